This design comes from an exercise in tuning for small area on the open sky130 flow, not from production work. Where RTL was checked, it was by simulation tests only, not by an equivalence proof against the original. Order is by start time. A run may have started before the one above it ended, and the first run may already hold edits. The series may have gaps, and a smaller design here may also do less where the tests do not look. Only the layout flow was run in runs 2 to 4; the RTL was not checked for function there. Power figures rest on the tool's default switching activity, not on a simulated workload.

==> flow/config.mk <==
export PLATFORM = sky130hd
export DESIGN_NAME = RISC_V_pp
export DESIGN_NICKNAME = RISC_V_pp
export VERILOG_FILES = /design/flow/design.v
export SDC_FILE = /design/flow/constraint.sdc
export NUM_CORES = 4
export LEC_CHECK = 0
export CAP_MARGIN = 20
export CORE_MARGIN = 2
export CORE_UTILIZATION = 40
export SLEW_MARGIN = 20
==> flow/design.v <==
module RISC_V_pp (
    input clk,
    input rst_n,
    output [31:0] imem_addr,
    input  [31:0] imem_rdata,
    output [31:0] dmem_addr,
    output [31:0] dmem_wdata,
    output        dmem_we,
    input  [31:0] dmem_rdata
);
    localparam INIT = 3'd0, WIN = 3'd1, ZERO = 3'd2, EXEC = 3'd3,
               ITER = 3'd4, FIN = 3'd5, PCU = 3'd6;
    reg [2:0]  st;
    reg [4:0]  h;
    reg [4:0]  cnt;
    reg [31:0] w [0:30];
    reg [31:0] A, B, PC;
    reg [32:0] R;
    reg [4:0]  rdp;
    reg        seenA, seenB, seenW, sgn, zA, taken;
    wire [31:0] ins = imem_rdata;
    wire [4:0] rs1 = ins[19:15];
    wire [4:0] rs2 = ins[24:20];
    wire [4:0] rd  = ins[11:7];
    wire isR   = ~ins[6] &  ins[5] &  ins[4];
    wire isI   = ~ins[6] & ~ins[5] &  ins[4];
    wire isLd  = ~ins[6] & ~ins[5] & ~ins[4] & ins[0];
    wire isSt  = ~ins[6] &  ins[5] & ~ins[4];
    wire isBr  =  ins[6] & ~ins[2];
    wire isJal =  ins[6] &  ins[2];
    wire isM   = isR & ins[25];
    wire isDiv = isM & ins[14];
    wire isAlu = (isR & ~isM) | isI;
    wire use1 = isR | isI | isLd | isSt | isBr;
    wire use2 = isR | isSt | isBr;
    wire z1 = (rs1 == 5'd0);
    wire z2 = (rs2 == 5'd0);
    reg [31:0] imm;
    always @(*) begin
        if (isSt)      imm = {{20{ins[31]}}, ins[31:25], ins[11:7]};
        else if (isBr) imm = {{20{ins[31]}}, ins[7], ins[30:25], ins[11:8], 1'b0};
        else if (isJal) imm = {{12{ins[31]}}, ins[19:12], ins[20], ins[30:21], 1'b0};
        else           imm = {{20{ins[31]}}, ins[31:20]};
    end
    reg [9:0] rom;
    always @(*) begin
        case (h)
            5'd1: rom = 10'd4;    5'd2: rom = 10'd120;  5'd3: rom = 10'd2;
            5'd4: rom = 10'd4;    5'd5: rom = 10'd1;    5'd6: rom = 10'd14;
            5'd7: rom = 10'd4;    5'd8: rom = 10'd24;   5'd9: rom = 10'd12;
            5'd10: rom = 10'd23;  5'd11: rom = 10'd4;   5'd12: rom = 10'd90;
            5'd13: rom = 10'd10;  5'd14: rom = 10'd1000; 5'd15: rom = 10'd30;
            5'd16: rom = 10'd40;  5'd17: rom = 10'd50;  5'd18: rom = 10'd60;
            5'd19: rom = 10'd70;  5'd20: rom = 10'd80;  5'd21: rom = 10'd80;
            5'd22: rom = 10'd90;  5'd23: rom = 10'd70;  5'd24: rom = 10'd60;
            5'd25: rom = 10'd65;  5'd26: rom = 10'd4;   5'd27: rom = 10'd32;
            5'd28: rom = 10'd12;  5'd29: rom = 10'd34;  5'd30: rom = 10'd5;
            default: rom = 10'd10;
        endcase
    end
    wire [31:0] head = w[30];
    wire hitW = (h == rdp);
    wire [31:0] wmux = (st == INIT) ? {22'd0, rom} : (hitW ? R[31:0] : head);
    wire inWin = (st == WIN);
    wire needA = use2 & ~z2;
    wire needB = use1 & ~z1;
    wire hitA = inWin & needA & ~seenA & (h == rs2);
    wire hitB = inWin & needB & ~seenB & (h == rs1);
    wire doneA = ~needA | seenA | hitA;
    wire doneB = ~needB | seenB | hitB;
    wire doneW = (rdp == 5'd0) | seenW | hitW;
    wire negq = sgn & ~zA;
    wire sgnBr = isBr & ~ins[13];
    reg [32:0] X, Yp;
    reg inv, cin;
    always @(*) begin
        X = 33'd0; Yp = 33'd0; inv = 1'b0; cin = 1'b0;
        case (st)
            WIN: begin
                Yp = {1'b0, wmux};
                inv = isDiv & wmux[31]; cin = inv;
            end
            EXEC: begin
                if (isJal) begin
                    X = {1'b0, PC}; Yp = 33'd4;
                end else if (isAlu | isLd | isSt | isBr) begin
                    X = {sgnBr & B[31], B};
                    Yp = (isR | isBr) ? {sgnBr & A[31], A} : {1'b0, imm};
                    inv = (isR & ins[30]) | isBr; cin = inv;
                end
            end
            ITER: begin
                X = {R[31:0], isDiv & B[31]};
                if (isDiv) begin
                    Yp = {1'b0, A}; inv = ~R[32]; cin = inv;
                end else
                    Yp = B[31] ? {1'b0, A} : 33'd0;
            end
            FIN: begin
                X = {1'b0, B}; cin = negq;
            end
            PCU: begin
                X = {1'b0, PC}; Yp = taken ? {1'b0, imm} : 33'd4;
            end
            default: ;
        endcase
    end
    wire [32:0] S = X + (Yp ^ {33{inv}}) + {32'd0, cin};
    wire eqz = (S[31:0] == 32'd0);
    wire brc = ins[14] ? (S[32] ^ ins[12]) : (eqz ^ ins[12]);
    assign imem_addr  = PC;
    assign dmem_addr  = S[31:0];
    assign dmem_wdata = A;
    assign dmem_we    = (st == EXEC) & isSt;
    integer k;
    always @(posedge clk) begin
        w[0] <= wmux;
        for (k = 1; k < 31; k = k + 1) w[k] <= w[k-1];
    end
    always @(posedge clk or negedge rst_n) begin
        if (!rst_n) begin
            st <= INIT;
            h  <= 5'd1;
        end else begin
            h <= (h == 5'd31) ? 5'd1 : h + 5'd1;
            case (st)
                INIT: if (h == 5'd31) st <= WIN;
                WIN:  if (doneA & doneB & doneW)
                          st <= ((needA | ~use2) & (needB | ~use1)) ? EXEC : ZERO;
                ZERO: st <= EXEC;
                EXEC: st <= isM ? ITER : PCU;
                ITER: if (cnt == 5'd31) st <= FIN;
                FIN:  st <= PCU;
                default: st <= WIN;
            endcase
        end
    end
    always @(posedge clk) begin
        case (st)
            INIT: begin
                PC <= S[31:0];
                rdp <= 5'd0; seenW <= 1'b0;
                seenA <= 1'b0; seenB <= 1'b0; sgn <= 1'b0; zA <= 1'b1;
            end
            WIN: begin
                if (hitA) begin A <= S[31:0]; zA <= eqz; end
                if (hitB) B <= S[31:0];
                sgn <= sgn ^ (hitA & wmux[31]) ^ (hitB & wmux[31]);
                seenA <= seenA | hitA;
                seenB <= seenB | hitB;
                seenW <= seenW | hitW;
            end
            ZERO: begin
                if (use2 & z2) A <= S[31:0];
                if (use1 & z1) B <= S[31:0];
                seenW <= seenW | hitW;
            end
            EXEC: begin
                cnt <= 5'd0;
                taken <= (isBr & brc) | isJal;
                seenW <= 1'b0;
                if (isLd) R <= {1'b0, dmem_rdata};
                else if (isAlu & ins[13]) R <= {1'b0, ins[12] ? (X[31:0] & Yp[31:0]) : (X[31:0] | Yp[31:0])};
                else R <= S;
                rdp <= (isAlu | isLd | isJal) ? rd : 5'd0;
            end
            ITER: begin
                cnt <= cnt + 5'd1;
                R <= S;
                B <= {B[30:0], isDiv & (~S[32] ^ negq)};
            end
            FIN: begin
                if (isDiv) R <= S;
                rdp <= rd; seenW <= 1'b0;
            end
            PCU: begin
                PC <= S[31:0];
                seenA <= 1'b0; seenB <= 1'b0; sgn <= 1'b0; zA <= 1'b1;
                seenW <= seenW | hitW;
            end
            default: ;
        endcase
    end
endmodule
==> flow/run.sh <==
#!/bin/bash
# synth_recipe.tcl (not shown) runs the flow's synth.tcl, then flattens the netlist and writes it again
# the make line also repeats each setting of config.mk as NAME=value (left out here)
make -C /OpenROAD-flow-scripts/flow DESIGN_CONFIG=/design/flow/config.mk WORK_HOME=/design/flow/orfs CLKGATE_MAP_FILE= SYNTH_SCRIPT=/design/flow/synth_recipe.tcl finish
==> flow/constraint.sdc <==
create_clock -name core_clock -period 150.0 [get_ports {clk}]
set_input_delay 30.0000 -clock core_clock [delete_from_list [all_inputs] [get_ports {clk}]]
set_output_delay 30.0000 -clock core_clock [all_outputs]
set_load 0.01 [all_outputs]
==> results of run 1 <==
## registers in the layout, summed over array words and instances, names as in the netlist
register and cells:
sgn 1, seenB 1, A 32, R 33, seenW 1, zA 1, h 5, taken 1
st 3, B 32, PC 32, seenA 1, rdp 5, w 992, cnt 5
## critical path: cells and delay by family
kind	cells	cell delay, ns
buffers and inverters	4	1.92
AOI/OAI and AO/OA	5	1.88
and+or+nand+nor	5	1.37
xor gates and xnor gates	2	0.99
adders and majority gates	1	0.55
## metal layers
metal | track usage | vias up
li1 | - | 8135
met1 | 0.258 | 8568
met2 | 0.268 | 653
met3 | 0.0420 | 128
met4 | 0.0566 | 0
met5 | 0 | -
## worst max path at each step
| stage | slack (ns) | endpoint | cells after the start | from |
|---|---|---|---|---|
| 5_1_grt | 82.95 | dmem_addr[26] | 18 | imem_rdata[6] |
| 3_3_place_gp | 83.31 | dmem_addr[20] | 17 | imem_rdata[6] |
| 3_5_place_dp | 83.31 | dmem_addr[20] | 17 | imem_rdata[6] |
| 6_report | 83.24 | dmem_addr[20] | 17 | imem_rdata[6] |
| 2_1_floorplan | 85.62 | dmem_addr[14] | 16 | imem_rdata[5] |
| 4_1_cts | 83.27 | dmem_addr[20] | 17 | imem_rdata[6] |
## cell type report
| type | count | area share |
|---|---|---|
| Sequential cell | 1145 | 0.647 |
| Inverter | 72 | 0.00720 |
| Multi-Input combinational cell | 931 | 0.169 |
| Clock inverter | 46 | 0.0136 |
| Clock buffer | 146 | 0.0810 |
| Tap cell | 1040 | 0.0345 |
| Timing Repair Buffer | 184 | 0.0476 |
## cells in the mapped netlist (16+ instances only)
cell type	instances	area (µm²)
a222oi_1	47	470
dfxtp_1	992	19900
nor2_1	93	349
o21ai_0	73	365
nand3_1	30	150
mux2i_1	38	380
nor3_1	23	115
clkbuf_1	61	229
xor2_1	36	315
a22oi_1	16	120
xnor2_1	44	385
edfxtp_1	145	4350
a21oi_1	76	380
inv_1	72	270
nand2_1	153	574
a21o_1	16	120
ha_1	42	526
maj3_1	32	320
## logic make-up (layout without fill, tap and decap cells)
| family | Yosys count | count (layout) | share of synthesized area |
|---|---|---|---|
| AOI/OAI and AO/OA | 350 | 350 | 0.0793 |
| muxes | 40 | 40 | 0.0128 |
| adders and majority gates | 76 | 76 | 0.0282 |
| xor gates and xnor gates | 80 | 80 | 0.0223 |
| DFF | 1145 | 1145 | 0.778 |
| buffers and inverters | 155 | 448 | 0.0211 |
| and+or+nand+nor | 385 | 385 | 0.0577 |
## report_power, final
| part | switching (mW) | internal (mW) | leakage [nW] |
|---|---|---|---|
| combinational | 0.123 | 0.0684 | 3.95 |
| clock | 0.112 | 0.153 | 1.77 |
| sequential | 0.0194 | 0.380 | 9.48 |
## placed cells by master (no fill, tap or decap), drive strengths merged, types with 44 or more instances in the layout
cell type / netlist / final
xnor2: 44 / 44
inv: 72 / 81
edfxtp: 145 / 145
a21oi: 78 / 78
nand2: 153 / 153
nor2: 93 / 93
dfxtp: 992 / 992
clkdlybuf4s50: 0 / 160
clkbuf: 61 / 146
o21ai: 74 / 74
a222oi: 47 / 47
==> flow_summary.json, run 1 <==
{
  "status": "finished clean",
  "period_share": 0.445,
  "drt_iter0_markers": 1725,
  "gr-usage-all-layers": 0.180,
  "highest_layer": "met4",
  "min_period_ns": 66.76,
  "synth_edf_count": 145,
  "die_w_um": 284,
  "cts_made_buffers": 102,
  "antenna_found_initial": 2,
  "worst_pin_slew_ns": 1.18,
  "multi_input_area_um2": 6370,
  "cts_resized": 0,
  "portBuffers": 160,
  "maxSlewViolCount": 0,
  "final_area_um2": 37700,
  "num-nets-final": 2546,
  "synth_cell_types": 80,
  "drive_gt1_frac": 0.0951,
  "num-fill-cells": 6759,
  "max_cap_viol_count": 0,
  "placed_cells": 3371,
  "initial_core_util": 0.404,
  "total_power_mw": 0.855,
  "cpPeakStageDelay_ns": 0.85,
  "relSlewSlack": 0.207,
  "diodes": 0,
  "reg2reg_slack_ns": 142.62,
  "rr_worst_depth": 19,
  "core_area_um2": 77600,
  "synth_flop_cell": "dfxtp_1",
  "worstPathRequired_ns": 120.00,
  "postPlaceCellArea_um2": 34100,
  "p_per_area_nw_per_um2": 22.7,
  "holdWs_ns": 0.308,
  "synth_async_sr_flop_share": 0.00699,
  "grt_pass1_vias": 17500,
  "hold_path_end": "w[14][30]",
  "rows": 102,
  "drc": 0,
  "cts_tree": "yes",
  "cts_setup_buffers": 0,
  "die_h_um": 284,
  "ant_nets": 0,
  "dr_wl_met2_um": 31700,
  "dr.pass1.iters": 9,
  "grt_pass1_wl_um": 110000,
  "critPathArrivalTime_ns": 36.76,
  "p_leak_nw": 15.2,
  "grt_start_max_net_pins": 45,
  "timing.final.ws_setup_ns": 83.24,
  "cts.clk_slew.worst_paths_ns": 0.07,
  "synth.cell_area_um2": 31400,
  "synth.yosys.seq_area_share": 0.778,
  "netlist_instances": 2231,
  "ctsHoldBuffers": 0,
  "ios": 163,
  "dp_slack_ns": 83.31,
  "fmax_ghz": 0.0150,
  "overflow": 0,
  "fin_tns_setup_ns": 0,
  "end_kind": "primary output",
  "worst_skew_pair.late_latency_ns": 0.67,
  "syn-num-nets": 2341,
  "crit_type": "input port to primary output",
  "fin_util": 0.486,
  "via_per_inst": 4.91,
  "finalClockSkew_ns": 0.0324,
  "hold_violations": 0,
  "root_buffer": "clkbuf_16",
  "post_drt_wl_per_cell_um": 20.4,
  "wl_met3_um": 5090,
  "start_kind": "input port",
  "setup_viol": 0,
  "hp-start": "w[13][30]",
  "hp-class": "flip-flop to flip-flop",
  "rsz0062_at_grt": "false",
  "critPathMaxFanout": 22,
  "r2r-start": "h[3]",
  "cts_max_path_buffers": 3,
  "gp_congestion": 0.885,
  "area_growth_pct": 20.3,
  "wirelength_um": 72900,
  "synth-seq-cells": 1145,
  "regArea_um2": 24400,
  "ys_warn_count": 2,
  "worstReg2RegEnd": "taken",
  "synth.avg_cell_area_um2": 14.1,
  "finalNonFillerCells": 3564,
  "htree_levels": 3,
  "dieArea_um2": 80700,
  "cp_cell_sequence": "clkdlybuf4s50_1, buf_4, nor2b_1, a21o_1, o21ai_0, nor3_1, a21o_2, buf_4, xnor2_1, ha_1, nand4_4, or3_1, a2111o_1, a21oi_4, nor2_1, xnor2_1, clkdlybuf4s50_1",
  "dp_hpwl_um": 47500,
  "cts.sinks": 1145,
  "vdd_ir_drop_max_mv": 0.0126,
  "whs_path_depth": 0,
  "cp_slowest_cell": "xnor2_1",
  "vias": 17500,
  "wl_met1_um": 34100
}
==> inputs of run 2 (changes only) <==
--- a/flow/design.v
+++ b/flow/design.v
@@ -106,5 +106,13 @@
         endcase
     end
-    wire [32:0] S = X + (Yp ^ {33{inv}}) + {32'd0, cin};
+    wire [32:0] Yx = Yp ^ {33{inv}};
+    wire [33:0] cy;
+    wire [32:0] S;
+    assign cy[0] = cin;
+    genvar gi;
+    generate for (gi = 0; gi < 33; gi = gi + 1) begin : g_add
+        assign S[gi] = X[gi] ^ Yx[gi] ^ cy[gi];
+        assign cy[gi+1] = (X[gi] & Yx[gi]) | (X[gi] & cy[gi]) | (Yx[gi] & cy[gi]);
+    end endgenerate
     wire eqz = (S[31:0] == 32'd0);
     wire brc = ins[14] ? (S[32] ^ ins[12]) : (eqz ^ ins[12]);
--- a/flow/config.mk
+++ b/flow/config.mk
@@ -8,4 +8,7 @@
 export CAP_MARGIN = 20
 export CORE_MARGIN = 2
-export CORE_UTILIZATION = 40
+export CORE_UTILIZATION = 60
+export CTS_BUF_LIST = sky130_fd_sc_hd__clkbuf_4
+export CTS_CLUSTER_DIAMETER = 40
+export CTS_CLUSTER_SIZE = 10
 export SLEW_MARGIN = 20
==> run 2 against run 1 <==
Count of clock-buffer cells in the layout is 23 higher. Largest cell class unchanged. Still clean on timing, DRC and antenna. Total power is 21% lower. Synthesized cell count shrank 9.6%. Sequential cell count unchanged. Clock power is 39% lower. Critical path type unchanged. Maximum frequency fell by 15%.
==> flow_summary.json, run 2 <==
{
  "p_comb_frac": 0.189,
  "cts_tree": "yes",
  "fin_tns_setup_ns": 0,
  "synth_edf_count": 145,
  "num-nets-final": 2385,
  "hp-start": "w[6][7]",
  "status": "finished clean",
  "final_cell_mix": "dfxtp_1 (992), clkbuf_4 (169), clkdlybuf4s50_1 (159)",
  "switching_share": 0.282,
  "worstPathRequired_ns": 120.00,
  "rr_worst_depth": 46,
  "total_power_mw": 0.679,
  "synthTopCellsByArea": "dfxtp_1 (65%), edfxtp_1 (14%), fa_1 (2.1%)",
  "vias": 16100,
  "portBuffers": 160,
  "cpPeakStageDelay_ns": 0.85,
  "worst_skew_pair.late_latency_ns": 0.98,
  "crit_path_start": "imem_rdata[5]",
  "ios": 163,
  "drive_gt1_frac": 0.120,
  "critPathMaxFanout": 15,
  "r2r-start": "h[3]",
  "hold_violations": 0,
  "min_period_ns": 78.83,
  "critPathArrivalTime_ns": 48.83,
  "max_cap_viol_count": 0,
  "synth.yosys.seq_area_share": 0.803,
  "post_drt_wl_per_cell_um": 21.3,
  "period_share": 0.526,
  "critPathBufInv": 3,
  "core_area_um2": 50100,
  "largest_reg_flops": 992,
  "pwr-share-seq": 0.574,
  "syn-num-nets": 2125,
  "hp-class": "flip-flop to flip-flop",
  "yosysMostFrequentCell": "dfxtp_1",
  "wirelength_um": 64200,
  "die_h_um": 229,
  "via_per_inst": 5.33,
  "synth_flop_cell": "dfxtp_1",
  "synth.cell_area_um2": 30400,
  "maxSlewViolCount": 0,
  "cts_resized": 0,
  "crit_family": "adder cells",
  "finalClockSkew_ns": 0.0574,
  "grt_pass1_wl_um": 97700,
  "cp_slowest_cell": "clkdlybuf4s50_1",
  "start_kind": "input port",
  "drc": 0,
  "largestRegisters": "w (992), R (33)",
  "mostFrequentLayoutCell": "dfxtp_1",
  "netlist.area_leader.share": 0.653,
  "relSlewSlack": 0.323,
  "grt_pass1_vias": 16300,
  "ant_nets": 0,
  "crit_type": "input port to primary output",
  "grt_start_max_net_pins": 71,
  "p_per_area_nw_per_um2": 19.7,
  "overflow": 0,
  "whs_path_depth": 0,
  "cts.clk_slew.worst_paths_ns": 0.10,
  "area_growth_pct": 13.1,
  "die_w_um": 229,
  "cts.sinks": 1145,
  "fin_util": 0.687,
  "p_leak_nw": 13.6,
  "synth_cell_types": 80,
  "synth_async_sr_flop_share": 0.00699,
  "power.internal_mw": 0.488,
  "worst_pin_slew_ns": 1.02,
  "cts_max_path_buffers": 3,
  "dp_hpwl_um": 41900,
  "fmax_ghz": 0.0127,
  "ys_warn_count": 2,
  "vdd_ir_drop_max_mv": 0.0136,
  "dr.pass1.iters": 8,
  "gr-usage-all-layers": 0.251,
  "end_kind": "primary output",
  "htree_levels": 4,
  "root_buffer": "clkbuf_4",
  "path_common_cell": "fa_1",
  "dieArea_um2": 52500,
  "setup_viol": 0,
  "drt_iter0_markers": 1349,
  "ctsHoldBuffers": 0,
  "rows": 82,
  "cts_made_buffers": 145,
  "switching_power_mw": 0.191,
  "crit_cells": 41,
  "yosysTopAreaCell": "dfxtp_1",
  "antenna_found_initial": 3,
  "rsz0062_at_grt": "false",
  "power_frac_clock": 0.237,
  "synth-seq-cells": 1145,
  "initial_core_util": 0.607,
  "synth_common_cells": "dfxtp_1 (992), edfxtp_1 (145), nor2_1 (113)",
  "top_register": "w",
  "gp_congestion": 0.882,
  "netlist_instances": 2016,
  "cts_setup_buffers": 0,
  "num-fill-cells": 3513,
  "synth.avg_cell_area_um2": 15.1
}
[run 2: worst register-to-register path, delay by kind of cell, from the launching register on]
family	cells	cell delay, ns
fa+ha+maj	32	15.51
simple gates	7	2.19
flops	1	1.02
compound gates	5	0.70
mux	1	0.40
xor+xnor	1	0.15
[run 2: cell families (layout without fill, tap and decap cells)]
group,Yosys count,count (layout),synth area share
AND/OR/NAND/NOR,273,273,0.0428
buffers and inverters,131,454,0.0196
AO/OA/AOI/OAI,289,289,0.0660
adder cells (fa/ha/maj),72,72,0.0352
flip-flops,1145,1145,0.803
other,0,2,0
XOR/XNOR,51,51,0.0151
multiplexers,55,55,0.0184
[run 2: metal layers]
metal	track usage	share of wire	wire length [µm]
met1	0.355	0.45	29000
met2	0.366	0.44	28000
met3	0.0661	0.078	5030
met4	0.109	0.032	2070
met5	0	0.00020	13
[run 2: path summary, 6_finish.rpt]
| kind | endpoint | slack, ns |
|---|---|---|
| worst max-delay path | dmem_addr[31] | 71.17 |
| worst min-delay path | w[7][7] | 0.31 |
| worst max register to register | taken | 129.81 |
| worst min register to register | w[7][7] | 0.31 |
| max in group asynchronous | h[0] | 120.23 |
| min in group asynchronous | st[0] | 29.39 |
[run 2: per-stage QoR]
step           std cells  setup WS (ns)  instance area, µm²  hold slack [ns]
3_5_place_dp        2800          71.22               32700            0.312
5_1_grt             3013          70.60               34400            0.306
6_report            3013          71.17               34400            0.310
3_3_place_gp        2800          71.24               32700            0.310
4_1_cts             3010          71.16               34400            0.295
2_1_floorplan       2016          73.80               30400            0.310
[run 2: final cells by class]
type	count	area, µm²	area share
clock buffers	169	1270	0.0369
well taps	672	841	0.0244
diodes	2	5.00	0.000145
clock inverters	41	409	0.0119
inverters	58	218	0.00633
repair buffers	186	1800	0.0524
flip-flops and latches	1145	24400	0.710
multi-input cells	740	5440	0.158
[run 2: power by group through the flow]
stage	Clock, mW	Combinational (mW)	Sequential, mW
final	0.161	0.128	0.390
after global routing	0.179	0.138	0.395
after CTS	0.166	0.127	0.391
after detailed placement	0	0.126	0.397
after global placement	0	0.125	0.395
after floorplan	0	0.0737	0.388
==> inputs of run 3 (changes only) <==
--- a/flow/config.mk
+++ b/flow/config.mk
@@ -9,6 +9,6 @@
 export CORE_MARGIN = 2
 export CORE_UTILIZATION = 60
-export CTS_BUF_LIST = sky130_fd_sc_hd__clkbuf_4
-export CTS_CLUSTER_DIAMETER = 40
-export CTS_CLUSTER_SIZE = 10
+export CTS_BUF_LIST = sky130_fd_sc_hd__clkbuf_8
+export CTS_CLUSTER_DIAMETER = 60
+export CTS_CLUSTER_SIZE = 16
 export SLEW_MARGIN = 20
==> run 3 against run 2 <==
Worst setup slack worse by 0.088 ns. Total power is 1.7% lower. Combinational power hardly changed. Critical endpoint unchanged. Largest cell class unchanged. Largest power group unchanged. Highest routed layer unchanged.
==> flow_summary.json, run 3 <==
{
  "status": "finished clean",
  "ant_nets": 0,
  "largestRegisters": "w (992), R (33)",
  "cts.sinks": 1145,
  "cts_setup_buffers": 0,
  "p_comb_frac": 0.192,
  "synth.cell_area_um2": 30400,
  "regArea_um2": 24400,
  "drive_gt1_frac": 0.0799,
  "synth.yosys.seq_area_share": 0.803,
  "maxSlewViolCount": 0,
  "top_register": "w",
  "crit_path_start": "imem_rdata[5]",
  "largest_reg_flops": 992,
  "cts_resized": 0,
  "start_kind": "input port",
  "hold_violations": 0,
  "cp_slowest_cell": "clkdlybuf4s50_1",
  "vdd_ir_drop_max_mv": 0.0184,
  "finalClockSkew_ns": 0.0349,
  "crit_end": "dmem_addr[31]",
  "cts_made_buffers": 85,
  "crit_type": "input port to primary output",
  "die_w_um": 229,
  "worstReg2RegEnd": "taken",
  "cpPeakStageDelay_ns": 0.85,
  "total_power_mw": 0.668,
  "wirelength_um": 63500,
  "p_per_area_nw_per_um2": 19.5,
  "htree_levels": 3,
  "synth_common_cells": "dfxtp_1 (992), edfxtp_1 (145), nor2_1 (113)",
  "reg2reg_slack_ns": 129.82,
  "drt_iter0_markers": 1518,
  "dr.pass1.iters": 6,
  "yosysTopAreaCell": "dfxtp_1",
  "ys_warn_count": 2,
  "end_kind": "primary output",
  "fmax_ghz": 0.0127,
  "root_buffer": "clkbuf_8",
  "overflow": 0,
  "yosysMostFrequentCell": "dfxtp_1",
  "ctsHoldBuffers": 0,
  "syn-num-nets": 2125,
  "synth_cell_types": 80,
  "synth_flop_cell": "dfxtp_1",
  "num-nets-final": 2325,
  "cts_tree": "yes",
  "synth_async_sr_flop_share": 0.00699,
  "portBuffers": 160,
  "num-fill-cells": 3483,
  "switching_share": 0.279,
  "mostFrequentLayoutCell": "dfxtp_1",
  "hp-class": "flip-flop to flip-flop",
  "pwr-share-seq": 0.584,
  "min_period_ns": 78.92,
  "cts_max_path_buffers": 3,
  "worst_skew_pair.late_latency_ns": 0.72,
  "via_per_inst": 5.35,
  "worstPathRequired_ns": 120.00,
  "crit_family": "adder cells",
  "crit_cells": 41,
  "netlist_instances": 2016,
  "die_h_um": 229,
  "drc": 0,
  "rsz0062_at_grt": "false",
  "vias": 15700,
  "synth.avg_cell_area_um2": 15.1,
  "rows": 82,
  "netlist.area_leader.share": 0.653,
  "core_area_um2": 50100,
  "grt_pass1_wl_um": 95900,
  "synth-seq-cells": 1145,
  "cts.clk_slew.worst_paths_ns": 0.10,
  "p_leak_nw": 13.4,
  "final_cell_mix": "dfxtp_1 (992), clkdlybuf4s50_1 (159), edfxtp_1 (145)",
  "path_common_cell": "fa_1",
  "area_growth_pct": 12.5,
  "gp_congestion": 0.882,
  "rr_worst_depth": 46,
  "worst_pin_slew_ns": 1.03,
  "power.internal_mw": 0.481,
  "grt_start_max_net_pins": 71,
  "relSlewSlack": 0.312,
  "gr-usage-all-layers": 0.244,
  "period_share": 0.526,
  "dieArea_um2": 52500,
  "fin_tns_setup_ns": 0,
  "antenna_found_initial": 2,
  "critPathMaxFanout": 15,
  "multi_input_area_um2": 5440,
  "critPathBufInv": 3,
  "setup_viol": 0,
  "r2r-start": "h[3]",
  "dp_hpwl_um": 41900,
  "diodes": 0,
  "ios": 163,
  "post_drt_wl_per_cell_um": 21.7,
  "grt_pass1_vias": 15700,
  "switching_power_mw": 0.187,
  "synth_edf_count": 145,
  "initial_core_util": 0.607,
  "critPathArrivalTime_ns": 48.92,
  "max_cap_viol_count": 0,
  "power_frac_clock": 0.224,
  "synthTopCellsByArea": "dfxtp_1 (65%), edfxtp_1 (14%), fa_1 (2.1%)"
}
==> run 3: cell counts after synthesis <==
No cell type changed its count.
==> run 3: metrics by stage <==
stage	hold slack, ns	std cells	util	cell area, µm²	worst slack [ns]
6_report	0.314	2924	0.683	34200	71.08
5_1_grt	0.317	2924	0.683	34200	70.60
2_1_floorplan	0.310	2016	-	30400	73.80
3_3_place_gp	0.310	2800	0.653	32700	71.24
3_5_place_dp	0.312	2800	0.653	32700	71.22
4_1_cts	0.316	2923	0.683	34200	71.16
==> run 3: kinds of logic after synthesis <==
group | count (synthesis) | synth area share
xor gates and xnor gates | 51 | 0.0151
DFF | 1145 | 0.803
adders and majority gates | 72 | 0.0352
and+or+nand+nor | 273 | 0.0428
muxes | 55 | 0.0184
buffers and inverters | 131 | 0.0196
AOI/OAI and AO/OA | 289 | 0.0660
==> run 3: how the worst min path moves through the flow <==
stage / from / end / cells past startpoint
after floorplan: w[9][0] / w[10][0] / 0
after global placement: w[1][23] / w[2][23] / 0
after detailed placement: w[12][9] / w[13][9] / 0
after CTS: w[25][11] / w[26][11] / 0
after global routing: w[0][4] / w[1][4] / 0
final: w[15][12] / w[16][12] / 0
==> run 3: power by group through the flow <==
stage,Clock (mW),Combinational (mW),Sequential [mW]
final,0.150,0.128,0.390
after global routing,0.165,0.138,0.395
after CTS,0.154,0.127,0.391
after detailed placement,0,0.126,0.397
after global placement,0,0.125,0.395
after floorplan,0,0.0737,0.388
==> run 3: final cells by class <==
| type | instances | area share |
|---|---|---|
| flip-flops and latches | 1145 | 0.714 |
| multi-input cells | 740 | 0.159 |
| repair buffers | 186 | 0.0527 |
| clock buffers | 90 | 0.0362 |
| well taps | 672 | 0.0246 |
| clock inverters | 33 | 0.00750 |
| inverters | 58 | 0.00636 |
==> run 3: metal layers <==
metal  routed length, µm  GRT usage  share of wire
met1               29000      0.354           0.46
met3                4800     0.0565          0.076
met5                  13          0        0.00020
met2               27700      0.364           0.44
met4                1980     0.0848          0.031
==> inputs of run 4 (changes only) <==
==> flow/flow/run.sh (new file) <==
#!/bin/bash
# Standard layout, with the port buffers made from the smallest buffer cell.
cp standard.sh standard.sh.txt 2>/dev/null
export BUFFER_PORTS_ARGS="-buffer_cell sky130_fd_sc_hd__buf_1"
bash standard.sh > standard.log 2>&1
==> flow/standard.sh (new file) <==
#!/bin/bash
# synth_recipe.tcl (not shown) runs the flow's synth.tcl, then flattens the netlist and writes it again
# the make line also repeats each setting of config.mk as NAME=value (left out here)
make -C /OpenROAD-flow-scripts/flow DESIGN_CONFIG=/design/flow/config.mk WORK_HOME=/design/flow/orfs CLKGATE_MAP_FILE= SYNTH_SCRIPT=/design/flow/synth_recipe.tcl "${@:-finish}"
removed: flow/run.sh
==> run 4 against run 3 <==
Worst hold slack got worse by 0.0070 ns. Routed wire length increased by 1.0%. Utilization fell by 1.9 points. Combinational power is 9% lower. Worst setup slack improved by 0.59 ns. Via count fell by 0.43%. Sequential cell count unchanged. Critical endpoint unchanged. Highest routed layer is now met4.
==> flow_summary.json, run 4 <==
{
  "dr.pass1.iters": 8,
  "hp-class": "flip-flop to flip-flop",
  "final_cell_mix": "dfxtp_1 (992), buf_1 (159), edfxtp_1 (145)",
  "largestRegisters": "w (992), R (33)",
  "num-nets-final": 2328,
  "gp_congestion": 0.903,
  "portBuffers": 160,
  "period_share": 0.522,
  "post_drt_wl_per_cell_um": 22.0,
  "overflow": 0,
  "area_growth_pct": 9.32,
  "ys_warn_count": 2,
  "via_per_inst": 5.34,
  "dp_slack_ns": 71.72,
  "cts.sinks": 1145,
  "top_register": "w",
  "p_per_area_nw_per_um2": 19.8,
  "diodes": 0,
  "drc": 0,
  "wirelength_um": 64100,
  "rsz0062_at_grt": "false",
  "dieArea_um2": 52500,
  "dp_hpwl_um": 42300,
  "yosysMostFrequentCell": "dfxtp_1",
  "synthTopCellsByArea": "dfxtp_1 (65%), edfxtp_1 (14%), fa_1 (2.1%)",
  "hold_violations": 0,
  "mostFrequentLayoutCell": "dfxtp_1",
  "synth.yosys.seq_area_share": 0.803,
  "end_kind": "primary output",
  "netlist.area_leader.share": 0.653,
  "critPathMaxFanout": 36,
  "htree_levels": 3,
  "power.internal_mw": 0.471,
  "fin_util": 0.664,
  "worst_pin_slew_ns": 1.12,
  "syn-num-nets": 2125,
  "setup_viol": 0,
  "cts.clk_slew.worst_paths_ns": 0.10,
  "drive_gt1_frac": 0.0809,
  "grt_start_max_net_pins": 71,
  "gr-usage-all-layers": 0.245,
  "vdd_ir_drop_max_mv": 0.0133,
  "p_leak_nw": 13.0,
  "ant_nets": 0,
  "switching_power_mw": 0.188,
  "cts_max_path_buffers": 3,
  "maxSlewViolCount": 0,
  "cts_setup_buffers": 0,
  "yosysTopAreaCell": "dfxtp_1",
  "synth.cell_area_um2": 30400,
  "grt_pass1_wl_um": 95900,
  "status": "finished clean",
  "finalClockSkew_ns": 0.0471,
  "cts_tree": "yes",
  "rows": 82,
  "core_area_um2": 50100,
  "synth_common_cells": "dfxtp_1 (992), edfxtp_1 (145), nor2_1 (113)",
  "fmax_ghz": 0.0128,
  "die_w_um": 229,
  "netlist_instances": 2016,
  "ctsHoldBuffers": 0,
  "synth_edf_count": 145,
  "cts_resized": 0,
  "synth.avg_cell_area_um2": 15.1,
  "holdWs_ns": 0.307,
  "ios": 163,
  "synth_flop_cell": "dfxtp_1",
  "max_cap_viol_count": 0,
  "worstPathRequired_ns": 120.00,
  "synth_cell_types": 80,
  "synth_async_sr_flop_share": 0.00699,
  "vias": 15600,
  "critPathArrivalTime_ns": 48.33,
  "largest_reg_flops": 992,
  "cts_made_buffers": 85,
  "worst_skew_pair.late_latency_ns": 0.73,
  "start_kind": "input port",
  "root_buffer": "clkbuf_8",
  "die_h_um": 229,
  "power_frac_clock": 0.232,
  "grt_pass1_vias": 15600,
  "cpPeakStageDelay_ns": 0.60,
  "switching_share": 0.286,
  "min_period_ns": 78.33,
  "relSlewSlack": 0.253,
  "cp_slowest_cell": "fa_1",
  "p_comb_frac": 0.176,
  "initial_core_util": 0.607,
  "crit_type": "input port to primary output",
  "synth-seq-cells": 1145,
  "antenna_found_initial": 0,
  "drt_iter0_markers": 1465,
  "timing.final.ws_setup_ns": 71.67,
  "path_common_cell": "fa_1",
  "fin_tns_setup_ns": 0,
  "pwr-share-seq": 0.592
}
## run 4: worst max-delay path, delay by kind of cell
kind	cells	cell delay (ns)
adder cells (fa/ha/maj)	32	15.47
buffers and inverters	4	1.44
AND/OR/NAND/NOR	3	0.70
AO/OA/AOI/OAI	3	0.70
## run 4: area by class of cell
class	count	area, µm²
tap	672	841
inverter	58	218
sequential	1145	24400
timing repair buffer	189	820
clock inverter	29	295
clock buffer	88	1210
fill	3645	16800
multi-input combinational	740	5440
## run 4: path summary, 6_finish.rpt
path,startpoint,to,slack (ns),cells past startpoint
worst max register to register,st[1],taken,129.88,47
min in group asynchronous,rst_n,st[2],29.27,1
worst min register to register,w[28][6],w[29][6],0.31,0
max in group asynchronous,rst_n,h[2],120.31,1
worst max-delay path,imem_rdata[5],dmem_addr[31],71.67,42
worst min-delay path,w[28][6],w[29][6],0.31,0
## run 4: power groups by stage
stage | clock, mW | combinational, mW | sequential (mW)
after floorplan | 0 | 0.0737 | 0.388
after global placement | 0 | 0.112 | 0.395
after detailed placement | 0 | 0.114 | 0.397
after CTS | 0.157 | 0.115 | 0.391
after global routing | 0.168 | 0.125 | 0.395
final | 0.153 | 0.116 | 0.391
## run 4: metrics by stage
stage / power (mW) / area (µm²) / std cells
floorplan: 0.462 / 30400 / 2016
global placement: 0.508 / 31700 / 2804
detailed placement: 0.511 / 31700 / 2804
CTS: 0.663 / 33200 / 2921
global route: 0.688 / 33200 / 2921
finish: 0.659 / 33200 / 2921
## run 4: logic make-up after synthesis
kind of cell / synth area share
DFF: 0.803
AOI/OAI and AO/OA: 0.0660
and+or+nand+nor: 0.0428
buffers and inverters: 0.0196
adders and majority gates: 0.0352
muxes: 0.0184
xor gates and xnor gates: 0.0151
## run 4: routing by layer
| metal | GRT usage | share of wire | vias to the layer above |
|---|---|---|---|
| met2 | 0.367 | 0.44 | 556 |
| met4 | 0.0826 | 0.029 | 0 |
| met3 | 0.0544 | 0.068 | 138 |
| met1 | 0.356 | 0.46 | 7629 |
| met5 | 0 | 0 | - |
| li1 | - | - | 7266 |
==> inputs of run 5 (changes only) <==
--- a/flow/design.v
+++ b/flow/design.v
@@ -10,5 +10,5 @@
 );
     localparam INIT = 3'd0, WIN = 3'd1, ZERO = 3'd2, EXEC = 3'd3,
-               ITER = 3'd4, FIN = 3'd5, PCU = 3'd6;
+               ITER = 3'd4, FIN = 3'd5, PCU = 3'd6, MEM = 3'd7;
     reg [2:0]  st;
     reg [4:0]  h;
@@ -100,4 +100,7 @@
                 X = {1'b0, B}; cin = negq;
             end
+            MEM: begin
+                Yp = {1'b0, dmem_rdata};
+            end
             PCU: begin
                 X = {1'b0, PC}; Yp = taken ? {1'b0, imm} : 33'd4;
@@ -118,7 +121,7 @@
     wire brc = ins[14] ? (S[32] ^ ins[12]) : (eqz ^ ins[12]);
     assign imem_addr  = PC;
-    assign dmem_addr  = S[31:0];
+    assign dmem_addr  = B;
     assign dmem_wdata = A;
-    assign dmem_we    = (st == EXEC) & isSt;
+    assign dmem_we    = (st == MEM) & isSt;
     integer k;
     always @(posedge clk) begin
@@ -137,5 +140,6 @@
                           st <= ((needA | ~use2) & (needB | ~use1)) ? EXEC : ZERO;
                 ZERO: st <= EXEC;
-                EXEC: st <= isM ? ITER : PCU;
+                EXEC: st <= isM ? ITER : ((isLd | isSt) ? MEM : PCU);
+                MEM:  st <= PCU;
                 ITER: if (cnt == 5'd31) st <= FIN;
                 FIN:  st <= PCU;
@@ -168,8 +172,8 @@
                 taken <= (isBr & brc) | isJal;
                 seenW <= 1'b0;
-                if (isLd) R <= {1'b0, dmem_rdata};
+                if (isLd | isSt) B <= S[31:0];
                 else if (isAlu & ins[13]) R <= {1'b0, ins[12] ? (X[31:0] & Yp[31:0]) : (X[31:0] | Yp[31:0])};
                 else R <= S;
-                rdp <= (isAlu | isLd | isJal) ? rd : 5'd0;
+                rdp <= (isAlu | isJal) ? rd : 5'd0;
             end
             ITER: begin
@@ -178,4 +182,9 @@
                 B <= {B[30:0], isDiv & (~S[32] ^ negq)};
             end
+            MEM: begin
+                R <= S;
+                rdp <= isLd ? rd : 5'd0;
+                seenW <= 1'b0;
+            end
             FIN: begin
                 if (isDiv) R <= S;
==> run 5 against run 4 <==
Non-clock buffer count down 1. Worst hold slack worse by 0.012 ns. Highest routed layer unchanged. Largest power group unchanged. Synthesized cell count up 11%. Via count up 10%. Worst setup slack better by 17 ns.
==> flow_summary.json, run 5 <==
{
  "gr-usage-all-layers": 0.250,
  "final_cell_mix": "dfxtp_1 (992), buf_1 (160), edfxtp_1 (145)",
  "cts_tree": "yes",
  "fmax_ghz": 0.0163,
  "grt_start_max_net_pins": 73,
  "period_share": 0.409,
  "wirelength_um": 66200,
  "fin_util": 0.662,
  "antenna_found_initial": 1,
  "vdd_ir_drop_max_mv": 0.0144,
  "drive_gt1_frac": 0.0651,
  "vias": 17200,
  "netlist_instances": 2243,
  "grt_pass1_vias": 17000,
  "drc": 0,
  "mostFrequentLayoutCell": "dfxtp_1",
  "cts_made_buffers": 85,
  "finalClockSkew_ns": 0.0510,
  "end_kind": "primary output",
  "worstPathRequired_ns": 120.00,
  "total_power_mw": 0.784,
  "synth_async_sr_flop_share": 0.00699,
  "dieArea_um2": 53800,
  "whs_path_depth": 0,
  "synthTopCellsByArea": "dfxtp_1 (64%), edfxtp_1 (14%), fa_1 (2.1%)",
  "synth.cell_area_um2": 31200,
  "cts_setup_buffers": 0,
  "synth.yosys.seq_area_share": 0.783,
  "setup_viol": 0,
  "root_buffer": "clkbuf_8",
  "cts.sinks": 1145,
  "netlist.area_leader.share": 0.637,
  "ios": 163,
  "critPathMaxFanout": 14,
  "synth_cell_types": 86,
  "top_register": "w",
  "synth.avg_cell_area_um2": 13.9,
  "synth_flop_cell": "dfxtp_1",
  "synth-seq-cells": 1145,
  "cp_slowest_cell": "nor3b_2",
  "synth_common_cells": "dfxtp_1 (992), edfxtp_1 (145), a21oi_1 (127)",
  "start_kind": "input port",
  "post_drt_wl_per_cell_um": 21.1,
  "relSlewSlack": 0.239,
  "cts_resized": 0,
  "crit_type": "input port to primary output",
  "gp_congestion": 0.899,
  "area_growth_pct": 9.11,
  "portBuffers": 160,
  "status": "finished clean",
  "rsz0062_at_grt": "false",
  "htree_levels": 3,
  "max_cap_viol_count": 0,
  "core_area_um2": 51400,
  "rr_worst_depth": 48,
  "worst_skew_pair.late_latency_ns": 0.70,
  "worst_pin_slew_ns": 1.13,
  "p_leak_nw": 13.0,
  "path_common_cell": "buf_1",
  "dp_hpwl_um": 42500,
  "maxSlewViolCount": 0,
  "cpPeakStageDelay_ns": 0.50,
  "yosysMostFrequentCell": "dfxtp_1",
  "timing.final.ws_setup_ns": 88.69,
  "ys_warn_count": 2,
  "initial_core_util": 0.607,
  "dp_slack_ns": 88.72,
  "critPathArrivalTime_ns": 31.31,
  "die_w_um": 232,
  "yosysTopAreaCell": "dfxtp_1",
  "via_per_inst": 5.47,
  "syn-num-nets": 2353,
  "hold_violations": 0,
  "rows": 83,
  "cts_max_path_buffers": 3,
  "largestRegisters": "w (992), R (33)",
  "cp_cell_sequence": "buf_1, nor3b_2, and2_1, buf_1",
  "hp-class": "flip-flop to flip-flop",
  "num-nets-final": 2535,
  "drt_iter0_markers": 1402,
  "ant_nets": 0,
  "fin_tns_setup_ns": 0,
  "overflow": 0,
  "min_period_ns": 61.31,
  "p_per_area_nw_per_um2": 23.0,
  "grt_pass1_wl_um": 100000,
  "die_h_um": 232,
  "synth_edf_count": 145,
  "ctsHoldBuffers": 0,
  "cts.clk_slew.worst_paths_ns": 0.10,
  "largest_reg_flops": 992,
  "dr.pass1.iters": 5
}
run 5: changes by cell type after synthesis, moves of 30 or more:
cell      change
a222oi_1     -32
a31oi_1      +41
mux2i_1      -43
nor3_1       +30
o21ai_0      +31
o22ai_1      -32
o31ai_1      +30
xnor2_1      +33
run 5: cells by family (layout without fill, tap and decap cells):
logic type                 count (synthesis)  after routing  share of synthesized area
DFF                                     1145           1145                      0.783
AOI/OAI and AO/OA                        436            436                     0.0903
and+or+nand+nor                          377            377                     0.0596
buffers and inverters                    177            393                     0.0229
xor gates and xnor gates                  57             57                     0.0167
adders and majority gates                 44             44                     0.0254
muxes                                      7              7                    0.00233
other                                      0              1                          0
run 5: layer usage:
layer / global-route usage / vias to the layer above / routed length (µm)
li1: - / 8008 / -
met1: 0.354 / 8308 / 29500
met2: 0.363 / 698 / 28400
met3: 0.0610 / 159 / 5450
met4: 0.123 / 0 / 2790
met5: 0 / - / 0
run 5: critical path, delay by kind of cell:
kind	cells	cell delay (ns)
buffers and inverters	2	0.61
AND/OR/NAND/NOR	2	0.70
run 5: area by class of cell:
type,count,area [µm²]
Sequential cell,1145,24400
Fill cell,3807,17400
Multi-Input combinational cell,921,6130
Clock buffer,89,1220
Tap cell,680,851
Timing Repair Buffer,188,811
Inverter,84,320
Clock inverter,32,275
Antenna cell,1,2.50
run 5: stage by stage:
stage / cell area, µm² / instances / hold slack, ns
detailed placement: 32500 / 3018 / 0.312
finish: 34000 / 3140 / 0.295
CTS: 34000 / 3139 / 0.290
global route: 34000 / 3140 / 0.288
floorplan: 31200 / 2243 / 0.310
global placement: 32500 / 3018 / 0.310
run 5: path summary, 6_finish.rpt:
kind                          startpoint       end  slack [ns]
max in group asynchronous          rst_n      h[0]      120.43
hold reg to reg                 w[1][30]  w[2][30]        0.30
hold / removal                  w[1][30]  w[2][30]        0.30
setup / recovery           imem_rdata[5]   dmem_we       88.69
setup reg to reg                   st[1]     taken      129.24
min in group asynchronous          rst_n     st[1]       29.22
run 5: where the power goes:
group	switching [mW]	total, mW	internal [mW]
registers	0.0236	0.426	0.403
clock network	0.0917	0.151	0.0595
logic	0.141	0.207	0.0658
==> inputs of run 6 (changes only) <==
--- a/flow/config.mk
+++ b/flow/config.mk
@@ -8,7 +8,7 @@
 export CAP_MARGIN = 20
 export CORE_MARGIN = 2
-export CORE_UTILIZATION = 60
-export CTS_BUF_LIST = sky130_fd_sc_hd__clkbuf_8
-export CTS_CLUSTER_DIAMETER = 60
-export CTS_CLUSTER_SIZE = 16
+export CORE_UTILIZATION = 70
+export CTS_BUF_LIST = sky130_fd_sc_hd__clkbuf_16
+export CTS_CLUSTER_DIAMETER = 80
+export CTS_CLUSTER_SIZE = 30
 export SLEW_MARGIN = 20
==> run 6 against run 5 <==
Sequential cell count stayed put. Worst setup slack better by 0.014 ns. Die area is 14% lower. Clock power hardly changed. Via count is 8.3% higher. Cell count is 4.6% lower. Still clean on timing, DRC and antenna. Maximum frequency hardly changed. Synthesized cell count stayed put. Largest cell class unchanged. Global-route usage is 10 points higher. Combinational power is 8% higher. Worst hold slack better by 0.014 ns. Sequential share of layout area is 0.65 points higher.
==> flow_summary.json, run 6 <==
{
  "status": "finished clean",
  "critPathArrivalTime_ns": 31.30,
  "hold_violations": 0,
  "ios": 163,
  "finalClockSkew_ns": 0.0418,
  "worst_pin_slew_ns": 1.20,
  "portBuffers": 160,
  "p_per_area_nw_per_um2": 24.0,
  "ant_nets": 0,
  "dp_hpwl_um": 46600,
  "netlist.area_leader.share": 0.637,
  "dieArea_um2": 46300,
  "relSlewSlack": 0.192,
  "fmax_ghz": 0.0163,
  "timing.final.ws_setup_ns": 88.70,
  "cts_tree": "yes",
  "initial_core_util": 0.707,
  "maxSlewViolCount": 0,
  "synth-seq-cells": 1145,
  "grt_start_max_net_pins": 73,
  "vdd_ir_drop_max_mv": 0.0150,
  "gp_congestion": 0.929,
  "largest_reg_flops": 992,
  "mostFrequentLayoutCell": "dfxtp_1",
  "cts_setup_buffers": 0,
  "via_per_inst": 6.21,
  "placed_cells": 2930,
  "worstPathRequired_ns": 120.00,
  "yosysTopAreaCell": "dfxtp_1",
  "drc": 0,
  "crit_family": "simple AND/OR/NAND/NOR gates",
  "max_cap_viol_count": 0,
  "dr.pass1.iters": 6,
  "largestRegisters": "w (992), R (33)",
  "drive_gt1_frac": 0.0466,
  "fin_tns_setup_ns": 0,
  "area_growth_pct": 8.14,
  "netlist_instances": 2243,
  "rows": 77,
  "rsz0062_at_grt": "false",
  "cts_resized": 0,
  "antenna_found_initial": 5,
  "ys_warn_count": 2,
  "die_w_um": 215,
  "final_area_um2": 33700,
  "cts_made_buffers": 45,
  "final_cell_mix": "dfxtp_1 (992), buf_1 (160), edfxtp_1 (145)",
  "synth_cell_types": 86,
  "top_register": "w",
  "htree_levels": 2,
  "syn-num-nets": 2353,
  "dp_slack_ns": 88.74,
  "start_kind": "input port",
  "synth.avg_cell_area_um2": 13.9,
  "cpPeakStageDelay_ns": 0.45,
  "grt_pass1_vias": 18700,
  "die_h_um": 215,
  "cts.sinks": 1145,
  "synth_common_cells": "dfxtp_1 (992), edfxtp_1 (145), a21oi_1 (127)",
  "hp-class": "flip-flop to flip-flop",
  "synth_async_sr_flop_share": 0.00699,
  "worst_skew_pair.late_latency_ns": 0.64,
  "synthTopCellsByArea": "dfxtp_1 (64%), edfxtp_1 (14%), fa_1 (2.1%)",
  "p_leak_nw": 12.9,
  "wirelength_um": 81300,
  "synth.yosys.seq_area_share": 0.783,
  "cp_cell_sequence": "buf_1, nor3b_2, and2_1, buf_1",
  "synth.cell_area_um2": 31200,
  "core_area_um2": 44100,
  "period_share": 0.409,
  "grt_pass1_wl_um": 120000,
  "min_period_ns": 61.30,
  "yosysMostFrequentCell": "dfxtp_1",
  "drt_iter0_markers": 2456,
  "critPathBufInv": 2,
  "gr-usage-all-layers": 0.352,
  "root_buffer": "clkbuf_16",
  "ctsHoldBuffers": 0,
  "end_kind": "primary output",
  "num-nets-final": 2495,
  "overflow": 0,
  "postPlaceCellArea_um2": 32400,
  "cts_max_path_buffers": 3,
  "vias": 18600,
  "critPathMaxFanout": 14,
  "post_drt_wl_per_cell_um": 27.1,
  "path_common_cell": "buf_1",
  "finalNonFillerCells": 2996,
  "synth_flop_cell": "dfxtp_1",
  "cts.clk_slew.worst_paths_ns": 0.11,
  "synth_edf_count": 145,
  "crit_type": "input port to primary output",
  "cp_slowest_cell": "buf_1",
  "setup_viol": 0
}
==> run 6: cell counts after synthesis <==
Identical to the previous run, type by type.
==> run 6: layer usage <==
layer | global-route usage | part of all wire | vias up
met4 | 0.174 | 0.060 | 0
met3 | 0.0992 | 0.12 | 337
met5 | 0 | 0 | -
li1 | - | - | 7918
met1 | 0.465 | 0.38 | 8965
met2 | 0.539 | 0.45 | 1377
==> run 6: worst paths after layout <==
check                         startpoint       end  slack [ns]  depth (start not counted)
max                        imem_rdata[5]   dmem_we       88.70                          4
min                             w[27][5]  w[28][5]        0.31                          0
max reg2reg                    flip-flop     taken      129.41                         47
min reg2reg                     w[27][5]  w[28][5]        0.31                          0
max in group asynchronous          rst_n     st[0]      120.34                          1
min in group asynchronous          rst_n     st[1]       29.30                          1
==> run 6: metrics by stage <==
stage,utilization,hold WS (ns),power [mW]
2_1_floorplan,-,0.310,0.556
6_report,0.764,0.309,0.809
3_5_place_dp,0.735,0.312,0.638
5_1_grt,0.764,0.327,0.833
4_1_cts,0.764,0.324,0.798
3_3_place_gp,0.735,0.310,0.623
==> run 6: area by class of cell <==
class / count / area (µm²)
Timing Repair Buffer: 188 / 811
Multi-Input combinational cell: 921 / 6140
Clock inverter: 19 / 145
Clock buffer: 46 / 1150
Inverter: 84 / 320
Antenna cell: 1 / 2.50
Sequential cell: 1145 / 24400
Fill cell: 2482 / 10400
Tap cell: 592 / 741
==> run 6: logic make-up (layout without fill, tap and decap cells) <==
logic type / count (synthesis) / after routing / share of synthesized area
DFF: 1145 / 1145 / 0.783
AOI/OAI and AO/OA: 436 / 436 / 0.0903
and+or+nand+nor: 377 / 377 / 0.0596
buffers and inverters: 177 / 337 / 0.0229
xor gates and xnor gates: 57 / 57 / 0.0167
adders and majority gates: 44 / 44 / 0.0254
muxes: 7 / 7 / 0.00233
other: 0 / 1 / 0
==> run 6: power by group <==
| part | internal, mW | switching (mW) |
|---|---|---|
| Sequential | 0.403 | 0.0321 |
| Combinational | 0.0659 | 0.158 |
| Clock | 0.0581 | 0.0922 |
==> inputs of run 7 (changes only) <==
--- a/flow/design.v
+++ b/flow/design.v
@@ -13,7 +13,8 @@
     reg [2:0]  st;
     reg [4:0]  h;
-    reg [4:0]  cnt;
     reg [31:0] w [0:30];
-    reg [31:0] A, B, PC;
+    reg [31:0] A, B;
+    reg [31:1] PCh;
+    wire [31:0] PC = {PCh, 1'b0};
     reg [32:0] R;
     reg [4:0]  rdp;
@@ -60,5 +61,5 @@
     end
     wire [31:0] head = w[30];
-    wire hitW = (h == rdp);
+    wire hitW = (h == rdp) & (st != ITER);    
     wire [31:0] wmux = (st == INIT) ? {22'd0, rom} : (hitW ? R[31:0] : head);
     wire inWin = (st == WIN);
@@ -142,5 +143,5 @@
                 EXEC: st <= isM ? ITER : ((isLd | isSt) ? MEM : PCU);
                 MEM:  st <= PCU;
-                ITER: if (cnt == 5'd31) st <= FIN;
+                ITER: if (rdp == 5'd31) st <= FIN;
                 FIN:  st <= PCU;
                 default: st <= WIN;
@@ -151,5 +152,5 @@
         case (st)
             INIT: begin
-                PC <= S[31:0];
+                PCh <= S[31:1];
                 rdp <= 5'd0; seenW <= 1'b0;
                 seenA <= 1'b0; seenB <= 1'b0; sgn <= 1'b0; zA <= 1'b1;
@@ -169,5 +170,4 @@
             end
             EXEC: begin
-                cnt <= 5'd0;
                 taken <= (isBr & brc) | isJal;
                 seenW <= 1'b0;
@@ -175,8 +175,8 @@
                 else if (isAlu & ins[13]) R <= {1'b0, ins[12] ? (X[31:0] & Yp[31:0]) : (X[31:0] | Yp[31:0])};
                 else R <= S;
-                rdp <= (isAlu | isJal) ? rd : 5'd0;
+                rdp <= (isAlu | isJal) ? rd : 5'd0;    
             end
             ITER: begin
-                cnt <= cnt + 5'd1;
+                rdp <= rdp + 5'd1;
                 R <= S;
                 B <= {B[30:0], isDiv & (~S[32] ^ negq)};
@@ -192,5 +192,5 @@
             end
             PCU: begin
-                PC <= S[31:0];
+                PCh <= S[31:1];
                 seenA <= 1'b0; seenB <= 1'b0; sgn <= 1'b0; zA <= 1'b1;
                 seenW <= seenW | hitW;
--- a/flow/config.mk
+++ b/flow/config.mk
@@ -8,7 +8,7 @@
 export CAP_MARGIN = 20
 export CORE_MARGIN = 2
-export CORE_UTILIZATION = 70
-export CTS_BUF_LIST = sky130_fd_sc_hd__clkbuf_16
-export CTS_CLUSTER_DIAMETER = 80
-export CTS_CLUSTER_SIZE = 30
+export CORE_UTILIZATION = 60
+export CTS_BUF_LIST = sky130_fd_sc_hd__clkbuf_8
+export CTS_CLUSTER_DIAMETER = 60
+export CTS_CLUSTER_SIZE = 16
 export SLEW_MARGIN = 20
==> run 7 against run 6 <==
Maximum frequency rose by 0.30%. Synthesized cell count fell by 13%. Sequential share of layout area rose by 1.9 points. Combinational power fell by 29%. Routed wire length fell by 29%. Cell count fell by 5.7%. Critical path type unchanged. Critical endpoint unchanged. Largest cell class unchanged. Highest routed layer is now met5.
==> flow_summary.json, run 7 <==
{
  "grt_start_max_net_pins": 74,
  "hold_violations": 0,
  "ios": 163,
  "initial_core_util": 0.610,
  "netlist.area_leader.share": 0.663,
  "die_h_um": 227,
  "yosysTopAreaCell": "dfxtp_1",
  "synth.yosys.seq_area_share": 0.810,
  "synth_common_cells": "dfxtp_1 (992), edfxtp_1 (139), a21oi_1 (75)",
  "drive_gt1_frac": 0.0694,
  "largest_reg_flops": 992,
  "cpPeakStageDelay_ns": 0.49,
  "htree_levels": 3,
  "path_common_cell": "buf_1",
  "vias": 14800,
  "fin_tns_setup_ns": 0,
  "antenna_found_initial": 1,
  "p_leak_nw": 12.7,
  "status": "finished clean",
  "syn-num-nets": 2053,
  "yosysMostFrequentCell": "dfxtp_1",
  "setup_viol": 0,
  "cts_made_buffers": 83,
  "final_cell_mix": "dfxtp_1 (992), buf_1 (158), edfxtp_1 (139)",
  "maxSlewViolCount": 0,
  "worst_skew_pair.late_latency_ns": 0.70,
  "netlist_instances": 1942,
  "rsz0062_at_grt": "false",
  "cts_resized": 0,
  "postPlaceCellArea_um2": 31200,
  "grt_pass1_wl_um": 85800,
  "cts_tree": "yes",
  "cts.sinks": 1139,
  "dieArea_um2": 51700,
  "portBuffers": 159,
  "ys_warn_count": 2,
  "area_growth_pct": 8.90,
  "num-fill-cells": 3633,
  "via_per_inst": 5.25,
  "crit_type": "input port to primary output",
  "largestRegisters": "w (992), R (33)",
  "cts.clk_slew.worst_paths_ns": 0.11,
  "fin_util": 0.665,
  "dr.pass1.iters": 6,
  "cp_slowest_cell": "buf_1",
  "synth-seq-cells": 1139,
  "vdd_ir_drop_max_mv": 0.0147,
  "final_area_um2": 32600,
  "top_register": "w",
  "fmax_ghz": 0.0164,
  "worst_pin_slew_ns": 0.897,
  "gr-usage-all-layers": 0.224,
  "rows": 81,
  "synth_async_sr_flop_share": 0.00702,
  "critPathMaxFanout": 17,
  "max_cap_viol_count": 0,
  "cts_max_path_buffers": 3,
  "min_period_ns": 61.12,
  "synth.avg_cell_area_um2": 15.4,
  "placed_cells": 2709,
  "num-nets-final": 2241,
  "synth_flop_cell": "dfxtp_1",
  "cts_setup_buffers": 0,
  "dp_hpwl_um": 36900,
  "post_drt_wl_per_cell_um": 20.3,
  "relSlewSlack": 0.402,
  "die_w_um": 227,
  "synth_edf_count": 139,
  "multi_input_area_um2": 5240,
  "critPathArrivalTime_ns": 31.12,
  "drt_iter0_markers": 1190,
  "cp_cell_sequence": "buf_1, nor2_1, and3_1, buf_1",
  "hp-class": "flip-flop to flip-flop",
  "ctsHoldBuffers": 0,
  "mostFrequentLayoutCell": "dfxtp_1",
  "start_kind": "input port",
  "synthTopCellsByArea": "dfxtp_1 (66%), edfxtp_1 (14%), fa_1 (2.1%)",
  "ant_nets": 0,
  "overflow": 0,
  "end_kind": "primary output",
  "worstPathRequired_ns": 120.00,
  "wirelength_um": 57400,
  "synth.cell_area_um2": 29900,
  "diodes": 0,
  "finalNonFillerCells": 2826,
  "period_share": 0.407,
  "core_area_um2": 49100,
  "drc": 0,
  "p_per_area_nw_per_um2": 21.8,
  "root_buffer": "clkbuf_8",
  "gp_congestion": 0.842,
  "grt_pass1_vias": 14700,
  "finalClockSkew_ns": 0.0341,
  "synth_cell_types": 76,
  "regArea_um2": 24200
}
-- run 7: final cells by class --
type | count | share of cell area
flip-flops and latches | 1139 | 0.743
clock inverters | 34 | 0.00691
repair buffers | 180 | 0.0232
well taps | 664 | 0.0255
inverters | 46 | 0.00530
multi-input cells | 680 | 0.161
clock buffers | 83 | 0.0350
-- run 7: metal layers --
metal  vias up  part of all wire  global-route usage
li1       6955                 -                   -
met1      7219              0.45               0.315
met2       523              0.44               0.335
met3       133             0.078              0.0621
met4         2             0.031              0.0841
met5         -           0.00023                   0
-- run 7: path summary, 6_finish.rpt --
check / from / end / slack (ns) / cells after the start
setup / recovery: imem_rdata[6] / dmem_we / 88.88 / 4
hold reg to reg: w[2][4] / w[3][4] / 0.32 / 0
max in group asynchronous: rst_n / h[0] / 120.46 / 1
hold / removal: w[2][4] / w[3][4] / 0.32 / 0
setup reg to reg: h[2] / taken / 129.95 / 44
min in group asynchronous: rst_n / h[3] / 29.21 / 1
-- run 7: logic make-up (layout without fill, tap and decap cells) --
logic type	after synthesis	after routing	share of synthesized area
other	1	1	0.000125
flip-flops	1139	1139	0.810
AND/OR/NAND/NOR	236	236	0.0390
AO/OA/AOI/OAI	249	249	0.0592
adder cells (fa/ha/maj)	77	77	0.0376
XOR/XNOR	56	56	0.0164
buffers and inverters	123	343	0.0174
multiplexers	61	61	0.0206
-- run 7: worst max-delay path: cells and delay by family --
| family | cells | cell delay, ns |
|---|---|---|
| buffers and inverters | 2 | 0.63 |
| AND/OR/NAND/NOR | 2 | 0.49 |
-- run 7: power by group --
group | switching, mW | internal (mW) | total (mW)
combinational | 0.103 | 0.0559 | 0.159
sequential | 0.0226 | 0.387 | 0.410
clock | 0.0886 | 0.0540 | 0.143
-- run 7: through the flow --
stage	total power [mW]	setup slack, ns	hold WS (ns)
finish	0.711	88.88	0.319
global route	0.746	88.81	0.334
CTS	0.716	88.92	0.316
detailed placement	0.573	88.93	0.312
global placement	0.568	88.90	0.310
floorplan	0.513	89.44	0.310
==> inputs of run 8 (changes only) <==
--- a/flow/config.mk
+++ b/flow/config.mk
@@ -8,7 +8,7 @@
 export CAP_MARGIN = 20
 export CORE_MARGIN = 2
-export CORE_UTILIZATION = 60
+export CORE_UTILIZATION = 70
 export CTS_BUF_LIST = sky130_fd_sc_hd__clkbuf_8
-export CTS_CLUSTER_DIAMETER = 60
-export CTS_CLUSTER_SIZE = 16
+export CTS_CLUSTER_DIAMETER = 50
+export CTS_CLUSTER_SIZE = 20
 export SLEW_MARGIN = 20
==> run 8 against run 7 <==
Register-to-register slack better by 0.21 ns. Cell count down 4.8%. Sequential cell count unchanged. Clock skew about the same. Total power down 0.53%. Area after synthesis unchanged. Clock power down 4%. Non-clock buffer count up 2. First-iteration DRC count up 21%. Sequential share of layout area up 0.62 points. Count of clock-buffer cells in the layout down 10. Utilization up 10 points. Highest routed layer unchanged.
==> flow_summary.json, run 8 <==
{
  "status": "finished clean",
  "cts_setup_buffers": 0,
  "setup_viol": 0,
  "maxSlewViolCount": 0,
  "vdd_ir_drop_max_mv": 0.0165,
  "initial_core_util": 0.712,
  "gp_congestion": 0.885,
  "p_leak_nw": 12.6,
  "dp_slack_ns": 88.93,
  "mostFrequentLayoutCell": "dfxtp_1",
  "num-fill-cells": 2355,
  "cts_max_path_buffers": 3,
  "drive_gt1_frac": 0.0675,
  "ios": 163,
  "grt.busiest_layer": "met2",
  "power.internal_mw": 0.492,
  "grt_pass1_wl_um": 89000,
  "syn-num-nets": 2053,
  "power_frac_clock": 0.194,
  "critPathArrivalTime_ns": 31.12,
  "synth_common_cells": "dfxtp_1 (992), edfxtp_1 (139), a21oi_1 (75)",
  "top_register": "w",
  "yosysMostFrequentCell": "dfxtp_1",
  "synthAdderAreaFrac": 0.0376,
  "die_h_um": 211,
  "pwr-share-seq": 0.581,
  "cts_resized": 0,
  "ys_warn_count": 2,
  "worstPathRequired_ns": 120.00,
  "synth.avg_cell_area_um2": 15.4,
  "portBuffers": 159,
  "max_cap_viol_count": 0,
  "dp_hpwl_um": 37300,
  "ant_nets": 0,
  "postPlaceCellArea_um2": 31100,
  "rsz0062_at_grt": "false",
  "core_area_um2": 42000,
  "worst_skew_pair.late_latency_ns": 0.68,
  "cts_made_buffers": 71,
  "drc": 0,
  "synth-seq-cells": 1139,
  "area_growth_pct": 8.01,
  "wirelength_um": 58900,
  "fin_util": 0.769,
  "synth_async_sr_flop_share": 0.00702,
  "regArea_um2": 24200,
  "synth.cell_area_um2": 29900,
  "via_per_inst": 5.55,
  "crit_type": "input port to primary output",
  "synth_cell_types": 76,
  "relSlewSlack": 0.333,
  "ctsHoldBuffers": 0,
  "synthXorXnorAreaFrac": 0.0164,
  "synth-simple-area-share": 0.0390,
  "yosysTopAreaCell": "dfxtp_1",
  "final_area_um2": 32300,
  "switching_power_mw": 0.215,
  "vias": 14900,
  "synth.yosys.seq_area_share": 0.810,
  "grt_start_max_net_pins": 68,
  "netlist.area_leader.share": 0.663,
  "antenna_found_initial": 2,
  "drt_iter0_markers": 1434,
  "hold_violations": 0,
  "synth_edf_count": 139,
  "die_w_um": 211,
  "total_power_mw": 0.707,
  "synth_top_family_by_area": "compound AO/OA/AOI/OAI gates",
  "p_per_area_nw_per_um2": 21.9,
  "final_cell_mix": "dfxtp_1 (992), buf_1 (158), edfxtp_1 (139)",
  "grt_use_met3": 0.0574,
  "largestRegisters": "w (992), R (33)",
  "grt_pass1_vias": 15200,
  "largest_reg_flops": 992,
  "start_kind": "input port",
  "synth_flop_cell": "dfxtp_1",
  "period_share": 0.407,
  "cts_tree": "yes",
  "synth.area.mux_share": 0.0206,
  "p_comb_frac": 0.225,
  "dr.pass1.iters": 9,
  "min_period_ns": 61.12,
  "multi_input_area_um2": 5240,
  "synth_compound_area_frac": 0.0592,
  "timing.final.ws_setup_ns": 88.88,
  "cts.sinks": 1139,
  "post_drt_wl_per_cell_um": 21.9,
  "num-nets-final": 2231,
  "hp-class": "flip-flop to flip-flop",
  "critPathMaxFanout": 17,
  "netlist_instances": 1942,
  "synthTopCellsByArea": "dfxtp_1 (66%), edfxtp_1 (14%), fa_1 (2.1%)",
  "cts.clk_slew.worst_paths_ns": 0.12,
  "finalClockSkew_ns": 0.0342,
  "root_buffer": "clkbuf_8",
  "rows": 75,
  "grtUsageMet2": 0.421,
  "dieArea_um2": 44400,
  "end_kind": "primary output",
  "htree_levels": 3,
  "grtUsageMet1": 0.371,
  "worst_pin_slew_ns": 1.00,
  "overflow": 0,
  "fin_tns_setup_ns": 0,
  "switching_share": 0.304,
  "gr-usage-all-layers": 0.269,
  "fmax_ghz": 0.0164
}
## run 8: cell count changes in the layout (fill, tap and decap cells not counted), moves of 2 or more
| cell | delta |
|---|---|
| inv_1 | -10 |
| clkbuf_8 | -10 |
| buf_4 | +2 |
| inv_8 | -3 |
| clkinvlp_4 | +3 |
| diode_2 | +4 |
## run 8: kinds of logic (layout without fill, tap and decap cells)
logic type	after synthesis	in the layout
AO/OA/AOI/OAI	249	249
XOR/XNOR	56	56
adder cells (fa/ha/maj)	77	77
buffers and inverters	123	329
flip-flops	1139	1139
multiplexers	61	61
other	1	5
AND/OR/NAND/NOR	236	236
## run 8: worst max-delay path: stages
cell	delay [ns]
buf_1	0.52
nor2_1	0.19
and3_1	0.27
buf_1	0.14
## run 8: final timing paths
path / start / to / slack, ns / cells after the start
min in group asynchronous: rst_n / st[0] / 29.25 / 1
max in group asynchronous: rst_n / h[0] / 120.38 / 1
max: imem_rdata[6] / dmem_we / 88.88 / 4
min: w[16][4] / w[17][4] / 0.32 / 0
min reg2reg: w[16][4] / w[17][4] / 0.32 / 0
max reg2reg: h[3] / taken / 130.16 / 45
## run 8: layout make-up
cell class              instances  area share
diodes                          4    0.000310
inverters                      46     0.00534
clock buffers                  73      0.0311
multi-input cells             680       0.162
clock inverters                28     0.00704
well taps                     539      0.0209
flip-flops and latches       1139       0.750
repair buffers                182      0.0238
## run 8: per-stage QoR
step,hold slack [ns],cells
finish,0.319,2691
global route,0.335,2688
CTS,0.328,2687
detailed placement,0.312,2586
global placement,0.310,2586
floorplan,0.310,1942
## run 8: routing by layer
metal	vias to the layer above	wire length, µm
li1	6937	-
met4	2	1970
met1	7245	25100
met2	604	27400
met5	-	15
met3	136	4440
## run 8: power groups by stage
stage | Combinational [mW] | Clock [mW] | Sequential, mW
3_5_place_dp | 0.157 | 0 | 0.416
2_1_floorplan | 0.102 | 0 | 0.411
3_3_place_gp | 0.151 | 0 | 0.414
4_1_cts | 0.157 | 0.140 | 0.411
5_1_grt | 0.172 | 0.151 | 0.415
6_report | 0.159 | 0.137 | 0.411
==> inputs of run 9 (changes only) <==
--- a/flow/design.v
+++ b/flow/design.v
@@ -26,5 +26,5 @@
     wire isR   = ~ins[6] &  ins[5] &  ins[4];
     wire isI   = ~ins[6] & ~ins[5] &  ins[4];
-    wire isLd  = ~ins[6] & ~ins[5] & ~ins[4] & ins[0];
+    wire isLd  = ~ins[6] & ~ins[5] & ~ins[4] & ins[13];    
     wire isSt  = ~ins[6] &  ins[5] & ~ins[4];
     wire isBr  =  ins[6] & ~ins[2];
==> flow/flow/run.sh (replaced) <==
#!/bin/bash
# Standard layout (standard.sh) with two changes: the port buffers
# use the smallest buffer cell, and CTS inserts no dummy loads.
export BUFFER_PORTS_ARGS="-buffer_cell sky130_fd_sc_hd__buf_1"
export CTS_ARGS="-sink_clustering_enable -repair_clock_nets -buf_list sky130_fd_sc_hd__clkbuf_8 -sink_clustering_size 16 -sink_clustering_max_diameter 60 -dont_use_dummy_load"
bash standard.sh > standard.log 2>&1
--- a/flow/config.mk
+++ b/flow/config.mk
@@ -10,5 +10,5 @@
 export CORE_UTILIZATION = 70
 export CTS_BUF_LIST = sky130_fd_sc_hd__clkbuf_8
-export CTS_CLUSTER_DIAMETER = 50
-export CTS_CLUSTER_SIZE = 20
+export CTS_CLUSTER_DIAMETER = 60
+export CTS_CLUSTER_SIZE = 16
 export SLEW_MARGIN = 20
==> run 9 against run 8 <==
Synthesized cell count fell by 0.21%. Non-clock buffer count rose by 4. Maximum frequency fell by 0.13%. Worst hold slack got worse by 0.021 ns. Die area fell by 0.34%.
==> flow_summary.json, run 9 <==
{
  "status": "finished clean",
  "hold_violations": 0,
  "synth.area.mux_share": 0.0150,
  "fin_tns_setup_ns": 0,
  "synthTopCellsByArea": "dfxtp_1 (67%), edfxtp_1 (14%), fa_1 (2.1%)",
  "cts_setup_buffers": 0,
  "gp_congestion": 0.860,
  "largest_reg_flops": 992,
  "worstPathRequired_ns": 120.00,
  "die_h_um": 210,
  "p_per_area_nw_per_um2": 22.4,
  "synth_flop_cell": "dfxtp_1",
  "synth.cell_area_um2": 29800,
  "fmax_ghz": 0.0163,
  "start_kind": "input port",
  "yosysTopAreaCell": "dfxtp_1",
  "largestRegisters": "w (992), R (33)",
  "grt_start_max_net_pins": 72,
  "num-nets-final": 2245,
  "dr.pass1.iters": 9,
  "postPlaceCellArea_um2": 31000,
  "ctsHoldBuffers": 0,
  "max_cap_viol_count": 0,
  "maxSlewViolCount": 0,
  "via_per_inst": 5.73,
  "vdd_ir_drop_max_mv": 0.0170,
  "synth_edf_count": 139,
  "ios": 163,
  "period_share": 0.408,
  "die_w_um": 210,
  "initial_core_util": 0.710,
  "hp-class": "flip-flop to flip-flop",
  "worst_pin_slew_ns": 0.929,
  "overflow": 0,
  "gr-usage-all-layers": 0.283,
  "ant_nets": 0,
  "synth-seq-cells": 1139,
  "p_leak_nw": 12.6,
  "critPathMaxFanout": 11,
  "synth_top_family_by_area": "compound AO/OA/AOI/OAI gates",
  "mostFrequentLayoutCell": "dfxtp_1",
  "rsz0062_at_grt": "false",
  "final_area_um2": 32100,
  "synth.yosys.seq_area_share": 0.812,
  "cts.clk_slew.worst_paths_ns": 0.09,
  "cts_max_path_buffers": 3,
  "antenna_found_initial": 1,
  "drc": 0,
  "netlist_instances": 1938,
  "grt_pass1_vias": 15700,
  "area_growth_pct": 7.74,
  "netlist.area_leader.share": 0.666,
  "dieArea_um2": 44300,
  "total_power_mw": 0.721,
  "syn-num-nets": 2049,
  "relSlewSlack": 0.381,
  "synthXorXnorAreaFrac": 0.0167,
  "synthAdderAreaFrac": 0.0279,
  "htree_levels": 3,
  "min_period_ns": 61.20,
  "drive_gt1_frac": 0.0671,
  "synth_cell_types": 73,
  "post_drt_wl_per_cell_um": 23.0,
  "synth_async_sr_flop_share": 0.00702,
  "portBuffers": 158,
  "rows": 75,
  "dp_hpwl_um": 40100,
  "cts.sinks": 1139,
  "critPathArrivalTime_ns": 31.20,
  "cts_resized": 0,
  "grt_pass1_wl_um": 93100,
  "synth_compound_area_frac": 0.0706,
  "crit_type": "input port to primary output",
  "yosysMostFrequentCell": "dfxtp_1",
  "cts_tree": "yes",
  "finalClockSkew_ns": 0.0794,
  "fin_util": 0.765,
  "end_kind": "primary output",
  "worst_skew_pair.late_latency_ns": 0.68,
  "cts_made_buffers": 82,
  "vias": 15300,
  "final_cell_mix": "dfxtp_1 (992), buf_1 (158), edfxtp_1 (139)",
  "wirelength_um": 61300,
  "synth_common_cells": "dfxtp_1 (992), edfxtp_1 (139), a21oi_1 (89)",
  "timing.final.ws_setup_ns": 88.80,
  "root_buffer": "clkbuf_8",
  "core_area_um2": 42000,
  "setup_viol": 0,
  "dp_slack_ns": 88.83,
  "synth.avg_cell_area_um2": 15.4,
  "top_register": "w",
  "synth-simple-area-share": 0.0395,
  "drt_iter0_markers": 1643,
  "ys_warn_count": 2
}
run 9: final timing paths:
check | depth (start not counted) | startpoint | end | slack [ns]
setup reg to reg | 44 | h[3] | taken | 130.32
max in group asynchronous | 1 | rst_n | st[2] | 120.26
hold reg to reg | 0 | w[21][31] | w[22][31] | 0.30
setup / recovery | 4 | imem_rdata[5] | dmem_we | 88.80
hold / removal | 0 | w[21][31] | w[22][31] | 0.30
min in group asynchronous | 1 | rst_n | st[0] | 29.33
run 9: cell type report:
cell class              count  area [µm²]
inverters                  46         173
multi-input cells         679        5120
repair buffers            186         803
flip-flops and latches   1139       24200
clock buffers              82        1130
diodes                      1        2.50
well taps                 539         674
fillers                  2394        9900
run 9: per-layer routing:
layer / share of wire / track usage / vias up
li1: - / - / 6951
met5: 0 / 0 / -
met1: 0.40 / 0.378 / 7367
met2: 0.47 / 0.461 / 834
met3: 0.092 / 0.0617 / 165
met4: 0.033 / 0.103 / 0
run 9: critical path, cell delays in order:
cell,delay [ns]
buf_1,0.41
nor3b_1,0.44
and2_1,0.20
buf_1,0.16
run 9: cells by family (layout without fill, tap and decap cells):
group,after synthesis,after routing
and+or+nand+nor,236,236
AOI/OAI and AO/OA,293,293
muxes,44,44
buffers and inverters,120,314
DFF,1139,1139
adders and majority gates,48,48
xor gates and xnor gates,57,57
other,1,2
run 9: power by group:
| group | internal, mW | leakage [nW] | switching [mW] |
|---|---|---|---|
| registers | 0.390 | 9.46 | 0.0244 |
| logic | 0.0603 | 2.51 | 0.114 |
| clock network | 0.0492 | 0.590 | 0.0831 |
| total | 0.500 | 12.6 | 0.221 |
run 9: stage by stage:
| stage | hold WS [ns] | cells |
|---|---|---|
| final | 0.297 | 2672 |
| after global placement | 0.310 | 2589 |
| after global routing | 0.303 | 2671 |
| after CTS | 0.300 | 2671 |
| after detailed placement | 0.312 | 2589 |
| after floorplan | 0.310 | 1938 |
==> inputs of run 10 (changes only) <==
==> flow/flow/run.sh (replaced) <==
#!/bin/bash
# Standard layout (standard.sh) with two changes: the port buffers
# use the smallest buffer cell, and CTS inserts no dummy loads.
export BUFFER_PORTS_ARGS="-buffer_cell sky130_fd_sc_hd__buf_1"
export CTS_ARGS="-sink_clustering_enable -repair_clock_nets -buf_list sky130_fd_sc_hd__clkbuf_8 -sink_clustering_size 20 -sink_clustering_max_diameter 50 -dont_use_dummy_load"
bash standard.sh > standard.log 2>&1
--- a/flow/config.mk
+++ b/flow/config.mk
@@ -6,9 +6,9 @@
 export NUM_CORES = 4
 export LEC_CHECK = 0
-export CAP_MARGIN = 20
+export CAP_MARGIN = 5
 export CORE_MARGIN = 2
 export CORE_UTILIZATION = 70
 export CTS_BUF_LIST = sky130_fd_sc_hd__clkbuf_8
-export CTS_CLUSTER_DIAMETER = 60
-export CTS_CLUSTER_SIZE = 16
-export SLEW_MARGIN = 20
+export CTS_CLUSTER_DIAMETER = 50
+export CTS_CLUSTER_SIZE = 20
+export SLEW_MARGIN = 5
==> run 10 against run 9 <==
Still clean. Sequential share of layout area rose by 0.39 points. Critical path depth is the same. Utilization shrank 0.39 points. Synthesized cell count stayed put. Critical path type unchanged. Highest routed layer unchanged.
==> flow_summary.json, run 10 <==
{
  "status": "finished clean",
  "p_per_area_nw_per_um2": 22.3,
  "yosysMostFrequentCell": "dfxtp_1",
  "ios": 163,
  "die_w_um": 210,
  "gr-usage-all-layers": 0.285,
  "synth.yosys.seq_area_share": 0.812,
  "crit_family": "simple AND/OR/NAND/NOR gates",
  "dp_hpwl_um": 40100,
  "cp_cell_sequence": "buf_1, nor3b_1, and2_1, buf_1",
  "cts_resized": 0,
  "rsz0062_at_grt": "false",
  "die_h_um": 210,
  "worstPathRequired_ns": 120.00,
  "top_register": "w",
  "largest_reg_flops": 992,
  "critPathArrivalTime_ns": 31.22,
  "max_cap_viol_count": 0,
  "hp-class": "flip-flop to flip-flop",
  "antenna_found_initial": 1,
  "cts_made_buffers": 70,
  "p_leak_nw": 12.5,
  "crit_cells": 4,
  "gp_congestion": 0.860,
  "cts.sinks": 1139,
  "portBuffers": 158,
  "end_kind": "primary output",
  "synth_edf_count": 139,
  "period_share": 0.408,
  "postPlaceCellArea_um2": 31000,
  "finalClockSkew_ns": 0.105,
  "cp_slowest_cell": "nor3b_1",
  "cts_max_path_buffers": 3,
  "synth_cell_types": 73,
  "synthTopCellsByArea": "dfxtp_1 (67%), edfxtp_1 (14%), fa_1 (2.1%)",
  "fmax_ghz": 0.0163,
  "ys_warn_count": 2,
  "final_cell_mix": "dfxtp_1 (992), buf_1 (158), edfxtp_1 (139)",
  "worst_skew_pair.late_latency_ns": 0.67,
  "synth.cell_area_um2": 29800,
  "htree_levels": 3,
  "dieArea_um2": 44300,
  "vdd_ir_drop_max_mv": 0.0168,
  "total_power_mw": 0.714,
  "synth_flop_cell": "dfxtp_1",
  "setup_viol": 0,
  "root_buffer": "clkbuf_8",
  "fin_util": 0.761,
  "path_common_cell": "buf_1",
  "syn-num-nets": 2049,
  "netlist.area_leader.share": 0.666,
  "cpPeakStageDelay_ns": 0.44,
  "dp_slack_ns": 88.83,
  "synth.avg_cell_area_um2": 15.4,
  "crit_type": "input port to primary output",
  "final_area_um2": 32000,
  "drive_gt1_frac": 0.0618,
  "maxSlewViolCount": 0,
  "grt_pass1_wl_um": 93500,
  "area_growth_pct": 7.19,
  "ctsHoldBuffers": 0,
  "grt_start_max_net_pins": 72,
  "largestRegisters": "w (992), R (33)",
  "rr_worst_depth": 44,
  "grt_pass1_vias": 15600,
  "core_area_um2": 42000,
  "initial_core_util": 0.710,
  "cts_setup_buffers": 0,
  "holdWs_ns": 0.272,
  "via_per_inst": 5.71,
  "placed_cells": 2589,
  "wirelength_um": 62200,
  "synth_async_sr_flop_share": 0.00702,
  "synth_common_cells": "dfxtp_1 (992), edfxtp_1 (139), a21oi_1 (89)",
  "cts.clk_slew.worst_paths_ns": 0.11,
  "ant_nets": 0,
  "overflow": 0,
  "num-nets-final": 2233,
  "netlist_instances": 1938,
  "vias": 15200,
  "hold_violations": 0,
  "synth-seq-cells": 1139,
  "fin_tns_setup_ns": 0,
  "start_kind": "input port",
  "finalNonFillerCells": 2660,
  "worst_pin_slew_ns": 0.914,
  "mostFrequentLayoutCell": "dfxtp_1",
  "whs_path_depth": 0,
  "min_period_ns": 61.22,
  "drc": 0,
  "timing.final.ws_setup_ns": 88.78,
  "critPathMaxFanout": 11,
  "rows": 75,
  "critPathBufInv": 2,
  "yosysTopAreaCell": "dfxtp_1",
  "post_drt_wl_per_cell_um": 23.4,
  "drt_iter0_markers": 1797,
  "cts_tree": "yes",
  "relSlewSlack": 0.391,
  "dr.pass1.iters": 6
}
[run 10: layer usage]
layer	track usage	routed length, µm
met3	0.0602	5890
met5	0	0
met4	0.107	2080
met2	0.465	29300
met1	0.380	24900
[run 10: power by group]
part	switching, mW	internal [mW]
Combinational	0.114	0.0602
Sequential	0.0250	0.390
Clock	0.0824	0.0424
[run 10: cells by family (layout without fill, tap and decap cells)]
family / count (synthesis) / in the layout / share of synthesized area
multiplexers: 44 / 44 / 0.0150
buffers and inverters: 120 / 302 / 0.0177
AO/OA/AOI/OAI: 293 / 293 / 0.0706
flip-flops: 1139 / 1139 / 0.812
other: 1 / 2 / 0.000126
adder cells (fa/ha/maj): 48 / 48 / 0.0279
XOR/XNOR: 57 / 57 / 0.0167
AND/OR/NAND/NOR: 236 / 236 / 0.0395
[run 10: worst paths after layout]
check / from / to / slack [ns]
max: imem_rdata[5] / dmem_we / 88.78
min: w[16][29] / w[17][29] / 0.27
max reg2reg: h[3] / taken / 130.38
min reg2reg: w[16][29] / w[17][29] / 0.27
max in group asynchronous: rst_n / h[2] / 120.24
min in group asynchronous: rst_n / h[4] / 29.32
[run 10: final cells by class]
class                      instances  area, µm²
antenna                            1       2.50
sequential                      1139      24200
multi-input combinational        679       5120
clock buffer                      70        963
timing repair buffer             186        803
inverter                          46        173
tap                              539        674
fill                            2404      10100
[run 10: worst register-to-register path: cells and delay by family, from the launching register on]
kind            cells  cell delay, ns
compound gates      3            0.42
xor+xnor            3            0.63
fa+ha+maj          32           15.34
flops               1            0.94
simple gates        6            2.13
==> inputs of run 11 (changes only) <==
--- a/flow/config.mk
+++ b/flow/config.mk
@@ -12,3 +12,5 @@
 export CTS_CLUSTER_DIAMETER = 50
 export CTS_CLUSTER_SIZE = 20
+export GPL_ROUTABILITY_DRIVEN = 0
+export GPL_TIMING_DRIVEN = 0
 export SLEW_MARGIN = 5
==> run 11 against run 10 <==
Synthesized cell count unchanged. Largest power group unchanged. Count of clock-buffer cells in the layout increased by 2. Cell count increased by 2.1%. Maximum frequency about the same. Sequential cell count unchanged.
==> flow_summary.json, run 11 <==
{
  "status": "finished clean",
  "largest_reg_flops": 992,
  "die_w_um": 210,
  "maxSlewViolCount": 0,
  "finalNonFillerCells": 2716,
  "synth.cell_area_um2": 29800,
  "ant_nets": 0,
  "start_kind": "input port",
  "worst_pin_slew_ns": 1.28,
  "cts_tree": "yes",
  "gr-usage-all-layers": 0.277,
  "synth.yosys.seq_area_share": 0.812,
  "dp_hpwl_um": 41400,
  "initial_core_util": 0.710,
  "area_growth_pct": 8.09,
  "synthTopCellsByArea": "dfxtp_1 (67%), edfxtp_1 (14%), fa_1 (2.1%)",
  "total_power_mw": 0.718,
  "num-fill-cells": 2532,
  "synth_cell_types": 73,
  "mostFrequentLayoutCell": "dfxtp_1",
  "antenna_found_initial": 4,
  "period_share": 0.408,
  "portBuffers": 157,
  "hold_violations": 0,
  "ctsHoldBuffers": 0,
  "grt_pass1_vias": 15500,
  "num-nets-final": 2287,
  "worstPathRequired_ns": 120.00,
  "fin_tns_setup_ns": 0,
  "setup_viol": 0,
  "dieArea_um2": 44300,
  "rsz0062_at_grt": "false",
  "fmax_ghz": 0.0164,
  "postPlaceCellArea_um2": 31200,
  "p_per_area_nw_per_um2": 22.3,
  "cts_made_buffers": 72,
  "htree_levels": 3,
  "cts.sinks": 1139,
  "ys_warn_count": 2,
  "top_register": "w",
  "drive_gt1_frac": 0.0630,
  "die_h_um": 210,
  "synth_async_sr_flop_share": 0.00702,
  "end_kind": "primary output",
  "final_area_um2": 32200,
  "placed_cells": 2641,
  "syn-num-nets": 2049,
  "root_buffer": "clkbuf_8",
  "critPathArrivalTime_ns": 31.16,
  "synth-seq-cells": 1139,
  "vias": 15600,
  "drt_iter0_markers": 2288,
  "cts_setup_buffers": 0,
  "cts_max_path_buffers": 3,
  "worst_skew_pair.late_latency_ns": 0.68,
  "synth_common_cells": "dfxtp_1 (992), edfxtp_1 (139), a21oi_1 (89)",
  "hp-class": "flip-flop to flip-flop",
  "post_drt_wl_per_cell_um": 22.3,
  "grt_start_max_net_pins": 21,
  "largestRegisters": "w (992), R (33)",
  "max_cap_viol_count": 0,
  "rows": 75,
  "via_per_inst": 5.74,
  "ios": 163,
  "netlist_instances": 1938,
  "overflow": 0,
  "netlist.area_leader.share": 0.666,
  "yosysTopAreaCell": "dfxtp_1",
  "synth_edf_count": 139,
  "min_period_ns": 61.16,
  "core_area_um2": 42000,
  "wirelength_um": 60500,
  "finalClockSkew_ns": 0.0803,
  "multi_input_area_um2": 5100,
  "vdd_ir_drop_max_mv": 0.0154,
  "dr.pass1.iters": 8,
  "critPathMaxFanout": 10,
  "relSlewSlack": 0.140,
  "crit_type": "input port to primary output",
  "grt_pass1_wl_um": 91300,
  "synth_flop_cell": "dfxtp_1",
  "p_leak_nw": 12.6,
  "synth.avg_cell_area_um2": 15.4,
  "yosysMostFrequentCell": "dfxtp_1",
  "fin_util": 0.767,
  "cts.clk_slew.worst_paths_ns": 0.11,
  "drc": 0,
  "final_cell_mix": "dfxtp_1 (992), buf_1 (163), edfxtp_1 (139)",
  "cts_resized": 0,
  "regArea_um2": 24200
}
[run 11: power by group]
group          internal, mW  switching (mW)  leakage [nW]
clock                0.0435          0.0822         0.518
sequential            0.390          0.0243          9.46
combinational        0.0621           0.116          2.61
total                 0.496           0.222          12.6
[run 11: worst max-delay path, cell delays in order]
cell	delay [ns]
buf_1	0.08
clkbuf_1	0.23
nor3b_1	0.45
and2_1	0.23
buf_1	0.17
[run 11: metal layers]
| metal | track usage | part of all wire | vias to the layer above |
|---|---|---|---|
| met5 | 0 | 0.00018 | - |
| met4 | 0.131 | 0.049 | 2 |
| met3 | 0.0894 | 0.12 | 206 |
| met2 | 0.409 | 0.43 | 911 |
| met1 | 0.377 | 0.40 | 7423 |
| li1 | - | - | 7046 |
[run 11: worst paths after layout]
kind	start	to	slack (ns)	cells after the start
max reg2reg	h[0]	taken	130.08	47
min reg2reg	w[1][8]	w[2][8]	0.29	0
min	w[1][8]	w[2][8]	0.29	0
max	imem_rdata[4]	dmem_we	88.84	5
min in group asynchronous	rst_n	h[1]	29.27	1
max in group asynchronous	rst_n	st[2]	120.37	1
[run 11: per-stage QoR]
step	hold WS [ns]	setup slack, ns
CTS	0.285	88.87
global placement	0.310	88.95
global route	0.284	88.77
floorplan	0.310	89.32
finish	0.286	88.84
detailed placement	0.312	88.87
[run 11: cells by family after synthesis]
kind of cell | Yosys count | synth area share
muxes | 44 | 0.0150
AOI/OAI and AO/OA | 293 | 0.0706
buffers and inverters | 120 | 0.0177
adders and majority gates | 48 | 0.0279
other | 1 | 0.000126
and+or+nand+nor | 236 | 0.0395
DFF | 1139 | 0.812
xor gates and xnor gates | 57 | 0.0167
[run 11: area by class of cell]
class / instances / share of cell area
well taps: 539 / 0.0209
multi-input cells: 679 / 0.158
plain buffers: 74 / 0.0111
diodes: 3 / 0.000233
flip-flops and latches: 1139 / 0.752
repair buffers: 164 / 0.0220
clock buffers: 72 / 0.0307
inverters: 46 / 0.00535
==> inputs of run 12 (changes only) <==
==> flow/flow/run.sh (replaced) <==
#!/bin/bash
# Standard layout (standard.sh) with two changes: the port buffers
# use the smallest buffer cell, and CTS inserts no dummy loads.
export BUFFER_PORTS_ARGS="-buffer_cell sky130_fd_sc_hd__buf_1"
export CTS_ARGS="-sink_clustering_enable -repair_clock_nets -buf_list sky130_fd_sc_hd__clkbuf_16 -sink_clustering_size 30 -sink_clustering_max_diameter 40 -dont_use_dummy_load"
bash standard.sh > standard.log 2>&1
--- a/flow/config.mk
+++ b/flow/config.mk
@@ -9,8 +9,6 @@
 export CORE_MARGIN = 2
 export CORE_UTILIZATION = 70
-export CTS_BUF_LIST = sky130_fd_sc_hd__clkbuf_8
-export CTS_CLUSTER_DIAMETER = 50
-export CTS_CLUSTER_SIZE = 20
-export GPL_ROUTABILITY_DRIVEN = 0
-export GPL_TIMING_DRIVEN = 0
+export CTS_BUF_LIST = sky130_fd_sc_hd__clkbuf_16
+export CTS_CLUSTER_DIAMETER = 40
+export CTS_CLUSTER_SIZE = 30
 export SLEW_MARGIN = 5
==> run 12 against run 11 <==
Area after synthesis is the same. Cell count fell by 1.2%. Sequential power increased by 1%. Sequential cell count stayed put. Via count up 4.6%. Register-to-register slack improved by 0.04 ns. Worst hold slack worse by 0.011 ns. Count of clock-buffer cells in the layout up 20. Routed wire length is 19% higher. Global-route usage increased by 5.5 points. Clock skew is 0.0069 ns lower. Sequential share of layout area shrank 2.4 points.
==> flow_summary.json, run 12 <==
{
  "synthTopCellsByArea": "dfxtp_1 (67%), edfxtp_1 (14%), fa_1 (2.1%)",
  "min_period_ns": 61.21,
  "dieArea_um2": 44300,
  "max_cap_viol_count": 0,
  "period_share": 0.408,
  "finalClockSkew_ns": 0.0734,
  "drc": 0,
  "r2r-start": "h[3]",
  "ctsHoldBuffers": 0,
  "setup_viol": 0,
  "portBuffers": 158,
  "reg2reg_slack_ns": 130.12,
  "mostFrequentLayoutCell": "dfxtp_1",
  "crit_type": "input port to primary output",
  "vias": 16300,
  "wirelength_um": 72200,
  "cts.clk_slew.worst_paths_ns": 0.06,
  "ant_nets": 0,
  "post_drt_wl_per_cell_um": 26.9,
  "relSlewSlack": 0.384,
  "yosysMostFrequentCell": "dfxtp_1",
  "grt_start_max_net_pins": 72,
  "netlist_instances": 1938,
  "gr-usage-all-layers": 0.332,
  "hold_path_end": "w[4][6]",
  "worst_skew_pair.late_latency_ns": 0.65,
  "gp_congestion": 0.860,
  "critPathMaxFanout": 11,
  "rr_worst_depth": 44,
  "whs_path_depth": 0,
  "p_leak_nw": 13.1,
  "start_kind": "input port",
  "yosysTopAreaCell": "dfxtp_1",
  "worstPathRequired_ns": 120.00,
  "final_cell_mix": "dfxtp_1 (992), buf_1 (158), edfxtp_1 (139)",
  "hold_violations": 0,
  "die_h_um": 210,
  "synth_common_cells": "dfxtp_1 (992), edfxtp_1 (139), a21oi_1 (89)",
  "synth.cell_area_um2": 29800,
  "cts_setup_buffers": 0,
  "drt_iter0_markers": 2161,
  "syn-num-nets": 2049,
  "p_per_area_nw_per_um2": 24.4,
  "dp_hpwl_um": 40100,
  "cts_tree": "yes",
  "hp-class": "flip-flop to flip-flop",
  "grt_pass1_vias": 17100,
  "overflow": 0,
  "synth.avg_cell_area_um2": 15.4,
  "largestRegisters": "w (992), R (33)",
  "initial_core_util": 0.710,
  "synth_async_sr_flop_share": 0.00702,
  "cts_made_buffers": 92,
  "htree_levels": 3,
  "holdWs_ns": 0.275,
  "antenna_found_initial": 2,
  "rows": 75,
  "synth_cell_types": 73,
  "root_buffer": "clkbuf_16",
  "status": "finished clean",
  "synth-seq-cells": 1139,
  "regArea_um2": 24200,
  "num-fill-cells": 2113,
  "cts.sinks": 1139,
  "cts_max_path_buffers": 3,
  "top_register": "w",
  "cts_resized": 0,
  "rsz0062_at_grt": "false",
  "finalNonFillerCells": 2684,
  "via_per_inst": 6.08,
  "synth_flop_cell": "dfxtp_1",
  "netlist.area_leader.share": 0.666,
  "critPathArrivalTime_ns": 31.21,
  "die_w_um": 210,
  "end_kind": "primary output",
  "vdd_ir_drop_max_mv": 0.0206,
  "fin_tns_setup_ns": 0,
  "multi_input_area_um2": 5120,
  "num-nets-final": 2255,
  "synth_edf_count": 139,
  "placed_cells": 2589,
  "area_growth_pct": 11.7,
  "ys_warn_count": 2,
  "core_area_um2": 42000,
  "worstReg2RegEnd": "taken",
  "maxSlewViolCount": 0,
  "ios": 163,
  "largest_reg_flops": 992,
  "fmax_ghz": 0.0163,
  "dr.pass1.iters": 9,
  "drive_gt1_frac": 0.0714,
  "grt_pass1_wl_um": 107000,
  "worst_pin_slew_ns": 0.925,
  "synth.yosys.seq_area_share": 0.812,
  "hp-start": "w[3][6]"
}
-- run 12: cell type report --
type                    instances  share of cell area
diodes                          3            0.000225
clock buffers                  92              0.0691
inverters                      46             0.00518
multi-input cells             679               0.154
flip-flops and latches       1139               0.727
well taps                     539              0.0202
repair buffers                186              0.0241
-- run 12: power by group --
group | internal [mW] | switching [mW] | leakage, nW
Combinational | 0.0605 | 0.125 | 2.51
Clock | 0.108 | 0.0983 | 1.13
Sequential | 0.391 | 0.0283 | 9.46
-- run 12: how the worst max path moves through the flow --
stage	start	end	slack, ns	cells past startpoint
after floorplan	imem_rdata[4]	dmem_we	89.32	3
after global placement	imem_rdata[5]	dmem_we	88.87	4
after detailed placement	imem_rdata[5]	dmem_we	88.83	4
after CTS	imem_rdata[5]	dmem_we	88.83	4
after global routing	imem_rdata[5]	dmem_we	88.70	4
final	imem_rdata[5]	dmem_we	88.79	4
-- run 12: cell families after synthesis --
kind of cell	Yosys count	synth area share
xor gates and xnor gates	57	0.0167
other	1	0.000126
buffers and inverters	120	0.0177
adders and majority gates	48	0.0279
AOI/OAI and AO/OA	293	0.0706
and+or+nand+nor	236	0.0395
muxes	44	0.0150
DFF	1139	0.812
-- run 12: critical path: stages --
cell and delay (ns):
buf_1 0.41, nor3b_1 0.44, and2_1 0.20, buf_1 0.16
-- run 12: per-stage QoR --
stage	total power, mW	setup WS, ns	util	area (µm²)
3_3_place_gp	0.580	88.87	0.738	31000
3_5_place_dp	0.591	88.83	0.738	31000
5_1_grt	0.837	88.70	0.792	33300
6_report	0.811	88.79	0.793	33300
2_1_floorplan	0.523	89.32	-	29800
4_1_cts	0.807	88.83	0.792	33300
-- run 12: layer usage --
layer / routed length, µm / GRT usage / up-vias
met5: 0 / 0 / -
met4: 3880 / 0.167 / 0
met3: 7330 / 0.0885 / 339
met2: 34900 / 0.557 / 1164
met1: 26000 / 0.399 / 7818
li1: - / - / 6991
==> inputs of run 13 (changes only) <==
==> flow/flow/run.sh (replaced) <==
#!/bin/bash
# Standard layout (standard.sh) with two changes: the port buffers
# use the smallest buffer cell, and CTS inserts no dummy loads.
export BUFFER_PORTS_ARGS="-buffer_cell sky130_fd_sc_hd__buf_1"
export CTS_ARGS="-sink_clustering_enable -repair_clock_nets -buf_list sky130_fd_sc_hd__clkbuf_16 -sink_clustering_size 36 -sink_clustering_max_diameter 45 -dont_use_dummy_load"
bash standard.sh > standard.log 2>&1
--- a/flow/config.mk
+++ b/flow/config.mk
@@ -10,5 +10,5 @@
 export CORE_UTILIZATION = 70
 export CTS_BUF_LIST = sky130_fd_sc_hd__clkbuf_16
-export CTS_CLUSTER_DIAMETER = 40
-export CTS_CLUSTER_SIZE = 30
+export CTS_CLUSTER_DIAMETER = 45
+export CTS_CLUSTER_SIZE = 36
 export SLEW_MARGIN = 5
==> run 13 against run 12 <==
Still clean on timing, DRC and antenna. Clock power down 15%. Design area decreased by 1.5%. Total power is 4.3% lower. Global-route usage fell by 1.6 points. Worst setup slack worse by 0.043 ns. Combinational power down 2%. Area after synthesis unchanged. Utilization decreased by 1.2 points.
==> flow_summary.json, run 13 <==
{
  "root_buffer": "clkbuf_16",
  "synth_common_cells": "dfxtp_1 (992), edfxtp_1 (139), a21oi_1 (89)",
  "gr-usage-all-layers": 0.317,
  "synth-seq-cells": 1139,
  "rsz0062_at_grt": "false",
  "cts_setup_buffers": 0,
  "final_area_um2": 32800,
  "portBuffers": 158,
  "cpPeakStageDelay_ns": 0.46,
  "synth.area.mux_share": 0.0150,
  "synth_cell_types": 73,
  "grt_start_max_net_pins": 72,
  "cts_made_buffers": 72,
  "cp_cell_sequence": "buf_1, nor3b_1, and2_1, buf_1",
  "cts_resized": 0,
  "die_h_um": 210,
  "start_kind": "input port",
  "worstPathRequired_ns": 120.00,
  "synthTopCellsByArea": "dfxtp_1 (67%), edfxtp_1 (14%), fa_1 (2.1%)",
  "drt_iter0_markers": 2321,
  "pwr-share-seq": 0.538,
  "status": "finished clean",
  "ctsHoldBuffers": 0,
  "synth_compound_area_frac": 0.0706,
  "end_kind": "primary output",
  "critPathArrivalTime_ns": 31.25,
  "fmax_ghz": 0.0163,
  "total_power_mw": 0.777,
  "synth_async_sr_flop_share": 0.00702,
  "holdWs_ns": 0.278,
  "dp_slack_ns": 88.83,
  "mostFrequentLayoutCell": "dfxtp_1",
  "grt_pass1_vias": 16500,
  "postPlaceCellArea_um2": 31000,
  "netlist.area_leader.share": 0.666,
  "dp_hpwl_um": 40100,
  "htree_levels": 3,
  "initial_core_util": 0.710,
  "placed_cells": 2589,
  "power_frac_clock": 0.227,
  "cp_slowest_cell": "nor3b_1",
  "core_area_um2": 42000,
  "largest_reg_flops": 992,
  "rr_worst_depth": 44,
  "synth.avg_cell_area_um2": 15.4,
  "worst_pin_slew_ns": 0.945,
  "worst_skew_pair.late_latency_ns": 0.64,
  "switching_share": 0.309,
  "ys_warn_count": 2,
  "drc": 0,
  "antenna_found_initial": 1,
  "relSlewSlack": 0.370,
  "num-nets-final": 2235,
  "synth.cell_area_um2": 29800,
  "synth_edf_count": 139,
  "die_w_um": 210,
  "setup_viol": 0,
  "synth.yosys.seq_area_share": 0.812,
  "gp_congestion": 0.860,
  "synth_flop_cell": "dfxtp_1",
  "top_register": "w",
  "grt_pass1_wl_um": 103000,
  "timing.final.ws_setup_ns": 88.75,
  "overflow": 0,
  "fin_tns_setup_ns": 0,
  "cts.sinks": 1139,
  "wirelength_um": 68700,
  "ant_nets": 0,
  "cts_max_path_buffers": 3,
  "synthXorXnorAreaFrac": 0.0167,
  "yosysTopAreaCell": "dfxtp_1",
  "vias": 15700,
  "switching_power_mw": 0.240,
  "fin_util": 0.781,
  "drive_gt1_frac": 0.0627,
  "path_common_cell": "buf_1",
  "synth-simple-area-share": 0.0395,
  "cts_tree": "yes",
  "critPathMaxFanout": 11,
  "maxSlewViolCount": 0,
  "dr.pass1.iters": 9,
  "area_growth_pct": 10.0,
  "p_comb_frac": 0.235,
  "syn-num-nets": 2049,
  "finalClockSkew_ns": 0.0755,
  "post_drt_wl_per_cell_um": 25.8,
  "dieArea_um2": 44300,
  "period_share": 0.408,
  "p_leak_nw": 12.9,
  "vdd_ir_drop_max_mv": 0.0198,
  "ios": 163,
  "whs_path_depth": 0,
  "hold_violations": 0,
  "p_per_area_nw_per_um2": 23.7,
  "final_cell_mix": "dfxtp_1 (992), buf_1 (158), edfxtp_1 (139)",
  "netlist_instances": 1938,
  "cts.clk_slew.worst_paths_ns": 0.11,
  "hp-class": "flip-flop to flip-flop",
  "rows": 75,
  "synthAdderAreaFrac": 0.0279,
  "via_per_inst": 5.91,
  "synth_top_family_by_area": "compound AO/OA/AOI/OAI gates",
  "finalNonFillerCells": 2662,
  "min_period_ns": 61.25,
  "yosysMostFrequentCell": "dfxtp_1",
  "power.internal_mw": 0.537,
  "crit_type": "input port to primary output",
  "max_cap_viol_count": 0,
  "largestRegisters": "w (992), R (33)"
}
run 13: cell counts after synthesis:
Identical to the previous run, type by type.
run 13: power by group through the flow:
stage / logic [mW] / registers, mW / clock network (mW)
after floorplan: 0.109 / 0.414 / 0
after global placement: 0.162 / 0.418 / 0
after detailed placement: 0.170 / 0.421 / 0
after CTS: 0.177 / 0.418 / 0.179
after global routing: 0.193 / 0.422 / 0.188
final: 0.182 / 0.418 / 0.176
run 13: metal layers:
metal  vias to the layer above  share of wire  GRT usage
met1                      7525           0.37      0.397
met3                       252          0.097     0.0757
met5                         -              0          0
li1                       6935              -          -
met2                      1024           0.48      0.530
met4                         0          0.047      0.137
run 13: critical path, delay by kind of cell:
family / cells / cell delay (ns)
buffers and inverters: 2 / 0.59
AND/OR/NAND/NOR: 2 / 0.66
run 13: cell type report:
type / instances / area (µm²)
flip-flops and latches: 1139 / 24200
multi-input cells: 679 / 5120
inverters: 46 / 173
repair buffers: 186 / 803
diodes: 1 / 2.50
fillers: 2232 / 9230
clock buffers: 72 / 1800
well taps: 539 / 674
run 13: logic make-up after synthesis:
logic type	after synthesis
compound gates	293
xor+xnor	57
fa+ha+maj	48
buf+inv	120
flops	1139
mux	44
other cells	1
simple gates	236
run 13: worst paths after layout:
kind                            end          start  slack [ns]
setup reg to reg              taken           h[3]      130.27
setup / recovery            dmem_we  imem_rdata[5]       88.75
max in group asynchronous      h[2]          rst_n      120.24
min in group asynchronous      h[4]          rst_n       29.36
hold / removal             w[2][14]       w[1][14]        0.28
hold reg to reg            w[2][14]       w[1][14]        0.28
==> inputs of run 14 (changes only) <==
==> flow/flow/run.sh (replaced) <==
#!/bin/bash
# Standard layout (standard.sh) with two changes: the port buffers
# use the smallest buffer cell, and CTS inserts no dummy loads.
export BUFFER_PORTS_ARGS="-buffer_cell sky130_fd_sc_hd__buf_1"
export CTS_ARGS="-sink_clustering_enable -repair_clock_nets -buf_list sky130_fd_sc_hd__clkbuf_8 -sink_clustering_size 20 -sink_clustering_max_diameter 50 -dont_use_dummy_load"
bash standard.sh > standard.log 2>&1
==> flow/config.mk (replaced) <==
export PLATFORM = sky130hd
export DESIGN_NAME = RISC_V_pp
export DESIGN_NICKNAME = RISC_V_pp
export VERILOG_FILES = /design/flow/design.v
export SDC_FILE = /design/flow/constraint.sdc
export NUM_CORES = 4
export LEC_CHECK = 0
export CAP_MARGIN = 0
export CORE_MARGIN = 2
export CORE_UTILIZATION = 70
export CTS_BUF_LIST = sky130_fd_sc_hd__clkbuf_8
export CTS_CLUSTER_DIAMETER = 50
export CTS_CLUSTER_SIZE = 20
export SLEW_MARGIN = 0
==> run 14 against run 13 <==
Still clean on timing, DRC and antenna. Sequential cell count stayed put. Clock power is 29% lower. Utilization down 2.0 points. Design area down 2.6%. Die area unchanged. Count of clock-buffer cells in the layout shrank 2. Sequential power about the same. Worst setup slack gained 0.034 ns. Combinational power is 4% lower. Register-to-register slack better by 0.11 ns. Highest routed layer unchanged.
==> flow_summary.json, run 14 <==
{
  "worst_pin_slew_ns": 0.914,
  "antenna_found_initial": 1,
  "largest_reg_flops": 992,
  "synth_flop_cell": "dfxtp_1",
  "final_cell_mix": "dfxtp_1 (992), buf_1 (158), edfxtp_1 (139)",
  "start_kind": "input port",
  "critPathArrivalTime_ns": 31.22,
  "path_common_cell": "buf_1",
  "crit_type": "input port to primary output",
  "cts_setup_buffers": 0,
  "grt_start_max_net_pins": 72,
  "rsz0062_at_grt": "false",
  "die_w_um": 210,
  "synth_common_cells": "dfxtp_1 (992), edfxtp_1 (139), a21oi_1 (89)",
  "num-fill-cells": 2404,
  "ctsHoldBuffers": 0,
  "drc": 0,
  "synthXorXnorAreaFrac": 0.0167,
  "synth.area.mux_share": 0.0150,
  "critPathMaxFanout": 11,
  "htree_levels": 3,
  "ios": 163,
  "critPathBufInv": 2,
  "fmax_ghz": 0.0163,
  "initial_core_util": 0.710,
  "ant_nets": 0,
  "worst_skew_pair.late_latency_ns": 0.67,
  "hold_violations": 0,
  "fin_tns_setup_ns": 0,
  "hp-start": "w[16][29]",
  "portBuffers": 158,
  "reg2reg_slack_ns": 130.38,
  "die_h_um": 210,
  "netlist_instances": 1938,
  "dieArea_um2": 44300,
  "synth.yosys.seq_area_share": 0.812,
  "cp_cell_sequence": "buf_1, nor3b_1, and2_1, buf_1",
  "synth-seq-cells": 1139,
  "cts_resized": 0,
  "crit_family": "simple AND/OR/NAND/NOR gates",
  "synth_cell_types": 73,
  "status": "finished clean",
  "p_per_area_nw_per_um2": 22.3,
  "maxSlewViolCount": 0,
  "num-nets-final": 2233,
  "drt_iter0_markers": 1797,
  "dr.pass1.iters": 6,
  "r2r-start": "h[3]",
  "finalNonFillerCells": 2660,
  "cts.clk_slew.worst_paths_ns": 0.11,
  "hold_path_end": "w[17][29]",
  "gr-usage-all-layers": 0.285,
  "cts.sinks": 1139,
  "worstPathRequired_ns": 120.00,
  "netlist.area_leader.share": 0.666,
  "vdd_ir_drop_max_mv": 0.0168,
  "grt_pass1_wl_um": 93500,
  "synth_compound_area_frac": 0.0706,
  "cts_max_path_buffers": 3,
  "top_register": "w",
  "largestRegisters": "w (992), R (33)",
  "synth-simple-area-share": 0.0395,
  "rr_worst_depth": 44,
  "synth.cell_area_um2": 29800,
  "p_leak_nw": 12.5,
  "finalClockSkew_ns": 0.105,
  "setup_viol": 0,
  "gp_congestion": 0.860,
  "placed_cells": 2589,
  "cts_tree": "yes",
  "synth_edf_count": 139,
  "area_growth_pct": 7.19,
  "syn-num-nets": 2049,
  "synth_top_family_by_area": "compound AO/OA/AOI/OAI gates",
  "yosysMostFrequentCell": "dfxtp_1",
  "ys_warn_count": 2,
  "overflow": 0,
  "wirelength_um": 62200,
  "hp-class": "flip-flop to flip-flop",
  "dp_hpwl_um": 40100,
  "fin_util": 0.761,
  "synthAdderAreaFrac": 0.0279,
  "core_area_um2": 42000,
  "synthTopCellsByArea": "dfxtp_1 (67%), edfxtp_1 (14%), fa_1 (2.1%)",
  "synth_async_sr_flop_share": 0.00702,
  "period_share": 0.408,
  "whs_path_depth": 0,
  "end_kind": "primary output",
  "max_cap_viol_count": 0,
  "cts_made_buffers": 70,
  "cp_slowest_cell": "nor3b_1",
  "worstReg2RegEnd": "taken",
  "post_drt_wl_per_cell_um": 23.4,
  "mostFrequentLayoutCell": "dfxtp_1",
  "drive_gt1_frac": 0.0618,
  "via_per_inst": 5.71,
  "min_period_ns": 61.22,
  "yosysTopAreaCell": "dfxtp_1",
  "synth.avg_cell_area_um2": 15.4,
  "root_buffer": "clkbuf_8",
  "rows": 75,
  "cpPeakStageDelay_ns": 0.44,
  "grt_pass1_vias": 15600,
  "relSlewSlack": 0.391,
  "vias": 15200
}
run 14: report_power, final:
part / switching [mW] / internal (mW) / leakage [nW] / total, mW
combinational: 0.114 / 0.0602 / 2.51 / 0.174
sequential: 0.0250 / 0.390 / 9.46 / 0.415
clock: 0.0824 / 0.0424 / 0.503 / 0.125
run 14: area by class of cell:
class / count / area [µm²] / area share
inverters: 46 / 173 / 0.00540
multi-input cells: 679 / 5120 / 0.160
flip-flops and latches: 1139 / 24200 / 0.758
well taps: 539 / 674 / 0.0211
clock buffers: 70 / 963 / 0.0301
repair buffers: 186 / 803 / 0.0251
diodes: 1 / 2.50 / 0.0000783
run 14: worst max path at each step:
stage                   from      end  cells past startpoint
2_1_floorplan  imem_rdata[4]  dmem_we                      3
3_3_place_gp   imem_rdata[5]  dmem_we                      4
3_5_place_dp   imem_rdata[5]  dmem_we                      4
4_1_cts        imem_rdata[5]  dmem_we                      4
5_1_grt        imem_rdata[5]  dmem_we                      4
6_report       imem_rdata[5]  dmem_we                      4
run 14: cell families after synthesis:
kind of cell,after synthesis
DFF,1139
AOI/OAI and AO/OA,293
and+or+nand+nor,236
buffers and inverters,120
xor gates and xnor gates,57
adders and majority gates,48
muxes,44
other,1
run 14: per-stage QoR:
step / hold slack (ns) / area [µm²] / power [mW] / setup WS [ns]
6_report: 0.272 / 32000 / 0.714 / 88.78
5_1_grt: 0.269 / 32000 / 0.744 / 88.72
4_1_cts: 0.268 / 32000 / 0.714 / 88.83
3_5_place_dp: 0.312 / 31000 / 0.591 / 88.83
3_3_place_gp: 0.310 / 31000 / 0.580 / 88.87
2_1_floorplan: 0.310 / 29800 / 0.523 / 89.32
run 14: routing by layer:
metal / vias up / part of all wire / global-route usage / wire, µm
met5: - / 0 / 0 / 0
met4: 0 / 0.033 / 0.107 / 2080
met3: 161 / 0.095 / 0.0602 / 5890
met2: 848 / 0.47 / 0.465 / 29300
met1: 7266 / 0.40 / 0.380 / 24900
li1: 6923 / - / - / -
run 14: worst register-to-register path, delay by kind of cell, from the launching register on:
family	cells	cell delay (ns)
AOI/OAI and AO/OA	3	0.42
DFF	1	0.94
and+or+nand+nor	6	2.13
adders and majority gates	32	15.34
xor gates and xnor gates	3	0.63
==> inputs of run 15 (changes only) <==
==> flow/flow/run.sh (replaced) <==
#!/bin/bash
# Standard layout (standard.sh) with two changes: the port buffers
# use the smallest buffer cell, and CTS inserts no dummy loads.
export BUFFER_PORTS_ARGS="-buffer_cell sky130_fd_sc_hd__buf_1"
export CTS_ARGS="-sink_clustering_enable -repair_clock_nets -buf_list sky130_fd_sc_hd__clkbuf_8 -sink_clustering_size 22 -sink_clustering_max_diameter 50 -dont_use_dummy_load"
bash standard.sh > standard.log 2>&1
--- a/flow/config.mk
+++ b/flow/config.mk
@@ -6,9 +6,9 @@
 export NUM_CORES = 4
 export LEC_CHECK = 0
-export CAP_MARGIN = 0
+export CAP_MARGIN = 5
 export CORE_MARGIN = 2
 export CORE_UTILIZATION = 70
 export CTS_BUF_LIST = sky130_fd_sc_hd__clkbuf_8
 export CTS_CLUSTER_DIAMETER = 50
-export CTS_CLUSTER_SIZE = 20
-export SLEW_MARGIN = 0
+export CTS_CLUSTER_SIZE = 22
+export SLEW_MARGIN = 5
==> run 15 against run 14 <==
Global-route usage decreased by 0.40 points. Routed wire length decreased by 1.5%. Count of clock-buffer cells in the layout decreased by 4. Critical path type unchanged. Largest cell class unchanged. Largest power group unchanged.
==> flow_summary.json, run 15 <==
{
  "hold_path_end": "w[2][8]",
  "start_kind": "input port",
  "antenna_found_initial": 1,
  "cts_setup_buffers": 0,
  "fin_tns_setup_ns": 0,
  "fin_util": 0.759,
  "synth.yosys.seq_area_share": 0.812,
  "syn-num-nets": 2049,
  "num-fill-cells": 2419,
  "dp_slack_ns": 88.83,
  "cts.clk_slew.worst_paths_ns": 0.12,
  "timing.final.ws_setup_ns": 88.74,
  "portBuffers": 158,
  "top_register": "w",
  "die_h_um": 210,
  "p_leak_nw": 12.4,
  "critPathArrivalTime_ns": 31.26,
  "synth-seq-cells": 1139,
  "relSlewSlack": 0.391,
  "drive_gt1_frac": 0.0600,
  "hp-class": "flip-flop to flip-flop",
  "maxSlewViolCount": 0,
  "netlist.area_leader.share": 0.666,
  "num-nets-final": 2229,
  "largestRegisters": "w (992), R (33)",
  "drc": 0,
  "finalNonFillerCells": 2657,
  "holdWs_ns": 0.273,
  "ant_nets": 0,
  "grt_start_max_net_pins": 72,
  "core_area_um2": 42000,
  "final_cell_mix": "dfxtp_1 (992), buf_1 (158), edfxtp_1 (139)",
  "max_cap_viol_count": 0,
  "ys_warn_count": 2,
  "dr.pass1.iters": 7,
  "rr_worst_depth": 44,
  "die_w_um": 210,
  "worst_pin_slew_ns": 0.913,
  "worstReg2RegEnd": "taken",
  "placed_cells": 2589,
  "rows": 75,
  "min_period_ns": 61.26,
  "reg2reg_slack_ns": 130.26,
  "cts_resized": 0,
  "hold_violations": 0,
  "htree_levels": 3,
  "netlist_instances": 1938,
  "p_per_area_nw_per_um2": 22.2,
  "finalClockSkew_ns": 0.0939,
  "grt_pass1_wl_um": 92400,
  "root_buffer": "clkbuf_8",
  "crit_type": "input port to primary output",
  "hp-start": "w[1][8]",
  "ctsHoldBuffers": 0,
  "r2r-start": "h[3]",
  "whs_path_depth": 0,
  "initial_core_util": 0.710,
  "via_per_inst": 5.70,
  "ios": 163,
  "postPlaceCellArea_um2": 31000,
  "status": "finished clean",
  "synth_common_cells": "dfxtp_1 (992), edfxtp_1 (139), a21oi_1 (89)",
  "total_power_mw": 0.709,
  "critPathMaxFanout": 11,
  "vias": 15200,
  "vdd_ir_drop_max_mv": 0.0158,
  "period_share": 0.408,
  "area_growth_pct": 7.01,
  "wirelength_um": 61200,
  "fmax_ghz": 0.0163,
  "largest_reg_flops": 992,
  "gr-usage-all-layers": 0.281,
  "synth_async_sr_flop_share": 0.00702,
  "yosysTopAreaCell": "dfxtp_1",
  "dp_hpwl_um": 40100,
  "synthTopCellsByArea": "dfxtp_1 (67%), edfxtp_1 (14%), fa_1 (2.1%)",
  "post_drt_wl_per_cell_um": 23.1,
  "rsz0062_at_grt": "false",
  "mostFrequentLayoutCell": "dfxtp_1",
  "final_area_um2": 31900,
  "end_kind": "primary output",
  "synth_edf_count": 139,
  "drt_iter0_markers": 1762,
  "yosysMostFrequentCell": "dfxtp_1",
  "dieArea_um2": 44300,
  "synth_flop_cell": "dfxtp_1",
  "gp_congestion": 0.860,
  "worst_skew_pair.late_latency_ns": 0.67,
  "cts_max_path_buffers": 3,
  "overflow": 0,
  "cts_made_buffers": 66,
  "setup_viol": 0,
  "synth.cell_area_um2": 29800,
  "synth_cell_types": 73,
  "cts_tree": "yes",
  "worstPathRequired_ns": 120.00,
  "synth.avg_cell_area_um2": 15.4,
  "grt_pass1_vias": 15500,
  "cts.sinks": 1139
}
==> run 15: cell counts after synthesis <==
Identical to the previous run, type by type.
==> run 15: routing by layer <==
| layer | share of wire | vias to the layer above | routed length (µm) | track usage |
|---|---|---|---|---|
| met5 | 0 | - | 0 | 0 |
| met4 | 0.036 | 0 | 2230 | 0.107 |
| met3 | 0.091 | 158 | 5590 | 0.0611 |
| met2 | 0.47 | 804 | 28800 | 0.456 |
| met1 | 0.40 | 7285 | 24600 | 0.375 |
| li1 | - | 6907 | - | - |
==> run 15: worst max-delay path: stages <==
cell     delay, ns
buf_1         0.43
nor3b_1       0.46
and2_1        0.20
buf_1         0.16
==> run 15: worst max-delay path by stage <==
stage / endpoint / slack (ns) / depth (start not counted) / start
after floorplan: dmem_we / 89.32 / 3 / imem_rdata[4]
after global placement: dmem_we / 88.87 / 4 / imem_rdata[5]
after detailed placement: dmem_we / 88.83 / 4 / imem_rdata[5]
after CTS: dmem_we / 88.83 / 4 / imem_rdata[5]
after global routing: dmem_we / 88.70 / 4 / imem_rdata[5]
final: dmem_we / 88.74 / 4 / imem_rdata[5]
==> run 15: cell families after synthesis <==
group,count (synthesis),synth area share
adder cells (fa/ha/maj),48,0.0279
flip-flops,1139,0.812
multiplexers,44,0.0150
AND/OR/NAND/NOR,236,0.0395
other,1,0.000126
buffers and inverters,120,0.0177
XOR/XNOR,57,0.0167
AO/OA/AOI/OAI,293,0.0706
==> run 15: power by group <==
part | leakage [nW] | internal, mW | switching (mW)
Combinational | 2.51 | 0.0602 | 0.113
Clock | 0.475 | 0.0400 | 0.0810
Sequential | 9.46 | 0.390 | 0.0246
==> run 15: cell type report <==
| class | instances | area [µm²] | share of cell area |
|---|---|---|---|
| multi-input combinational | 679 | 5120 | 0.161 |
| tap | 539 | 674 | 0.0211 |
| antenna | 2 | 5.00 | 0.000157 |
| inverter | 46 | 173 | 0.00541 |
| sequential | 1139 | 24200 | 0.759 |
| timing repair buffer | 186 | 803 | 0.0252 |
| clock buffer | 66 | 908 | 0.0285 |
==> inputs of run 16 (changes only) <==
==> flow/flow/run.sh (replaced) <==
#!/bin/bash
# Standard layout (standard.sh) with two changes: the port buffers
# use the smallest buffer cell, and CTS inserts no dummy loads.
export BUFFER_PORTS_ARGS="-buffer_cell sky130_fd_sc_hd__buf_1"
export CTS_ARGS="-sink_clustering_enable -repair_clock_nets -buf_list sky130_fd_sc_hd__clkbuf_8 -sink_clustering_size 20 -sink_clustering_max_diameter 50 -dont_use_dummy_load"
bash standard.sh > standard.log 2>&1
--- a/flow/config.mk
+++ b/flow/config.mk
@@ -8,7 +8,7 @@
 export CAP_MARGIN = 5
 export CORE_MARGIN = 2
-export CORE_UTILIZATION = 70
+export CORE_UTILIZATION = 65
 export CTS_BUF_LIST = sky130_fd_sc_hd__clkbuf_8
 export CTS_CLUSTER_DIAMETER = 50
-export CTS_CLUSTER_SIZE = 22
+export CTS_CLUSTER_SIZE = 20
 export SLEW_MARGIN = 5
==> run 16 against run 15 <==
Via count down 1.7%. Sequential share of layout area down 0.32 points. Clock skew down 0.014 ns. Maximum frequency about the same. Utilization down 5.3 points. Critical endpoint unchanged. Synthesized cell count unchanged. Still clean on timing, DRC and antenna. Highest routed layer is now met5. Register-to-register slack worse by 0.35 ns.
==> flow_summary.json, run 16 <==
{
  "num-fill-cells": 2966,
  "critPathBufInv": 2,
  "holdWs_ns": 0.264,
  "cts_max_path_buffers": 3,
  "placed_cells": 2648,
  "hold_violations": 0,
  "cts_tree": "yes",
  "critPathArrivalTime_ns": 31.26,
  "finalNonFillerCells": 2721,
  "cts_made_buffers": 72,
  "gr-usage-all-layers": 0.255,
  "synth.cell_area_um2": 29800,
  "crit_type": "input port to primary output",
  "largest_reg_flops": 992,
  "cp_slowest_cell": "nor3b_1",
  "root_buffer": "clkbuf_8",
  "synth.avg_cell_area_um2": 15.4,
  "relSlewSlack": 0.265,
  "worst_skew_pair.late_latency_ns": 0.67,
  "die_h_um": 218,
  "drc": 0,
  "ys_warn_count": 2,
  "grt_use_met3": 0.0566,
  "synth_edf_count": 139,
  "fin_util": 0.706,
  "dp_hpwl_um": 38300,
  "grtUsageMet1": 0.360,
  "cts_resized": 0,
  "dieArea_um2": 47600,
  "netlist_instances": 1938,
  "area_growth_pct": 7.46,
  "timing.final.ws_setup_ns": 88.74,
  "worstPathRequired_ns": 120.00,
  "drt_iter0_markers": 1480,
  "vias": 14900,
  "die_w_um": 218,
  "cts_setup_buffers": 0,
  "rows": 78,
  "p_leak_nw": 12.5,
  "postPlaceCellArea_um2": 31100,
  "worst_pin_slew_ns": 1.10,
  "gp_congestion": 0.892,
  "rsz0062_at_grt": "false",
  "yosysTopAreaCell": "dfxtp_1",
  "drive_gt1_frac": 0.0618,
  "dr.pass1.iters": 6,
  "cts.sinks": 1139,
  "grtUsageMet2": 0.393,
  "p_per_area_nw_per_um2": 22.2,
  "period_share": 0.408,
  "synth-seq-cells": 1139,
  "vdd_ir_drop_max_mv": 0.0131,
  "htree_levels": 3,
  "grt_start_max_net_pins": 72,
  "core_area_um2": 45400,
  "synth_cell_types": 73,
  "post_drt_wl_per_cell_um": 21.8,
  "maxSlewViolCount": 0,
  "syn-num-nets": 2049,
  "status": "finished clean",
  "cp_cell_sequence": "buf_1, nor3b_1, and2_1, buf_1",
  "num-nets-final": 2233,
  "mostFrequentLayoutCell": "dfxtp_1",
  "wirelength_um": 59300,
  "final_cell_mix": "dfxtp_1 (992), buf_1 (158), edfxtp_1 (139)",
  "synth_async_sr_flop_share": 0.00702,
  "synth_common_cells": "dfxtp_1 (992), edfxtp_1 (139), a21oi_1 (89)",
  "ctsHoldBuffers": 0,
  "ios": 163,
  "initial_core_util": 0.657,
  "cts.clk_slew.worst_paths_ns": 0.10,
  "via_per_inst": 5.47,
  "overflow": 0,
  "grt.busiest_layer": "met2",
  "setup_viol": 0,
  "fin_tns_setup_ns": 0,
  "synth.yosys.seq_area_share": 0.812,
  "total_power_mw": 0.711,
  "grt_pass1_vias": 15200,
  "min_period_ns": 61.26,
  "critPathMaxFanout": 21,
  "largestRegisters": "w (992), R (33)",
  "start_kind": "input port",
  "antenna_found_initial": 2,
  "max_cap_viol_count": 0,
  "grt_pass1_wl_um": 90800,
  "path_common_cell": "buf_1",
  "cpPeakStageDelay_ns": 0.54,
  "crit_family": "simple AND/OR/NAND/NOR gates",
  "finalClockSkew_ns": 0.0796,
  "yosysMostFrequentCell": "dfxtp_1",
  "top_register": "w",
  "hp-class": "flip-flop to flip-flop",
  "end_kind": "primary output",
  "dp_slack_ns": 88.79,
  "synthTopCellsByArea": "dfxtp_1 (67%), edfxtp_1 (14%), fa_1 (2.1%)",
  "synth_flop_cell": "dfxtp_1",
  "fmax_ghz": 0.0163,
  "netlist.area_leader.share": 0.666,
  "portBuffers": 158,
  "final_area_um2": 32100,
  "ant_nets": 0
}
## run 16: cell counts after synthesis
Identical to the previous run, type by type.
## run 16: final timing paths
kind,start,end,slack [ns],cells after the start
max in group asynchronous,rst_n,h[0],120.24,1
worst min-delay path,w[22][0],w[23][0],0.26,0
min in group asynchronous,rst_n,h[1],29.32,1
worst max register to register,st[2],taken,129.91,48
worst min register to register,w[22][0],w[23][0],0.26,0
worst max-delay path,imem_rdata[6],dmem_we,88.74,4
## run 16: cell type report
| cell class | count | area, µm² | share of cell area |
|---|---|---|---|
| inverters | 46 | 173 | 0.00539 |
| repair buffers | 184 | 788 | 0.0246 |
| diodes | 1 | 2.50 | 0.0000781 |
| well taps | 600 | 751 | 0.0234 |
| multi-input cells | 679 | 5120 | 0.160 |
| clock buffers | 72 | 991 | 0.0309 |
| flip-flops and latches | 1139 | 24200 | 0.756 |
## run 16: routing by layer
layer	vias to the layer above	part of all wire
li1	6932	-
met5	-	0.00022
met4	2	0.029
met3	128	0.083
met1	7187	0.43
met2	645	0.45
## run 16: power by group
group / leakage [nW] / switching [mW] / internal (mW)
registers: 9.46 / 0.0239 / 0.390
clock network: 0.518 / 0.0821 / 0.0435
logic: 2.50 / 0.112 / 0.0599
total: 12.5 / 0.218 / 0.494
## run 16: cells by family after synthesis
family                   share of synthesized area
XOR/XNOR                                    0.0167
AO/OA/AOI/OAI                               0.0706
other                                     0.000126
flip-flops                                   0.812
multiplexers                                0.0150
buffers and inverters                       0.0177
AND/OR/NAND/NOR                             0.0395
adder cells (fa/ha/maj)                     0.0279
## run 16: worst register-to-register path: cells and delay by family, from the launching register on
family          cells  cell delay, ns
buf+inv             3            1.46
flops               1            0.33
mux                 1            0.43
simple gates        7            1.56
compound gates      3            0.48
fa+ha+maj          32           15.33
xor+xnor            2            0.26
==> inputs of run 17 (changes only) <==
--- a/flow/design.v
+++ b/flow/design.v
@@ -33,4 +33,5 @@
     wire isDiv = isM & ins[14];
     wire isAlu = (isR & ~isM) | isI;
+    wire isLog = isAlu & ins[13];        
     wire use1 = isR | isI | isLd | isSt | isBr;
     wire use2 = isR | isSt | isBr;
@@ -85,4 +86,6 @@
                 if (isJal) begin
                     X = {1'b0, PC}; Yp = 33'd4;
+                end else if (isLog) begin
+                    Yp = isR ? {1'b0, A} : {1'b0, imm};
                 end else if (isAlu | isLd | isSt | isBr) begin
                     X = {sgnBr & B[31], B};
@@ -92,9 +95,9 @@
             end
             ITER: begin
-                X = {R[31:0], isDiv & B[31]};
+                X = {R[31:0], isDiv ? B[31] : (isLog & (ins[12] ? (B[31] & R[31]) : (B[31] | R[31])))};
                 if (isDiv) begin
                     Yp = {1'b0, A}; inv = ~R[32]; cin = inv;
-                end else
-                    Yp = B[31] ? {1'b0, A} : 33'd0;
+                end else if (isM & B[31])
+                    Yp = {1'b0, A};
             end
             FIN: begin
@@ -141,5 +144,5 @@
                           st <= ((needA | ~use2) & (needB | ~use1)) ? EXEC : ZERO;
                 ZERO: st <= EXEC;
-                EXEC: st <= isM ? ITER : ((isLd | isSt) ? MEM : PCU);
+                EXEC: st <= (isM | isLog) ? ITER : ((isLd | isSt) ? MEM : PCU);
                 MEM:  st <= PCU;
                 ITER: if (rdp == 5'd31) st <= FIN;
@@ -173,7 +176,6 @@
                 seenW <= 1'b0;
                 if (isLd | isSt) B <= S[31:0];
-                else if (isAlu & ins[13]) R <= {1'b0, ins[12] ? (X[31:0] & Yp[31:0]) : (X[31:0] | Yp[31:0])};
                 else R <= S;
-                rdp <= (isAlu | isJal) ? rd : 5'd0;    
+                rdp <= ((isAlu & ~isLog) | isJal) ? rd : 5'd0;    
             end
             ITER: begin
--- a/flow/config.mk
+++ b/flow/config.mk
@@ -8,5 +8,5 @@
 export CAP_MARGIN = 5
 export CORE_MARGIN = 2
-export CORE_UTILIZATION = 65
+export CORE_UTILIZATION = 70
 export CTS_BUF_LIST = sky130_fd_sc_hd__clkbuf_8
 export CTS_CLUSTER_DIAMETER = 50
==> run 17 against run 16 <==
Sequential share of layout area is 1.5 points higher. Die area is 8.9% lower. Critical path depth stayed put. Design area is 2.0% lower. Global-route usage is 1.9 points higher. First-iteration DRC count is 8.2% lower. Register-to-register slack better by 0.23 ns. Sequential power is 2% lower. Total power is 7.4% lower. Worst hold slack better by 0.0045 ns. Largest power group unchanged.
==> flow_summary.json, run 17 <==
{
  "postPlaceCellArea_um2": 30400,
  "ios": 163,
  "final_cell_mix": "dfxtp_1 (992), buf_1 (158), edfxtp_1 (139)",
  "hold_violations": 0,
  "mostFrequentLayoutCell": "dfxtp_1",
  "dp_hpwl_um": 38400,
  "p_comb_frac": 0.195,
  "finalClockSkew_ns": 0.0740,
  "period_share": 0.407,
  "cpPeakStageDelay_ns": 0.53,
  "netlist_instances": 1857,
  "synth_common_cells": "dfxtp_1 (992), edfxtp_1 (139), nor2_1 (90)",
  "yosysTopAreaCell": "dfxtp_1",
  "total_power_mw": 0.659,
  "die_h_um": 208,
  "dr.pass1.iters": 6,
  "gr-usage-all-layers": 0.274,
  "synth_cell_types": 70,
  "start_kind": "input port",
  "synth.area.mux_share": 0.0145,
  "max_cap_viol_count": 0,
  "via_per_inst": 5.60,
  "top_register": "w",
  "min_period_ns": 61.10,
  "worstPathRequired_ns": 120.00,
  "initial_core_util": 0.713,
  "root_buffer": "clkbuf_8",
  "power_frac_clock": 0.190,
  "cts_resized": 0,
  "crit_type": "input port to primary output",
  "cts_tree": "yes",
  "grt_start_max_net_pins": 57,
  "switching_share": 0.295,
  "critPathArrivalTime_ns": 31.10,
  "cts_max_path_buffers": 3,
  "synth.cell_area_um2": 29200,
  "area_growth_pct": 7.49,
  "synth_edf_count": 139,
  "maxSlewViolCount": 0,
  "power.internal_mw": 0.464,
  "htree_levels": 3,
  "whs_path_depth": 0,
  "cts.sinks": 1139,
  "fin_tns_setup_ns": 0,
  "synth.yosys.seq_area_share": 0.829,
  "core_area_um2": 41000,
  "cts.clk_slew.worst_paths_ns": 0.10,
  "yosysMostFrequentCell": "dfxtp_1",
  "die_w_um": 208,
  "overflow": 0,
  "portBuffers": 158,
  "grt_pass1_wl_um": 88800,
  "cp_slowest_cell": "buf_1",
  "cp_cell_sequence": "buf_1, nor2_1, and3_1, buf_1",
  "status": "finished clean",
  "gp_congestion": 0.871,
  "num-nets-final": 2157,
  "drive_gt1_frac": 0.0548,
  "critPathMaxFanout": 17,
  "synth-seq-cells": 1139,
  "synth-simple-area-share": 0.0383,
  "rows": 74,
  "worst_pin_slew_ns": 0.848,
  "largestRegisters": "w (992), R (33)",
  "synthTopCellsByArea": "dfxtp_1 (68%), edfxtp_1 (14%), fa_1 (2.2%)",
  "post_drt_wl_per_cell_um": 22.7,
  "synth_top_family_by_area": "compound AO/OA/AOI/OAI gates",
  "p_leak_nw": 12.2,
  "drt_iter0_markers": 1358,
  "wirelength_um": 58500,
  "cts_setup_buffers": 0,
  "switching_power_mw": 0.194,
  "rsz0062_at_grt": "false",
  "syn-num-nets": 1968,
  "vdd_ir_drop_max_mv": 0.0150,
  "synthAdderAreaFrac": 0.0275,
  "setup_viol": 0,
  "end_kind": "primary output",
  "fmax_ghz": 0.0164,
  "ant_nets": 0,
  "antenna_found_initial": 4,
  "p_per_area_nw_per_um2": 21.0,
  "pwr-share-seq": 0.615,
  "rr_worst_depth": 45,
  "netlist.area_leader.share": 0.679,
  "synthXorXnorAreaFrac": 0.0173,
  "largest_reg_flops": 992,
  "ctsHoldBuffers": 0,
  "synth.avg_cell_area_um2": 15.7,
  "relSlewSlack": 0.434,
  "synth_async_sr_flop_share": 0.00702,
  "drc": 0,
  "dieArea_um2": 43400,
  "synth_flop_cell": "dfxtp_1",
  "synth_compound_area_frac": 0.0585,
  "hp-class": "flip-flop to flip-flop",
  "final_area_um2": 31400,
  "ys_warn_count": 2,
  "vias": 14400,
  "path_common_cell": "buf_1",
  "cts_made_buffers": 71,
  "worst_skew_pair.late_latency_ns": 0.67,
  "grt_pass1_vias": 14800
}
==> run 17: worst paths after layout <==
path                               start       end  slack (ns)
max reg2reg                        st[2]     taken      130.14
min                             w[1][14]  w[2][14]        0.27
max in group asynchronous          rst_n     st[1]      120.39
max                        imem_rdata[6]   dmem_we       88.90
min reg2reg                     w[1][14]  w[2][14]        0.27
min in group asynchronous          rst_n      h[1]       29.25
==> run 17: power groups by stage <==
stage	Combinational (mW)	Clock, mW	Sequential, mW
floorplan	0.0745	0	0.404
global placement	0.120	0	0.408
detailed placement	0.126	0	0.411
CTS	0.127	0.128	0.405
global route	0.138	0.136	0.410
finish	0.128	0.125	0.405
==> run 17: critical path: cells and delay by family <==
family	cells	cell delay (ns)
simple gates	2	0.42
buf+inv	2	0.66
==> run 17: cells by family after synthesis <==
kind of cell               after synthesis
xor gates and xnor gates                56
muxes                                   42
buffers and inverters                  107
DFF                                   1139
and+or+nand+nor                        227
AOI/OAI and AO/OA                      240
adders and majority gates               45
other                                    1
==> run 17: metrics by stage <==
stage               utilization  setup WS (ns)  std cells  hold slack (ns)
floorplan                     -          89.51       1857            0.310
global placement          0.742          88.90       2505            0.310
detailed placement        0.742          88.94       2505            0.312
CTS                       0.766          88.93       2576            0.267
global route              0.766          88.80       2576            0.253
finish                    0.766          88.90       2577            0.269
==> run 17: metal layers <==
| layer | track usage | part of all wire | up-vias |
|---|---|---|---|
| li1 | - | - | 6625 |
| met1 | 0.356 | 0.40 | 6920 |
| met2 | 0.436 | 0.46 | 726 |
| met3 | 0.0826 | 0.10 | 152 |
| met4 | 0.110 | 0.036 | 6 |
| met5 | 0 | 0.00058 | - |
==> run 17: layout make-up <==
class	instances	area [µm²]
Sequential cell	1139	24200
Tap cell	532	666
Multi-Input combinational cell	611	4630
Inverter	46	173
Antenna cell	1	2.50
Fill cell	2227	9600
Clock buffer	71	977
Timing Repair Buffer	177	736
==> inputs of run 18 (changes only) <==
==> flow/flow/run.sh (replaced) <==
#!/bin/bash
# Standard layout (standard.sh) with two changes: the port buffers
# use the smallest buffer cell, and CTS inserts no dummy loads.
export BUFFER_PORTS_ARGS="-buffer_cell sky130_fd_sc_hd__buf_1"
export CTS_ARGS="-sink_clustering_enable -repair_clock_nets -buf_list sky130_fd_sc_hd__clkbuf_8 -root_buf sky130_fd_sc_hd__clkbuf_4 -tree_buf sky130_fd_sc_hd__clkbuf_4 -sink_clustering_size 20 -sink_clustering_max_diameter 50 -dont_use_dummy_load"
bash standard.sh > standard.log 2>&1
==> run 18 against run 17 <==
Sequential power about the same. Worst setup slack got worse by 0.0086 ns. Combinational power about the same. Area after synthesis stayed put. First-iteration DRC count is 1.3% higher. Synthesized cell count did not move. Clock power is essentially flat. Via count is 0.51% lower. Worst hold slack improved by 0.00088 ns. Highest routed layer unchanged.
==> flow_summary.json, run 18 <==
{
  "status": "finished clean",
  "via_per_inst": 5.56,
  "drt_iter0_markers": 1375,
  "finalNonFillerCells": 2580,
  "period_share": 0.407,
  "gp_congestion": 0.871,
  "placed_cells": 2505,
  "dr.pass1.iters": 6,
  "largestRegisters": "w (992), R (33)",
  "root_buffer": "clkbuf_4",
  "ys_warn_count": 2,
  "synth.yosys.seq_area_share": 0.829,
  "postPlaceCellArea_um2": 30400,
  "final_cell_mix": "dfxtp_1 (992), buf_1 (158), edfxtp_1 (139)",
  "core_area_um2": 41000,
  "antenna_found_initial": 6,
  "grt_pass1_wl_um": 89500,
  "gr-usage-all-layers": 0.277,
  "rows": 74,
  "yosysTopAreaCell": "dfxtp_1",
  "pwr-share-seq": 0.617,
  "synth_cell_types": 70,
  "largest_reg_flops": 992,
  "num-fill-cells": 2244,
  "mostFrequentLayoutCell": "dfxtp_1",
  "drc": 0,
  "ant_nets": 0,
  "netlist.area_leader.share": 0.679,
  "cts.sinks": 1139,
  "critPathArrivalTime_ns": 31.10,
  "synth_async_sr_flop_share": 0.00702,
  "netlist_instances": 1857,
  "start_kind": "input port",
  "worst_skew_pair.late_latency_ns": 0.87,
  "die_w_um": 208,
  "hold_violations": 0,
  "yosysMostFrequentCell": "dfxtp_1",
  "overflow": 0,
  "dp_hpwl_um": 38400,
  "fin_tns_setup_ns": 0,
  "cts_resized": 0,
  "switching_share": 0.298,
  "ctsHoldBuffers": 0,
  "synth.cell_area_um2": 29200,
  "portBuffers": 158,
  "reg2reg_slack_ns": 130.15,
  "synth_common_cells": "dfxtp_1 (992), edfxtp_1 (139), nor2_1 (90)",
  "setup_viol": 0,
  "dieArea_um2": 43400,
  "vdd_ir_drop_max_mv": 0.0150,
  "finalClockSkew_ns": 0.0874,
  "cts.clk_slew.worst_paths_ns": 0.10,
  "cts_tree": "yes",
  "num-nets-final": 2157,
  "cts_max_path_buffers": 3,
  "final_area_um2": 31400,
  "grt_start_max_net_pins": 57,
  "area_growth_pct": 7.32,
  "wirelength_um": 59000,
  "cts_made_buffers": 71,
  "post_drt_wl_per_cell_um": 22.9,
  "fmax_ghz": 0.0164,
  "crit_type": "input port to primary output",
  "end_kind": "primary output",
  "critPathMaxFanout": 17,
  "synth-seq-cells": 1139,
  "die_h_um": 208,
  "hp-class": "flip-flop to flip-flop",
  "p_leak_nw": 12.2,
  "initial_core_util": 0.713,
  "ios": 163,
  "cts_setup_buffers": 0,
  "vias": 14400,
  "rsz0062_at_grt": "false",
  "min_period_ns": 61.10,
  "p_per_area_nw_per_um2": 20.9,
  "syn-num-nets": 1968,
  "grt_pass1_vias": 14800,
  "total_power_mw": 0.657,
  "switching_power_mw": 0.196,
  "synthTopCellsByArea": "dfxtp_1 (68%), edfxtp_1 (14%), fa_1 (2.2%)",
  "power_frac_clock": 0.186,
  "maxSlewViolCount": 0,
  "power.internal_mw": 0.461,
  "worst_pin_slew_ns": 0.840,
  "synth_flop_cell": "dfxtp_1",
  "synth.avg_cell_area_um2": 15.7,
  "worstPathRequired_ns": 120.00,
  "relSlewSlack": 0.439,
  "htree_levels": 3,
  "top_register": "w",
  "max_cap_viol_count": 0,
  "p_comb_frac": 0.197,
  "drive_gt1_frac": 0.0548,
  "synth_edf_count": 139
}
-- run 18: cell types whose count changed in the layout (fill, tap and decap cells not counted) --
cell / before / now
clkbuf_4: 0 / 9
clkbuf_8: 71 / 62
diode_2: 1 / 4
-- run 18: power groups by stage --
stage          sequential, mW  clock [mW]  combinational, mW
5_1_grt                 0.410       0.133              0.138
3_5_place_dp            0.411           0              0.126
3_3_place_gp            0.408           0              0.120
2_1_floorplan           0.404           0             0.0745
6_report                0.405       0.122              0.129
4_1_cts                 0.405       0.124              0.127
-- run 18: kinds of logic after synthesis --
group	Yosys count	synth area share
compound gates	240	0.0585
xor+xnor	56	0.0173
fa+ha+maj	45	0.0275
buf+inv	107	0.0147
flops	1139	0.829
mux	42	0.0145
other cells	1	0.000128
simple gates	227	0.0383
-- run 18: worst max-delay path, cell delays in order --
cell,delay (ns)
buf_1,0.54
nor2_1,0.18
and3_1,0.25
buf_1,0.13
-- run 18: stage by stage --
stage	util	hold slack, ns	setup slack [ns]
2_1_floorplan	-	0.310	89.51
5_1_grt	0.765	0.253	88.80
6_report	0.765	0.269	88.90
4_1_cts	0.765	0.267	88.93
3_3_place_gp	0.742	0.310	88.90
3_5_place_dp	0.742	0.312	88.94
-- run 18: area by class of cell --
cell class,count,area [µm²],area share
multi-input cells,611,4630,0.148
repair buffers,177,736,0.0235
well taps,532,666,0.0212
inverters,46,173,0.00550
flip-flops and latches,1139,24200,0.773
diodes,4,10.0,0.000319
clock buffers,71,921,0.0294
-- run 18: per-layer routing --
metal  routed length, µm  track usage
met1               23800        0.364
met2               27600        0.443
met3                5490       0.0782
met4                2070        0.105
met5                  32            0
-- run 18: final timing paths --
kind | startpoint | endpoint | depth (start not counted)
max in group asynchronous | rst_n | st[1] | 1
setup reg to reg | st[2] | taken | 45
min in group asynchronous | rst_n | h[1] | 1
setup / recovery | imem_rdata[6] | dmem_we | 4
hold reg to reg | w[1][14] | w[2][14] | 0
hold / removal | w[1][14] | w[2][14] | 0

-- port drivers added, routing unchanged --
The flow's constraints put no driver on any port. The routed layouts listed below were extracted and timed again, unchanged, in two steps.
Step 1 (the two cells are an assumption about what drives the block):
set clk [get_ports {clk}]
set_driving_cell -lib_cell sky130_fd_sc_hd__clkbuf_16 $clk
set_driving_cell -lib_cell sky130_fd_sc_hd__buf_2 [delete_from_list [all_inputs] $clk]
Step 2 also shifts input and output timing later by t, the mid clock arrival at the registers, as if the neighbouring blocks saw the same clock.
Three values: ideal, step 1, step 2; two values: the first two.
| run | t, ns | setup WS [ns] | worst setup path after step 2 | slew at the worst register clock pin (ns) | pins driven straight from the clock port |
|---|---|---|---|---|---|
| run 1 | 0.713 | 83.241 / 83.219 / 83.219 | input to output | 0.07 / 0.07 | 1 |
| run 2 | 1.014 | 71.166 / 71.138 / 71.138 | input to output | 0.12 / 0.12 | 1 |
| run 3 | 0.760 | 71.078 / 71.050 / 71.050 | input to output | 0.10 / 0.10 | 1 |
| run 4 | 0.764 | 71.671 / 71.592 / 71.592 | input to output | 0.11 / 0.11 | 1 |
| run 5 | 0.737 | 88.690 / 88.645 / 88.645 | input to output | 0.11 / 0.11 | 1 |
| run 6 | 0.684 | 88.704 / 88.678 / 88.678 | input to output | 0.12 / 0.12 | 1 |
| run 7 | 0.744 | 88.885 / 88.817 / 88.817 | input to output | 0.11 / 0.11 | 1 |
| run 8 | 0.720 | 88.877 / 88.801 / 88.801 | input to output | 0.12 / 0.12 | 1 |
| run 9 | 0.692 | 88.796 / 88.771 / 88.771 | input to output | 0.10 / 0.10 | 1 |
| run 10 | 0.666 | 88.785 / 88.759 / 88.759 | input to output | 0.12 / 0.12 | 1 |
| run 11 | 0.698 | 88.844 / 88.794 / 88.794 | input to output | 0.12 / 0.12 | 1 |
| run 12 | 0.673 | 88.794 / 88.769 / 88.769 | input to output | 0.10 / 0.10 | 1 |
| run 13 | 0.656 | 88.751 / 88.726 / 88.726 | input to output | 0.12 / 0.12 | 1 |
| run 14 | 0.666 | 88.785 / 88.759 / 88.759 | input to output | 0.12 / 0.12 | 1 |
| run 15 | 0.679 | 88.740 / 88.715 / 88.715 | input to output | 0.12 / 0.12 | 1 |
| run 16 | 0.684 | 88.737 / 88.709 / 88.708 | input to output | 0.12 / 0.12 | 1 |
| run 17 | 0.689 | 88.904 / 88.845 / 88.845 | input to output | 0.12 / 0.12 | 1 |
| run 18 | 0.881 | 88.896 / 88.842 / 88.842 | input to output | 0.13 / 0.13 | 1 |
After both steps every run listed still meets setup and hold. The setup slack of run 4, which loses most, moves by -0.079 ns with the drivers and by -0.079 ns with both steps.
